Source: an optimization exercise on an open RTL-to-GDS flow (aim: small area and a short achievable clock period). Production flows keep margins and buffers that such runs may drop. At most, simulation tests tie the RTL to the original design; equivalence was not proved. The runs stand in the order in which they began. Some may have run side by side, so a run need not build on the results above it, and the first need not be the original design. Not every run is shown, and edits may drop behaviour that the tests do not exercise. For run 1, only the layout was checked, not whether the RTL still works. Power and IR drop assume default switching activity.

$ cat flow/design.v
module clk60hz(
	input wire clk,
	input wire reset,
	output wire outclk
);
	reg [19:0] cnt;
	assign outclk = cnt == 833333;
	always @(posedge clk or posedge reset)
		if(reset)
			cnt <= 0;
		else if(outclk)
			cnt <= 0;
		else
			cnt <= cnt + 20'b1;
endmodule
module clk63_3hz(
	input wire clk,
	input wire reset,
	output wire outclk
);
	reg [19:0] cnt;
	assign outclk = cnt == 789900;
	always @(posedge clk or posedge reset)
		if(reset)
			cnt <= 0;
		else if(outclk)
			cnt <= 0;
		else
			cnt <= cnt + 20'b1;
endmodule
module clk50khz(
	input wire clk,
	input wire reset,
	output wire outclk
);
	reg [9:0] cnt;
	assign outclk = cnt == 1000;
	always @(posedge clk or posedge reset)
		if(reset)
			cnt <= 0;
		else if(outclk)
			cnt <= 0;
		else
			cnt <= cnt + 10'b1;
endmodule
module adr(input a, input b, input cin, input cins, input ckill, output s, output cout);
	wire c = cin | cins;
	assign s = a ^ b ^ c;
	assign cout = (a & b | (a^b)&c) & ~ckill;
endmodule
module pg(input clk, input reset, input in, output p);
	reg [1:0] x;
	always @(posedge clk or posedge reset)
		if(reset)
			x <= 0;
		else
			x <= { x[0], in };
	assign p = x[0] & !x[1];
endmodule
module pa(input wire clk, input wire reset, input wire in, output wire p);
	reg [1:0] x;
	reg [1:0] init;
	always @(posedge clk or posedge reset)
		if(reset) begin
			x <= 0;
			init <= 0;
		end else begin
			x <= { x[0], in };
			init <= { init[0], 1'b1 };
		end
	assign p = (&init) & x[0] & !x[1];
endmodule
module dcd(input clk, input reset, input p, input l, output q);
	reg [1:0] x;
	reg [1:0] init;
	always @(posedge clk or posedge reset)
		if(reset) begin
			x <= 0;
			init <= 0;
		end else begin
			x <= { x[0], p };
			init <= { init[0], 1'b1 };
		end
	assign q = l & (&init) & x[0] & !x[1];
endmodule
module pa_dcd(input clk, input reset, input p, input l, output q);
	dcd dcd(clk, reset, p, l, q);
endmodule
module pa_dcd2(input clk, input reset,
		input p1, input l1,
		input p2, input l2,
		output q);
	wire q1, q2;
	dcd dcd1(clk, reset, p1, l1, q1);
	dcd dcd2(clk, reset, p2, l2, q2);
	assign q = q1 | q2;
endmodule
module pa_dcd4(input clk, input reset,
		input p1, input l1,
		input p2, input l2,
		input p3, input l3,
		input p4, input l4,
		output q);
	wire q1, q2, q3, q4;
	dcd dcd1(clk, reset, p1, l1, q1);
	dcd dcd2(clk, reset, p2, l2, q2);
	dcd dcd3(clk, reset, p3, l3, q3);
	dcd dcd4(clk, reset, p4, l4, q4);
	assign q = q1 | q2 | q3 | q4;
endmodule
module bd(input clk, input reset, input in, output p);
	reg [2:0] r;
	always @(posedge clk or posedge reset) begin
		if(reset)
			r <= 0;
		else begin
			if(r)
				r <= r + 3'b1;
			if(in)
				r <= 1;
		end
	end
	assign p = r == 2;
endmodule
module dly30ns(input clk, input reset, input in, output p);
	reg [1-1:0] r;
	always @(posedge clk or posedge reset) begin
		if(reset)
			r <= 0;
		else begin
			if(r)
				r <= r + 1'b1;
			if(in)
				r <= 1;
		end
	end
	assign p = r == 1;
endmodule
module dly45ns(input clk, input reset, input in, output p);
	reg [2-1:0] r;
	always @(posedge clk or posedge reset) begin
		if(reset)
			r <= 0;
		else begin
			if(r)
				r <= r + 2'b1;
			if(in)
				r <= 1;
		end
	end
	assign p = r == 2;
endmodule
module dly50ns(input clk, input reset, input in, output p);
	reg [2-1:0] r;
	always @(posedge clk or posedge reset) begin
		if(reset)
			r <= 0;
		else begin
			if(r)
				r <= r + 2'b1;
			if(in)
				r <= 1;
		end
	end
	assign p = r == 2;
endmodule
module dly65ns(input clk, input reset, input in, output p);
	reg [2-1:0] r;
	always @(posedge clk or posedge reset) begin
		if(reset)
			r <= 0;
		else begin
			if(r)
				r <= r + 2'b1;
			if(in)
				r <= 1;
		end
	end
	assign p = r == 3;
endmodule
module dly70ns(input clk, input reset, input in, output p);
	reg [2-1:0] r;
	always @(posedge clk or posedge reset) begin
		if(reset)
			r <= 0;
		else begin
			if(r)
				r <= r + 2'b1;
			if(in)
				r <= 1;
		end
	end
	assign p = r == 3;
endmodule
module dly75ns(input clk, input reset, input in, output p);
	reg [2-1:0] r;
	always @(posedge clk or posedge reset) begin
		if(reset)
			r <= 0;
		else begin
			if(r)
				r <= r + 2'b1;
			if(in)
				r <= 1;
		end
	end
	assign p = r == 3;
endmodule
module dly90ns(input clk, input reset, input in, output p);
	reg [3-1:0] r;
	always @(posedge clk or posedge reset) begin
		if(reset)
			r <= 0;
		else begin
			if(r)
				r <= r + 3'b1;
			if(in)
				r <= 1;
		end
	end
	assign p = r == 4;
endmodule
module dly100ns(input clk, input reset, input in, output p);
	reg [3-1:0] r;
	always @(posedge clk or posedge reset) begin
		if(reset)
			r <= 0;
		else begin
			if(r)
				r <= r + 3'b1;
			if(in)
				r <= 1;
		end
	end
	assign p = r == 5;
endmodule
module dly115ns(input clk, input reset, input in, output p);
	reg [3-1:0] r;
	always @(posedge clk or posedge reset) begin
		if(reset)
			r <= 0;
		else begin
			if(r)
				r <= r + 3'b1;
			if(in)
				r <= 1;
		end
	end
	assign p = r == 5;
endmodule
module dly140ns(input clk, input reset, input in, output p);
	reg [3-1:0] r;
	always @(posedge clk or posedge reset) begin
		if(reset)
			r <= 0;
		else begin
			if(r)
				r <= r + 3'b1;
			if(in)
				r <= 1;
		end
	end
	assign p = r == 7;
endmodule
module dly150ns(input clk, input reset, input in, output p);
	reg [3-1:0] r;
	always @(posedge clk or posedge reset) begin
		if(reset)
			r <= 0;
		else begin
			if(r)
				r <= r + 3'b1;
			if(in)
				r <= 1;
		end
	end
	assign p = r == 7;
endmodule
module dly165ns(input clk, input reset, input in, output p);
	reg [4-1:0] r;
	always @(posedge clk or posedge reset) begin
		if(reset)
			r <= 0;
		else begin
			if(r)
				r <= r + 4'b1;
			if(in)
				r <= 1;
		end
	end
	assign p = r == 8;
endmodule
module dly170ns(input clk, input reset, input in, output p);
	reg [4-1:0] r;
	always @(posedge clk or posedge reset) begin
		if(reset)
			r <= 0;
		else begin
			if(r)
				r <= r + 4'b1;
			if(in)
				r <= 1;
		end
	end
	assign p = r == 8;
endmodule
module dly190ns(input clk, input reset, input in, output p);
	reg [4-1:0] r;
	always @(posedge clk or posedge reset) begin
		if(reset)
			r <= 0;
		else begin
			if(r)
				r <= r + 4'b1;
			if(in)
				r <= 1;
		end
	end
	assign p = r == 9;
endmodule
module dly200ns(input clk, input reset, input in, output p);
	reg [4-1:0] r;
	always @(posedge clk or posedge reset) begin
		if(reset)
			r <= 0;
		else begin
			if(r)
				r <= r + 4'b1;
			if(in)
				r <= 1;
		end
	end
	assign p = r == 10;
endmodule
module dly215ns(input clk, input reset, input in, output p);
	reg [4-1:0] r;
	always @(posedge clk or posedge reset) begin
		if(reset)
			r <= 0;
		else begin
			if(r)
				r <= r + 4'b1;
			if(in)
				r <= 1;
		end
	end
	assign p = r == 10;
endmodule
module dly240ns(input clk, input reset, input in, output p);
	reg [4-1:0] r;
	always @(posedge clk or posedge reset) begin
		if(reset)
			r <= 0;
		else begin
			if(r)
				r <= r + 4'b1;
			if(in)
				r <= 1;
		end
	end
	assign p = r == 12;
endmodule
module dly250ns(input clk, input reset, input in, output p);
	reg [4-1:0] r;
	always @(posedge clk or posedge reset) begin
		if(reset)
			r <= 0;
		else begin
			if(r)
				r <= r + 4'b1;
			if(in)
				r <= 1;
		end
	end
	assign p = r == 12;
endmodule
module dly265ns(input clk, input reset, input in, output p);
	reg [4-1:0] r;
	always @(posedge clk or posedge reset) begin
		if(reset)
			r <= 0;
		else begin
			if(r)
				r <= r + 4'b1;
			if(in)
				r <= 1;
		end
	end
	assign p = r == 13;
endmodule
module dly280ns(input clk, input reset, input in, output p);
	reg [4-1:0] r;
	always @(posedge clk or posedge reset) begin
		if(reset)
			r <= 0;
		else begin
			if(r)
				r <= r + 4'b1;
			if(in)
				r <= 1;
		end
	end
	assign p = r == 14;
endmodule
module dly300ns(input clk, input reset, input in, output p);
	reg [4-1:0] r;
	always @(posedge clk or posedge reset) begin
		if(reset)
			r <= 0;
		else begin
			if(r)
				r <= r + 4'b1;
			if(in)
				r <= 1;
		end
	end
	assign p = r == 15;
endmodule
module dly335ns(input clk, input reset, input in, output p);
	reg [5-1:0] r;
	always @(posedge clk or posedge reset) begin
		if(reset)
			r <= 0;
		else begin
			if(r)
				r <= r + 5'b1;
			if(in)
				r <= 1;
		end
	end
	assign p = r == 16;
endmodule
module dly400ns(input clk, input reset, input in, output p);
	reg [5-1:0] r;
	always @(posedge clk or posedge reset) begin
		if(reset)
			r <= 0;
		else begin
			if(r)
				r <= r + 5'b1;
			if(in)
				r <= 1;
		end
	end
	assign p = r == 20;
endmodule
module dly450ns(input clk, input reset, input in, output p);
	reg [5-1:0] r;
	always @(posedge clk or posedge reset) begin
		if(reset)
			r <= 0;
		else begin
			if(r)
				r <= r + 5'b1;
			if(in)
				r <= 1;
		end
	end
	assign p = r == 22;
endmodule
module ldly500ns(input clk, input reset, input in, output p, output reg l);
	reg [5-1:0] r;
	always @(posedge clk or posedge reset) begin
		if(reset) begin
			r <= 0;
			l <= 0;
		end else begin
			if(r)
				r <= r + 5'b1;
			if(in) begin
				r <= 1;
				l <= 1;
			end
			if(p) begin
				r <= 0;
				l <= 0;
			end
		end
	end
	assign p = r == 25;
endmodule
module dly550ns(input clk, input reset, input in, output p);
	reg [5-1:0] r;
	always @(posedge clk or posedge reset) begin
		if(reset)
			r <= 0;
		else begin
			if(r)
				r <= r + 5'b1;
			if(in)
				r <= 1;
		end
	end
	assign p = r == 27;
endmodule
module dly750ns(input clk, input reset, input in, output p);
	reg [6-1:0] r;
	always @(posedge clk or posedge reset) begin
		if(reset)
			r <= 0;
		else begin
			if(r)
				r <= r + 6'b1;
			if(in)
				r <= 1;
		end
	end
	assign p = r == 37;
endmodule
module dly800ns(input clk, input reset, input in, output p);
	reg [6-1:0] r;
	always @(posedge clk or posedge reset) begin
		if(reset)
			r <= 0;
		else begin
			if(r)
				r <= r + 6'b1;
			if(in)
				r <= 1;
		end
	end
	assign p = r == 40;
endmodule
module gdly0_2us(input clk, input reset, input p, input l, output q, output ql);
	reg [4-1:0] r;
	wire t;
	dcd dcd(.clk(clk), .reset(reset), .p(p), .l(l), .q(t));
	always @(posedge clk or posedge reset) begin
		if(reset) begin
			r <= 0;
		end else begin
			if(ql)
				r <= r + 1;
			if(t)
				r <= -10;
		end
	end
	assign ql = r != 0 | t;
	assign q = (r != -4'b1) & (r != 0) | t;
endmodule
module dly1us(input clk, input reset, input in, output p);
	reg [6-1:0] r;
	always @(posedge clk or posedge reset) begin
		if(reset)
			r <= 0;
		else begin
			if(r)
				r <= r + 6'b1;
			if(in)
				r <= 1;
		end
	end
	assign p = r == 50;
endmodule
module ldly1us(input clk, input reset, input in, output p, output reg l);
	reg [6-1:0] r;
	always @(posedge clk or posedge reset) begin
		if(reset) begin
			r <= 0;
			l <= 0;
		end else begin
			if(r)
				r <= r + 6'b1;
			if(in) begin
				r <= 1;
				l <= 1;
			end
			if(p) begin
				r <= 0;
				l <= 0;
			end
		end
	end
	assign p = r == 50;
endmodule
module gdly1us(input clk, input reset, input p, input l, output q, output ql);
	reg [6-1:0] r;
	wire t;
	dcd dcd(.clk(clk), .reset(reset), .p(p), .l(l), .q(t));
	always @(posedge clk or posedge reset) begin
		if(reset) begin
			r <= 0;
		end else begin
			if(ql)
				r <= r + 1;
			if(t)
				r <= -50;
		end
	end
	assign ql = r != 0 | t;
	assign q = (r != -6'b1) & (r != 0) | t;
endmodule
module ldly1_5us(input clk, input reset, input in, output p, output reg l);
	reg [7-1:0] r;
	always @(posedge clk or posedge reset) begin
		if(reset) begin
			r <= 0;
			l <= 0;
		end else begin
			if(r)
				r <= r + 7'b1;
			if(in) begin
				r <= 1;
				l <= 1;
			end
			if(p) begin
				r <= 0;
				l <= 0;
			end
		end
	end
	assign p = r == 75;
endmodule
module gdly1_5us(input clk, input reset, input p, input l, output q, output ql);
	reg [7-1:0] r;
	wire t;
	dcd dcd(.clk(clk), .reset(reset), .p(p), .l(l), .q(t));
	always @(posedge clk or posedge reset) begin
		if(reset) begin
			r <= 0;
		end else begin
			if(ql)
				r <= r + 1;
			if(t)
				r <= -75;
		end
	end
	assign ql = r != 0 | t;
	assign q = (r != -7'b1) & (r != 0) | t;
endmodule
module ldly2us(input clk, input reset, input in, output p, output reg l);
	reg [7-1:0] r;
	always @(posedge clk or posedge reset) begin
		if(reset) begin
			r <= 0;
			l <= 0;
		end else begin
			if(r)
				r <= r + 7'b1;
			if(in) begin
				r <= 1;
				l <= 1;
			end
			if(p) begin
				r <= 0;
				l <= 0;
			end
		end
	end
	assign p = r == 100;
endmodule
module gdly2us(input clk, input reset, input p, input l, output q, output ql);
	reg [7-1:0] r;
	wire t;
	dcd dcd(.clk(clk), .reset(reset), .p(p), .l(l), .q(t));
	always @(posedge clk or posedge reset) begin
		if(reset) begin
			r <= 0;
		end else begin
			if(ql)
				r <= r + 1;
			if(t)
				r <= -100;
		end
	end
	assign ql = r != 0 | t;
	assign q = (r != -7'b1) & (r != 0) | t;
endmodule
module gdly2_5us(input clk, input reset, input p, input l, output q, output ql);
	reg [7-1:0] r;
	wire t;
	dcd dcd(.clk(clk), .reset(reset), .p(p), .l(l), .q(t));
	always @(posedge clk or posedge reset) begin
		if(reset) begin
			r <= 0;
		end else begin
			if(ql)
				r <= r + 1;
			if(t)
				r <= -125;
		end
	end
	assign ql = r != 0 | t;
	assign q = (r != -7'b1) & (r != 0) | t;
endmodule
module dly2_8us(input clk, input reset, input in, output p);
	reg [8-1:0] r;
	always @(posedge clk or posedge reset) begin
		if(reset)
			r <= 0;
		else begin
			if(r)
				r <= r + 8'b1;
			if(in)
				r <= 1;
		end
	end
	assign p = r == 140;
endmodule
module dly35us(input clk, input reset, input in, output p);
	reg [11-1:0] r;
	always @(posedge clk or posedge reset) begin
		if(reset)
			r <= 0;
		else begin
			if(r)
				r <= r + 11'b1;
			if(in)
				r <= 1;
		end
	end
	assign p = r == 1750;
endmodule
module dly100us(input clk, input reset, input in, output p);
	reg [13-1:0] r;
	always @(posedge clk or posedge reset) begin
		if(reset)
			r <= 0;
		else begin
			if(r)
				r <= r + 13'b1;
			if(in)
				r <= 1;
		end
	end
	assign p = r == 5000;
endmodule
module ldly100us(input clk, input reset, input in, output p, output reg l);
	reg [13-1:0] r;
	always @(posedge clk or posedge reset) begin
		if(reset) begin
			r <= 0;
			l <= 0;
		end else begin
			if(r)
				r <= r + 13'b1;
			if(in) begin
				r <= 1;
				l <= 1;
			end
			if(p) begin
				r <= 0;
				l <= 0;
			end
		end
	end
	assign p = r == 5000;
endmodule
module gdly100us(input clk, input reset, input p, input l, output q, output ql);
	reg [13-1:0] r;
	wire t;
	dcd dcd(.clk(clk), .reset(reset), .p(p), .l(l), .q(t));
	always @(posedge clk or posedge reset) begin
		if(reset) begin
			r <= 0;
		end else begin
			if(ql)
				r <= r + 1;
			if(t)
				r <= -5000;
		end
	end
	assign ql = r != 0 | t;
	assign q = (r != -13'b1) & (r != 0) | t;
endmodule
module dly2_1ms(input clk, input reset, input in, output p);
	reg [17-1:0] r;
	always @(posedge clk or posedge reset) begin
		if(reset)
			r <= 0;
		else begin
			if(r)
				r <= r + 17'b1;
			if(in)
				r <= 1;
		end
	end
	assign p = r == 105000;
endmodule
module dly2_5ms(input clk, input reset, input in, output p);
	reg [17-1:0] r;
	always @(posedge clk or posedge reset) begin
		if(reset)
			r <= 0;
		else begin
			if(r)
				r <= r + 17'b1;
			if(in)
				r <= 1;
		end
	end
	assign p = r == 125000;
endmodule
module dly5ms(input clk, input reset, input in, output p);
	reg [18-1:0] r;
	always @(posedge clk or posedge reset) begin
		if(reset)
			r <= 0;
		else begin
			if(r)
				r <= r + 18'b1;
			if(in)
				r <= 1;
		end
	end
	assign p = r == 250000;
endmodule
module ldly5ms(input clk, input reset, input in, output p, output reg l);
	reg [18-1:0] r;
	always @(posedge clk or posedge reset) begin
		if(reset) begin
			r <= 0;
			l <= 0;
		end else begin
			if(r)
				r <= r + 18'b1;
			if(in) begin
				r <= 1;
				l <= 1;
			end
			if(p) begin
				r <= 0;
				l <= 0;
			end
		end
	end
	assign p = r == 250000;
endmodule
module ldly1s(input clk, input reset, input in, output p, output reg l);
	reg [26-1:0] r;
	always @(posedge clk or posedge reset) begin
		if(reset) begin
			r <= 0;
			l <= 0;
		end else begin
			if(r)
				r <= r + 26'b1;
			if(in) begin
				r <= 1;
				l <= 1;
			end
			if(p) begin
				r <= 0;
				l <= 0;
			end
		end
	end
	assign p = r == 50000000;
endmodule
module ldly5s(input clk, input reset, input in, output p, output reg l);
	reg [28-1:0] r;
	always @(posedge clk or posedge reset) begin
		if(reset) begin
			r <= 0;
			l <= 0;
		end else begin
			if(r)
				r <= r + 28'b1;
			if(in) begin
				r <= 1;
				l <= 1;
			end
			if(p) begin
				r <= 0;
				l <= 0;
			end
		end
	end
	assign p = r == 250000000;
endmodule
module ka10(
	input wire clk,
	input wire reset,
	input wire key_stop_sw,
	input wire key_exa_sw,
	input wire key_ex_nxt_sw,
	input wire key_dep_sw,
	input wire key_dep_nxt_sw,
	input wire key_reset_sw,
	input wire key_exe_sw,
	input wire key_sta_sw,
	input wire key_rdi_sw,
	input wire key_cont_sw,
	input wire key_sing_inst,
	input wire key_sing_cycle,
	input wire key_adr_inst,
	input wire key_adr_rd,
	input wire key_adr_wr,
	input wire key_adr_stop,
	input wire key_adr_brk,
	input wire key_par_stop,
	input wire key_nxm_stop,
	input wire key_repeat_sw,
	input wire [0:35] ds,
	input wire [18:35] as,
	output wire membus_rd_rq,
	output wire membus_wr_rq,
	output wire membus_rq_cyc,
	output wire membus_wr_rs,	 
	output wire [21:35] membus_ma,
	output wire [18:21] membus_sel,
	output wire membus_fmc_select,
	output wire [0:35] membus_mb_out,
	input  wire membus_addr_ack,	 
	input  wire membus_rd_rs,	 
	input  wire [0:35] membus_mb_in,
	output wire iobus_iob_poweron,	 
	output wire iobus_iob_reset,	 
	output wire iobus_datao_clear,	 
	output wire iobus_datao_set,	 
	output wire iobus_cono_clear,	 
	output wire iobus_cono_set,	 
	output wire iobus_iob_fm_datai,
	output wire iobus_iob_fm_status,
	output wire iobus_rdi_pulse,	 
	output wire [3:9]  iobus_ios,
	output wire [0:35] iobus_iob_out,
	input  wire [1:7]  iobus_pi_req,
	input  wire [0:35] iobus_iob_in,
	input  wire iobus_iob_dr_split,
	input  wire iobus_rdi_data,	 
	output wire ind_run,
	output wire ind_pi_on,
	output wire pwr_on_ind,
	output wire ind_prog_stop,
	output wire ind_user,
	output wire ind_mem_stop,
	output wire [1:7] ind_pih,
	output wire [1:7] ind_pir,
	output wire [1:7] ind_pio,
	output wire [1:7] ind_iob_req,
	output wire [18:35] ind_pc_reg,
	output wire [0:17] ind_ir_reg,
	output wire [18:35] ind_ma_reg,
	output wire [0:35] ind_mi_reg,
	output wire ind_mi_prog,
	output wire [6:0] ind_ar,
	output wire [0:35] ind_ar_reg,
	output wire [0:35] ind_br_reg,
	output wire [0:35] ind_mq_reg,
	output wire [10:0] ind_ad,
	output wire [0:35] ind_ad_reg,
	output wire ind_sc,
	output wire [0:8] ind_sc_reg,
	output wire [0:8] ind_fe_reg,
	output wire [7:0] ind_scad,
	output wire [0:8] ind_scad_reg,
	output wire [2:0] ind_ir,
	output wire [11:0] ind_key,
	output wire [11:0] ind_opr,
	output wire [5:0] ind_fetch,
	output wire [4:0] ind_store,
	output wire [32:35] ind_fma,
	output wire [15:0] ind_pr_reg,
	output wire [15:0] ind_rl_reg,
	output wire [15:0] ind_rla_reg,
	output wire [9:0] ind_mem,
	output wire [4:0] ind_ex,
	output wire [1:0] ind_pi,
	output wire [1:0] ind_byte,
	output wire [13:0] ind_cpa,
	output wire [15:0] ind_misc,
	output wire [2:0] ind_nr,
	output wire [1:0] ind_as,
	input wire sw_power,
	input wire sc_stop_sw,
	input wire fm_enable_sw,
	input wire key_repeat_bypass_sw,
	input wire mi_prog_dis_sw,
	input wire [3:9] rdi_sel,
	input wire [17:0] s_address,
	input wire s_write,
	input wire s_read,
	input wire [35:0] s_writedata,
	output wire [35:0] s_readdata,
	output wire s_waitrequest
);
	assign ind_run = run;
	assign ind_pi_on = pi_act;
	assign ind_prog_stop = key_prog_stop;
	assign ind_user = ex_user;
	assign ind_mem_stop = mc_stop;
	assign ind_pih = pih;
	assign ind_pir = pir;
	assign ind_pio = pio;
	assign ind_iob_req = iobus_pi_req;
	assign ind_pc_reg = pc;
	assign ind_ir_reg = ir;
	assign ind_ma_reg = ma;
	assign ind_mi_reg = mi;
	assign ind_mi_prog = mi_prog;
	assign ind_ar = {
		ar_ov_flag,
		ar_cry0_flag, ar_cry1_flag, ar_fov,
		ar_fxu, ar_dck, ar_ov_cond };
	assign ind_ar_reg = ar;
	assign ind_br_reg = br;
	assign ind_mq_reg = mq;
	assign ind_ad = {
		ad_ar_p_en, ad_ar_m_en,
		ad_br_p_en, ad_br_m_en, ad_cry_36,
		ad_cry_ins, ad_p1_lh, ad_m1_lh,
		ad_md_p, ad_md_m, ad_cond };
	assign ind_ad_reg = ad;
	assign ind_sc = sc_stop;
	assign ind_sc_reg = sc;
	assign ind_fe_reg = fe;
	assign ind_scad = {
		scad_data0, scad_data1,
		scad_sc_comp, scad_inc_en, scad_br_en,
		scad_ar6_11_en, scad_200_en, scad_33_en };
	assign ind_scad_reg = scad;
	assign ind_ir = { ir_uuo, ir_lt_en, ir_rt_en };
	assign ind_key = {
		key_f1, key_sync_rq, key_sync,
		key_reset, key_examine, key_ex_nxt,
		key_deposit, key_dep_nxt, key_rdi,
		key_start, key_execute, key_cont };
	assign ind_opr = {
		if0, af2, ff1,
		ff2, ff4, e_uuof,
		e_xctf, e_long, ef0_long,
		sf1, sf6, sf8 };
	assign ind_fetch = {
		fce, fce_pse, fac_inh,
		fac2, fcc_aclt, fcc_acrt };
	assign ind_store = {
		sce, st_inh,
		sac2, sac_inh, sac_eq_0 };	 
	assign ind_fma = fma;
	assign ind_pr_reg = { prb, pr };
	assign ind_rl_reg = { rlb, rl };
	assign ind_rla_reg = { rlc, rla };
	assign ind_mem = {
		mc_rq,
		mc_rd, mc_wr, mc_req_cyc,
		mc_split_cyc_sync, mc_fm_en, mai_fma_sel,
		fma_ac, fma_ac2, fma_xr };
	assign ind_ex = {
		ex_ill_op, ex_pi_sync,
		ex_mode_sync, ex_iot_user, ex_rel };
	assign ind_pi = { pi_ov, pi_cyc };
	assign ind_byte = { lb_byte_load, db_byte_dep };
	assign ind_cpa = {
		cpa_pwr_fail, cpa_adr_break,
		cpa_par_err, cpa_par_enb, cpa_pdl_ov,
		cpa_mem_prot_flag, cpa_non_ex_mem, cpa_clk_en,
		cpa_clk_flag, cpa_fov_en, cpa_ar_ov_en,
		cpa_pia };
	assign ind_misc = {
		bltf1, mpf1, mpf2,
		msf1, byf4, byf5,
		byf6, dsf1, dsf7,
		faf1, fdf1, fdf3,
		key_rim, iot_f1, iot_go };
	assign ind_nr = { nr_sh_rt_cond, nr_normal, nr_round };
	assign ind_as = { as_eq_rla, as_eq_fma };
	wire ma_trap_offset = 0;
	wire ir_fp_trap_sw = 0;
	wire pn_par_even = 0;
	assign membus_rd_rq = mc_rd;
	assign membus_wr_rq = mc_wr;
	assign membus_rq_cyc = mc_req_cyc;
	assign membus_wr_rs = mc_wr_rs;
	assign membus_sel = mai[18:21];
	assign membus_ma = mai[21:35];
	assign membus_fmc_select = 0;
	assign membus_mb_out =
		mc_membus_fm_ar1 ? ar :
		0;
	assign iobus_iob_poweron = sw_power;	 
	assign iobus_iob_reset = iot_reset;	 
	wire iob_dr_split = iobus_iob_dr_split;
	assign iobus_ios = ir[3:9];
	assign iobus_datao_clear = iot_datao_clr;	 
	assign iobus_datao_set = iot_datao_set;	 
	assign iobus_cono_clear = iot_cono_clr;	 
	assign iobus_cono_set = iot_cono_set;	 
	assign iobus_iob_fm_datai = iob_datai;
	assign iobus_iob_fm_status = iob_status;
	assign iobus_rdi_pulse = iot_rdi_pulse;	 
	assign iobus_iob_out = iob_fm_ar ? ar :
		cpa_status ? cpa_iob :
		pi_status ? pi_iob :
		0;
	wire [1:7] iob_pi = iobus_pi_req | {7{ cpa_req_enable}}&cpa_req;
	wire [0:35] iob = iobus_iob_in | iobus_iob_out;
	wire iob_status = iot_data_xfer & (iot_consx | iot_coni);
	wire iob_datai = iot_datai & iot_data_xfer;
	wire iob_fm_ar = iot_out_going & iot_data_xfer;
	wire bio_cpa_sel = ir[3:9] == 0;
	wire bio_pi_sel = ir[3:9] == 1;
	wire bio_ptp_sel = ir[3:9] == 'o20;
	wire bio_ptr_sel = ir[3:9] == 'o21;
	wire bio_tty_sel = ir[3:9] == 'o24;
	assign pwr_on_ind = sw_power;
	wire mr_pwr_clr;
	wire mr_start;
	wire mr_clr;
	pg mr_pg1(.clk(clk), .reset(reset), .in(sw_power), .p(mr_pwr_clr));
	pa mr_pa1(.clk(clk), .reset(reset),
		.in(mr_pwr_clr |
		    kt0a & key_rdi & ~run |
		    kst2),
		.p(mr_start));
	pa mr_pa2(.clk(clk), .reset(reset),
		.in(mr_start |
		    kt1 & ~key_cont |
		    it0),
		.p(mr_clr));
	reg key_examine, key_ex_nxt;
	reg key_deposit, key_dep_nxt;
	reg key_reset;
	reg key_execute;
	reg key_start;
	reg key_rdi;
	reg key_cont;
	reg key_rept_sync;
	reg key_pi_inh;
	reg key_sync;
	reg key_sync_rq;
	reg run;
	reg key_rim;
	reg key_f1;
	reg key_rdi_part2;
	wire key_manual = key_rdi_sw | key_sta_sw |
		key_cont_sw | key_reset_sw |
		key_exe_sw | key_exa_sw |
		key_dep_sw | key_ex_nxt_sw |
		key_dep_nxt_sw;
	wire key_next = key_dep_nxt | key_ex_nxt;
	wire key_mem_ref = key_dep_nxt | key_ex_nxt | key_examine | key_deposit;
	wire key_ex_OR_ex_nxt = key_examine | key_ex_nxt;
	wire key_dep_OR_dep_nxt = key_deposit | key_dep_nxt;
	wire key_dep_OR_dep_nxt_OR_exe = key_deposit | key_dep_nxt | key_execute;
	wire key_as_strobe_en = key_examine | key_deposit | key_start;
	wire kt1_en = ~run &
		(key_start | key_rdi | key_examine | key_deposit | key_execute);
	wire key_sync_ops = key_examine | key_deposit | key_execute;
	wire key_mid_inst_stop = mc_stop | sc_stop;
	wire key_prog_stop = ir_jrst & ir[10];
	wire key_fcn_strobe;
	wire key_fcn_clr;
	wire key_rept_dly;
	wire key_clr = mr_clr;
	wire key_run_clr = kst1 |
		et0 & (key_prog_stop | key_sing_inst);
	wire key_it0_en = run & ~pi_ov & (e_xctf | ~key_sync);
	wire key_at_inh;
	wire kt0;
	wire kt0a;
	wire kt1;
	wire kt2;
	wire kt3;
	wire kt3a;
	wire kt4;
	wire knt1;
	wire knt2;
	wire knt3;
	wire kct0;
	wire kst1;
	wire kst2;
	wire key_rdi_dly;
	wire key_rdi_done = st1 & key_rim & pi_ov;
	wire key_done;
	wire key_rept_in, key_at_inh_in;
	pa_dcd4 key_pa1(.clk(clk), .reset(reset),
		.p1(mr_pwr_clr), .l1(1'b1),
		.p2(kt0), .l2(run & (key_ex_nxt | key_dep_nxt | key_start | key_rdi)),
		.p3(key_done), .l3(~key_rept_sync),
		.p4(~key_rept_dly), .l4(~key_rept_sync),
		.q(key_fcn_clr));
	pa_dcd key_pa2(.clk(clk), .reset(reset),
		.p(~key_manual_D),
		.l(~key_rept_sync),
		.q(key_fcn_strobe));
	pa_dcd2 key_pa3(.clk(clk), .reset(reset),
		.p1(~key_fcn_strobe_D), .l1(1'b1),
		.p2(~key_rept_dly), .l2(key_rept_sync),
		.q(kt0));
	pa key_pa4(.clk(clk), .reset(reset), .in(kt0), .p(kt0a));
	pa key_pa5(.clk(clk), .reset(reset),
		.in(kt0a_D & kt1_en |
		    knt3_D |
		    st9 & key_sync & ~e_xctf),
		.p(kt1));
	pa key_pa6(.clk(clk), .reset(reset), .in(kt1_D), .p(kt2));
	pa key_pa7(.clk(clk), .reset(reset), .in(kt2_D), .p(kt3));
	pa key_pa8(.clk(clk), .reset(reset), .in(kt3_D), .p(kt3a));
	pa key_pa9(.clk(clk), .reset(reset),
		.in(kt3_D & key_start |
		    mc_rst1 & key_f1 |
		    kct0_D),
		.p(kt4));
	pa key_pa10(.clk(clk), .reset(reset),
		.in(kt0a & (key_cont & key_mid_inst_stop |
		            run & key_cont & ~key_mid_inst_stop) |
		    kt3a & key_execute |
		    kt4 |
		    kst2 |
		    key_run_clr & key_cont |
		    key_rdi_done),
		.p(key_done));
	pa key_pa11(.clk(clk), .reset(reset),
		.in(kt0a & key_next & ~run),
		.p(knt1));
	pa key_pa12(.clk(clk), .reset(reset),
		.in(knt1_D),
		.p(knt2));
	pa key_pa13(.clk(clk), .reset(reset),
		.in(knt2_D),
		.p(knt3));
	pa_dcd2 key_pa14(.clk(clk), .reset(reset),
		.p1(key_done), .l1(key_rept_sync),
		.p2(kt0), .l2(key_repeat_bypass_sw),
		.q(key_rept_in));
	pa key_pa15(.clk(clk), .reset(reset),
		.in(kt0a & ~run & key_cont & ~key_mid_inst_stop),
		.p(kct0));
	pa_dcd2 key_pa16(.clk(clk), .reset(reset),
		.p1(key_stop_sw), .l1(1'b1),
		.p2(kt0), .l2(key_reset & run),
		.q(kst1));
	pa_dcd key_pa17(.clk(clk), .reset(reset),
		.p(~key_at_inh), .l(key_reset),
		.q(kst2));
	wire key_manual_D;
	wire key_fcn_strobe_D;
	wire kt0a_D, kt1_D, kt2_D, kt3_D;
	wire knt1_D, knt2_D, knt3_D;
	wire kct0_D;
	wire kst1_D;
	gdly0_2us key_dly1(.clk(clk), .reset(reset),
		.p(key_manual), .l(1'b1),
		.q(key_manual_D));
	gdly1us key_dly2(.clk(clk), .reset(reset),
		.p(key_fcn_strobe), .l(1'b1),
		.q(key_fcn_strobe_D));
	dly165ns key_dly3(.clk(clk), .reset(reset), .in(kt0a), .p(kt0a_D));
	dly90ns key_dly4(.clk(clk), .reset(reset), .in(kt1), .p(kt1_D));
	dly90ns key_dly5(.clk(clk), .reset(reset), .in(kt2), .p(kt2_D));
	dly265ns key_dly6(.clk(clk), .reset(reset), .in(kt3), .p(kt3_D));
	dly90ns key_dly7(.clk(clk), .reset(reset), .in(knt1), .p(knt1_D));
	dly90ns key_dly8(.clk(clk), .reset(reset), .in(knt2), .p(knt2_D));
	dly90ns key_dly9(.clk(clk), .reset(reset), .in(knt3), .p(knt3_D));
	dly165ns key_dly10(.clk(clk), .reset(reset), .in(kct0), .p(kct0_D));
	gdly1us key_dly11(.clk(clk), .reset(reset),
		.p(key_rept_in), .l(1'b1),
		.q(key_rept_dly));
	gdly100us key_dly12(.clk(clk), .reset(reset),
		.p(kst1), .l(1'b1),
		.q(kst1_D));
	gdly100us key_dly13(.clk(clk), .reset(reset),
		.p(key_at_inh_in), .l(1'b1),
		.q(key_at_inh));
	gdly1_5us key_dly14(.clk(clk), .reset(reset),
		.p(kt0), .l(key_rdi & ~run),
		.q(key_rdi_dly));
	wire key_rept_sync_clr;
	wire key_rept_sync_set = 0;	 
	pa_dcd2 key_dcd1(.clk(clk), .reset(reset),
		.p1(key_done), .l1(~key_repeat_sw),
		.p2(key_reset_sw), .l2(1'b1),
		.q(key_rept_sync_clr));
	pa_dcd2 key_dcd2(.clk(clk), .reset(reset),
		.p1(kt0), .l1(key_reset & ~run),
		.p2(~kst1_D), .l2(1'b1),
		.q(key_at_inh_in));
	always @(posedge clk or posedge reset) begin
		if(reset) begin
			key_rept_sync <= 0;
			key_examine <= 0;
			key_ex_nxt <= 0;
			key_deposit <= 0;
			key_dep_nxt <= 0;
			key_reset <= 0;
			key_execute <= 0;
			key_start <= 0;
			key_rdi <= 0;
			key_cont <= 0;
			key_sync <= 0;
			key_sync_rq <= 0;
			run <= 0;
			key_rim <= 0;
			key_f1 <= 0;
			key_pi_inh <= 0;
			key_rdi_part2 <= 0;
		end else begin
			if(mr_pwr_clr)
				key_rept_sync <= 0;
			if(key_fcn_clr) begin
				key_examine <= 0;
				key_ex_nxt <= 0;
				key_deposit <= 0;
				key_dep_nxt <= 0;
				key_reset <= 0;
				key_execute <= 0;
				key_start <= 0;
				key_rdi <= 0;
				key_cont <= 0;
			end
			if(mr_start) begin
				key_sync <= 0;
				key_sync_rq <= 0;
				run <= 0;
				key_rim <= 0;
			end
			if(key_clr) begin
				key_f1 <= 0;
				key_pi_inh <= 0;
			end
			if(ex_clr)
				key_rdi_part2 <= 0;
			if(key_run_clr)
				run <= 0;
			if(key_fcn_strobe) begin
				key_examine <= key_exa_sw;
				key_ex_nxt <= key_ex_nxt_sw;
				key_deposit <= key_dep_sw;
				key_dep_nxt <= key_dep_nxt_sw;
				key_reset <= key_reset_sw;
				key_execute <= key_exe_sw;
				key_start <= key_sta_sw;
				key_rdi <= key_rdi_sw;
				key_cont <= key_cont_sw;
			end
			if((key_fcn_strobe | kt0) & key_repeat_sw)
				key_rept_sync <= 1;
			if(key_rept_sync_clr)
				key_rept_sync <= 0;
			if(key_rept_sync_set)
				key_rept_sync <= 1;
			if(key_rdi_done) begin
				key_rim <= 0;
				if(~key_sing_inst)
					run <= 1;
			end
			if(kt0a & key_cont & ~key_mid_inst_stop)
				run <= 1;
			if(kt0a & run & key_sync_ops)
				key_sync_rq <= 1;
			if(kt2 & key_execute)
				key_pi_inh <= 1;
			if(kt3) begin
				if(key_start)
					run <= 1;
				if(key_mem_ref)
					key_f1 <= 1;
				key_sync <= 0;
				key_sync_rq <= 0;
			end
			if(kt3a & key_rdi)
				key_rim <= 1;
			if(kt4)
				key_f1 <= 0;
			if(ft9 & key_sync_rq)
				key_sync <= 1;
		end
	end
	reg if0;
	wire it0;
	wire it1;
	pa i_pa1(.clk(clk), .reset(reset),
		.in(kt4 & run |
		    pi_t0_D |
		    st9 & key_it0_en),
		.p(it0));
	pa i_pa2(.clk(clk), .reset(reset),
		.in(kt3a & (key_execute | key_rim) |
		    mc_rst1 & if0 |
		    mc_illeg_adr_del & if0 |
		    byt7a_D),
		.p(it1));
	always @(posedge clk or posedge reset) begin
		if(reset) begin
			if0 <= 0;
		end else begin
			if(mr_start | it1 | key_at_inh)
				if0 <= 0;
			if(it0 | at4)
				if0 <= 1;
		end
	end
	reg af2;
	wire at1;
	wire at2;
	wire at3;
	wire at4;
	wire at6;
	pa a_pa1(.clk(clk), .reset(reset),
		.in(it1 & ~pi_rq & ir[14:17] != 0),
		.p(at1));
	pa a_pa2(.clk(clk), .reset(reset),
		.in(at1_D & mc_fm_en |
		    mc_rst1 & af2),
		.p(at2));
	pa a_pa3(.clk(clk), .reset(reset),
		.in(at2_D |
		    it1 & ~pi_rq & ir[14:17] == 0 |
		    iot_t1),
		.p(at3));
	pa a_pa4(.clk(clk), .reset(reset),
		.in(at3_D & ir[13]),
		.p(at4));
	pa a_pa6(.clk(clk), .reset(reset),
		.in(at3_D & ~ir[13]),
		.p(at6));
	wire at1_D, at2_D, at3_D, at6_D;
	dly90ns a_dly1(.clk(clk), .reset(reset),
		.in(at1), .p(at1_D));
	dly90ns a_dly2(.clk(clk), .reset(reset),
		.in(at2), .p(at2_D));
	dly90ns a_dly3(.clk(clk), .reset(reset),
		.in(at3), .p(at3_D));
	dly90ns a_dly4(.clk(clk), .reset(reset),
		.in(at6), .p(at6_D));
	always @(posedge clk or posedge reset) begin
		if(reset) begin
			af2 <= 0;
		end else begin
			if(mr_clr | at3)
				af2 <= 0;
			if(at1)
				af2 <= 1;
		end
	end
	reg ff1;
	reg ff2;
	reg ff4;
	wire ft0;
	wire ft1;
	wire ft1a;
	wire ft2;
	wire ft3;
	wire ft4;
	wire ft4a;
	wire ft5;
	wire ft6;
	wire ft7;
	wire ft8;
	wire ft9;
	wire fce = ir_as_dir | ir_fwt_dir | hwt_dir |
		ir_skipx | ir_camx | ir_test_fce |
		ir_push | ir_fp_NOT_imm | ir_md_fce |
		byte_ptr_not_inc | lb_byte_load | iot_datao |
		ir_boole_dir & ~ir_boole_0 & ~ir_boole_5 & ~ir_boole_12 & ~ir_boole_17 |
		ir_ufa | db_byte_dep;
	wire fce_pse = ir_as_mem | ir_as_both | ir_fwt_self | hwt_self |
		ir_dfn | ir_exch | ir_xosx |
		byte_ptr_inc | iot_blk |
		ir_boole & ir[7] & ~ir_boole_0 & ~ir_boole_5 & ~ir_boole_12 & ~ir_boole_17 |
		hwt_3_let & hwt_mem;
	wire fac_inh = ir_fwt_dir | ir_fwt_imm | ir_fwt_self | hwt_self |
		ir_boole_0 | ir_boole_3 | ir_boole_14 | ir_boole_17 |
		ir_skips | byte_ptr_inc | byte_ptr_not_inc | lb_byte_load |
		ir_xct | ir_uuo | ir_iot | ir_254_7 | ir_jsr | ir_jsp |
		ir_hwt & ~hwt_3_let & ~hwt_mem;
	wire fac2 = ir_ashc | ir_rotc | ir_lshc | ir_div | ir_fdvl;
	wire fcc_aclt = ir_jra | ir_blt;
	wire fcc_acrt = ir_pop | ir_popj;
	pa f_pa1(.clk(clk), .reset(reset),
		.in(at6 & fce),
		.p(ft0));
	pa f_pa2(.clk(clk), .reset(reset),
		.in(at6_D & fce_pse),
		.p(ft1));
	pa f_pa3(.clk(clk), .reset(reset),
		.in(at6 & ~ir_fp_imm & ~fce_pse & ~fce |
		    mc_rst1 & ff1 |
		    ft8_D),
		.p(ft1a));
	pa f_pa4(.clk(clk), .reset(reset),
		.in(ft1a & ~fac_inh),
		.p(ft2));
	pa f_pa5(.clk(clk), .reset(reset),
		.in(ft2_D & mc_fm_en |
		    mc_rst1 & ff2),
		.p(ft3));
	pa f_pa6(.clk(clk), .reset(reset),
		.in(ft3_D & fac2),
		.p(ft4));
	pa f_pa7(.clk(clk), .reset(reset),
		.in(ft4_D & mc_fm_en),
		.p(ft5));
	pa f_pa8(.clk(clk), .reset(reset),
		.in(ft5_D |
		    mc_rst1 & ff4),
		.p(ft4a));
	pa f_pa9(.clk(clk), .reset(reset),
		.in(ft3_D & fcc_aclt |
		    blt_t3_D & ~pi_rq),
		.p(ft6));
	pa f_pa10(.clk(clk), .reset(reset),
		.in(ft3_D & fcc_acrt |
		    ft6_D),
		.p(ft7));
	pa f_pa11(.clk(clk), .reset(reset),
		.in(at6 & ir_fp_imm),
		.p(ft8));
	pa f_pa12(.clk(clk), .reset(reset),
		.in(ft1a & fac_inh |
		    ft3 & ~fac2 & ~fcc_aclt & ~fcc_acrt |
		    ft4a),
		.p(ft9));
	wire ft2_D, ft3_D, ft4_D, ft5_D, ft6_D, ft8_D;
	wire ft9_D1, ft9_D2;
	dly100ns f_dly1(.clk(clk), .reset(reset), .in(ft2), .p(ft2_D));
	dly90ns f_dly2(.clk(clk), .reset(reset), .in(ft3), .p(ft3_D));
	dly90ns f_dly3(.clk(clk), .reset(reset), .in(ft4), .p(ft4_D));
	dly90ns f_dly4(.clk(clk), .reset(reset), .in(ft5), .p(ft5_D));
	dly115ns f_dly5(.clk(clk), .reset(reset), .in(ft6), .p(ft6_D));
	dly65ns f_dly6(.clk(clk), .reset(reset), .in(ft8), .p(ft8_D));
	dly90ns f_dly7(.clk(clk), .reset(reset), .in(ft9), .p(ft9_D1));
	dly265ns f_dly8(.clk(clk), .reset(reset), .in(ft9), .p(ft9_D2));
	always @(posedge clk or posedge reset) begin
		if(reset) begin
			ff1 <= 0;
			ff2 <= 0;
			ff4 <= 0;
		end else begin
			if(mr_clr) begin
				ff1 <= 0;
				ff2 <= 0;
				ff4 <= 0;
			end
			if(ft0 | ft1)
				ff1 <= 1;
			if(ft1a)
				ff1 <= 0;
			if(ft2)
				ff2 <= 1;
			if(ft3)
				ff2 <= 0;
			if(ft4 | ft7)
				ff4 <= 1;
			if(ft4a)
				ff4 <= 0;
		end
	end
	reg e_uuof;
	reg e_xctf;
	wire e_long = ir_boole_2 | ir_boole_10 | ir_boole_13 | ir_boole_16 |
		hwt_e_long | ir_test |
		ir_26x_e_long | key_prog_stop | ir_dfn | ir_idiv | ir_fsc | ir_blt |
		ir_div_OR_fdvl | ir_jffo;
	wire ef0_long = ir_as | ir_21x | ir_3xx |
		ir_aobjp | ir_aobjn | ir_260_3 |
		ir_idiv | ir_fsb | iot_blk |
		ir_dfn | ir_fdv_NOT_l | ir_jffo;
	wire e_long_OR_st_inh = e_long | st_inh;
	wire et0;
	wire et0_del, et0_dela;
	wire et1;
	wire et2;
	wire et2b_del;
	pa e_pa1(.clk(clk), .reset(reset),
		.in(ft9_D1 & ~ef0_long |
		    ft9_D2 & ef0_long),
		.p(et0));
	pa e_pa2(.clk(clk), .reset(reset),
		.in(et0_del & e_long),
		.p(et1));
	pa e_pa3(.clk(clk), .reset(reset),
		.in(et1_D),
		.p(et2));
	wire et1_D;
	dly140ns e_dly1(.clk(clk), .reset(reset), .in(et0), .p(et0_del));
	dly165ns e_dly2(.clk(clk), .reset(reset), .in(et0), .p(et0_dela));
	dly215ns e_dly3(.clk(clk), .reset(reset), .in(et1), .p(et1_D));
	dly90ns e_dly4(.clk(clk), .reset(reset), .in(et2), .p(et2b_del));
	always @(posedge clk or posedge reset) begin
		if(reset) begin
			e_uuof <= 0;
			e_xctf <= 0;
		end else begin
			if(mr_start | it1) begin
				e_uuof <= 0;
				e_xctf <= 0;
			end
			if(et0 & ir_uuo)
				e_uuof <= 1;
			if(et0 & (ir_uuo | ir_xct) | key_rdi_done)
				e_xctf <= 1;
		end
	end
	reg sf1;
	reg sf6;
	reg sf8;
	wire sce = ir_jsr | ir_uuo | ir_fwt_mem |
		ir_fp_mem | ir_fp_both | ir_md_sce |
		iot_datai | iot_coni | hwt_sce |
		ir_boole & ir[7] & ~fce_pse |
		db_byte_dep;
	wire sar_ne_br = ir_push | ir_pushj | ir_pop |
		ir_jsa | ir_exch | ir_dfn;
	wire sac2 = ir_ashc | ir_fp_long | ir_md_sac2 |
		ir_lshc | ir_rotc;
	wire sac_eq_0 = ir[9:12] == 0;
	wire sac_inh = ir_md_sac_inh | db_byte_dep |
		ir_fp_mem | ir_boole_mem | ir_fwt_mem | hwt_mem |
		ir_cax | ir_jumpx | ir_txnx | ir_jsr | ir_254_7 | ir_uuo |
		ir_iot | ir_as_mem | ir_ibp |
		(ir_fwt_self | hwt_self | ir_skips) & sac_eq_0;
	wire st_inh =
		sr_op | ir_md | ir_fp | ir_blt | ir_iot | ir_fsc |
		ir_ufa | byte_ptr_inc | byte_ptr_not_inc |
		lb_byte_load | db_byte_dep | ir_jffo;
	wire sar_ne_br_OR_sac2 = sar_ne_br | sac2;
	wire sac_inh_OR_fm_en = sac_inh | mc_fm_en;
	wire sce_OR_fce_pse = sce | fce_pse;
	wire st0;
	wire st1;
	wire st1a;
	wire st2;
	wire st5;
	wire st6;
	wire st6a;
	wire st7;
	wire st8;
	wire st9;
	pa s_pa1(.clk(clk), .reset(reset),
		.in(iot_t4 & ~iot_consx |
		    iot_t5 |
		    blt_t3 & pi_rq |
		    et2 & ir_jffo & ~jffo_cycle |
		    jffo_t1_del & ~jffo_cycle |
		    sct4 & sr_op |
		    lbt1 | dbt5 |
		    mpt2 & ir[6] | mpt4 |
		    div_t5 |
		    nrt99 |
		    fdt8_del & ir_fdv_NOT_l |
		    fdt14),
		.p(st0));
	pa s_pa2(.clk(clk), .reset(reset),
		.in(et2b_del & ~st_inh |
		    et0_del & ~e_long_OR_st_inh |
		    st0_D),
		.p(st1));
	pa s_pa3(.clk(clk), .reset(reset),
		.in(st1 & ex_pi_sync & sac_inh_OR_fm_en &
		          ~sce_OR_fce_pse & ~sar_ne_br_OR_sac2 |
		    blt_t2 |
		    mc_rst1 & byf4 & ir_ibp),
		.p(st1a));
	pa s_pa4(.clk(clk), .reset(reset),
		.in(mc_rst1 & sf1 |
		    st1 & sac_inh_OR_fm_en & sar_ne_br_OR_sac2),
		.p(st2));
	pa s_pa5(.clk(clk), .reset(reset),
		.in(st1 & sac_inh_OR_fm_en & fce_pse & ~sar_ne_br_OR_sac2 |
		    st2 & fce_pse),
		.p(st5));
	pa s_pa6(.clk(clk), .reset(reset),
		.in(st1 & sac_inh_OR_fm_en & sce & ~sar_ne_br_OR_sac2 |
		    st2 & ~fce_pse & sar_ne_br |
		    st2 & sce & ~sar_ne_br),	 
		.p(st6));
	pa s_pa7(.clk(clk), .reset(reset),
		.in(mc_rst1 & sf6),
		.p(st6a));
	pa s_pa8(.clk(clk), .reset(reset),
		.in(st6a & sac2 |
		    st2 & ~sce_OR_fce_pse & ~sar_ne_br & sac2),
		.p(st7));
	pa s_pa9(.clk(clk), .reset(reset), .in(st7_D), .p(st8));
	pa s_pa10(.clk(clk), .reset(reset),
		.in(st1 & ~ex_pi_sync & sac_inh_OR_fm_en &
		          ~sce_OR_fce_pse & ~sar_ne_br_OR_sac2 |
		    st1a |
		    st2 & ~sce_OR_fce_pse & ~sar_ne_br_OR_sac2 |
		    st6a & ~sac2 |
		    st8 & mc_fm_en |
		    mc_rst1 & sf8 |
		    mc_illeg_adr_del & ~if0 |
		    dst7),
		.p(st9));
	wire st0_D, st1_D, st7_D;
	dly90ns s_dly1(.clk(clk), .reset(reset), .in(st0), .p(st0_D));
	dly90ns s_dly2(.clk(clk), .reset(reset), .in(st1), .p(st1_D));
	dly115ns s_dly3(.clk(clk), .reset(reset), .in(st7), .p(st7_D));
	always @(posedge clk or posedge reset) begin
		if(reset) begin
			sf1 <= 0;
			sf6 <= 0;
			sf8 <= 0;
		end else begin
			if(mr_clr) begin
				sf1 <= 0;
				sf6 <= 0;
				sf8 <= 0;
			end
			if(st1 & ~sac_inh_OR_fm_en)
				sf1 <= 1;
			if(st2)
				sf1 <= 0;
			if(st5 | st6)
				sf6 <= 1;
			if(st6a)
				sf6 <= 0;
			if(st8 & ~mc_fm_en)
				sf8 <= 1;
			if(st9)
				sf8 <= 0;
		end
	end
	reg pi_act;
	reg pi_ov;
	reg pi_cyc;
	reg [1:7] pih;
	reg [1:7] pir;
	reg [1:7] pio;
	wire [1:7] pi_req = pir & ~pih & pi_ok;
	wire [1:7] pi_ok = { pi_act, ~pir[1:6] & ~pih[1:6] & pi_ok[1:6] };
	wire [32:34] pi_enc;
	wire pi_rq = (pi_req != 0) & ~pi_cyc & ~key_pi_inh;
	wire pi_data_io = iot_datao | iot_datai;
	wire pi_sel = bio_pi_sel;
	wire pi_status = pi_sel & iob_status;
	wire pi_hold = pi_cyc & (~ir_iot | ~pi_ov & pi_data_io);
	wire pi_restore = ir_jrst & ir[9] |
		 pi_cyc & ~pi_ov & pi_data_io;
	wire pi_ov_en = pi_cyc | key_rim;
	wire pi_reset =
		mr_start |
		iot_cono_clr & pi_sel & iob[23];
	wire pi_cono_set = iot_cono_set & pi_sel;
	wire pio_set = pi_cono_set & iob[25];
	wire pio_clr = pi_cono_set & iob[26];
	wire pir_fm_iob1 = pi_cono_set & iob[24];
	wire pir_stb = mc_rq_pulse & ~pi_cyc;
	wire pih_fm_pi_chrq = ft9 & pi_hold;
	wire pi_ok_clrs_pih = et0 & pi_restore;
	wire pi_t0;
	assign pi_enc[32] = pi_req[4] | pi_req[5] | pi_req[6] | pi_req[7];
	assign pi_enc[33] = pi_req[2] | pi_req[3] | pi_req[6] | pi_req[7];
	assign pi_enc[34] = pi_req[1] | pi_req[3] | pi_req[5] | pi_req[7];
	wire [18:35] pi_iob = {
		cpa_pwr_fail, cpa_par_err, cpa_par_enb,
		pih, pi_act, pio };
	pa pi_pa0(.clk(clk), .reset(reset),
		.in(it1 & pi_rq |
		    st9 & pi_ov),
		.p(pi_t0));
	wire pi_t0_D;
	dly90ns pi_dly0(.clk(clk), .reset(reset), .in(pi_t0), .p(pi_t0_D));
	always @(posedge clk or posedge reset) begin
		if(reset) begin
			pi_ov <= 0;
			pi_cyc <= 0;
			pih <= 0;
			pir <= 0;
			pio <= 0;
			pi_act <= 0;
		end else begin
			if(mr_start) begin
				pi_ov <= 0;
				pi_cyc <= 0;
			end
			if(st1 & pi_hold)
				pi_cyc <= 0;
			if(pi_t0)
				pi_cyc <= 1;
			if(st1 & pi_hold | key_rdi_done)
				pi_ov <= 0;
			if(et0 & iot_blk & pi_ov_en & ad_cry[0])
				pi_ov <= 1;
			if(pi_reset) begin
				pih <= 0;
				pir <= 0;
				pio <= 0;
				pi_act <= 0;
			end else if(pir_stb)
				pir <= pir | iob_pi & pio;
			else if(pir_fm_iob1)
				pir <= pir | iob[29:35];
			else
	if(pih)
				pir <= pir & ~pih;
			if(pih_fm_pi_chrq)
				pih <= pih | pi_req;
			if(pi_ok_clrs_pih)
				pih <= pih & ~pi_ok;
			if(pi_cono_set) begin
				if(iob[27] &  pi_act) pi_act <= 0;
				if(iob[28] & ~pi_act) pi_act <= 1;
			end
			if(pio_clr & ~pio_set)
				pio <= pio & ~iob[29:35];
			if(~pio_clr & pio_set)
				pio <= pio | iob[29:35];
			if(pio_clr & pio_set)
				pio <= pio ^ iob[29:35];
		end
	end
	reg ex_user;
	reg ex_ill_op;
	reg ex_pi_sync;
	reg ex_mode_sync;
	reg ex_iot_user;
	wire ex_clr = mr_start | iot_datao_clr & bio_cpa_sel;
	wire ex_set = iot_datao_set & bio_cpa_sel;
	wire ex_allow_iots = ex_iot_user | ~ex_user;
	wire ex_trap_cond = ex_pi_sync | ex_ill_op;
	wire ex_rel = ex_user & ~ex_trap_cond &
		~ma18_31_eq_0 & ~mai_fma_sel &
		~key_f1;
	wire ex_non_rel_uuo = ir_uuo &
		(~ex_user | ir[2] | ir[3] | ir[4:8] == 0);
	always @(posedge clk or posedge reset) begin
		if(reset) begin
			ex_user <= 0;
			ex_ill_op <= 0;
			ex_iot_user <= 0;
			ex_pi_sync <= 0;
			ex_mode_sync <= 0;
		end else begin
			if(mr_start) begin
				ex_user <= 0;
				ex_ill_op <= 0;
				ex_iot_user <= 0;
			end
			if(mr_clr) begin
				if(~pi_cyc)	 
					ex_pi_sync <= 0;
				ex_mode_sync <= 0;
			end else if(pi_cyc)
				ex_pi_sync <= 1;
			if(et0_del & ex_trap_cond & ar_fm_pcJ_et0)
				ex_user <= 0;
			if(mr_clr & ex_mode_sync)
				ex_user <= 1;
			if(et0 & ex_non_rel_uuo)
				ex_ill_op <= 1;
			if(et0_del & ar_fm_pcJ_et0 |
			   et0 & iot_blk)
				ex_ill_op <= 0;
			if(arf_flags_fm_brJ) begin
				if(~br[6])
					ex_iot_user <= 0;
				else if(br[6] & ~ex_user)
					ex_iot_user <= 1;
			end
			if(arf_flags_fm_brJ & br[5] |
			   et0 & ir_jrst & ir[12])
				ex_mode_sync <= 1;
		end
	end
	reg [18:25] pr;
	reg [18:25] prb;
	reg [18:25] rl;
	reg [18:25] rlb;
	reg pr_wr_prot;
	wire [18:25] rla = rl + ma[18:25];
	wire [18:25] rlc = rlb + ma[18:25];
	wire pr1_ill_adr = ma[18:25] > pr;
	wire pr2_ill_adr = ma[18:25] > prb;
	wire pra_ill_adr =
		ex_rel &
		pr1_ill_adr &
		(pr2_ill_adr | ~ma[18] | pr_wr_prot) &
		(pr2_ill_adr | ~ma[18] | mc_wr);
	always @(posedge clk or posedge reset) begin
		if(reset) begin
			pr <= 0;
			prb <= 0;
			pr_wr_prot <= 0;
			rl <= 0;
			rlb <= 0;
		end else begin
			if(ex_clr) begin
				pr <= 0;
				prb <= 0;
				pr_wr_prot <= 0;
				rl <= 0;
				rlb <= 0;
			end
			if(ex_set) begin
				pr <= iob[0:7];
				prb <= iob[9:16];
				pr_wr_prot <= iob[17];
				rl <= iob[18:25];
				rlb <= iob[27:34];
			end
		end
	end
	reg cpa_pwr_fail;
	reg cpa_adr_break;
	reg cpa_par_err;
	reg cpa_par_enb;
	reg cpa_pdl_ov;
	reg cpa_mem_prot_flag;
	reg cpa_non_ex_mem;
	reg cpa_clk_en;
	reg cpa_clk_flag;
	reg cpa_fov_en;
	reg cpa_ar_ov_en;
	reg [33:35] cpa_pia;
	wire cpa_req_enable =	 
		cpa_pwr_fail |
		cpa_adr_break |
		cpa_par_enb & cpa_par_err |
		cpa_pdl_ov |
		cpa_mem_prot_flag |
		cpa_non_ex_mem |
		cpa_clk_en & cpa_clk_flag |
		cpa_fov_en & ar_fov |
		cpa_ar_ov_en & ar_ov_flag;
	wire [1:7] cpa_req = { cpa_req_enable, 7'b0 } >> cpa_pia;
	wire cpa_status = bio_cpa_sel & iob_status;
	wire cpa_pdl_ov_set =
		et0 & (ir_push | ir_pushj) & ad_cry[0] |
		et0 & ir_pops & ~ad_cry[0];
	wire cpa_cono_set = iot_cono_set & bio_cpa_sel;
	wire [18:35] cpa_iob = {
		1'b0, cpa_pdl_ov, ex_iot_user,
		cpa_adr_break, cpa_mem_prot_flag, cpa_non_ex_mem,
		1'b0, cpa_clk_en, cpa_clk_flag,
		1'b0, cpa_fov_en, ar_fov,
		ma_trap_offset, cpa_ar_ov_en, ar_ov_flag,
		cpa_pia };
	wire cpa_adr_break_set;
	dcd cpa_dcd(.clk(clk), .reset(reset),
		.p(mc_adr_break_set), .l(1'b1),
		.q(cpa_adr_break_set));
	wire cpa_pwr_clk;
	clk60hz cpa_clk(.clk(clk), .reset(reset), .outclk(cpa_pwr_clk));
	always @(posedge clk or posedge reset) begin
		if(reset) begin
			cpa_pwr_fail <= 0;
			cpa_adr_break <= 0;
			cpa_par_err <= 0;
			cpa_par_enb <= 0;
			cpa_pdl_ov <= 0;
			cpa_mem_prot_flag <= 0;
			cpa_non_ex_mem <= 0;
			cpa_clk_en <= 0;
			cpa_clk_flag <= 0;
			cpa_fov_en <= 0;
			cpa_ar_ov_en <= 0;
			cpa_pia <= 0;
		end else begin
			if(mr_start) begin
				cpa_pwr_fail <= 0;
				cpa_adr_break <= 0;
				cpa_par_err <= 0;
				cpa_par_enb <= 0;
				cpa_pdl_ov <= 0;
				cpa_mem_prot_flag <= 0;
				cpa_non_ex_mem <= 0;
				cpa_clk_en <= 0;
				cpa_clk_flag <= 0;
				cpa_fov_en <= 0;
				cpa_ar_ov_en <= 0;
				cpa_pia <= 0;
			end
			if(cpa_pdl_ov_set)
				cpa_pdl_ov <= 1;
			if(mc_non_ex_mem)
				cpa_non_ex_mem <= 1;
			if(mc_illeg_adr)
				cpa_mem_prot_flag <= 1;
			if(cpa_adr_break_set)
				cpa_adr_break <= 1;
			if(cpa_cono_set) begin
				if(iob[18]) cpa_pdl_ov <= 0;
				if(iob[21]) cpa_adr_break <= 0;
				if(iob[22]) cpa_mem_prot_flag <= 0;
				if(iob[23]) cpa_non_ex_mem <= 0;
				if(iob[24] &  cpa_clk_en) cpa_clk_en <= 0;
				if(iob[25] & ~cpa_clk_en) cpa_clk_en <= 1;
				if(iob[26]) cpa_clk_flag <= 0;
				if(iob[27] &  cpa_fov_en) cpa_fov_en <= 0;
				if(iob[28] & ~cpa_fov_en) cpa_fov_en <= 1;
				if(iob[30] &  cpa_ar_ov_en) cpa_ar_ov_en <= 0;
				if(iob[31] & ~cpa_ar_ov_en) cpa_ar_ov_en <= 1;
				cpa_pia <= iob[33:35];
			end
			if(pi_cono_set) begin
				if(iob[18]) cpa_pwr_fail <= 0;
				if(iob[19]) cpa_par_err <= 0;
				if(iob[20] &  cpa_par_enb) cpa_par_enb <= 0;
				if(iob[21] & ~cpa_par_enb) cpa_par_enb <= 1;
			end
			if(~key_sing_inst & cpa_pwr_clk)
				cpa_clk_flag <= 1;
		end
	end
	reg [0:35] mq;
	wire mq_clr = mr_clr | ft6 | nrt7;
	wire mq_fm_adJ =
		et0 & mq_fm_adJ_et0 |
		et1 & (ir_idiv | jffo_f1) |
		et2 & ir_blt |
		ft4 | ft7 | ft4a |
		dbt2 |
		mst0 |
		div_t0 & ar[0] |
		div_t1 |
		dst5 |
		nlt1 | nlt4 |
		fdt13;
	wire mq_sh_lt =
		et2 & ir_idiv |
		jffo_t1 |
		sct3 & (sr_go_left | db_byte_dep | dsf1 | byf4) |
		div_t4 |
		dst3 |
		nrt2 & ~ir_fdvx;
	wire mq_sh_rt =
		sct3 & (sr_go_right | msf1 | faf1) |
		mpt2 |
		nrt10 & ~ir_fdvx |
		fdt3;
	wire mq_fm_adJ_et0 = ir_pops | ir_pushj;
	always @(posedge clk or posedge reset) begin
		if(reset) begin
			mq <= 0;
		end else begin
			if(mq_clr)
				mq <= 0;
			if(mq_fm_adJ)
				mq <= ad;
			if(et0 & jffo_swap) begin
				mq[31] <= 1;
				mq[34] <= 1;
			end
			if(mq_sh_lt)
				mq <= { mq0_sh_lt_inp, mq[2:7],
					mq7_sh_lt_inp, mq[9:35],
					mq35_sh_lt_inp };
			if(mq_sh_rt)
				mq <= { mq0_sh_rt_inp,
					mq1_sh_rt_inp, mq[1:6],
					mq8_sh_rt_inp, mq[8:34] };
			if(fmt3)
				mq[35] <= 0;
		end
	end
	wire armq_fp_sh_en = ir_fp | ir_ufa | ir_fsc;
	wire armq_byte_mask = byte_ptr_inc | byte_ptr_not_inc;
	wire armq_preserve_sign = (ir_ash | ir_ashc | armq_fp_sh_en) & ~dsf1;
	wire armq_mul_OR_ashx_OR_fp = armq_preserve_sign | msf1;
	wire armq_ar35_fm_mq0_en = ir_lshc | ir_rotc | ir_xdiv;
	wire armq_fdv_norm = ir_fdvx & ~dsf1;
	wire armq_lrc_OR_mul = ir_lshc | ir_rotc | msf1;
	wire armq_ashc_OR_mul_last = ir_ashc | ir_xmul & ~msf1;
	wire ar0_sh_lt_inp = armq_preserve_sign & ad[0] | ~armq_preserve_sign & ad[1];
	wire ar35_sh_lt_inp =
		ir_rot & ad[0] |
		armq_ar35_fm_mq0_en & mq[0] |
		ir_ashc & mq[1] |
		armq_fp_sh_en & ~armq_fdv_norm & mq[8];
	wire ar0_sh_rt_inp =
		armq_mul_OR_ashx_OR_fp & ad[0] |
		ir_rot & ad[35] |
		ir_rotc & mq[35];
	wire mq0_sh_lt_inp = mq[1] & ~ir_ashc | ad[0] & ir_ashc;
	wire mq7_sh_lt_inp = mq[8] & ~armq_fp_sh_en;
	wire mq35_sh_lt_inp = armq_byte_mask | ad[0] & ir_rotc | ~ad[0] & dsf1;
	wire mq0_sh_rt_inp =
		armq_lrc_OR_mul & ~armq_fp_sh_en & ad[35] |
		armq_ashc_OR_mul_last & ~armq_fp_sh_en & ad[0];
	wire mq1_sh_rt_inp = ir_ashc & ad[35] | ~ir_ashc & mq[0];
	wire mq8_sh_rt_inp = armq_fp_sh_en & ad[35] | ~armq_fp_sh_en & mq[7];
	reg [0:35] ar;
	wire ar_clr =	 
		et0 & (iot_datai | iot_coni | iot_consx) |
		mc_rd_rq_pulse |
		mc_rdwr_rq_pulse |
		kt1 | at1 |
		ft2 | ft4 |
		mst1 |
		nlt1 & scad[0] |
		fat4 |
		fdt9 |
		fdt12 & ~ar0_eq_scad0;
	wire arlt_clr =
		ar_clr |
		et0 & hwt_arlt_clr_et0 |
		et1 & ir_idiv |
		at3 |
		blt_t1;
	wire arrt_clr =
		ar_clr |
		et1 & ir_idiv |
		et0 & hwt_arrt_clr_et0;
	wire ar_sh_lt =
		sct3 & (db_byte_dep | sr_go_left | dsf1) |
		nrt2 |
		et2 & ir_idiv;	 
	wire ar_sh_rt =
		sct3 & (lb_byte_load | sr_go_right | msf1 | faf1) |
		nrt10 | nlt2 |
		fdt3 |
		fdt6 & ir[6];
	wire ar_fm_ds1 =
		kt2 & key_dep_OR_dep_nxt_OR_exe |
		iot_t3 & bio_cpa_sel & iob_datai;
	wire ar_fm_pcJ =
		et0 & ar_fm_pcJ_et0 |
		et1 & ir_jsa |
		knt1 |
		knt3;
	wire arrt_fm_pcJ = ar_fm_pcJ;
	wire arlt_fm_ir1 = et0 & ir_uuo;
	wire arlt_fm_flagsJ = et0 & ar_fm_flags_et0;
	wire ar_fm_fm1 =
		at2 & mc_fm_en |
		ft3 & mc_fm_en |
		ft5 |
		fmat1 & mc_rd |
		fdt10;
	wire ar_fm_iob1 = iot_t3;
	wire ar_swap = ft6 | ft8;
	wire arlt_fm_arrtJ =
		ar_swap |
		et0 & arlt_fm_arrt_et0 |
		et1 & arlt_fm_arrt_et1 |
		et2 & ar_swap_et2;
	wire arrt_fm_arltJ =
		ar_swap |
		et0 & arrt_fm_arlt_et0 |
		et1 & arrt_fm_arlt_et1 |
		et2 & ar_swap_et2;
	wire ar_fm_adJ =
		st2 & sar_ne_br |
		byt2 |
		dbt3 |
		mpt2 |
		div_t3 |
		dst3 |
		dst4 & ~mq[35] |
		div_t5 & dsf7_XOR_br0 |
		nrt7 |
		fmt3 |
		fat3a | fat8 |
		fdt8 & (dsf7 ^ br[0]) |
		fdt14;
	wire arlt_fm_adJ =
		ar_fm_adJ |
		et0 & arlt_fm_adJ_et0 |
		et1 & arlt_fm_adJ_et1;
	wire arrt_fm_adJ =
		ar_fm_adJ |
		et0 & arrt_fm_adJ_et0 |
		et1 & arrt_fm_adJ_et1 |
		at3 & af2 |
		jffo_t1;
	wire ar_fm_ad0 =
		et0 & ar_fm_ad0_et0 |
		et1 & ar_fm_ad0_et1 |
		et2 & ar_fm_adJ_et2;
	wire ar_fm_ad1 =
		et0 & ar_fm_ad1_et0 |
		et1 & ar_fm_ad1_et1 |
		et2 & ar_fm_adJ_et2 |
		dbt5;
	wire arlt_fm_ad0 = arlt_fm_adJ | ar_fm_ad0;
	wire arlt_fm_ad1 = arlt_fm_adJ | ar_fm_ad1;
	wire arrt_fm_ad0 = arrt_fm_adJ | ar_fm_ad0;
	wire arrt_fm_ad1 = arrt_fm_adJ | ar_fm_ad1;
	wire ar_fm_mqJ =
		st7 |
		blt_t3 |
		ft4a |
		dbt2 |
		mpt4 |
		div_t0 & ar[0] |
		div_t1 |
		dst5 |
		nlt1 & ~scad[0] |
		nlt4 |
		fdt11;
	wire ar_fm_mq0 =
		ar_fm_mqJ |
		et0 & ir_pops |
		et1 & ar_fm_mqJ_et1 |
		et2 & ar_fm_mqJ_et2 |
		lbt1 |
		dbt4;
	wire ar_fm_mq1 =
		ar_fm_mqJ |
		et0 & ir_pops |
		et1 & ar_fm_mqJ_et1 |
		et2 & ar_fm_mqJ_et2;
	wire arlt_fm_mq0 = ar_fm_mq0;
	wire arlt_fm_mq1 = ar_fm_mq1;
	wire arrt_fm_mq0 = ar_fm_mq0 | blt_t1;
	wire arrt_fm_mq1 = ar_fm_mq1 | blt_t1;
	wire ar0_5_fm_scad3_8J = byt4;
	wire ar1_8_fm_scad1_8J =
		et1 & ir_dfn |
		nrt5 |
		nlt3 & ad[9:35] != 0 |
		fdt12 & ar0_eq_scad0 & ~ad_eq_0;
	wire ar1_8_fm_ar0J =
		et1 & ir_fsc |
		fpt3 |
		fat5;
	wire ari_dfn_clr = ir_dfn & ~scad[0];
	wire ari_dfn_set = ir_dfn & scad[0];
	wire ar_fm_adJ_et0 =
		ir_as | ir_exch | ir_3xx | ir_aobjp | ir_aobjn | ir_push |
		iot_blk | ir_jra | ir_movnx |
		ar[0] & (ir_movmx | ir_idiv | ir_fdv_NOT_l) |
		ir_dfn | ir_boole_0 | ir_boole_6 |
		ir_boole_11 | ir_boole_12 | ir_boole_14;
	wire ar_fm_ad0_et0 =
		ar_fm_adJ_et0 |
		ir_boole_1 | ir_boole_4 | ir_boole_13 | ir_boole_16;
	wire ar_fm_ad1_et0 =
		ar_fm_adJ_et0 |
		ir_boole_2 | ir_boole_7 | ir_boole_10 | ir_boole_15 | ir_boole_17;
	wire arlt_fm_arrt_et0 =
		ir_movsx | ir_test_swap |
		hwt_lt_fm_rt_et0 | iot_cono |
		ir_blt | jffo_swap;
	wire arrt_fm_arlt_et0 =
		ir_movsx | ir_test_swap |
		hwt_rt_fm_lt_et0 |
		ir_blt | jffo_swap;
	wire arlt_fm_adJ_et0 = hwt_arlt_fm_adJ_et0 | ir_fsb;
	wire arrt_fm_adJ_et0 = hwt_arrt_fm_adJ_et0 | ir_fsb;
	wire ar_fm_pcJ_et0 = ir_pushj | ir_jsa | ir_jsp | ir_jsr | ir_jrst;
	wire ar_fm_flags_et0 = ir_jsr | ir_jsp | ir_pushj;
	wire arlt_fm_arrt_et1 = hwt_lt_fm_rt_et1 | ir_jsa;
	wire arrt_fm_arlt_et1 = hwt_rt_fm_lt_et1;
	wire arlt_fm_adJ_et1 = hwt_e_long & ir[3];
	wire arrt_fm_adJ_et1 = hwt_e_long & ~ir[3];
	wire ar_fm_ad0_et1 = ir_pop | ir_txzx | ir_txcx;
	wire ar_fm_ad1_et1 = ir_pop | ir_txcx | ir_txox;
	wire ar_fm_mqJ_et1 = ir_popj | ir_jra | ir_pushj | jffo_f1;
	wire ar_fm_adJ_et2 = ir_boole | ir_dfn;
	wire ar_swap_et2 = ir_test_swap | ir_jsa;
	wire ar_fm_mqJ_et2 = ir_pop | ir_blt;
	wire ar0_eq_br0 = ar[0] == br[0];
	wire ar0_eq_scad0 = ar[0] == scad[0];
	always @(posedge clk or posedge reset) begin: arctl
		integer i;
		if(reset) begin
			ar <= 0;
		end else begin
			if(arlt_fm_ir1)
				ar[0:12] <= ar[0:12] | ir[0:12];
			if(ar_fm_iob1)
				ar <= ar | iob;
			if(ar_fm_ds1)
				ar <= ar | ds;
			if(arlt_clr)
				ar[0:17] <= 0;
			if(arrt_clr)
				ar[18:35] <= 0;
			if(arlt_fm_arrtJ)
				ar[0:17] <= ar[18:35];
			if(arrt_fm_arltJ)
				ar[18:35] <= ar[0:17];
			if(ar_sh_lt)
				ar <= { ar0_sh_lt_inp, ad[2:35], ar35_sh_lt_inp };
			if(ar_sh_rt)
				ar <= { ar0_sh_rt_inp, ad[0:34] };
			if(arlt_fm_flagsJ) begin
				ar[0:6] <= { ar_ov_flag, ar_cry0_flag, ar_cry1_flag, ar_fov,
					byf6, ex_user, ex_iot_user };
				ar[11:12] <= { ar_fxu, ar_dck };
			end
			if(arrt_fm_pcJ)
				ar[18:35] <= pc;
			for(i = 0; i < 18; i = i+1) begin
				if(arlt_fm_ad0 & ~ad[i])
					ar[i] <= 0;
				if(arlt_fm_ad1 & ad[i])
					ar[i] <= 1;
				if(arrt_fm_ad0 & ~ad[i+18])
					ar[i+18] <= 0;
				if(arrt_fm_ad1 & ad[i+18])
					ar[i+18] <= 1;
				if(arlt_fm_mq0 & ~mq[i])
					ar[i] <= 0;
				if(arlt_fm_mq1 & mq[i])
					ar[i] <= 1;
				if(arrt_fm_mq0 & ~mq[i+18])
					ar[i+18] <= 0;
				if(arrt_fm_mq1 & mq[i+18])
					ar[i+18] <= 1;
			end
			if(ar0_5_fm_scad3_8J)
				ar[0:5] <= scad[3:8];
			if(ar1_8_fm_scad1_8J) begin
				ar[1:8] <= scad[1:8];
				if(ari_dfn_clr)
					ar[0] <= 0;
				if(ari_dfn_set)
					ar[0] <= 1;
			end
			if(ar1_8_fm_ar0J)
				ar[1:8] <= {8{ar[0]}};
			if(mc_rd)
				ar <= ar | membus_mb_in;
			if(ar_fm_fm1)
				ar <= ar | fm;
		end
	end
	reg ar_ov_flag;
	reg ar_cry0_flag;
	reg ar_cry1_flag;
	reg ar_fov;
	reg ar_fxu;
	reg ar_dck;
	reg ar_fxu_hold;	 
	wire ar_ov_cond = ad_cry[0] ^ ad_cry[1];
	wire ar0_XOR_ar1 = ar[0] ^ ar[1];
	wire arf_flags_fm_brJ = et0 & ir_jrst & ir[11];
	wire ar_jfcl_clr = et0 & ir_jfcl;
	wire arf_cry_stb =
		et0 & (ir_as | ir_3xx & ir[3] | ar_fm_adJ_et0 & ir_21x);
	wire ar_ov_set =
		mpt2 & ad[0] & mpf2 |
		mpt4 & ~ad_eq_0 |
		sct3 & ar0_XOR_ar1 & sr_go_left & ir_24x & ir[7:8] == 0 |
		dst7 |
		nrt4 & ~sc[0];
	always @(posedge clk or posedge reset) begin
		if(reset) begin
			ar_ov_flag <= 0;
			ar_cry0_flag <= 0;
			ar_cry1_flag <= 0;
			ar_fov <= 0;
			ar_dck <= 0;
			ar_fxu_hold <= 0;
			ar_fxu <= 0;
		end else begin
			if(mr_start) begin
				ar_ov_flag = 0;
				ar_cry0_flag = 0;
				ar_cry1_flag = 0;
				ar_fov = 0;
				ar_fxu = 0;
				ar_dck = 0;
			end
			if(arf_cry_stb & ar_ov_cond | ar_ov_set)
				ar_ov_flag <= 1;
			if(arf_cry_stb & ad_cry[0])
				ar_cry0_flag <= 1;
			if(arf_cry_stb & ad_cry[1])
				ar_cry1_flag <= 1;
			if(ar_jfcl_clr & ir[9])
				ar_ov_flag <= 0;
			if(ar_jfcl_clr & ir[10])
				ar_cry0_flag <= 0;
			if(ar_jfcl_clr & ir[11])
				ar_cry1_flag <= 0;
			if(ar_jfcl_clr & ir[12])
				ar_fov <= 0;
			if(ar_ov_set & (ir_fp | ir_13x))
				ar_fov <= 1;
			if(dst7)
				ar_dck <= 1;
			if(mr_clr)
				ar_fxu_hold <= 0;
			if(nrt1 & ~nrf1 & sc_sc0_XOR_sc1 |
			   fdt4 & sc_sc0_XOR_sc1)
				ar_fxu_hold <= 1;
			if(nrt4 & ~sc[0] & ~ar_fxu_hold)
				ar_fxu <= 1;
			if(arf_flags_fm_brJ) begin
				ar_ov_flag <= br[0];
				ar_cry0_flag <= br[1];
				ar_cry1_flag <= br[2];
				ar_fov <= br[3];
				ar_fxu <= br[11];
				ar_dck <= br[12];
			end
			if(cpa_cono_set) begin
				if(iob[29]) ar_fov <= 0;
				if(iob[32]) ar_ov_flag <= 0;
			end
		end
	end
	reg [0:35] br;
	wire br_fm_ar0 =
		br_fm_arJ |
		et1 & ir_test |
		iot_t4 & iot_consx |
		dbt3;
	wire br_fm_ar1 = br_fm_arJ;
	wire br_fm_arJ =
		et0 & br_fm_arJ_et0 |
		et1 & br_fm_arJ_et1 |
		et2 & ir_dfn |
		at1 | at3 |
		ft1a & ~ir_jrst |
		dbt2 |
		mst0 |
		fat3a |
		fdt9;
	wire br1_8_clr = (fpt3 | fat7) & ~br[0];
	wire br1_8_set = (fpt3 | fat7) & br[0];
	wire br_fm_arJ_et0 = ir_jsa | ir_exch | ir_fsb |
		hwt_e_long | ir_dfn | ir_fsc;
	wire br_fm_arJ_et1 = ir_pushj | ir_pop;
	always @(posedge clk or posedge reset) begin: brctl
		integer i;
		if(reset) begin
			br <= 0;
		end else begin
			for(i = 0; i < 36; i = i+1) begin
				if(br_fm_ar0 & ~ar[i])
					br[i] <= 0;
				if(br_fm_ar1 & ar[i])
					br[i] <= 1;
			end
			if(br1_8_clr)
				br[1:8] <= 0;
			if(br1_8_set)
				br[1:8] <= 8'o377;
		end
	end
	reg ad_ar_p_en;
	reg ad_ar_m_en;
	reg ad_br_p_en;
	reg ad_br_m_en;
	reg ad_cry_ins;
	reg ad_p1_lh;
	reg ad_m1_lh;
	reg ad_cry_36;
	wire ad_cry_allow =
		ad_ar_p_en & ad_br_p_en |
		ad_ar_p_en & ad_br_m_en |
		ad_ar_m_en & ad_br_p_en |
		ad_ar_m_en & ad_br_m_en |
		ad_cry_36;
	wire ad_cond = ad[0] ^ (ad_cry[0] ^ ad_cry[1]);
	wire ad_md_p =
		msf1 & mq[35] & ~mq[34] |
		dsf1 & (ad[0] ^ br[0]);
	wire ad_md_m =
		msf1 & ~mq[35] & mq[34] |
		dsf1 & (ad[0] == br[0]);
	wire ad_ar_p_en_clr =
		ft9 & ~ad_ar_p_en_ft9 |
		et0 & ad_br_p_only_en_et0 |
		et1 & ir_test |
		et2 & ~st_inh |
		st0 |
		dbt1 |
		dst4 & dsf7 |
		dst5 & ir[1] |
		fdt7 | fdt13;
	wire ad_ar_p_en_set =
		mr_clr |
		et0 & ir_idiv |
		sct0 |
		div_t1 |
		dst1 |
		dst5 & ~ir[1] |
		nrt0 |
		fat4 |
		fdt1 | fdt8;
	wire ad_ar_m_en_clr =
		et0 & ad_br_p_only_en_et0 |
		et0 & ir_idiv |
		et2 & ~st_inh |
		st0 |
		sct0 |
		dbt3 |
		div_t1 |
		dst5 & ~ir[1] |
		fpt3 |
		fdt8;
	wire ad_ar_m_en_set =
		ft9 & ad_ar_m_en_ft9 |
		et1 & ir_boole |
		dbt2 |
		dst4 & dsf7 |
		dst5 & ir[1] |
		fdt7;
	wire ad_br_p_en_clr =
		at3 |
		et1 & ir_boole |
		sct3 & ~ad_md_p |
		dbt2 |
		mst1 |
		mpt3 |
		dst3 & ~ad_md_p |
		dst4 |
		nrt0 |
		fat5 |
		fdt2;
	wire ad_br_p_en_set =
		mr_clr | at4 |
		ft9 & ad_br_p_en_ft9 |
		et0 & ad_br_p_only_en_et0 |
		et1 & ir_test |
		et2 & ~st_inh |
		st0 |
		iot_t3 |
		sct3 & ad_md_p |
		byt7a |
		dbt1 | dbt3 |
		dst1 & br[0] |
		dst3 & ad_md_p |
		fmt1 |
		fat1 | fat6 |
		fdt1 & br[0] |
		fdt13;
	wire ad_br_m_en_clr =
		mr_clr |
		et0 & ad_br_p_only_en_et0 |
		et1 & (ir_boole | ir_test) |
		et2 & ~st_inh |
		st0 |
		blt_t3 |
		sct3 & ~ad_md_m |
		mst1 & ~mq[35] |
		mpt3 |
		dst3 & ~ad_md_m |
		dst4 |
		nrt0 |
		fat1 |
		fdt2;
	wire ad_br_m_en_set =
		ft9 & ad_br_m_en_ft9 |
		blt_t1 |
		sct3 & ad_md_m |
		mst1 & mq[35] |
		dst1 & ~br[0] |
		dst3 & ad_md_m |
		fdt1 & ~br[0];
	wire ad_clr = mr_clr | dst1;
	wire ad_cry_ins_clr = et1 | st0;
	wire ad_cry_ins_set =
		ft9 & ad_cry_ins_ft9 |
		mpt3 & ar[0];
	wire ad_cry36_clr =
		et0 & (ir_idiv | ad_br_p_only_en_et0) |
		et0 & ir_dfn & ad[9:35] != 0 |
		et2 & ~st_inh |
		st0 |
		blt_t1 |
		sct3 & ~ad_md_m |
		byt7a |
		mst1 & ~mq[35] |
		mpt3 |
		div_t1 & ~div_low_zero_cond |
		dst3 & ~ad_md_m |
		dst4 & ~dsf7 |
		nrt0 |
		fpt3 |
		fat1 |
		fdt2 | fdt8;
	wire ad_cry36_set =
		ft9 & ad_cry36_ft9 |
		et1 & jffo_f1 |
		sct3 & ad_md_m |
		mst1 & mq[35] |
		div_t0 & ar[0] |
		dst1 & ~br[0] |
		dst3 & ad_md_m |
		dst4 & dsf7 |
		dst5 |
		nrt6 |
		fdt1 & ~br[0] |
		fdt7;
	wire [0:35] ad_cry_kill = {
		5'b0, ~ad_cry_allow,
		8'b0, ~ad_cry_allow,
		8'b0, ~ad_cry_allow,
		8'b0, ~ad_cry_allow,
		3'b0 };
	wire [0:35] ad_ar_inp = {36{ad_ar_p_en}} & ar | {36{ad_ar_m_en}} & ~ar;
	wire [0:35] ad_br_inp =
		({36{ad_br_p_en}} & br | {36{ad_br_m_en}} & ~br) &
		 ~{ 17'b0, ad_m1_lh, 18'b0 } |
		{ 17'b0, ad_p1_lh, 18'b0 };
	wire [0:35] ad;
	wire [0:36] ad_cry;
	assign ad_cry[36] = ad_cry_36;
	genvar i;
	generate
		for(i = 0; i < 36; i = i + 1) begin : adgen
			adr ad_adr(ad_ar_inp[i], ad_br_inp[i],
				ad_cry[i+1], ad_cry_ins, ad_cry_kill[i],
				ad[i], ad_cry[i]);
		end
	endgenerate
	wire ad_eq_0 = ad == 0;
	wire ad_inc_both_ft9 = ir_aobjp | ir_aobjn |
		ir_push | ir_pushj |
		iot_blk | ir_blt;
	wire ad_ar_negate_ft9 = ir_21x | ir_idiv | ir_fdv_NOT_l;
	wire ad_minus_br_ft9 = ir_sub | ir_fsb | ir_cax | ir_dfn;
	wire ad_br_pm_ft9 = ir_soxx | ir_pops | hwt_br_pm_en_ft9;
	wire ad_ar_p_en_ft9 = ad_inc_both_ft9 |
		ir_as | ir_3xx | ir_pops | ir_txcx |
		byte_ptr_inc | ir_jffo;
	wire ad_ar_m_en_ft9 = ad_ar_negate_ft9 |
		ir_boole_6 | ir_boole_11 | ir_boole_12 | ir_boole_17 |
		ir_div_OR_fdvl;
	wire ad_br_p_en_ft9 = ad_br_pm_ft9 |
		ir_add | ir_exch | ir_jsa | ir_jra | ir_txox | ir_hwt |
		ir_xmul | ir_boole_1 | ir_boole_6 | ir_boole_7 | ir_boole_10 | ir_boole_16;
	wire ad_br_m_en_ft9 = ad_br_pm_ft9 | ad_minus_br_ft9 |
		ir_txcx | ir_txzx | ir_boole_2 | ir_boole_4 |
		ir_boole_11 | ir_boole_13 | ir_boole_14 | ir_boole_15;
	wire ad_cry_ins_ft9 = ir_boole_6 | ir_boole_11 | ir_txcx;
	wire ad_cry36_ft9 = ad_inc_both_ft9 | ad_minus_br_ft9 |
		ad_ar_negate_ft9 | ir_aoxx | byte_ptr_inc;
	wire ad_br_p_only_en_et0 = hwt_e_long | ir_pops |
		~e_long_OR_st_inh;
	always @(posedge clk or posedge reset) begin
		if(reset) begin
			ad_cry_ins <= 0;
			ad_p1_lh <= 0;
			ad_m1_lh <= 0;
			ad_cry_36 <= 0;
			ad_ar_p_en <= 0;
			ad_ar_m_en <= 0;
			ad_br_p_en <= 0;
			ad_br_m_en <= 0;
		end else begin
			if(ad_clr) begin
				ad_cry_ins <= 0;
				ad_p1_lh <= 0;
				ad_m1_lh <= 0;
				if(~ad_cry36_set)	 
					ad_cry_36 <= 0;
			end
			if(ad_cry_ins_clr)
				ad_cry_ins <= 0;
			if(ad_cry_ins_set)
				ad_cry_ins <= 1;
			if(ad_cry36_clr)
				ad_cry_36 <= 0;
			if(ad_cry36_set)
				ad_cry_36 <= 1;
			if(et0 & ~ir_blt | et2)
				ad_p1_lh <= 0;
			if(ft9 & ad_inc_both_ft9)
				ad_p1_lh <= 1;
			if(et0)
				ad_m1_lh <= 0;
			if(ft9 & ir_pops)
				ad_m1_lh <= 1;
			if(ad_ar_p_en_clr) ad_ar_p_en <= 0;
			if(ad_ar_m_en_clr | ad_clr) ad_ar_m_en <= 0;
			if(ad_ar_p_en_set) ad_ar_p_en <= 1;
			if(ad_ar_m_en_set) ad_ar_m_en <= 1;
			if(ad_br_p_en_clr) ad_br_p_en <= 0;
			if(ad_br_m_en_clr) ad_br_m_en <= 0;
			if(ad_br_p_en_set) ad_br_p_en <= 1;
			if(ad_br_m_en_set) ad_br_m_en <= 1;
		end
	end
	reg [18:35] pc;
	wire pc_inc_inh =
		ir_xct | ir_uuo | iot_blk |
		ir_blt | pi_cyc | key_pi_inh |
		ir_134_7 & ~byf5;
	wire pc_cond_p =
		ir[6:8] == 4 |			 
		~ir[6] & ir[7] & ad_eq_0 |	 
		ir[6] & ~ir[8] & ~ad_eq_0;	 
	wire pc_cond_r =
		~ir[6] & ir[8] & ad[0] |	 
		ir[6] & ~ir[7] & ~ad[0] |	 
		ir[6] & ~ad_eq_0 & ~ad[0];	 
	wire pc_cond_q =
		~ir[6] & ir[8] & ad_cond |	 
		ir[6] & ~ir[7] & ~ad_cond |	 
		ir[6] & ~ad_eq_0 & ~ad_cond;	 
	wire pc_fm_ma =
		et0 & (pc_set_et0 | ir_jumps & (pc_cond_r | pc_cond_p)) |
		et2 & (ir_popj | ir_jra) |
		knt1 |
		knt3 |
		kt3 & key_start;
	wire pc_inc =
		et0 & ir_skips & (pc_cond_p | pc_cond_r) |
		et0 & ir_cax & (pc_cond_p | pc_cond_q) |
		et0 & iot_blk & ~pi_cyc & ~ad_cry[0] |
		et2 & pc_inc_et2 |
		ft9 & ~pc_inc_inh |
		knt2 |
		iot_t5 & (iot_conso & ~ad_eq_0 |
		          iot_consz & ad_eq_0) |
		blt_t2;
	wire pc_set_et0 =
		ir_aobjp & ~ad[0] |
		ir_aobjn & ad[0] |
		ir_jffo & ~ad_eq_0 |
		ar_fm_pcJ_et0 |
		ir_jfcl &
			(ir[9] & ar_ov_flag |
			 ir[10] & ar_cry0_flag |
			 ir[11] & ar_cry1_flag |
			 ir[12] & ar_fov);
	wire pc_inc_et2 =
		ir_test & (ir[6:7] == 1 & ad_eq_0 |
		           ir[6:7] == 2 |
		           ir[6:7] == 3 & ~ad_eq_0) |
		ir_jsr | ir_jsa;
	always @(posedge clk or posedge reset) begin
		if(reset) begin
			pc <= 0;
		end else begin
			if(pc_fm_ma)
				pc <= ma;
			if(pc_inc)
				pc <= pc + 1;
		end
	end
	reg [0:17] ir;
	reg ir_lt_en;
	reg ir_rt_en;
	wire ir_rdi_setup = kt3 & key_rdi;
	wire ir_lt_clr = mr_clr;
	wire ir_rt_clr = mr_clr | at4 | at6 & ir_134_7;
	wire ir_uuo = ir[0:1] == 0 &
			(ir_fp_trap_sw |
			 ir[2] == 0 |
			 ir[3] == 0 & (ir[4] == 0 | ir[5] == 0)) |
		ir_jrsta & ~ex_allow_iots & (ir[9] | ir[10]) |
		ir_iota & ~ex_allow_iots & ~ex_pi_sync;
	wire ir_0xx = ir[0:2] == 0;
	wire ir_1xx = ir[0:2] == 1;
	wire ir_2xx = ir[0:2] == 2;
	wire ir_3xx = ir[0:2] == 3;
	wire ir_boole = ir[0:2] == 4;
	wire ir_hwt = ir[0:2] == 5;
	wire ir_test = ir[0:2] == 6;
	wire ir_iota = ir[0:2] == 7;
	wire ir_iot = ir_iota & ~ir_uuo;
	wire ir_20x = ir_2xx & ir[3:5] == 0;
	wire ir_21x = ir_2xx & ir[3:5] == 1;
	wire ir_xmul = ir_2xx & ir[3:5] == 2;
	wire ir_xdiv = ir_2xx & ir[3:5] == 3;
	wire ir_24x = ir_2xx & ir[3:5] == 4;
	wire ir_25x = ir_2xx & ir[3:5] == 5;
	wire ir_26x = ir_2xx & ir[3:5] == 6;
	wire ir_as = ir_2xx & ir[3:5] == 7;
	wire ir_13x = ir[0:5] == 6'o13 & ~ir_uuo;
	wire ir_134_7 = ir_13x & ir[6];
	wire ir_ufa = ir_13x & ir[6:8] == 0;
	wire ir_dfn = ir_13x & ir[6:8] == 1;
	wire ir_fsc = ir_13x & ir[6:8] == 2;
	wire ir_ibp = ir_13x & ir[6:8] == 3;
	wire ir_ildb = ir_13x & ir[6:8] == 4;
	wire ir_ldb = ir_13x & ir[6:8] == 5;
	wire ir_idpb = ir_13x & ir[6:8] == 6;
	wire ir_dpb = ir_13x & ir[6:8] == 7;
	wire ir_fp = ir_1xx & ir[3] & ~ir_uuo;
	wire ir_fad = ir_fp & ir[4:5] == 0;
	wire ir_fsb = ir_fp & ir[4:5] == 1;
	wire ir_fmp = ir_fp & ir[4:5] == 2;
	wire ir_fdvx = ir_fp & ir[4:5] == 3;
	wire ir_fp_dir = ir_fp & ir[7:8] == 0;
	wire ir_fp_l_i = ir_fp & ir[7:8] == 1;
	wire ir_fp_mem = ir_fp & ir[7:8] == 2;
	wire ir_fp_both = ir_fp & ir[7:8] == 3;
	wire ir_fp_long = ir_fp_l_i & ~ir[6];
	wire ir_fp_imm = ir_fp_l_i & ir[6];
	wire ir_fp_NOT_imm = ir_fp & (~ir[6] | ir[7] | ~ir[8]);
	wire ir_fdvl = ir_fdvx & ir_fp_long;
	wire ir_fdv_NOT_l = ir_fdvx & ~ir_fp_long;
	wire ir_fwt = ir_20x | ir_21x;
	wire ir_movex = ir_fwt & ir[5:6] == 0;
	wire ir_movsx = ir_fwt & ir[5:6] == 1;
	wire ir_movnx = ir_fwt & ir[5:6] == 2;
	wire ir_movmx = ir_fwt & ir[5:6] == 3;
	wire ir_fwt_dir = ir_fwt & ir[7:8] == 0;
	wire ir_fwt_imm = ir_fwt & ir[7:8] == 1;
	wire ir_fwt_mem = ir_fwt & ir[7:8] == 2;
	wire ir_fwt_self = ir_fwt & ir[7:8] == 3;
	wire ir_idiv = ir_xdiv & ~ir[6];
	wire ir_div = ir_xdiv & ir[6];
	wire ir_md = ir_2xx & ~ir[3] & ir[4];
	wire ir_md_sce = ir_md & ir[7];
	wire ir_md_fce = ir_md & (ir[7] | ~ir[8]);
	wire ir_md_sac_inh = ir_md & ir[7] & ~ir[8];
	wire ir_md_sac2 = ~ir_md_sac_inh & (ir_xdiv | ir_xmul & ir[6]);
	wire ir_ash = ir_24x & ir[6:8] == 0;
	wire ir_rot = ir_24x & ir[6:8] == 1;
	wire ir_lsh = ir_24x & ir[6:8] == 2;
	wire ir_jffo = ir_24x & ir[6:8] == 3;
	wire ir_ashc = ir_24x & ir[6:8] == 4;
	wire ir_rotc = ir_24x & ir[6:8] == 5;
	wire ir_lshc = ir_24x & ir[6:8] == 6;
	wire ir_247 = ir_24x & ir[6:8] == 7;
	wire ir_254_7 = ir_25x & ir[6];
	wire ir_exch = ir_25x & ir[6:8] == 0;
	wire ir_blt = ir_25x & ir[6:8] == 1;
	wire ir_aobjp = ir_25x & ir[6:8] == 2;
	wire ir_aobjn = ir_25x & ir[6:8] == 3;
	wire ir_jrsta = ir_25x & ir[6:8] == 4;
	wire ir_jfcl = ir_25x & ir[6:8] == 5;
	wire ir_xct = ir_25x & ir[6:8] == 6;
	wire ir_257 = ir_25x & ir[6:8] == 7;
	wire ir_jrst = ir_jrsta & ~ir_uuo;
	wire ir_26x_e_long = ir_26x & ~ir_jsp;
	wire ir_260_3 = ir_26x & ~ir[6];
	wire ir_pushj = ir_26x & ir[6:8] == 0;
	wire ir_push = ir_26x & ir[6:8] == 1;
	wire ir_pop = ir_26x & ir[6:8] == 2;
	wire ir_popj = ir_26x & ir[6:8] == 3;
	wire ir_jsr = ir_26x & ir[6:8] == 4;
	wire ir_jsp = ir_26x & ir[6:8] == 5;
	wire ir_jsa = ir_26x & ir[6:8] == 6;
	wire ir_jra = ir_26x & ir[6:8] == 7;
	wire ir_pops = ir_pop | ir_popj;
	wire ir_add = ir_as & ~ir[6];
	wire ir_sub = ir_as & ir[6];
	wire ir_as_dir = ir_as & ir[7:8] == 0;
	wire ir_as_imm = ir_as & ir[7:8] == 1;
	wire ir_as_mem = ir_as & ir[7:8] == 2;
	wire ir_as_both = ir_as & ir[7:8] == 3;
	wire ir_caix = ir_3xx & ir[3:5] == 0;
	wire ir_camx = ir_3xx & ir[3:5] == 1;
	wire ir_jumpx = ir_3xx & ir[3:5] == 2;
	wire ir_skipx = ir_3xx & ir[3:5] == 3;
	wire ir_aojx = ir_3xx & ir[3:5] == 4;
	wire ir_aosx = ir_3xx & ir[3:5] == 5;
	wire ir_sojx = ir_3xx & ir[3:5] == 6;
	wire ir_sosx = ir_3xx & ir[3:5] == 7;
	wire ir_cax = ir_caix | ir_camx;
	wire ir_jumps = ir_jumpx | ir_aojx | ir_sojx;
	wire ir_aoxx = ir_aojx | ir_aosx;
	wire ir_soxx = ir_sojx | ir_sosx;
	wire ir_xosx = ir_3xx & ir[3] & ir[5];
	wire ir_skips = ir_3xx & ir[5] & ~ir_camx;
	wire ir_boole_0 = ir_boole & ir[3:6] == 0;
	wire ir_boole_1 = ir_boole & ir[3:6] == 1;
	wire ir_boole_2 = ir_boole & ir[3:6] == 2;
	wire ir_boole_3 = ir_boole & ir[3:6] == 3;
	wire ir_boole_4 = ir_boole & ir[3:6] == 4;
	wire ir_boole_5 = ir_boole & ir[3:6] == 5;
	wire ir_boole_6 = ir_boole & ir[3:6] == 6;
	wire ir_boole_7 = ir_boole & ir[3:6] == 7;
	wire ir_boole_10 = ir_boole & ir[3:6] == 8;
	wire ir_boole_11 = ir_boole & ir[3:6] == 9;
	wire ir_boole_12 = ir_boole & ir[3:6] == 10;
	wire ir_boole_13 = ir_boole & ir[3:6] == 11;
	wire ir_boole_14 = ir_boole & ir[3:6] == 12;
	wire ir_boole_15 = ir_boole & ir[3:6] == 13;
	wire ir_boole_16 = ir_boole & ir[3:6] == 14;
	wire ir_boole_17 = ir_boole & ir[3:6] == 15;
	wire ir_boole_dir = ir_boole & ir[7:8] == 0;
	wire ir_boole_mem = ir_boole & ir[7:8] == 2;
	wire ir_txnx = ir_test & ir[3:4] == 0;
	wire ir_txzx = ir_test & ir[3:4] == 1;
	wire ir_txcx = ir_test & ir[3:4] == 2;
	wire ir_txox = ir_test & ir[3:4] == 3;
	wire ir_test_fce = ir_test & ir[5];
	wire ir_test_swap = ir_test & ir[8];
	wire ir_div_OR_fdvl = ir_div | ir_fdvl;
	always @(posedge clk or posedge reset) begin
		if(reset) begin
			ir <= 0;
			ir_lt_en <= 0;
			ir_rt_en <= 0;
		end else begin
			if(ir_lt_en)
				ir[0:12] <= ir[0:12] | membus_mb_in[0:12];
			if(ir_rt_en)
				ir[13:17] <= ir[13:17] | membus_mb_in[13:17];
			if(ir_lt_clr)
				ir[0:12] <= 0;
			if(ir_rt_clr)
				ir[13:17] <= 0;
			if(it1) begin
				ir_lt_en <= 0;
				ir_rt_en <= 0;
			end
			if(ft1a)
				ir_rt_en <= 0;
			if(at4 | at6 & ir_134_7)
				ir_rt_en <= 1;
			if(kt2 & key_execute | it0) begin
				ir_lt_en <= 1;
				ir_rt_en <= 1;
			end
			if(st1 & key_rim)
				ir[12] <= 0;
			if(et0 & iot_blk)
				ir[12] <= 1;
			if(ir_rdi_setup) begin
				ir[0:2] <= 3'o7;
				ir[3:9] <= rdi_sel;
				ir[12] <= ~key_rdi_part2;
			end
		end
	end
	wire hwt_3_let = ir_hwt & ir[4:5] == 0;
	wire hwt_z = ir_hwt & ir[4:5] == 1;
	wire hwt_o = ir_hwt & ir[4:5] == 2;
	wire hwt_e = ir_hwt & ir[4:5] == 3;
	wire hwt_dir = ir_hwt & ir[7:8] == 0;
	wire hwt_imm = ir_hwt & ir[7:8] == 1;
	wire hwt_mem = ir_hwt & ir[7:8] == 2;
	wire hwt_self = ir_hwt & ir[7:8] == 3;
	wire hwt_e_long = hwt_3_let & ir[6] & ~ir[7];
	wire hwt_sce = hwt_mem & ~hwt_3_let;
	wire hwt_e_test =
		(ir[3]^ir[6]) & ar[18] |
		~(ir[3]^ir[6]) & ar[0];
	wire hwt_br_pm_en_ft9 = ir_hwt & ir[4];
	wire hwt_lt_fm_rt_et0 = ir_hwt & ir[6] & ~hwt_e_long & ~ir[3];
	wire hwt_rt_fm_lt_et0 = ir_hwt & ir[6] & ~hwt_e_long & ir[3];
	wire hwt_lt_fm_rt_et1 = ir_hwt & ir[6] & hwt_e_long & ~ir[3];
	wire hwt_rt_fm_lt_et1 = ir_hwt & ir[6] & hwt_e_long & ir[3];
	wire hwt_arrt_clr_et0 = hwt_e & ~hwt_e_test & ~ir[3] |
		hwt_z & ~ir[3];
	wire hwt_arlt_clr_et0 = hwt_e & ~hwt_e_test & ir[3] |
		hwt_z & ir[3];
	wire hwt_arrt_fm_adJ_et0 = hwt_e & hwt_e_test & ~ir[3] |
		hwt_e_long |
		hwt_3_let & hwt_mem & ~ir[3] |
		hwt_3_let & ~ir[7] & ir[3] |
		hwt_o & ~ir[3];
	wire hwt_arlt_fm_adJ_et0 = hwt_e & hwt_e_test & ir[3] |
		hwt_e_long |
		hwt_3_let & hwt_mem & ir[3] |
		hwt_3_let & ~ir[7] & ~ir[3] |
		hwt_o & ir[3];
	reg jffo_f1;
	wire jffo_swap = ir_jffo & ad[0:17] == 0;
	wire jffo_t1;
	wire jffo_t1_del;
	wire jffo_cycle = jffo_f1 & ~mq[0];
	pa jffo_pa1(.clk(clk), .reset(reset),
		.in((et2b_del | jffo_t1_del) & jffo_cycle),
		.p(jffo_t1));
	dly170ns jffo_dly1(.clk(clk), .reset(reset), .in(jffo_t1), .p(jffo_t1_del));
	always @(posedge clk or posedge reset) begin
		if(reset) begin
			jffo_f1 <= 0;
		end else begin
			if(mr_clr)
				jffo_f1 <= 0;
			if(et0 & ir_jffo & ~ad_eq_0)
				jffo_f1 <= 1;
		end
	end
	reg bltf1;
	wire blt_t1;
	wire blt_t2;
	wire blt_t3;
	pa blt_pa1(.clk(clk), .reset(reset),
		.in(mc_rst1 & bltf1),
		.p(blt_t1));
	pa blt_pa2(.clk(clk), .reset(reset),
		.in(blt_t1_D & ~ad[17]),
		.p(blt_t2));
	pa blt_pa3(.clk(clk), .reset(reset),
		.in(blt_t1_D & ad[17]),
		.p(blt_t3));
	wire blt_t1_D, blt_t3_D;
	dly265ns blt_dly1(.clk(clk), .reset(reset), .in(blt_t1), .p(blt_t1_D));
	dly90ns blt_dly3(.clk(clk), .reset(reset), .in(blt_t3), .p(blt_t3_D));
	always @(posedge clk or posedge reset) begin
		if(reset) begin
			bltf1 <= 0;
		end else begin
			if(mr_clr | blt_t1)
				bltf1 <= 0;
			if(et2 & ir_blt)
				bltf1 <= 1;
		end
	end
	reg byf4;
	reg byf5;
	reg byf6;
	wire byte_ptr_inc = (ir_ildb | ir_idpb | ir_ibp) & ~byf5 & ~byf6;
	wire byte_ptr_not_inc = (ir_ldb | ir_dpb | byf6) & ir_134_7 & ~byf5;
	wire lb_byte_load = (ir_ildb | ir_ldb) & byf5;
	wire db_byte_dep = (ir_idpb | ir_dpb) & byf5;
	wire byt1;
	wire byt2;
	wire byt3;
	wire byt4;
	wire byt6;
	wire byt7;
	wire byt7a;
	wire lbt1;
	wire dbt1;
	wire dbt2;
	wire dbt3;
	wire dbt4;
	wire dbt5;
	pa by_pa1(.clk(clk), .reset(reset),
		.in(et0 & byte_ptr_inc),
		.p(byt1));
	pa by_pa2(.clk(clk), .reset(reset),
		.in(byt1_D & scad[0]),
		.p(byt2));
	pa by_pa3(.clk(clk), .reset(reset), .in(byt2_D), .p(byt3));
	pa by_pa4(.clk(clk), .reset(reset),
		.in(byt1_D & ~scad[0] |
		    byt3_D),
		.p(byt4));
	pa by_pa5(.clk(clk), .reset(reset),
		.in(et0 & byte_ptr_not_inc),
		.p(byt6));
	pa by_pa6(.clk(clk), .reset(reset),
		.in(byt6_D | mc_rst1 & byf4 & ~ir_ibp),
		.p(byt7));
	pa by_pa7(.clk(clk), .reset(reset),
		.in(sct4 & byf4),
		.p(byt7a));
	pa by_pa8(.clk(clk), .reset(reset), .in(sct4 & lb_byte_load), .p(lbt1));
	pa by_pa9(.clk(clk), .reset(reset), .in(sct4 & db_byte_dep), .p(dbt1));
	pa by_pa10(.clk(clk), .reset(reset), .in(dbt1_D), .p(dbt2));
	pa by_pa11(.clk(clk), .reset(reset), .in(dbt2_D), .p(dbt3));
	pa by_pa12(.clk(clk), .reset(reset), .in(dbt3_D), .p(dbt4));
	pa by_pa13(.clk(clk), .reset(reset), .in(dbt4_D), .p(dbt5));
	wire byt1_D, byt2_D, byt3_D, byt6_D, byt7a_D;
	wire dbt1_D, dbt2_D, dbt3_D, dbt4_D;
	dly215ns by_dly1(.clk(clk), .reset(reset), .in(byt1), .p(byt1_D));
	dly90ns by_dly2(.clk(clk), .reset(reset), .in(byt2), .p(byt2_D));
	dly115ns by_dly3(.clk(clk), .reset(reset), .in(byt3), .p(byt3_D));
	dly190ns by_dly4(.clk(clk), .reset(reset), .in(byt6), .p(byt6_D));
	dly65ns by_dly5(.clk(clk), .reset(reset), .in(byt7a), .p(byt7a_D));
	dly115ns by_dly6(.clk(clk), .reset(reset), .in(dbt1), .p(dbt1_D));
	dly115ns by_dly7(.clk(clk), .reset(reset), .in(dbt2), .p(dbt2_D));
	dly90ns by_dly8(.clk(clk), .reset(reset), .in(dbt3), .p(dbt3_D));
	dly90ns by_dly9(.clk(clk), .reset(reset), .in(dbt4), .p(dbt4_D));
	always @(posedge clk or posedge reset) begin
		if(reset) begin
			byf4 <= 0;
			byf5 <= 0;
			byf6 <= 0;
		end else begin
			if(mr_clr | st1a | byt7a)
				byf4 <= 0;
			if(byt4 | byt6)
				byf4 <= 1;
			if(mr_clr)
				byf5 <= 0;
			if(byt7a)
				byf5 <= 1;
			if(mr_start |
			   arlt_fm_flagsJ |
			   arf_flags_fm_brJ & ~br[4] |
			   lbt1 | dbt1)
				byf6 <= 0;
			if(arf_flags_fm_brJ & br[4] | byt7a)
				byf6 <= 1;
		end
	end
	reg iot_f1;
	reg iot_go;
	wire iot_blki = ir_iot & ir[10:12] == 0;
	wire iot_datai = ir_iot & ir[10:12] == 1;
	wire iot_blko = ir_iot & ir[10:12] == 2;
	wire iot_datao = ir_iot & ir[10:12] == 3;
	wire iot_cono = ir_iot & ir[10:12] == 4;
	wire iot_coni = ir_iot & ir[10:12] == 5;
	wire iot_consz = ir_iot & ir[10:12] == 6;
	wire iot_conso = ir_iot & ir[10:12] == 7;
	wire iot_consx = iot_conso | iot_consz;
	wire iot_blk = iot_blki | iot_blko;
	wire iot_out_going = iot_cono | iot_datao;
	wire iot_t0;
	wire iot_t1;
	wire iot_t2;
	wire iot_t3;
	wire iot_t4;
	wire iot_t5;
	wire iot_rdi_pulse;
	wire iot_initial_setup_dly;
	wire iot_restart_dly;
	wire iot_data_dly;
	wire iot_reset_dly;
	wire iot_data_xfer = iot_restart_dly | iot_data_dly;
	wire iob_bus_reset = iot_reset_dly & ~iot_data_dly;
	wire iot_datao_clr;
	wire iot_datao_set;
	wire iot_cono_clr;
	wire iot_cono_set;
	wire iot_reset;
	dcd iot_dcd1(.clk(clk), .reset(reset),
		.p(iot_go & ~iot_reset_dly), .l(1'b1),
		.q(iot_t0));
	dcd iot_dcd2(.clk(clk), .reset(reset),
		.p(~iot_initial_setup_dly), .l(1'b1),
		.q(iot_t2));
	dcd iot_dcd3(.clk(clk), .reset(reset),
		.p(~iot_restart_dly), .l(1'b1),
		.q(iot_t3));
	dcd iot_dcd4(.clk(clk), .reset(reset),
		.p(~iot_data_dly), .l(1'b1),
		.q(iot_t4));
	dcd iot_dcd5(.clk(clk), .reset(reset),
		.p(~key_rdi_dly), .l(1'b1),
		.q(iot_rdi_pulse));
	pa iot_pa1(.clk(clk), .reset(reset),
		.in(iot_t4_D & iot_consx),
		.p(iot_t5));
	pa iot_pa2(.clk(clk), .reset(reset),
		.in(mc_rst1 & iot_f1),
		.p(iot_t1));
	pa iot_pa3(.clk(clk), .reset(reset),
		.in(iot_t2 & iot_datao),
		.p(iot_datao_clr));
	pa iot_pa4(.clk(clk), .reset(reset),
		.in(iot_t2 & iot_cono),
		.p(iot_cono_clr));
	pa iot_pa5(.clk(clk), .reset(reset),
		.in(iot_t3 & iot_datao),
		.p(iot_datao_set));
	pa iot_pa6(.clk(clk), .reset(reset),
		.in(iot_t3 & iot_cono),
		.p(iot_cono_set));
	pa iot_pa7(.clk(clk), .reset(reset),
		.in(mr_start |
		    cpa_cono_set & iob[19]),
		.p(iot_reset));
	wire iot_t4_D;
	gdly1us iot_dly1(.clk(clk), .reset(reset),
		.p(iot_t0), .l(1'b1),
		.q(iot_initial_setup_dly));
	gdly2us iot_dly2(.clk(clk), .reset(reset),
		.p(iot_t0), .l(1'b1),
		.q(iot_restart_dly));
	gdly1_5us iot_dly3(.clk(clk), .reset(reset),
		.p(iot_t2), .l(1'b1),
		.q(iot_data_dly));
	gdly2_5us iot_dly4(.clk(clk), .reset(reset),
		.p(iot_t3), .l(1'b1),
		.q(iot_reset_dly));
	dly190ns iot_dly5(.clk(clk), .reset(reset),
		.in(iot_t4),
		.p(iot_t4_D));
	always @(posedge clk or posedge reset) begin
		if(reset) begin
			iot_f1 <= 0;
			iot_go <= 0;
		end else begin
			if(mr_clr | iot_t1)
				iot_f1 <= 0;
			if(et0 & iot_blk)
				iot_f1 <= 1;
			if(mr_start | iot_t2)
				iot_go <= 0;
			if(et0 & ir_iot & ~iot_blk)
				iot_go <= 1;
		end
	end
	reg [0:8] sc;
	wire [0:8] scad = scad_inp_a + scad_inp_b + scad_inc_en;
	wire [0:8] scad_inp_a = scad_sc_comp ? ~sc : sc;
	wire [0:8] scad_inp_b = {9{scad_data1}} & sc_data | {9{scad_data0}} & ~sc_data;
	wire [0:8] sc_data =
		{9{scad_br_en}} & br[0:8] |
		{6{scad_ar6_11_en}} & ar[6:11] |
		{5{scad_33_en}} & (5'o33 & ~fdf3) |
		(scad_200_en << 7);
	always @(posedge clk or posedge reset) begin
		if(reset) begin
			sc <= 0;
		end else begin
			if(sc_clr)
				sc <= 0;
			if(sc_fm_scadJ)
				sc <= scad;
			if(sc_fm_ar0_5_1)
				sc[3:8] <= sc[3:8] | ar[0:5];
			if(sc_fm_ar0_8_1)
				sc <= sc | ar[0:8];
			if(sc_fm_br1)
				sc <= sc | { br[18], br[28:35] };
			if(sc_inc)
				sc <= sc + 1;
			if(sc_md_setup)
				sc <= sc | 9'o735;
			if(sc_fp_setup) begin
				sc[0:7] <= sc[0:7] | 9'o744>>1;
				if(~ir[5])
					sc[8] <= 1;
			end
			if(sc_fm_fe1)
				sc <= sc | fe;
			if(byt3)
				sc <= sc | 'o44;
			if(fdt5 & ~ir[6])
				sc[8] <= 1;
		end
	end
	reg scad_data0;
	reg scad_data1;
	reg scad_sc_comp;
	reg scad_inc_en;
	reg scad_br_en;
	reg scad_ar6_11_en;
	reg scad_200_en;
	reg scad_33_en;
	wire sc_sc0_XOR_sc1 = sc[0] ^ sc[1];
	wire sc0_eq_ar0 = sc[0] == ar[0];
	wire sc_clr =
		mr_clr |
		byt2 | byt4 |
		fpt3 & ~ir[5] |
		fat4 |
		fdt4 | fdt9;
	wire sc_inc = sct1;
	wire sc_fm_scadJ =
		srt1 |
		byt7 |
		et0 & (byf5 | ir_dfn) |
		et2 & ir_fsc |
		nrt2 | nrt3 | nrt4 | nrt6 | nrt10 | nlt1 |
		fpt1 | fpt2 |
		fpt3 & ir[5] |
		fat2 | fat3 | fat7 |
		fat8 & br[0];
	wire sc_fm_fe1 = fmt3 | fdt6;
	wire sc_fm_ar0_5_1 = byt1 | byt7a;
	wire sc_fm_br1 = et0 & (ir_fsc | sr_op);
	wire sc_fm_ar0_8_1 = fpt0 | fat1 | fdt11;
	wire sc_negate_setup =
		et0 & sr_go_left |
		byt7a |
		fat2 & ~scad[0] & ar0_eq_br0;
	wire scad_sc_inc_setup =
		sct0 |
		nrt0 | nrt2 |
		fpt3 |
		fat2 & scad[0] & ~ar0_eq_br0;
	wire scad_sc_comp_setup =
		nrt1 | nrt3 |
		fpt0 & ar[0] |
		fat2 & ~scad[0] & ~ar0_eq_br0 |
		fat7;
	wire scad_sc_p_br_setup =
		ft9 & ir_dfn |
		et0 & ir_fsc & ~ar[0] |
		fat1 & ~ar0_eq_br0 |
		fat6;
	wire scad_sc_m_br_setup =
		et0 & ir_fsc & ar[0] |
		fat1 & ar0_eq_br0;
	wire sc_md_setup = et0 & ir_md;
	wire sc_fp_setup = fmt1 | fdt5;
	wire scad_all_dis =
		mr_clr |
		et0 & ir_dfn |
		nrt4 & ~ar[0] |
		nlt2 |
		fat2 & scad[0] & ar0_eq_br0;
	wire scad_misc_clr =
		scad_all_dis |
		scad_sc_inc_setup |
		scad_sc_p_br_setup |
		scad_sc_m_br_setup;
	wire sc_p_en =
		scad_sc_p_br_setup |
		fpt2 & ir[5] |
		fdt11 & ar[0];
	wire sc_m_en =
		byt1 | byt6 |
		nlt0 |
		scad_sc_m_br_setup |
		fpt2 & ~ir[5] |
		fdt11 & ~ar[0];
	always @(posedge clk or posedge reset) begin
		if(reset) begin
			scad_data0 <= 0;
			scad_data1 <= 0;
			scad_sc_comp <= 0;
			scad_inc_en <= 0;
			scad_br_en <= 0;
			scad_ar6_11_en <= 0;
			scad_200_en <= 0;
			scad_33_en <= 0;
		end else begin
			if(scad_all_dis) begin
				scad_data0 <= 0;
				scad_data1 <= 0;
				scad_sc_comp <= 0;
				scad_inc_en <= 0;
				scad_br_en <= 0;
				scad_ar6_11_en <= 0;
			end
			if(scad_misc_clr) begin
				scad_200_en <= 0;
				scad_33_en <= 0;
			end
			if(scad_sc_comp_setup) begin
				scad_data0 <= 0;
				scad_data1 <= 0;
				scad_sc_comp <= 1;
				scad_inc_en <= 0;
			end
			if(sc_negate_setup) begin
				scad_data0 <= 0;
				scad_data1 <= 0;
				scad_sc_comp <= 1;
				scad_inc_en <= 1;
			end
			if(scad_sc_inc_setup) begin
				scad_data0 <= 0;
				scad_data1 <= 0;
				scad_sc_comp <= 0;
				scad_inc_en <= 1;
				scad_br_en <= 0;
			end
			if(sc_p_en) begin
				scad_data0 <= 0;
				scad_data1 <= 1;
				scad_sc_comp <= 0;
				scad_inc_en <= 0;
			end
			if(sc_m_en) begin
				scad_data0 <= 1;
				scad_data1 <= 0;
				scad_sc_comp <= 0;
				if(~ir_fsc)
					scad_inc_en <= 1;
			end
			if(fpt1) begin
				if(fp_exp_add)
					scad_data0 <= 1;
				else
					scad_data1 <= 1;
				scad_sc_comp <= 0;
				if(ir[5])
					scad_inc_en <= 1;
			end
			if(fpt2)
				scad_br_en <= 0;
			if(scad_sc_p_br_setup | scad_sc_m_br_setup | fpt1)
				scad_br_en <= 1;
			if(byt1 | byt6)
				scad_ar6_11_en <= 1;
			if(byt7a)
				scad_ar6_11_en <= 0;
			if(nlt0 | fdt11)
				scad_33_en <= 1;
			if(fpt2)
				scad_200_en <= 1;
		end
	end
	reg sc_stop;
	wire sr_op = ~ir_jffo & ~ir_247 & ir_24x;
	wire sr_go_left = sr_op & ~br[18];
	wire sr_go_right = sr_op & br[18];
	wire sc_sbr_et0 = db_byte_dep | lb_byte_load | sr_go_right;
	wire srt1;
	wire sct0;
	wire sct1;
	wire sct2;
	wire sct3;
	wire sct4;
	wire sct4_del;
	pa sr_pa1(.clk(clk), .reset(reset), .in(et0_D & sr_go_left), .p(srt1));
	pa sc_pa2(.clk(clk), .reset(reset),
		.in(et0_D & sc_sbr_et0 |
		    srt1 |
		    byt7 |
		    mst1 |
		    dst2 |
		    fat5),
		.p(sct0));
	pa sc_pa3(.clk(clk), .reset(reset),
		.in((sct0_D | sct3_D) & ~sc_stop & sc[0] |
		    kt0a & sc_stop),
		.p(sct1));
	pa sc_pa4(.clk(clk), .reset(reset),
		.in(sct1 & (ad_br_p_en | ad_br_m_en)),
		.p(sct2));
	pa sc_pa5(.clk(clk), .reset(reset),
		.in(sct1 & ~ad_br_p_en & ~ad_br_m_en |
		    sct2_D),
		.p(sct3));
	pa sc_pa6(.clk(clk), .reset(reset),
		.in((sct0_D | sct3_D) & ~sc[0]),
		.p(sct4));
	wire et0_D;
	wire sct0_D, sct2_D, sct3_D;
	dly140ns sr_dly1(.clk(clk), .reset(reset), .in(et0), .p(et0_D));
	dly165ns sc_dly1(.clk(clk), .reset(reset), .in(sct0), .p(sct0_D));
	dly280ns sc_dly2(.clk(clk), .reset(reset), .in(sct2), .p(sct2_D));
	dly150ns sc_dly3(.clk(clk), .reset(reset), .in(sct3), .p(sct3_D));
	dly165ns sc_dly4(.clk(clk), .reset(reset), .in(sct4), .p(sct4_del));
	always @(posedge clk or posedge reset) begin
		if(reset) begin
			sc_stop <= 0;
		end else begin
			if(mr_clr | sct4)
				sc_stop <= 0;
			if(sct0 & sc_stop_sw)
				sc_stop <= 1;
		end
	end
	reg mpf1;
	reg mpf2;
	reg msf1;
	wire mpt2;
	wire mpt3;
	wire mpt4;
	wire mst0;
	wire mst1;
	pa ms_pa1(.clk(clk), .reset(reset),
		.in(et0 & ir_xmul |
		    fmt1_D),
		.p(mst0));
	pa ms_pa2(.clk(clk), .reset(reset), .in(mst0_D), .p(mst1));
	pa ms_pa3(.clk(clk), .reset(reset),
		.in(sct4_del & mpf1),
		.p(mpt2));
	pa ms_pa4(.clk(clk), .reset(reset), .in(mpt2_D & ~ir[6]), .p(mpt3));
	pa ms_pa5(.clk(clk), .reset(reset), .in(mpt3_D), .p(mpt4));
	wire mst0_D, mpt2_D, mpt3_D;
	dly115ns ms_dly1(.clk(clk), .reset(reset), .in(mst0), .p(mst0_D));
	dly115ns ms_dly2(.clk(clk), .reset(reset), .in(mpt2), .p(mpt2_D));
	dly165ns ms_dly3(.clk(clk), .reset(reset), .in(mpt3), .p(mpt3_D));
	always @(posedge clk or posedge reset) begin
		if(reset) begin
			mpf1 <= 0;
			mpf2 <= 0;
			msf1 <= 0;
		end else begin
			if(mr_clr) begin
				mpf1 <= 0;
				mpf2 <= 0;
				msf1 <= 0;
			end
			if(mpt2)
				mpf1 <= 0;
			if(et0 & ir_xmul)
				mpf1 <= 1;
			if(mst0 & ar[0] & br[0])
				mpf2 <= 1;
			if(sct4)
				msf1 <= 0;
			if(mst1)
				msf1 <= 1;
		end
	end
	reg dsf1;
	reg dsf7;
	wire div_t0;
	wire div_t1;
	wire div_t3;
	wire div_t4;
	wire div_t4_del;
	wire div_t5;
	wire dst1;
	wire dst2;
	wire dst3;
	wire dst4;
	wire dst5;
	wire dst5_del;
	wire dst7;
	wire div_low_zero_cond = ir[1] & ad_cry[1] | ~ir[0] & ad[8:35] == 0;
	wire dsf7_XOR_br0 = dsf7 ^ br[0];
	pa div_pa1(.clk(clk), .reset(reset),
		.in(et0 & ir_div_OR_fdvl),
		.p(div_t0));
	pa div_pa2(.clk(clk), .reset(reset),
		.in(et2 & ir_idiv |
		    div_t4_del & ~ir_fdvl |
		    fdt5),
		.p(dst1));
	pa div_pa3(.clk(clk), .reset(reset),
		.in(et2 & ir_div_OR_fdvl & dsf7),
		.p(div_t1));
	pa div_pa4(.clk(clk), .reset(reset),
		.in(div_t1_D),
		.p(div_t3));
	pa div_pa5(.clk(clk), .reset(reset),
		.in(div_t3 | et2 & ir_div_OR_fdvl & ~dsf7),
		.p(div_t4));
	pa div_pa6(.clk(clk), .reset(reset),
		.in(dst1_D & ad[0]),
		.p(dst2));
	pa div_pa7(.clk(clk), .reset(reset),
		.in(dst1_D & ~ad[0]),
		.p(dst7));
	pa div_pa8(.clk(clk), .reset(reset),
		.in(sct4_del & dsf1),
		.p(dst3));
	pa div_pa9(.clk(clk), .reset(reset),
		.in(dst3_D),
		.p(dst4));
	pa div_pa10(.clk(clk), .reset(reset),
		.in(dst4_D),
		.p(dst5));
	pa div_pa11(.clk(clk), .reset(reset),
		.in(dst5_del & ir[1]),
		.p(div_t5));
	wire div_t1_D, dst1_D, dst3_D, dst4_D;
	dly240ns div_dly1(.clk(clk), .reset(reset), .in(div_t1), .p(div_t1_D));
	dly115ns div_dly2(.clk(clk), .reset(reset), .in(div_t4), .p(div_t4_del));
	dly280ns div_dly3(.clk(clk), .reset(reset), .in(dst1), .p(dst1_D));
	dly240ns div_dly4(.clk(clk), .reset(reset), .in(dst3), .p(dst3_D));
	dly240ns div_dly5(.clk(clk), .reset(reset), .in(dst4), .p(dst4_D));
	dly240ns div_dly6(.clk(clk), .reset(reset), .in(dst5), .p(dst5_del));
	always @(posedge clk or posedge reset) begin
		if(reset) begin
			dsf1 <= 0;
			dsf7 <= 0;
		end else begin
			if(mr_clr) begin
				dsf1 <= 0;
				dsf7 <= 0;
			end
			if(dst4)
				dsf1 <= 0;
			if(dst1)
				dsf1 <= 1;
			if(div_t0 & ar[0] |
			   et0 & ar[0] & (ir_idiv | ir_fdv_NOT_l))
				dsf7 <= 1;
		end
	end
	reg nrf1;
	wire nr_all_zero = ad_eq_0 & (mq[8:35] == 0 | ir_fdvx);
	wire nr_normal = (ar[0] ^ ar[9]) | ad[9] & ad[10:35] == 0 | ir_ufa;
	wire nr_sh_rt_cond = (ar[0] ^ ar[8]) | ad[9:35] == 0;
	wire nr_round = ~nrf1 & ir[6] & mq[8] & (mq[9:35] != 0 & ~ar[0]);
	wire nrt0;
	wire nrt0_del;
	wire nrt10;
	wire nrt1;
	wire nrt2;
	wire nrt3;
	wire nrt4;
	wire nrt5;
	wire nrt6;
	wire nrt7;
	wire nrt99;
	wire nlt0;
	wire nlt1;
	wire nlt2;
	wire nlt3;
	wire nlt4;
	pa pa_nrt1(.clk(clk), .reset(reset),
		.in(et2 & ir_fsc |
		    nrt7 |
		    fmt3 |
		    fat8 |
		    fdt6),
		.p(nrt0));
	pa pa_nrt2(.clk(clk), .reset(reset),
		.in(nrt0_del & nr_sh_rt_cond),
		.p(nrt10));
	pa pa_nrt3(.clk(clk), .reset(reset),
		.in(nrt0_del & ~nr_all_zero),
		.p(nrt1));
	pa pa_nrt4(.clk(clk), .reset(reset),
		.in((nrt1_D | nrt2_D) & ~nr_normal),
		.p(nrt2));
	pa pa_nrt5(.clk(clk), .reset(reset),
		.in((nrt1_D | nrt2_D) & nr_normal),
		.p(nrt3));
	pa pa_nrt6(.clk(clk), .reset(reset),
		.in(nrt3_D & ~nr_round),
		.p(nrt4));
	pa pa_nrt7(.clk(clk), .reset(reset), .in(nrt4_D), .p(nrt5));
	pa pa_nrt8(.clk(clk), .reset(reset),
		.in(nrt3_D & nr_round),
		.p(nrt6));
	pa pa_nrt9(.clk(clk), .reset(reset), .in(nrt6_D), .p(nrt7));
	pa pa_nrt10(.clk(clk), .reset(reset),
		.in(nrt5 & ~ir_fdvx & ir_fp_long),
		.p(nlt0));
	pa pa_nrt11(.clk(clk), .reset(reset), .in(nlt0_D), .p(nlt1));
	pa pa_nrt12(.clk(clk), .reset(reset), .in(nlt1_D), .p(nlt2));
	pa pa_nrt13(.clk(clk), .reset(reset), .in(nlt2_D), .p(nlt3));
	pa pa_nrt14(.clk(clk), .reset(reset), .in(nlt3_D), .p(nlt4));
	pa pa_nrt15(.clk(clk), .reset(reset),
		.in(nlt4 |
		    nrt0_del & nr_all_zero |
		    nrt5 & ~ir_fdvx & ~ir_fp_long),
		.p(nrt99));
	wire nrt1_D, nrt2_D, nrt3_D, nrt4_D, nrt6_D;
	wire nlt0_D, nlt1_D, nlt2_D, nlt3_D;
	dly215ns pa_dly1(.clk(clk), .reset(reset), .in(nrt0), .p(nrt0_del));
	dly215ns pa_dly2(.clk(clk), .reset(reset), .in(nrt1), .p(nrt1_D));
	dly215ns pa_dly3(.clk(clk), .reset(reset), .in(nrt2), .p(nrt2_D));
	dly165ns pa_dly4(.clk(clk), .reset(reset), .in(nrt3), .p(nrt3_D));
	dly140ns pa_dly5(.clk(clk), .reset(reset), .in(nrt4), .p(nrt4_D));
	dly240ns pa_dly6(.clk(clk), .reset(reset), .in(nrt6), .p(nrt6_D));
	dly190ns pa_dly7(.clk(clk), .reset(reset), .in(nlt0), .p(nlt0_D));
	dly115ns pa_dly8(.clk(clk), .reset(reset), .in(nlt1), .p(nlt1_D));
	dly190ns pa_dly9(.clk(clk), .reset(reset), .in(nlt2), .p(nlt2_D));
	dly65ns pa_dly10(.clk(clk), .reset(reset), .in(nlt3), .p(nlt3_D));
	always @(posedge clk or posedge reset) begin
		if(reset) begin
			nrf1 <= 0;
		end else begin
			if(mr_clr)
				nrf1 <= 0;
			if(nrt6 | fdt6)
				nrf1 <= 1;
		end
	end
	reg [0:8] fe;
	wire fe_clr = mr_clr | fdt2;
	wire fe_fm_scad1 = fpt3 | fdt3;
	always @(posedge clk or posedge reset) begin
		if(reset) begin
			fe <= 0;
		end else begin
			if(fe_clr)
				fe <= 0;
			if(fe_fm_scad1)
				fe <= fe | scad;
		end
	end
	wire fp_exp_add = ir[5] ^ br[0];
	wire fpt0;
	wire fpt1;
	wire fpt2;
	wire fpt3;
	wire fpt3_del;
	wire fmt1;
	wire fmt3;
	pa fp_pa1(.clk(clk), .reset(reset),
		.in(et0_del & ir_fdv_NOT_l |
		    et0 & ir_fmp |
		    div_t4_del & ir_fdvl),
		.p(fpt0));
	pa fp_pa2(.clk(clk), .reset(reset), .in(fpt0_D), .p(fpt1));
	pa fp_pa3(.clk(clk), .reset(reset), .in(fpt1_D), .p(fpt2));
	pa fp_pa4(.clk(clk), .reset(reset), .in(fpt2_D), .p(fpt3));
	pa fm_pa1(.clk(clk), .reset(reset), .in(fpt3_del & ~ir[5]), .p(fmt1));
	pa fm_pa2(.clk(clk), .reset(reset), .in(sct4_del & ir_fmp), .p(fmt3));
	wire fpt0_D, fpt1_D, fpt2_D;
	wire fmt1_D;
	dly140ns fp_dly1(.clk(clk), .reset(reset), .in(fpt0), .p(fpt0_D));
	dly140ns fp_dly2(.clk(clk), .reset(reset), .in(fpt1), .p(fpt1_D));
	dly140ns fp_dly3(.clk(clk), .reset(reset), .in(fpt2), .p(fpt2_D));
	dly65ns fp_dly4(.clk(clk), .reset(reset), .in(fpt3), .p(fpt3_del));
	dly90ns fm_dly1(.clk(clk), .reset(reset), .in(fmt1), .p(fmt1_D));
	reg faf1;
	wire fat1;
	wire fat2;
	wire fat3;
	wire fat3a;
	wire fat4;
	wire fat5;
	wire fat6;
	wire fat7;
	wire fat8;
	pa fa_pa1(.clk(clk), .reset(reset),
		.in(et0_del & (ir_fad | ir_fsb | ir_ufa)),
		.p(fat1));
	pa fa_pa2(.clk(clk), .reset(reset), .in(fat1_D), .p(fat2));
	pa fa_pa3(.clk(clk), .reset(reset), .in(fat2_D), .p(fat3));
	pa fa_pa4(.clk(clk), .reset(reset), .in(fat3 & sc0_eq_ar0), .p(fat3a));
	pa fa_pa5(.clk(clk), .reset(reset),
		.in(fat3_D & sc[0] & (~sc[1] | ~sc[2])),	 
		.p(fat4));
	pa fa_pa6(.clk(clk), .reset(reset),
		.in(fat3_D & (~sc[0] | sc[1] & sc[2])),		 
		.p(fat5));
	pa fa_pa7(.clk(clk), .reset(reset),
		.in(sct4 & faf1 | fat4),
		.p(fat6));
	pa fa_pa8(.clk(clk), .reset(reset), .in(fat6_D), .p(fat7));
	pa fa_pa9(.clk(clk), .reset(reset), .in(fat7_D), .p(fat8));
	wire fat1_D, fat2_D, fat3_D, fat6_D, fat7_D;
	dly190ns fa_dly1(.clk(clk), .reset(reset), .in(fat1), .p(fat1_D));
	dly165ns fa_dly2(.clk(clk), .reset(reset), .in(fat2), .p(fat2_D));
	dly140ns fa_dly3(.clk(clk), .reset(reset), .in(fat3), .p(fat3_D));
	dly165ns fa_dly4(.clk(clk), .reset(reset), .in(fat6), .p(fat6_D));
	dly140ns fa_dly5(.clk(clk), .reset(reset), .in(fat7), .p(fat7_D));
	always @(posedge clk or posedge reset) begin
		if(reset) begin
			faf1 <= 0;
		end else begin
			if(mr_clr | fat6)
				faf1 <= 0;
			if(fat5)
				faf1 <= 1;
		end
	end
	reg fdf1;
	reg fdf3;
	wire fdt1;
	wire fdt2;
	wire fdt3;
	wire fdt4;
	wire fdt5;
	wire fdt6;
	wire fdt7;
	wire fdt8;
	wire fdt8_del;
	wire fdt9;
	wire fdt10;
	wire fdt11;
	wire fdt12;
	wire fdt13;
	wire fdt14;
	pa fd_pa1(.clk(clk), .reset(reset),
		.in(fpt3_del & ir[5]),
		.p(fdt1));
	pa fd_pa2(.clk(clk), .reset(reset),
		.in(fdt1_D & ~ar[0]),
		.p(fdt2));
	pa fd_pa3(.clk(clk), .reset(reset), .in(fdt2_D), .p(fdt3));
	pa fd_pa4(.clk(clk), .reset(reset),
		.in(fdt1_D & ar[0] |
		    fdt3),
		.p(fdt4));
	pa fd_pa5(.clk(clk), .reset(reset), .in(fdt4_D), .p(fdt5));
	pa fd_pa6(.clk(clk), .reset(reset), .in(dst5_del & ~ir[1]), .p(fdt6));
	pa fd_pa7(.clk(clk), .reset(reset), .in(nrt5 & ir_fdvx), .p(fdt7));
	pa fd_pa8(.clk(clk), .reset(reset), .in(fdt7_D), .p(fdt8));
	pa fd_pa9(.clk(clk), .reset(reset), .in(fdt8_del & ir_fdvl), .p(fdt9));
	pa fd_pa10(.clk(clk), .reset(reset), .in(fdt9_D & mc_fm_en), .p(fdt10));
	pa fd_pa11(.clk(clk), .reset(reset),
		.in(fdt10_D |
		    mc_rst1 & fdf1),
		.p(fdt11));
	pa fd_pa12(.clk(clk), .reset(reset), .in(fdt11_D), .p(fdt12));
	pa fd_pa13(.clk(clk), .reset(reset), .in(fdt12_D), .p(fdt13));
	pa fd_pa14(.clk(clk), .reset(reset), .in(fdt13_D), .p(fdt14));
	wire fdt1_D, fdt2_D, fdt4_D, fdt7_D, fdt9_D;
	wire fdt10_D, fdt11_D, fdt12_D, fdt13_D;
	dly280ns fd_dly1(.clk(clk), .reset(reset), .in(fdt1), .p(fdt1_D));
	dly115ns fd_dly2(.clk(clk), .reset(reset), .in(fdt2), .p(fdt2_D));
	dly90ns fd_dly3(.clk(clk), .reset(reset), .in(fdt4), .p(fdt4_D));
	dly190ns fd_dly4(.clk(clk), .reset(reset), .in(fdt7), .p(fdt7_D));
	dly90ns fd_dly5(.clk(clk), .reset(reset), .in(fdt8), .p(fdt8_del));
	dly115ns fd_dly6(.clk(clk), .reset(reset), .in(fdt9), .p(fdt9_D));
	dly65ns fd_dly7(.clk(clk), .reset(reset), .in(fdt10), .p(fdt10_D));
	dly215ns fd_dly8(.clk(clk), .reset(reset), .in(fdt11), .p(fdt11_D));
	dly140ns fd_dly9(.clk(clk), .reset(reset), .in(fdt12), .p(fdt12_D));
	dly90ns fd_dly10(.clk(clk), .reset(reset), .in(fdt13), .p(fdt13_D));
	always @(posedge clk or posedge reset) begin
		if(reset) begin
			fdf1 <= 0;
			fdf3 <= 0;
		end else begin
			if(mr_clr | fdt11)
				fdf1 <= 0;
			if(fdt9)
				fdf1 <= 1;
			if(mr_clr)
				fdf3 <= 0;
			if(fdt3)
				fdf3 <= 1;
		end
	end
	reg [0:35] mi;
	reg mi_prog;
	wire mi_prog_en = bio_pi_sel & ~mi_prog_dis_sw;
	wire mi_load;
	wire mit0;
	wire mit1;
	pa mi_pa1(.clk(clk), .reset(reset),
		.in(mc_rst1 & key_f1 |
		    iot_datao_set & mi_prog_en |
		    mit1 & ~mi_prog),
		.p(mi_load));
	pa mi_pa2(.clk(clk), .reset(reset),
		.in(mc_rst0 & as_cond & mc_rd |
		    ar_fm_fm1 & as_eq_fma),
		.p(mit0));
	pa mi_pa3(.clk(clk), .reset(reset),
		.in(mit0_D |
		    st1 & as_eq_fma & ~sac_inh |
		    st8 & as_eq_fma |
		    mc_rst0 & as_cond & ~mc_rd),
		.p(mit1));
	wire mit0_D;
	pa mi_dly1(.clk(clk), .reset(reset), .in(mit0), .p(mit0_D));
	always @(posedge clk or posedge reset) begin
		if(reset) begin
			mi <= 0;
			mi_prog <= 0;
		end else begin
			if(mr_pwr_clr)
				mi <= 0;
			if(mi_load)
				mi <= ar;
			if(mr_start | key_f1 | mi_prog_dis_sw)
				mi_prog <= 0;
			if(iot_datao_set & mi_prog_en)
				mi_prog <= 1;
		end
	end
	wire as_eq_fma = as == { 14'b0, fma };
	wire as_eq_rla = as[18:25] == mai[18:25] & as[26:35] == ma[26:35];
	wire as_cond = as_eq_rla & ~mai_fma_sel | as_eq_fma & mai_fma_sel;
	reg [18:35] ma;
	wire ma18_31_eq_0 = ma[18:31] == 0;
	wire ma_fm_arJ =
		ft7 |
		et1 & (ir_blt | ir_jra | ir_push | ir_popj | ir_jrst) |
		et2 & br_fm_arJ_et1 |
		knt2 |
		kt1 & key_next |
		at4 |
		at6 & ~ir_uuo;
	wire ma_fm_asJ = kt2 & key_as_strobe_en;
	wire ma_fm_pcJ = it0 & ~pi_cyc & ~e_xctf;
	wire ma_fm_pich1 = it0 & pi_cyc;
	wire ma_clr = it1 | pi_t0 & pi_ov;
	always @(posedge clk or posedge reset) begin
		if(reset) begin
			ma <= 0;
		end else begin
			if(ma_clr)
				ma <= 0;
			if(ma_fm_arJ)
				ma <= ar[18:35];
			if(ma_fm_asJ)
				ma <= as;
			if(ma_fm_pcJ)
				ma <= pc;
			if(ma_fm_pich1) begin
				ma[30] <= 1;
				ma[32:34] <= ma[32:34] | pi_enc;
			end
			if(ma_fm_pich1 & ma_trap_offset |
			   et0 & ma_trap_offset & ex_non_rel_uuo)
				ma[29] <= 1;
			if(it0 & (pi_ov | e_uuof))
				ma[35] <= 1;
			if(et0) begin
				if(ir_uuo)
					ma[30] <= 1;
				if(ir_uuo & ir_1xx)
					ma[31] <= 1;
			end
		end
	end
	reg mai_fma_sel;
	wire [18:35] mai;
	assign mai[32:35] = mai_fma_sel ? fma : ma[32:35];
	assign mai[26:31] = mai_fma_sel ? 0 : ma[26:31];
	assign mai[18:25] =
		{8{ex_rel & ~pr1_ill_adr}} & rla |
		{8{ex_rel & pr1_ill_adr}} & rlc |
		{8{~ex_rel & ~mai_fma_sel}} & ma[18:25];
	wire mai_cmc_adr_ack = membus_addr_ack;
	wire mai_cmc_rd_rs = membus_rd_rs;
	always @(posedge clk or posedge reset) begin
		if(reset) begin
			mai_fma_sel <= 0;
		end else begin
			if(mr_start | mc_rst0)
				mai_fma_sel <= 0;
			if(mc_fm_rd_rq | mc_fm_wr_rq)
				mai_fma_sel <= 1;
		end
	end
	reg mc_rd;
	reg mc_wr;
	reg mc_rq;
	reg mc_stop;
	reg mc_split_cyc_sync;
	reg mc_par_stop;
	reg mc_ignore_parity;
	wire mc_req_cyc = (mc_rd | mc_wr) & mc_rq &
		(~ma18_31_eq_0 | ~mc_fm_en);
	wire mc_sw_cond =
		key_adr_inst & if0 |
		key_adr_rd & ~if0 & mc_rd |
		key_adr_wr & ~mc_rd & mc_wr;
	wire mc_stop_en =
		key_sing_cycle |
		as_cond & key_adr_stop & mc_sw_cond;
	wire mc_adr_break_set = mc_rq & mc_sw_cond & as_cond & key_adr_brk;
	wire mc_split_cyc_en =
		key_adr_stop | key_sing_cycle |
		~mc_fm_en | iob_dr_split;
	wire mc_fm_en = fm_enable_sw;
	wire mc_fm_rd_rq;
	wire mc_fm_wr_rq;
	wire mc_rdwr_rs;
	wire mc_rd_rq_pulse;
	wire mc_wr_rq_pulse;
	wire mc_rdwr_rq_pulse;
	wire mc_rq_pulse;
	wire mc_rq_set;
	wire mc_illeg_adr;
	wire mc_illeg_adr_del;
	wire mc_adr_ack;
	wire mc_rd_rs;
	wire mc_wr_rs;
	wire mc_membus_fm_ar1;
	wire mc_bus_wr_rs;
	wire mc_rst0;
	wire mc_rst1;
	wire mc_non_ex_mem;
	wire mc_nxm_rst;
	wire mc_nxm_rd;
	wire mc_stop_set;
	pa mc_pa1(.clk(clk), .reset(reset),
		.in(mc_fm_rd_rq |
		    kt3 & key_ex_OR_ex_nxt |
		    it0 |
		    at4 |
		    ft0 |
		    ft1 & (mc_split_cyc_sync | ma18_31_eq_0) |
		    ft7),
		.p(mc_rd_rq_pulse));
	pa mc_pa2(.clk(clk), .reset(reset),
		.in(mc_fm_wr_rq |
		    mc_rdwr_rs & mc_split_cyc_sync |
		    kt3 & key_dep_OR_dep_nxt |
		    et2 & ir_blt |
		    st6),
		.p(mc_wr_rq_pulse));
	pa mc_pa3(.clk(clk), .reset(reset),
		.in(ft1 & ~mc_split_cyc_sync & ~ma18_31_eq_0),
		.p(mc_rdwr_rq_pulse));
	pa mc_pa4(.clk(clk), .reset(reset),
		.in(et0 & iot_blk |
		    st5 |
		    byt4),
		.p(mc_rdwr_rs));
	pa mc_pa5(.clk(clk), .reset(reset),
		.in((at1 | ft2 | ft4 | fdt9) & ~mc_fm_en),
		.p(mc_fm_rd_rq));
	pa mc_pa6(.clk(clk), .reset(reset),
		.in(st1 & ~sac_inh_OR_fm_en |
		    st8 & ~mc_fm_en),
		.p(mc_fm_wr_rq));
	pa mc_pa7(.clk(clk), .reset(reset),
		.in(mc_rd_rq_pulse | mc_wr_rq_pulse | mc_rdwr_rq_pulse),
		.p(mc_rq_pulse));
	pa mc_pa8(.clk(clk), .reset(reset),
		.in(mc_rq_pulse_D2 & ex_user & pra_ill_adr),
		.p(mc_illeg_adr));
	pa mc_pa9(.clk(clk), .reset(reset),
		.in(mc_rq_pulse_D2 & ex_user & ~pra_ill_adr & ~ma18_31_eq_0 |
		    mc_rq_pulse_D1 & (~ex_user | ma18_31_eq_0)),
		.p(mc_rq_set));
	pa mc_pa10(.clk(clk), .reset(reset),
		.in(fmat2 | mai_cmc_adr_ack | mc_nxm_rst),
		.p(mc_adr_ack));
	pa mc_pa11(.clk(clk), .reset(reset),
		.in(mai_cmc_rd_rs),
		.p(mc_rd_rs));
	pa mc_pa12(.clk(clk), .reset(reset),
		.in(kt3 & key_execute |
		    mc_rdwr_rs_D & ~mc_split_cyc_sync |
		    mc_adr_ack & (fma_ma_en | mc_wr & ~mc_rd)),
		.p(mc_wr_rs));
	pa mc_pa13(.clk(clk), .reset(reset),
		.in(mc_wr_rs),
		.p(mc_membus_fm_ar1));
	pa mc_pa14(.clk(clk), .reset(reset),
		.in(mc_wr_rs_D),
		.p(mc_bus_wr_rs));
	pa mc_pa15(.clk(clk), .reset(reset),
		.in(mc_rd_rs_D & (~pn_par_even | mc_ignore_parity) & ~mc_stop & mc_par_stop |
		    mai_cmc_rd_rs & ~mc_stop & ~mc_par_stop |
		    mc_wr_rs & ~mc_stop |
		    mc_nxm_rd & ~mc_stop |
		    kt0a & mc_stop & key_cont
		),
		.p(mc_rst0));
	pa mc_pa16(.clk(clk), .reset(reset),
		.in(mc_rst0_D),
		.p(mc_rst1));
	pa_dcd mc_pa17(.clk(clk), .reset(reset),
		.p(~mc_rq_pulse_D3), .l(mc_rq & ~mc_stop),
		.q(mc_non_ex_mem));
	pa mc_pa18(.clk(clk), .reset(reset),
		.in(mc_non_ex_mem & ~key_nxm_stop),
		.p(mc_nxm_rst));
	pa mc_pa19(.clk(clk), .reset(reset),
		.in(mc_nxm_rst & mc_rd),
		.p(mc_nxm_rd));
	wire mc_rq_pulse_D1, mc_rq_pulse_D2, mc_rq_pulse_D3;
	wire mc_wr_rs_D, mc_rd_rs_D, mc_rdwr_rs_D;
	wire mc_rst0_D;
	dly45ns mc_dly1(.clk(clk), .reset(reset), .in(mc_rq_pulse), .p(mc_rq_pulse_D1));
	dly140ns mc_dly2(.clk(clk), .reset(reset), .in(mc_rq_pulse), .p(mc_rq_pulse_D2));
	dly215ns mc_dly3(.clk(clk), .reset(reset), .in(mc_rq_pulse), .p(mc_stop_set));
	dly190ns mc_dly4(.clk(clk), .reset(reset), .in(mc_wr_rs), .p(mc_wr_rs_D));
	dly140ns mc_dly5(.clk(clk), .reset(reset), .in(mc_rd_rs), .p(mc_rd_rs_D));
	dly65ns mc_dly6(.clk(clk), .reset(reset), .in(mc_rdwr_rs), .p(mc_rdwr_rs_D));
	dly65ns mc_dly7(.clk(clk), .reset(reset), .in(mc_rst0), .p(mc_rst0_D));
	dly265ns mc_dly8(.clk(clk), .reset(reset), .in(mc_illeg_adr), .p(mc_illeg_adr_del));
	gdly100us mc_dly9(.clk(clk), .reset(reset),
		.p(mc_rq_pulse), .l(1'b1),
		.q(mc_rq_pulse_D3));
	always @(posedge clk or posedge reset) begin
		if(reset) begin
			mc_rd <= 0;
			mc_wr <= 0;
			mc_rq <= 0;
			mc_stop <= 0;
			mc_ignore_parity <= 0;
			mc_split_cyc_sync <= 0;
			mc_par_stop <= 0;
		end else begin
			if(mr_start) begin
				mc_rd <= 0;
				mc_wr <= 0;
				mc_rq <= 0;
				mc_stop <= 0;
				mc_ignore_parity <= 0;
			end
			if(mr_clr) begin
				mc_split_cyc_sync <= 0;
				mc_par_stop <= 0;
			end
			if(mc_stop_set) begin
				if(key_par_stop)
					mc_par_stop <= 1;
				if(mc_stop_en |
				   mc_non_ex_mem & key_nxm_stop)
					mc_stop <= 1;
			end
			if(mc_wr_rq_pulse | mc_rst1)
				mc_rd <= 0;
			if(mc_rd_rq_pulse | mc_rdwr_rq_pulse)
				mc_rd <= 1;
			if(mc_rd_rq_pulse)
				mc_wr <= 0;
			if(mc_wr_rq_pulse | mc_rdwr_rq_pulse)
				mc_wr <= 1;
			if(mc_rq_pulse) begin
				mc_stop <= 0;
				mc_par_stop <= 0;
				mc_ignore_parity <= 0;
			end
			if(mc_rq_set)
				mc_rq <= 1;
			if(mc_adr_ack)
				mc_rq <= 0;
			if(kt0a & ~key_cont | mc_rst1)
				mc_stop <= 0;
			if(it1 & mc_split_cyc_en |
			   ft1 & ma18_31_eq_0)
				mc_split_cyc_sync <= 1;
		end
	end
	reg [0:35] fmem[0:15];
	reg fma_xr;
	reg fma_ac;
	reg fma_ac2;
	wire fma_ma_en = mc_rq & ma18_31_eq_0 & mc_fm_en;
	wire fma_xr_en = fma_xr & ~fma_ma_en;
	wire fma_ac_en = fma_ac & ~fma_ma_en;
	wire fma_ac2_en = fma_ac2 & ~fma_ma_en;
	wire [32:35] fma =
		{4{fma_ma_en}} & ma[32:35] |
		{4{fma_xr_en}} & ir[14:17] |
		{4{fma_ac_en}} & ir[9:12] |
		{4{fma_ac2_en}} & (ir[9:12]+1);
	wire [0:35] fm = fmem[fma];
	wire fmat1;
	wire fmat2;
	wire fma_fm_arJ =
		fmat1 & mc_wr |
		st1 & mc_fm_en & ~sac_inh |
		st8 & mc_fm_en;
	pa fma_pa1(.clk(clk), .reset(reset),
		.in(mc_rq_set_D & fma_ma_en),
		.p(fmat1));
	pa fma_pa2(.clk(clk), .reset(reset),
		.in(fmat1_D),
		.p(fmat2));
	wire mc_rq_set_D, fmat1_D;
	dly115ns fma_dly1(.clk(clk), .reset(reset), .in(mc_rq_set), .p(mc_rq_set_D));
	dly65ns fma_dly2(.clk(clk), .reset(reset), .in(fmat1), .p(fmat1_D));
	always @(posedge clk or posedge reset) begin
		if(reset) begin
			fma_xr <= 0;
			fma_ac <= 0;
			fma_ac2 <= 0;
		end else begin
			if(mr_clr | at4 | byt7a) begin
				fma_xr <= 1;
				fma_ac <= 0;
				fma_ac2 <= 0;
			end
			if(at3) begin
				fma_xr <= 0;
				fma_ac <= 1;
			end
			if(ft3 & fac2) begin
				fma_ac <= 0;
				fma_ac2 <= 1;
			end
			if(ft4a) begin
				fma_ac <= 1;
				fma_ac2 <= 0;
			end
			if(et0 & (ir_ufa | ir_jffo) |
			   st2) begin
				fma_ac <= 0;
				fma_ac2 <= 1;
			end
		end
	end
	always @(posedge clk) begin
		if(fma_fm_arJ)
			fmem[fma] <= ar;
		if(s_write)
			fmem[s_address[3:0]] <= s_writedata;
	end
	assign s_readdata = fmem[s_address[3:0]];
	assign s_waitrequest = 0;
endmodule
$ cat flow/run.sh
#!/bin/bash
# synth_recipe.tcl (not shown) runs the flow's synth.tcl, then flattens the netlist and writes it again
# the make line also repeats each setting of config.mk as NAME=value (left out here)
make -C /OpenROAD-flow-scripts/flow DESIGN_CONFIG=/design/flow/config.mk WORK_HOME=/design/flow/orfs CLKGATE_MAP_FILE= SYNTH_SCRIPT=/design/flow/synth_recipe.tcl finish
$ cat flow/config.mk
export PLATFORM = sky130hd
export DESIGN_NAME = ka10
export DESIGN_NICKNAME = ka10
export VERILOG_FILES = /design/flow/design.v
export SDC_FILE = /design/flow/constraint.sdc
export NUM_CORES = 4
export LEC_CHECK = 0
export CAP_MARGIN = 20
export CORE_MARGIN = 2
export CORE_UTILIZATION = 40
export PLACE_DENSITY = 0.6
export SLEW_MARGIN = 20
$ cat flow/constraint.sdc
create_clock -name core_clock -period 28.0 [get_ports {clk}]
set_input_delay 5.6000 -clock core_clock [delete_from_list [all_inputs] [get_ports {clk}]]
set_output_delay 5.6000 -clock core_clock [all_outputs]
set_load 0.01 [all_outputs]
==> impl_results.md, run 1 <==
- Static leakage: ~49 nW
- Nets@finish: approximately 11000
- Async S/R FF share, synth: around 67%
- FP Rows: approximately 180
- Area contributors post-synth: dfrtp_1, edfxtp_1, mux2_2, nand2_1, mux4_2
- 1st-pass router iterations: 8
- Die height: slightly above 500 um
- Num CTS Buffers: 200
- Largest fanout on the critical path: 2
- Final count of pins violating max slew: 0
- Cell variety after synth: slightly above 100
- Largest net degree at the start of global routing: between 150 and 200
- Final setup viols: 0
- Synth top cells by count: nand2_1, dfrtp_1, nor2_1
- Synthesized area: between 100000 and 150000 um^2
- Worst path arrival time: 21960 ps
- Core area: 250700 um^2
- Post-route DRC: 0
- Leading area contributor after synthesis: dfrtp_1
- Max-cap violations: 0
- FMAX: approximately 36 MHz
- Fillers: roughly 23000
- Die width: between 500 and 600 um
- Tot Pwr: 10.88 mW
- Placed cell count: ~14000
- Hold Path Class: reg2reg
- Starting density of the core: 40.16%
- Count leader, synth: nand2_1
- Synth Register Bits: approximately 1700
- Most used DFF post-synth: dfrtp_1
- CP Capture Type: primary output
- Post-Route WL: about 530000 um
- Vias in the first global route: 87005
- Crit path launch type: register
- H-tree depth: 4
- CP Class: reg2out
- Pwr dens: 90.71 nW/um^2
- Global Route Usage Sum: 39.85%
- Initial antenna violation count: 59
- Non-Filler Instances: 14115
- Clock Latency Late Sink: roughly 910 ps
- Share of layout cells above drive strength 1: about 16%
- Worst path max stage delay: about 430 ps
- Mapped Avg Cell Area: around 10 um^2
- RSZ-0062 raised after global routing: no
- ANT nets after route: 0
- Initial DRC Count: 13162
- Hold-fix buffers, CTS: 0
- Status: timing/DRC/antenna clean
- Clk slew on worst S/H paths: roughly 60 ps
- Number of synthesized flops with an enable pin: roughly 580
- Final Hold Fails: 0
- Clk_skew: approximately 46 ps
- I/O Pins: approximately 840
- Routed via count: 91372
- Clock sink count: around 1700
- Synthesis-to-finish area growth: 19.08%
- Drt via density: about 6.5
- Clk root buf: clkbuf_16
- Peak VDD IR: 148.1 uV
- Final GP Congestion: around 1.1
- First-pass GRT wire length: roughly 710000 um
- Register area share after synthesis: a little under half
- Post-synth top area share: around 29%
- Final worst-path setup slack: between 400 and 500 ps
- Hpwl dp: about 380000 um
- Final period util: between 90% and 100%
- TritonCTS clock tree: yes
- WP data required: around 22000 ps
- Area of the die: between 200000 and 300000 um^2
- Relative slew slack: a little under an eighth
- WL/cell: between 30 and 40 um
- CP max-delay cell: fa_2
- Worst slack, placed: -1175 ps
- Min Tclk post-route: 27560 ps
- Gr ovfl total: 0
- CTS Buffer Depth: 3
- Port Buf Inserts: roughly 820
- Cell count after synthesis: 10035
- Synth warn: 25
- Tightest Pin Transition: 1320 ps
-- what timing repair did --
item / CTS / global route
buffers inserted: 1 / 2
endpoints found under the hold margin: 0 / 0
setup endpoints to repair: 8 / 6
pin swaps: 24 / 22
gates resized for setup: 69 / 17
-- power by group --
group          switching (mW)  internal (mW)  total (mW)
combinational            3.12           1.65        4.77
sequential              0.388           2.95        3.33
clock                    1.17           1.60        2.77
total                    4.67           6.20        10.9
-- sequential cells by signal, summed over array words and instances, names as in the netlist, 8 cells and up --
signal	count
mq	36
fmem	576
sc	9
br	36
ma	18
mi	36
key_dly13.r	13
rlb	8
cpa_clk.cnt	20
ir	18
pr	8
key_dly12.r	13
prb	8
fe	9
ar	36
rl	8
mc_dly9.r	13
pc	18
-- logic make-up after synthesis --
| kind of cell | count (synthesis) | synth area share, % |
|---|---|---|
| fa+ha+maj | 354 | 4.695 |
| other cells | 2 | 0.007459 |
| simple gates | 3650 | 17.55 |
| flops | 1729 | 45.84 |
| buf+inv | 1219 | 5.278 |
| mux | 899 | 11.92 |
| compound gates | 1906 | 12.31 |
| xor+xnor | 276 | 2.401 |
-- through the flow --
| step | area, um^2 | util [%] | setup TNS [ps] | hold slack, ps |
|---|---|---|---|---|
| final | 119900 | 47.82 | 0 | 356.1 |
| after global routing | 119800 | 47.79 | 0 | 356.2 |
| after CTS | 119600 | 47.70 | 0 | 354.5 |
| after detailed placement | 112500 | 44.88 | -5113 | 353.7 |
| after global placement | 112500 | 44.87 | -4642 | 353.0 |
| after floorplan | 100700 | - | 0 | 346.3 |
-- layer usage --
metal | wire, um | track usage [%] | vias to the layer above | share of wire, %
met5 | 153 | 0 | - | 0.029
met4 | 49330 | 30.99 | 26 | 9.4
met3 | 64240 | 12.81 | 1517 | 12
met2 | 216100 | 56.61 | 6542 | 41
met1 | 195300 | 49.99 | 46252 | 37
li1 | - | - | 37035 | -
-- cells in the final DEF, fill, tap and decap left out, types with 118 or more instances in the layout --
master and count:
nand2_1 1243, dfrtp_1 1119, clkdlybuf4s50_1 814, nor2_1 736
mux2_2 591, edfxtp_1 576, o21ai_0 498, nand3_1 452
a21oi_1 448, inv_1 354, buf_4 339, ha_1 313
clkbuf_16 202, nand2b_1 185, mux4_2 180, xnor2_1 155
and3_1 145, nor3_1 128, mux2i_1 125, nand3b_1 121
a22oi_1 120, xor2_1 118
-- critical path: cells and delay by family, from the launching register on --
family	cells	cell delay, ps
AO/OA/AOI/OAI	4	320
flip-flops	1	390
adder cells (fa/ha/maj)	36	12980
buffers and inverters	3	420
AND/OR/NAND/NOR	31	6210
multiplexers	1	350
XOR/XNOR	2	410
-- area by class of cell --
cell class,count,area (um^2),share of cell area (%)
multi-input combinational,7089,50170,41.85
sequential,1729,46190,38.53
timing repair buffer,1174,11000,9.176
clock buffer,281,5712,4.764
tap,3348,4189,3.494
inverter,363,1376,1.148
clock inverter,88,1139,0.9497
antenna,43,107.6,0.08975
-- path summary, 6_finish.rpt --
| check | from | to | slack [ps] | depth (start not counted) |
|---|---|---|---|---|
| setup / recovery | ar[35]$_DFFE_PP0P_ | ind_ad[0] | 440 | 77 |
| hold / removal | fd_pa13.x[0]$_DFF_PP0_ | fd_pa13.x[1]$_DFF_PP0_ | 360 | 0 |
| setup reg to reg | ar[35]$_DFFE_PP0P_ | pc[20]$_DFFE_PP0P_ | 3160 | 83 |
| hold reg to reg | fd_pa13.x[0]$_DFF_PP0_ | fd_pa13.x[1]$_DFF_PP0_ | 360 | 0 |
| max in group asynchronous | reset | ar[8]$_DFFE_PP0P_ | 18430 | 7 |
| min in group asynchronous | reset | iot_dly1.r[2]$_DFFE_PP0P_ | 5090 | 2 |
==> run 2, diff against run 1 <==
--- a/flow/design.v
+++ b/flow/design.v
@@ -122,6 +122,59 @@
 	end
 	assign p = r == 2;
 endmodule
+module ka10_cla(input [0:35] g, input [0:35] p, input cin, output [0:35] c);
+	wire [35:0] G0, P0;
+	genvar k;
+	generate
+		for(k = 0; k < 36; k = k + 1) begin : rev
+			assign G0[k] = g[35-k];
+			assign P0[k] = p[35-k];
+		end
+	endgenerate
+	wire [35:0] Ga = { G0[35:1], G0[0] | P0[0] & cin };
+	wire [35:0] Pa = P0;
+	wire [35:0] G1, P1, G2, P2, G3, P3, G4, P4, G5, P5, G6;
+	generate
+		for(k = 0; k < 36; k = k + 1) begin : l1
+			if(k >= 1) begin
+				assign G1[k] = Ga[k] | Pa[k] & Ga[k-1];
+				assign P1[k] = Pa[k] & Pa[k-1];
+			end else begin
+				assign G1[k] = Ga[k]; assign P1[k] = Pa[k];
+			end
+			if(k >= 2) begin
+				assign G2[k] = G1[k] | P1[k] & G1[k-2];
+				assign P2[k] = P1[k] & P1[k-2];
+			end else begin
+				assign G2[k] = G1[k]; assign P2[k] = P1[k];
+			end
+			if(k >= 4) begin
+				assign G3[k] = G2[k] | P2[k] & G2[k-4];
+				assign P3[k] = P2[k] & P2[k-4];
+			end else begin
+				assign G3[k] = G2[k]; assign P3[k] = P2[k];
+			end
+			if(k >= 8) begin
+				assign G4[k] = G3[k] | P3[k] & G3[k-8];
+				assign P4[k] = P3[k] & P3[k-8];
+			end else begin
+				assign G4[k] = G3[k]; assign P4[k] = P3[k];
+			end
+			if(k >= 16) begin
+				assign G5[k] = G4[k] | P4[k] & G4[k-16];
+				assign P5[k] = P4[k] & P4[k-16];
+			end else begin
+				assign G5[k] = G4[k]; assign P5[k] = P4[k];
+			end
+			if(k >= 32) begin
+				assign G6[k] = G5[k] | P5[k] & G5[k-32];
+			end else begin
+				assign G6[k] = G5[k];
+			end
+			assign c[35-k] = G6[k];
+		end
+	endgenerate
+endmodule
 module dly30ns(input clk, input reset, input in, output p);
 	reg [1-1:0] r;
 	always @(posedge clk or posedge reset) begin
@@ -2575,15 +2628,16 @@
 		{ 17'b0, ad_p1_lh, 18'b0 };
 	wire [0:35] ad;
 	wire [0:36] ad_cry;
+	wire [0:35] ad_g = ad_ar_inp & ad_br_inp & ~ad_cry_kill;
+	wire [0:35] ad_x = ad_ar_inp ^ ad_br_inp;
+	wire [0:35] ad_p = ad_x & ~ad_cry_kill;
+	wire [0:35] ad_pg = (ad_ar_inp | ad_br_inp) & ~ad_cry_kill;
+	wire [0:36] ad_c;	 
+	ka10_cla ad_cla(.g(ad_g), .p(ad_p), .cin(ad_cry_36), .c(ad_c[0:35]));
+	assign ad_c[36] = ad_cry_36;
 	assign ad_cry[36] = ad_cry_36;
-	genvar i;
-	generate
-		for(i = 0; i < 36; i = i + 1) begin : adgen
-			adr ad_adr(ad_ar_inp[i], ad_br_inp[i],
-				ad_cry[i+1], ad_cry_ins, ad_cry_kill[i],
-				ad[i], ad_cry[i]);
-		end
-	endgenerate
+	assign ad_cry[0:35] = ad_cry_ins ? ad_pg : ad_c[0:35];
+	assign ad = ad_x ^ (ad_c[1:36] | {36{ad_cry_ins}});
 	wire ad_eq_0 = ad == 0;
 	wire ad_inc_both_ft9 = ir_aobjp | ir_aobjn |
 		ir_push | ir_pushj |
==> run 2 against run 1 <==
- sequential share of layout area down 0.29 points
- register-to-register slack better by 17000 ps
- area after synthesis grew 1.3%
- count of clock-buffer cells in the layout fell by 19
- core utilization fell by 0.25 points
- combinational power is 7.8% lower
- non-clock buffer count shrank 19
- global-route usage shrank 1.6 points
- highest routed layer unchanged
- sequential power rose by 2%
- critical path depth is 67 lower
- die area is 1.3% higher
==> impl_results.md, run 2 <==
- Status: timing/DRC/antenna clean (unchanged)
- Async S/R FF share, synth: 66.69% (unchanged)
- Final period util: 54.98% (was 98.42%)
- WP data required: 22400 ps (about the same)
- Initial antenna violation count: 53 (was 59)
- Hold Path Class: reg2reg (unchanged)
- ANT nets after route: 0 (unchanged)
- Largest fanout on the critical path: 35 (was 2)
- Gr ovfl total: 0 (unchanged)
- Drt via density: 6.497 (was 6.473)
- FMAX: 64.96 MHz (was 36.29 MHz)
- Post-Layout Inst Area: 120800 um^2 (was 119900 um^2)
- Final GP Congestion: 1.051 (was 1.050)
- Final count of pins violating max slew: 0 (unchanged)
- Vias in the first global route: 88097 (was 87005)
- Setup TNS: 0 ps (unchanged)
- Commonest non-fill, non-tap cell in the layout: nand2_1 (unchanged)
- CP Class: in2out (was reg2out)
- I/O Pins: 843 (unchanged)
- Peak VDD IR: 90.21 uV (was 148.1 uV)
- Port Buf Inserts: 823 (unchanged)
- Number of synthesized flops with an enable pin: 576 (unchanged)
- Pwr dens: 86.69 nW/um^2 (was 90.71 nW/um^2)
- Register area share after synthesis: 45.25% (was 45.84%)
- Core area: 253900 um^2 (was 250700 um^2)
- Crit path launch type: primary input (was register)
- Largest register FFs: 576 (unchanged)
- Min Tclk post-route: 15390 ps (was 27560 ps)
- Final Hold Fails: 0 (unchanged)
- Mapped Avg Cell Area: 10.03 um^2 (about the same)
- Area of the die: 259000 um^2 (was 255700 um^2)
- Relative slew slack: 12.71% (was 11.33%)
- Final core occ: 47.57% (was 47.82%)
- Clk_skew: 34.99 ps (was 45.62 ps)
- TritonCTS clock tree: yes (unchanged)
- Static leakage: 49.92 nW (was 48.86 nW)
- 1st-pass router iterations: 9 (was 8)
- Synth warn: 25 (unchanged)
- Initial DRC Count: 13437 (was 13162)
- H-tree depth: 4 (unchanged)
- Synthesized area: 102000 um^2 (was 100700 um^2)
- Post-route DRC: 0 (unchanged)
- Final setup viols: 0 (unchanged)
- FP Rows: 185 (was 184)
- Post-CTS Setup Inserts: 0 (was 1)
- Starting density of the core: 40.17% (was 40.16%)
- CTS Buffer Depth: 3 (unchanged)
- Most frequent cells in the layout: nand2_1, dfrtp_1, clkdlybuf4s50_1 (unchanged)
- Leading area contributor after synthesis: dfrtp_1 (unchanged)
- Tightest Pin Transition: 1305 ps (was 1320 ps)
- Share of layout cells above drive strength 1: 15.06% (was 15.73%)
- Cell variety after synth: 118 (was 103)
- WL/cell: 35.76 um (was 37.20 um)
- Clk root buf: clkbuf_16 (unchanged)
- Routed via count: 92612 (was 91372)
- Post-synth top area share: 28.29% (was 28.66%)
- Hpwl dp: 363900 um (was 376600 um)
- Placed Area: 114100 um^2 (was 112500 um^2)
- Num CTS Buffers: 194 (was 200)
- Fillers: 23222 (was 22898)
- Worst path arrival time: 9790 ps (was 21960 ps)
- Hold-fix buffers, CTS: 0 (unchanged)
- Hold WS: 353.8 ps (was 356.1 ps)
- Largest net degree at the start of global routing: 176 (was 177)
- Area contributors post-synth: dfrtp_1, edfxtp_1, mux2_2, nand2_1, ha_1 (was dfrtp_1, edfxtp_1, mux2_2, nand2_1, mux4_2)
- Max-cap violations: 0 (unchanged)
- Clock sink count: 1729 (unchanged)
- Synthesis-to-finish area growth: 18.44% (was 19.08%)
- Reg with most FFs: fmem (unchanged)
- Nets@finish: 11280 (was 11137)
- Most used DFF post-synth: dfrtp_1 (unchanged)
- Clk slew on worst S/H paths: 60 ps (about the same)
- Synth Register Bits: 1729 (unchanged)
- Cell count after synthesis: 10167 (was 10035)
- CTS resizes: 0 (was 69)
- Global Route Usage Sum: 38.23% (was 39.85%)
- CP Capture Type: primary output (unchanged)
- First-pass GRT wire length: 697500 um (was 714500 um)
- Synth top cells by count: nand2_1, dfrtp_1, nor2_1 (unchanged)
- RSZ-0062 raised after global routing: no (unchanged)
- Die height: 509.0 um (was 505.7 um)
- Clock Latency Late Sink: 900 ps (was 910 ps)
- Count leader, synth: nand2_1 (unchanged)
- Die width: 509.0 um (was 505.7 um)
- Post-Route WL: 509700 um (was 525100 um)
run 2: cell families after synthesis:
kind of cell	after synthesis	share of synthesized area (%)
flops	1729	45.25
xor+xnor	298	2.581
fa+ha+maj	356	4.394
mux	948	12.27
other cells	2	0.007364
compound gates	1994	13.22
buf+inv	1194	4.933
simple gates	3646	17.35
run 2: worst paths after layout:
kind                                              from                     endpoint  slack (ps)  cells past startpoint
worst min register to register   ms_pa2.x[0]$_DFF_PP0_        ms_pa2.x[1]$_DFF_PP0_         350                      0
worst min-delay path             ms_pa2.x[0]$_DFF_PP0_        ms_pa2.x[1]$_DFF_PP0_         350                      0
min in group asynchronous                        reset  key_dly12.r[10]$_DFFE_PP0P_        5050                      2
worst max-delay path                      fm_enable_sw                    ind_as[0]       12610                     10
max in group asynchronous                        reset           ar[12]$_DFFE_PP0P_       19180                      6
worst max register to register  ad_ar_p_en$_DFFE_PP0P_           ar[26]$_DFFE_PP0P_       19880                     16
run 2: where the power goes:
| group | total [mW] | switching [mW] | internal (mW) |
|---|---|---|---|
| combinational | 4.40 | 2.83 | 1.57 |
| clock | 2.68 | 1.15 | 1.52 |
| sequential | 3.40 | 0.434 | 2.96 |
run 2: routing by layer:
metal / GRT usage [%] / share of wire (%)
met3: 10.61 / 12
met1: 49.19 / 38
met2: 54.35 / 41
met5: 0.5370 / 0.074
met4: 29.12 / 9.3
run 2: area by class of cell:
cell class,instances,area [um^2],area share (%)
multi-input combinational,7246,51500,42.63
inverter,372,1411,1.168
sequential,1729,46200,38.25
clock buffer,262,5403,4.473
clock inverter,96,1121,0.9281
tap,3366,4212,3.487
antenna,29,72.57,0.06008
timing repair buffer,1155,10880,9.006
run 2: worst max-delay path, stage by stage:
cell and delay (ps):
clkdlybuf4s50_1 450, buf_4 270, nand3_1 650, mux2i_4 440, buf_4 310, inv_8 270
xnor2_1 150, nand4_1 170, nor4_2 730, clkdlybuf4s50_1 690
run 2: through the flow:
stage	total power, mW	instances	setup WS (ps)
floorplan	5.509	10169	6482
global placement	7.525	13863	12640
detailed placement	7.619	13865	12630
CTS	10.29	14223	12620
global route	10.72	14230	12490
finish	10.47	14255	12610

-- afterwards: timing with drivers on the ports --
No port has a modelled driver above. Below, the same layouts with a new extraction and two added sets of constraints. Step 1: set_driving_cell puts a clkbuf_16 on clk and a buf_2 on each other input, an assumption about the parent block. Step 2 also shifts input and output timing later by t, the mid clock arrival at the registers, as if the neighbouring blocks saw the same clock. Three values: no drivers, after step 1, after step 2; two values: the first two.
run | t (ns) | setup slack, ns | worst setup path at the end | latest minus earliest clock arrival (ns) | worst slew at a driven data input, ns
run 1 | 0.995 | 0.443 / 0.329 / 1.325 | register to output | 0.055 / 0.055 | 0.18
run 2 | 0.978 | 12.606 / 12.583 / 12.583 | input to output | 0.040 / 0.040 | 0.16
After both steps setup and hold are still met in every run listed. The setup slack of run 2, which loses most, moves by -0.023 ns with the drivers and by -0.023 ns with both steps.
